Context: an optimization exercise on an open-source flow, tuned for small area. The choices shown serve that exercise and are no tape-out recipe. Where RTL was checked, it was by simulation tests only, not by an equivalence proof against the original. The runs stand in the order in which they began. Some may have run side by side, so a run need not build on the results above it, and the first need not be the original design. Some runs may be left out. An edit can pass the tests and still lose a function that they never use. For run 1, only the layout was checked, not whether the RTL still works. The clock port is modelled as an ideal driver; clocking choices that lean on that would not hold on a real chip. No activity file was given, so power comes from the tool's default toggle rates.

**run.sh**
```bash
#!/bin/bash
# synth_recipe.tcl (not shown) runs the flow's synth.tcl, then flattens the netlist and writes it again
# the make line also repeats each setting of config.mk as NAME=value (left out here)
make -C /OpenROAD-flow-scripts/flow DESIGN_CONFIG=/design/flow/config.mk WORK_HOME=/design/flow/orfs CLKGATE_MAP_FILE= SYNTH_SCRIPT=/design/flow/synth_recipe.tcl finish
```
**config.mk**
```make
export PLATFORM = sky130hd
export DESIGN_NAME = busBridge3
export DESIGN_NICKNAME = busBridge3
export VERILOG_FILES = /design/flow/design.v
export SDC_FILE = /design/flow/constraint.sdc
export NUM_CORES = 4
export LEC_CHECK = 0
export CAP_MARGIN = 20
export CORE_MARGIN = 2
export CORE_UTILIZATION = 40
export SLEW_MARGIN = 20
```
**constraint.sdc**
```tcl
create_clock -name core_clock -period 5.0 [get_ports {i_CLK}]
set_input_delay 1.0000 -clock core_clock [delete_from_list [all_inputs] [get_ports {i_CLK}]]
set_output_delay 1.0000 -clock core_clock [all_outputs]
set_load 0.01 [all_outputs]
```
**design.v**
```verilog
`default_nettype none
module busBridge3
  (i_CLK,
   i_rst,
   i_dataRx,
   i_strobeRx,
   o_dataTx,
   i_strobeTx,
   i_strobeSync,
   o_busAddr,
   o_busData,
   i_busData,
   o_busWe,
   o_busRe,
   i_busAck  
   );
   input wire   i_CLK;      
   input wire   i_rst;  
   input wire [7:0] i_dataRx;
   input wire 	    i_strobeRx;  
   output wire [7:0] o_dataTx;
   input wire 	     i_strobeTx;  
   input wire 	     i_strobeSync;
   output reg [31:0] o_busAddr;
   output reg [31:0] o_busData;
   input wire [31:0] i_busData;
   output reg 	     o_busWe;   
   output reg 	     o_busRe;
   input wire 	     i_busAck;
   localparam STROBE_TX_DELAY = 32'd2;  
   reg 		     pendingRead;
   reg [15:0] 	     readMargin;
   reg [15:0] 	     readMarginMin;
   reg [31:0] 	     shiftIn;
   wire [31:0] 	     nextShiftIn = {i_dataRx, shiftIn[31:8]};
   reg [31:0] 	     shiftOut;
   wire [31:0] 	     nextShiftOut = {8'd0, shiftOut[31:8]};
   assign o_dataTx = shiftOut[7:0];
   localparam STATE_IDLE = 8'd0;
   localparam STATE_ADDRINC = 8'd1;
   localparam STATE_WORDWIDTH = 8'd2;
   localparam STATE_NWORDS = 8'd3;
   localparam STATE_ADDRWRITE = 8'd4;
   localparam STATE_WRITE = 8'd5;
   localparam STATE_ADDRREAD = 8'd6;
   localparam STATE_READ = 8'd7;
   localparam STATE_MARGIN = 8'd8;
   reg [1:0] 	     nRemMinusOne;
   reg [7:0] 	     state;
   reg [31:0] 	     addr;
   reg [7:0] 	     config_addrInc;
   reg [1:0] 	     config_wordwidthMinusOne;
   reg [15:0] 	     config_nWordsMinusOne;
   reg [15:0] 	     countNWords;
   task doRead(input [31:0] newAddr, input[15:0] paramCountMinusOne);
      begin
	 o_busRe <= 1'b1;
	 o_busAddr <= newAddr;
	 pendingRead <= 1'b1;
	 addr <= newAddr + {24'd0, config_addrInc};
	 readMargin <= 16'd0;	 
	 if (paramCountMinusOne == 16'd0) begin
	    state <= STATE_IDLE;
	    nRemMinusOne <= 2'd0;		 
	    countNWords <= 16'dx;		 
	 end else begin
	    countNWords <= paramCountMinusOne - 16'd1;
	    state <= STATE_READ;
	    nRemMinusOne <= config_wordwidthMinusOne;		 
	 end
      end
   endtask   
   always @(posedge i_CLK) begin
      o_busWe <= 1'b0;
      o_busRe <= 1'b0;      
      o_busAddr <= 32'bx;      
      o_busData <= 32'bx;      
      readMargin <= (readMargin == 16'hFFFF) ? readMargin : readMargin + 16'd1;
      if (i_strobeTx) begin
	 shiftOut 	<= nextShiftOut;
	 if (pendingRead)
	   readMarginMin <= 16'd0;  
	 else
	   readMarginMin <= readMargin < readMarginMin ? readMargin : readMarginMin;  
      end
      if (i_busAck & pendingRead) begin
	 shiftOut <= i_busData;
	 pendingRead <= 1'b0;
	 readMargin <= 16'd0;
      end
      if (i_strobeRx) begin
	 shiftIn <= nextShiftIn;
	 nRemMinusOne <= nRemMinusOne - 2'd1;
	 if (nRemMinusOne == 2'd0) begin
	    case (state)
	      STATE_IDLE: begin
		 case (i_dataRx)
		   STATE_ADDRWRITE: begin
		      state <= i_dataRx; 
		      nRemMinusOne <= 2'd3;
		   end
		   STATE_WRITE: begin
		      state <= i_dataRx;
		      countNWords <= config_nWordsMinusOne;
		      nRemMinusOne <= config_wordwidthMinusOne;      
		   end
		   STATE_ADDRREAD: begin
		      state <= i_dataRx; 
		      nRemMinusOne <= 2'd3;
		   end
		   STATE_ADDRINC: begin
		      state <= i_dataRx; 
		      nRemMinusOne <= 2'd0;
		   end
		   STATE_WORDWIDTH: begin 
		      state <= i_dataRx; 
		      nRemMinusOne <= 2'd0;
		   end
		   STATE_NWORDS: begin 
		      state <= i_dataRx; 
		      nRemMinusOne <= 2'd1;
		   end
		   STATE_READ: begin
		      doRead(addr, config_nWordsMinusOne);
		   end
		   STATE_MARGIN: begin
		      state <= i_dataRx; 
		      nRemMinusOne <= 2'd0;
		      if (pendingRead) begin
			 shiftOut <= 16'd0;
			 pendingRead <= 1'b0;
		      end else begin
			 shiftOut <= (readMarginMin < STROBE_TX_DELAY) ? 32'd0 : readMarginMin - STROBE_TX_DELAY;
		      end
		      readMarginMin <= 16'hFFFF;
		   end
		   default: begin 
		      state <= STATE_IDLE;
		      nRemMinusOne <= 2'd0;
		   end
		 endcase
	      end
	      STATE_ADDRWRITE: begin 
		 addr <= nextShiftIn;
		 state <= STATE_WRITE;
		 countNWords <= config_nWordsMinusOne;
		 nRemMinusOne <= config_wordwidthMinusOne;      
	      end
	      STATE_ADDRREAD: begin
		 doRead(nextShiftIn, config_nWordsMinusOne);
	      end
	      STATE_ADDRINC: begin 
		 config_addrInc <= nextShiftIn[31:24];
		 state <= STATE_IDLE;
		 nRemMinusOne <= 2'd0;
	      end
	      STATE_WORDWIDTH: begin
		 config_wordwidthMinusOne <= nextShiftIn[31:24];
		 state <= STATE_IDLE;
		 nRemMinusOne <= 2'd0;
	      end
	      STATE_NWORDS: begin
		 config_nWordsMinusOne <= nextShiftIn[31:16];
		 state <= STATE_IDLE;
		 nRemMinusOne <= 2'd0;
	      end
	      STATE_WRITE: begin
		 o_busWe <= 1'b1;
		 o_busAddr <= addr;		 
		 case (config_wordwidthMinusOne)
		   2'd0: o_busData <= {24'd0, nextShiftIn[31:24]};		   
		   2'd1: o_busData <= {16'd0, nextShiftIn[31:16]};
		   2'd2: o_busData <= {8'd0, nextShiftIn[31:8]};
		   2'd3: o_busData <= nextShiftIn;
		 endcase
		 addr <= addr + {24'd0, config_addrInc};
		 if (countNWords == 16'd0) begin
		    state <= STATE_IDLE;
		    nRemMinusOne <= 2'd0;		 
		    countNWords <= 16'dx;		 
		 end else begin
		    countNWords <= countNWords - 16'd1;
		    nRemMinusOne <= config_wordwidthMinusOne;		 
		 end
	      end
	      STATE_READ: begin
		 doRead(addr, countNWords);
	      end
	      STATE_MARGIN: begin
		 state <= STATE_IDLE;
		 nRemMinusOne <= 2'd0;		 	      
	      end
	      default: begin
		 state <= STATE_IDLE;
		 nRemMinusOne <= 2'd0;		 	      
	      end
	    endcase
	 end  
      end  
      if (i_strobeSync) begin
	 state <= STATE_IDLE;
	 nRemMinusOne <= 2'd0;
	 pendingRead <= 1'b0;	 
      end
      if (i_rst) begin
	 o_busWe <= 1'b0;
	 o_busRe <= 1'b0;
	 o_busAddr <= 32'd0;
	 pendingRead <= 1'b0;
	 readMargin <= 16'hFFFF;
	 readMarginMin <= 16'hFFFF;
	 shiftIn <= 32'd0;
	 shiftOut <= 32'd0;
	 nRemMinusOne <= 2'd0;
	 state <= STATE_IDLE;
	 addr <= 32'd0;
	 config_addrInc <= 8'd1;
	 config_wordwidthMinusOne <= 2'd3;
	 config_nWordsMinusOne <= 16'd0;
	 countNWords <= 16'd0;
      end
   end   
endmodule
```
==> impl_metrics.env, run 1 <==
export IMPL_final_cell_mix="239 x dfxtp_1, 168 x nand2_1, 152 x nor2_1, 117 x clkdlybuf4s50_1, 114 x a21oi_1"
export IMPL_tns_ps=0
export IMPL_hold_violations=0
export IMPL_syn2layout_area_growth_pct=19.03
export IMPL_grt_pass1_wl_mm=63.09
export IMPL_worst_pin_slew_ps=1010
export IMPL_cts_repair_resized=0
export IMPL_place_area_um2=14520
export IMPL_power_density_nw_per_um2=351.1
export IMPL_path_max_fanout=13
export IMPL_cts_sink_count=239
export IMPL_drive_above_1_share_pct=8.534
export IMPL_power_internal_mw=3.862
export IMPL_yosys_warnings=1
export IMPL_place_ws_ps=502.1
export IMPL_ant_nets=0
export IMPL_power_frac_comb_pct=21.0
export IMPL_drt_total_wl_mm=40.14
export IMPL_cts_root_buf="clkbuf_16"
export IMPL_synth_avg_cell_area_um2=8.186
export IMPL_setup_viol=0
export IMPL_postCtsHoldBufs=0
export IMPL_final_common_cell="dfxtp_1"
export IMPL_syn_num_nets=1663
export IMPL_dpl_hpwl_mm=27.26
export IMPL_clk_latency_ps=550
export IMPL_synthCells=1588
export IMPL_synth_edf_count=0
export IMPL_post_route_min_period_ps=4639
export IMPL_first_iter_violations=970
export IMPL_antenna_found_initial=0
export IMPL_num_vias=12150
export IMPL_relSlewSlack_pct=32.01
export IMPL_die_x_um=184.3
export IMPL_gp_congestion=0.8952
export IMPL_worstSetupEndpointType="register"
export IMPL_antennaDiodeCount=0
export IMPL_synth_yosys_seq_area_share_pct=36.81
export IMPL_clk_pin_slew_ps=60
export IMPL_worst_slack_ps=361.2
export IMPL_finClkSkew_ps=25.07
export IMPL_async_flop_share_pct=0
export IMPL_cts_tree="yes"
export IMPL_synth_distinct_cells=82
export IMPL_rsz0062_at_grt="no"
export IMPL_pwr_share_clk_pct=38.9
export IMPL_synth_largest_area_cell="dfxtp_1"
export IMPL_avgViaCountPerCell=5.768
export IMPL_critical_path_arrival_ps=5070
export IMPL_rows=66
export IMPL_die_h_um=184.3
export IMPL_drc=0
export IMPL_port_buffers=119
export IMPL_h_tree_depth=1
export IMPL_dr_pass1_iters=7
export IMPL_drv_slew=0
export IMPL_dp_cells=2057
export IMPL_min_path_type="reg -> reg"
export IMPL_ir_worst_vdd_mv=0.2621
export IMPL_netSwitchingPower_mw=1.571
export IMPL_synthTopCellsByArea="dfxtp_1 37%, mux2i_1 8.3%, nand2_1 4.9%, a21oi_1 4.4%, nor2_1 4.4%"
export IMPL_critPathLaunchType="register"
export IMPL_wl_per_cell_um=19.06
export IMPL_io_pins=120
export IMPL_max_freq_mhz=215.6
export IMPL_numCtsBuffers=28
export IMPL_required_ps=5430
export IMPL_period_share_pct=92.78
export IMPL_yosys_most_used_dff="dfxtp_1"
export IMPL_grt_usage_pct=23.14
export IMPL_dieArea_um2=33960
export IMPL_netlist_area_um2=13000
export IMPL_synth_top_area_share_pct=36.81
export IMPL_ff2ff_setup_slack_ps=360
export IMPL_grt_start_max_net_pins=64
export IMPL_p_seq_share_pct=40.1
export IMPL_swShare_pct=28.91
export IMPL_leakagePower_nw=6.249
export IMPL_max_cap_viol_count=0
export IMPL_overflow=0
export IMPL_status="complete, no violations"
export IMPL_cts_setup_buffers=0
export IMPL_nFillCells=3151
export IMPL_start_util_pct=40.26
export IMPL_core_area_um2=32290
export IMPL_finalPower_mw=5.432
export IMPL_final_nets=1720
export IMPL_grt_pass1_vias=11360
export IMPL_whs_ps=456.9
export IMPL_final_cells=2106
export IMPL_crit_type="reg -> reg"
export IMPL_finalInstanceArea_um2=15470
export IMPL_ys_ff_latch=239
export IMPL_final_util_pct=47.92
export IMPL_cts_buffer_depth=3
## synthesized netlist by cell type, types with 13 or more instances
| cell type | number |
|---|---|
| dfxtp_1 | 239 |
| nand2_1 | 169 |
| nor2_1 | 153 |
| a21oi_1 | 115 |
| mux2i_1 | 108 |
| clkbuf_1 | 101 |
| o21ai_0 | 89 |
| nand3_1 | 41 |
| nor3_1 | 41 |
| inv_1 | 35 |
| xnor2_1 | 32 |
| nor4_1 | 31 |
| a211oi_1 | 28 |
| ha_1 | 28 |
| nand4_1 | 28 |
| mux2_2 | 27 |
| a31oi_1 | 23 |
| and3_1 | 20 |
| xor2_1 | 19 |
| buf_2 | 18 |
| o22ai_1 | 17 |
| o221ai_1 | 16 |
| nor2b_1 | 13 |
## power groups by stage
stage	registers, mW	logic, mW	clock network (mW)
finish	2.18	1.14	2.11
global route	2.19	1.27	2.23
CTS	2.18	1.14	2.16
detailed placement	2.22	1.13	0
global placement	2.22	1.11	0
floorplan	2.16	0.876	0
## final timing paths
check                start  endpoint  depth (start not counted)
setup / recovery  state[3]  addr[16]                         13
hold / removal     addr[2]   addr[2]                          2
setup reg to reg  state[3]  addr[16]                         13
hold reg to reg    addr[2]   addr[2]                          2
## per-layer routing
metal	vias to the layer above	GRT usage [%]	part of all wire [%]	wire, µm
met2	412	38.16	47	18690
met5	-	0	0	0
met3	67	3.122	5.7	2288
li1	5878	-	-	-
met1	5790	31.30	45	17920
met4	0	7.360	3.1	1246
## sequential cells by signal, indices dropped and copies added (netlist names)
signal	flops
addr	32
o_busRe	1
shiftIn	24
config_nWordsMinusOne	16
config_addrInc	8
config_wordwidthMinusOne	2
readMargin	16
readMarginMin	16
shiftOut	32
pendingRead	1
o_busData	32
o_busWe	1
state	8
o_busAddr	32
countNWords	16
nRemMinusOne	2
## final cells by class
type | count | area (µm²) | area share (%)
flip-flops and latches | 239 | 4785 | 30.92
inverters | 38 | 142.6 | 0.9219
repair buffers | 161 | 1499 | 9.688
clock buffers | 41 | 830.8 | 5.370
multi-input cells | 1177 | 7542 | 48.75
clock inverters | 8 | 120.1 | 0.7763
well taps | 442 | 553.0 | 3.574
## cells by family after synthesis
family                   count (synthesis)  synth area share, %
AO/OA/AOI/OAI                          392                19.31
buffers and inverters                  172                5.284
multiplexers                           135                10.66
adder cells (fa/ha/maj)                 29                2.849
XOR/XNOR                                51                3.436
AND/OR/NAND/NOR                        570                21.66
flip-flops                             239                36.81
## critical path, stage by stage (launching register included)
cell and delay (ps):
dfxtp_1 340, or4_1 730, nor3_4 670, nand2_1 170
nand2_1 110, ha_1 200, fa_1 250, a211oi_1 90
nor2_1 260, o41a_1 470, nand2_1 190, or4b_2 640
a311oi_1 290, nor3_1 90
==> run 2: changes to the inputs <==
==> design.v (replaced) <==
`default_nettype none
module busBridge3
  (i_CLK,
   i_rst,
   i_dataRx,
   i_strobeRx,
   o_dataTx,
   i_strobeTx,
   i_strobeSync,
   o_busAddr,
   o_busData,
   i_busData,
   o_busWe,
   o_busRe,
   i_busAck  
   );
   input wire   i_CLK;
   input wire   i_rst;  
   input wire [7:0] i_dataRx;
   input wire 	    i_strobeRx;
   output wire [7:0] o_dataTx;
   input wire 	     i_strobeTx;
   input wire 	     i_strobeSync;
   output wire [31:0] o_busAddr;
   output wire [31:0] o_busData;
   input wire [31:0] i_busData;
   output reg 	     o_busWe;
   output reg 	     o_busRe;
   input wire 	     i_busAck;
   localparam [3:0] S_IDLE      = 4'd0;
   localparam [3:0] S_ADDRINC   = 4'd1;
   localparam [3:0] S_WORDWIDTH = 4'd2;
   localparam [3:0] S_NWORDS    = 4'd3;
   localparam [3:0] S_ADDRWRITE = 4'd4;
   localparam [3:0] S_WRITE     = 4'd5;
   localparam [3:0] S_ADDRREAD  = 4'd6;
   localparam [3:0] S_READ      = 4'd7;
   localparam [3:0] S_MARGIN    = 4'd8;
   reg [3:0] 	     state;
   reg [1:0] 	     byteIdx;       
   reg 		     pendingRead;
   reg [1:0] 	     marginPre;
   reg [15:0] 	     margin;
   reg [15:0] 	     marginMin;
   reg [31:0] 	     shiftIn;
   reg [31:0] 	     shiftOut;
   assign o_dataTx = shiftOut[7:0];
   reg [31:0] 	     addr;
   assign o_busAddr = addr;
   assign o_busData = shiftIn;
   reg [7:0] 	     config_addrInc;
   reg [1:0] 	     config_wordwidthMinusOne;
   reg [15:0] 	     config_nWordsMinusOne;
   reg [15:0] 	     countNWords;   
   wire 	     lastWord = countNWords == config_nWordsMinusOne;
   wire [31:0] 	     rxAddr = {i_dataRx, shiftIn[23:0]};
   reg [1:0] 	     lastIdx;
   always @(*) begin
      case (state)
	S_NWORDS: lastIdx = 2'd1;
	S_ADDRWRITE, S_ADDRREAD: lastIdx = 2'd3;
	S_WRITE, S_READ: lastIdx = config_wordwidthMinusOne;
	default: lastIdx = 2'd0;
      endcase
   end
   wire 	     lastByte = byteIdx == lastIdx;
   task doRead;
      begin
	 o_busRe <= 1'b1;
	 pendingRead <= 1'b1;
	 marginPre <= 2'd2;
	 margin <= 16'd0;
	 countNWords <= countNWords + 16'd1;
	 if (lastWord) begin
	    state <= S_IDLE;
	    countNWords <= 16'd0;
	 end else
	   state <= S_READ;
      end
   endtask
   always @(posedge i_CLK) begin
      o_busWe <= 1'b0;
      o_busRe <= 1'b0;
      if (marginPre != 2'd0)
	marginPre <= marginPre - 2'd1;
      else if (margin != 16'hFFFD)
	margin <= margin + 16'd1;
      if (o_busWe | o_busRe)
	addr <= addr + {24'd0, config_addrInc};
      if (i_strobeTx) begin
	 shiftOut <= {8'd0, shiftOut[31:8]};
	 if (pendingRead)
	   marginMin <= 16'd0;
	 else if (margin < marginMin)
	   marginMin <= margin;
      end
      if (i_busAck & pendingRead) begin
	 shiftOut <= i_busData;
	 pendingRead <= 1'b0;
	 marginPre <= 2'd2;
	 margin <= 16'd0;
      end
      if (i_strobeRx) begin
	 case (byteIdx)
	   2'd0: shiftIn <= {24'd0, i_dataRx};
	   2'd1: shiftIn[15:8] <= i_dataRx;
	   2'd2: shiftIn[23:16] <= i_dataRx;
	   2'd3: shiftIn[31:24] <= i_dataRx;
	 endcase
	 byteIdx <= byteIdx + 2'd1;
	 if (lastByte) begin
	    byteIdx <= 2'd0;
	    case (state)
	      S_IDLE: begin
		 case (i_dataRx)
		   8'd1, 8'd2, 8'd3, 8'd4, 8'd6: state <= i_dataRx[3:0];
		   8'd5: state <= S_WRITE;
		   8'd7: doRead;
		   8'd8: begin
		      state <= S_MARGIN;
		      if (pendingRead) begin
			 shiftOut <= 32'd0;
			 pendingRead <= 1'b0;
		      end else
			shiftOut <= {16'd0, marginMin};
		      marginMin <= 16'hFFFD;
		   end
		   default: ;
		 endcase
	      end
	      S_ADDRWRITE: begin
		 addr <= rxAddr;
		 state <= S_WRITE;
	      end
	      S_ADDRREAD: begin
		 addr <= rxAddr;
		 doRead;
	      end
	      S_ADDRINC: begin
		 config_addrInc <= i_dataRx;
		 state <= S_IDLE;
	      end
	      S_WORDWIDTH: begin
		 config_wordwidthMinusOne <= i_dataRx[1:0];
		 state <= S_IDLE;
	      end
	      S_NWORDS: begin
		 config_nWordsMinusOne <= {i_dataRx, shiftIn[7:0]};
		 state <= S_IDLE;
	      end
	      S_WRITE: begin
		 o_busWe <= 1'b1;
		 countNWords <= countNWords + 16'd1;
		 if (lastWord) begin
		    state <= S_IDLE;
		    countNWords <= 16'd0;
		 end
	      end
	      S_READ: doRead;
	      default: state <= S_IDLE;
	    endcase
	 end
      end
      if (i_strobeSync) begin
	 state <= S_IDLE;
	 byteIdx <= 2'd0;
	 pendingRead <= 1'b0;
	 countNWords <= 16'd0;
      end
      if (i_rst) begin
	 o_busWe <= 1'b0;
	 o_busRe <= 1'b0;
	 pendingRead <= 1'b0;
	 marginPre <= 2'd0;
	 margin <= 16'hFFFD;
	 marginMin <= 16'hFFFD;
	 shiftOut <= 32'd0;
	 byteIdx <= 2'd0;
	 state <= S_IDLE;
	 addr <= 32'd0;
	 config_addrInc <= 8'd1;
	 config_wordwidthMinusOne <= 2'd3;
	 config_nWordsMinusOne <= 16'd0;
	 countNWords <= 16'd0;
      end
   end
endmodule
==> run 2 against run 1 <==
Effect of this change:
- sequential share of layout area grew 4.9 points
- clock power shrank 36%
- via count shrank 37%
- still clean on timing, DRC and antenna
- synthesized area shrank 30%
- synthesized cell count shrank 37%
- highest routed layer unchanged
==> impl_metrics.env, run 2 <==
export IMPL_hold_depth=1
export IMPL_async_flop_share_pct=0
export IMPL_synth_distinct_cells=59
export IMPL_h_tree_depth=4
export IMPL_yosys_cell_count_top_type="dfxtp_1"
export IMPL_drive_above_1_share_pct=5.128
export IMPL_netSwitchingPower_mw=1.211
export IMPL_synth_avg_cell_area_um2=9.085
export IMPL_start_util_pct=40.57
export IMPL_power_density_nw_per_um2=358.9
export IMPL_required_ps=5270
export IMPL_wl_per_cell_um=17.92
export IMPL_num_vias=7623
export IMPL_crit_slowest_cell="o21ai_1"
export IMPL_met1_usage_pct=30.26
export IMPL_port_buffers=119
export IMPL_cts_buffer_depth=2
export IMPL_syn_num_nets=1085
export IMPL_cts_repair_resized=0
export IMPL_cts_tree="yes"
export IMPL_rsz0062_at_grt="no"
export IMPL_crit_type="in -> reg"
export IMPL_yosys_most_used_dff="dfxtp_1"
export IMPL_critPathLaunchType="primary input"
export IMPL_use_met3_pct=3.120
export IMPL_critical_path_arrival_ps=3680
export IMPL_rows=55
export IMPL_power_frac_comb_pct=22.4
export IMPL_pwr_share_clk_pct=34.1
export IMPL_die_h_um=155.3
export IMPL_yosys_top_cells_count="149 x dfxtp_1, 98 x nand2_1, 97 x nor2_1"
export IMPL_drc=0
export IMPL_reg2reg_from="state[2]"
export IMPL_holdPathEnd="marginPre[0]"
export IMPL_postCtsHoldBufs=0
export IMPL_relSlewSlack_pct=29.18
export IMPL_synthCells=1008
export IMPL_status="complete, no violations"
export IMPL_antennaDiodeCount=0
export IMPL_period_share_pct=68.13
export IMPL_final_cell_mix="149 x dfxtp_1, 117 x clkdlybuf4s50_1, 98 x nand2_1, 97 x nor2_1, 70 x a21oi_1"
export IMPL_leakagePower_nw=3.908
export IMPL_ys_ff_latch=181
export IMPL_cts_sink_count=181
export IMPL_dieArea_um2=24120
export IMPL_synth_largest_area_cell="dfxtp_1"
export IMPL_clk_pin_slew_ps=70
export IMPL_power_internal_mw=2.739
export IMPL_nFillCells=2132
export IMPL_grt_start_max_net_pins=71
export IMPL_drv_slew=0
export IMPL_min_from="marginPre[0]"
export IMPL_tns_ps=0
export IMPL_final_common_cell="dfxtp_1"
export IMPL_swShare_pct=30.66
export IMPL_synth_top_area_share_pct=32.57
export IMPL_place_area_um2=10420
export IMPL_grt_pass1_wl_mm=39.01
export IMPL_avgViaCountPerCell=5.536
export IMPL_antenna_found_initial=0
export IMPL_ff2ff_setup_slack_ps=1890
export IMPL_drt_total_wl_mm=24.68
export IMPL_dpl_hpwl_mm=16.91
export IMPL_synth_edf_count=32
export IMPL_numCtsBuffers=17
export IMPL_syn2layout_area_growth_pct=20.19
export IMPL_dr_pass1_iters=5
export IMPL_r2r_cells=7
export IMPL_grt_busiest_layer="met2"
export IMPL_min_path_type="reg -> reg"
export IMPL_synth_yosys_seq_area_share_pct=43.07
export IMPL_first_iter_violations=591
export IMPL_synthTopCellsByArea="dfxtp_1 33%, edfxtp_1 10%, xnor2_1 5.9%, ha_1 4.1%, nand2_1 4.0%"
export IMPL_gp_congestion=0.8518
export IMPL_ir_worst_vdd_mv=0.2656
export IMPL_max_cap_viol_count=0
export IMPL_yosys_warnings=1
export IMPL_whs_ps=452.0
export IMPL_die_x_um=155.3
export IMPL_ant_nets=0
export IMPL_grt_pass1_vias=6998
export IMPL_rr_endpoint="countNWords[9]"
export IMPL_core_area_um2=22570
export IMPL_max_freq_mhz=293.6
export IMPL_worstSetupEndpointType="register"
export IMPL_slowest_delay_ps=790
export IMPL_dp_cells=1345
export IMPL_grtUsageMet2_pct=30.43
export IMPL_multi_input_area_um2=4745
export IMPL_overflow=0
export IMPL_path_max_fanout=16
export IMPL_grt_usage_pct=20.26
export IMPL_netlist_area_um2=9158
export IMPL_setup_viol=0
export IMPL_final_nets=1156
export IMPL_final_cells=1377
export IMPL_finClkSkew_ps=18.37
export IMPL_path_cells="clkdlybuf4s50_1 > nor4_1 > and4b_1 > a22oi_1 > o21ai_1 > o21ai_0"
export IMPL_finalInstanceArea_um2=11010
export IMPL_post_route_min_period_ps=3406
export IMPL_cts_root_buf="clkbuf_16"
export IMPL_p_seq_share_pct=43.5
export IMPL_hold_violations=0
export IMPL_worst_pin_slew_ps=1053
export IMPL_clk_latency_ps=440
export IMPL_cts_setup_buffers=0
export IMPL_seqCellArea_um2=3944
export IMPL_io_pins=120
-- run 2: changes by cell type after synthesis, sizes merged, moves of 20 or more --
cell and delta:
edfxtp +32, a21oi -43, o21ai -67, nand2 -71, xnor2 +30, dfxtp -90, nor2 -56, a31oi -21
mux2 -27, nor4 -20, and2 +22, nor3 -26, mux2i -75, clkbuf -46
-- run 2: area by class of cell --
class | count | share of cell area (%)
Sequential cell | 181 | 35.83
Tap cell | 285 | 3.240
Timing Repair Buffer | 131 | 11.55
Inverter | 28 | 0.9549
Multi-Input combinational cell | 720 | 43.11
Clock buffer | 20 | 4.149
Clock inverter | 12 | 1.171
-- run 2: power groups by stage --
stage,logic (mW),clock network [mW],registers (mW)
2_1_floorplan,0.663,0,1.72
3_3_place_gp,0.872,0,1.75
3_5_place_dp,0.876,0,1.75
4_1_cts,0.885,1.37,1.72
5_1_grt,0.996,1.43,1.74
6_report,0.885,1.35,1.72
-- run 2: cells by family after synthesis --
family,after synthesis,share of synthesized area [%]
AOI/OAI and AO/OA,219,16.57
xor gates and xnor gates,75,7.173
and+or+nand+nor,362,19.98
buffers and inverters,107,5.287
DFF,181,43.07
adders and majority gates,31,4.318
muxes,33,3.607
-- run 2: how the worst max path moves through the flow --
stage | startpoint | end | slack (ps) | cells after the start
global placement | i_dataRx[5] | margin[2] | 1210 | 6
finish | i_dataRx[5] | margin[6] | 1590 | 6
CTS | i_dataRx[5] | margin[6] | 1620 | 6
global route | i_dataRx[5] | margin[6] | 1370 | 6
floorplan | i_dataRx[4] | countNWords[7] | 2390 | 7
detailed placement | i_dataRx[5] | margin[6] | 1160 | 6
-- run 2: stage by stage --
stage          util (%)  worst slack (ps)  power [mW]
6_report          48.76              1594       3.951
5_1_grt           48.76              1370       4.157
4_1_cts           48.75              1619       3.977
3_5_place_dp      46.15              1161       2.629
3_3_place_gp      46.15              1206       2.623
2_1_floorplan         -              2391       2.380
-- run 2: critical path, delay by kind of cell --
family / cells / cell delay [ps]
and+or+nand+nor: 2 / 910
AOI/OAI and AO/OA: 3 / 1130
buffers and inverters: 1 / 630
-- run 2: per-layer routing --
metal | wire [µm] | part of all wire [%] | vias up
met1 | 12270 | 50 | 3679
met5 | 0 | 0 | -
met4 | 343 | 1.4 | 0
met2 | 11050 | 45 | 148
li1 | - | - | 3769
met3 | 1023 | 4.1 | 27
==> run 3: changes to the inputs <==
==> flow/run.sh (new file) <==
#!/bin/bash
# Standard synthesis unchanged; the layout steps as standard, except that the ports
# are buffered with sky130_fd_sc_hd__buf_1 and CTS inserts no dummy loads.
set -euo pipefail
bash standard.sh synth > synth.log 2>&1
bash standard.sh \
  "BUFFER_PORTS_ARGS=-buffer_cell sky130_fd_sc_hd__buf_1" \
  "CTS_ARGS=-sink_clustering_enable -repair_clock_nets -dont_use_dummy_load" \
  finish > layout.log 2>&1
==> standard.sh (new file) <==
#!/bin/bash
# synth_recipe.tcl (not shown) runs the flow's synth.tcl, then flattens the netlist and writes it again
# the make line also repeats each setting of config.mk as NAME=value (left out here)
make -C /OpenROAD-flow-scripts/flow DESIGN_CONFIG=/design/flow/config.mk WORK_HOME=/design/flow/orfs CLKGATE_MAP_FILE= SYNTH_SCRIPT=/design/flow/synth_recipe.tcl "${@:-finish}"
removed: run.sh
==> run 3 against run 2 <==
Effect of this change:
- final cell count down 1.2%
- synthesized area stayed put
- via count is 0.59% lower
- non-clock buffer count is 1 lower
- wire length shrank 3.6%
- first-iteration DRC count down 8.0%
- synthesized cell count did not move
- cell area decreased by 8.2%
- critical endpoint is now countNWords[1]
- sequential share of layout area is 3.2 points higher
==> impl_metrics.env, run 3 <==
export IMPL_status="complete, no violations"
export IMPL_leakagePower_nw=3.546
export IMPL_path_max_fanout=31
export IMPL_required_ps=5350
export IMPL_dr_pass1_iters=5
export IMPL_cts_tree="yes"
export IMPL_finalInstanceArea_um2=10110
export IMPL_synth_top_area_share_pct=32.57
export IMPL_crit_family="compound AO/OA/AOI/OAI gates"
export IMPL_synth_edf_count=32
export IMPL_final_cell_mix="149 x dfxtp_1, 117 x buf_1, 98 x nand2_1, 97 x nor2_1, 70 x a21oi_1"
export IMPL_critical_path_arrival_ps=3550
export IMPL_drt_total_wl_mm=23.79
export IMPL_maxUsedRoutingLayer="met4"
export IMPL_synth_largest_area_cell="dfxtp_1"
export IMPL_post_route_min_period_ps=3202
export IMPL_cts_buffer_depth=2
export IMPL_avgViaCountPerCell=5.568
export IMPL_path_cells="nor2b_4 > a21oi_1 > o2111ai_4 > buf_4 > nor2_1 > a211o_1 > a21oi_1"
export IMPL_postCtsHoldBufs=0
export IMPL_hold_violations=0
export IMPL_rsz0062_at_grt="no"
export IMPL_setup_viol=0
export IMPL_syn_num_nets=1085
export IMPL_crit_buf_inv=1
export IMPL_async_flop_share_pct=0
export IMPL_ir_worst_vdd_mv=0.1944
export IMPL_yosys_warnings=1
export IMPL_crit_type="reg -> reg"
export IMPL_yosys_most_used_dff="dfxtp_1"
export IMPL_wl_per_cell_um=17.48
export IMPL_final_common_cell="dfxtp_1"
export IMPL_yosys_top_cells_count="149 x dfxtp_1, 98 x nand2_1, 97 x nor2_1"
export IMPL_cts_setup_buffers=0
export IMPL_num_vias=7578
export IMPL_syn2layout_area_growth_pct=10.37
export IMPL_max_freq_mhz=312.3
export IMPL_cp_startpoint="state[2]"
export IMPL_die_h_um=155.3
export IMPL_drive_above_1_share_pct=3.996
export IMPL_synth_distinct_cells=59
export IMPL_numCtsBuffers=17
export IMPL_clk_pin_slew_ps=70
export IMPL_wl_met2_mm=10.71
export IMPL_reg2reg_from="state[2]"
export IMPL_final_nets=1155
export IMPL_port_buffers=119
export IMPL_drv_slew=0
export IMPL_grt_pass1_wl_mm=37.91
export IMPL_cts_sink_count=181
export IMPL_cp_common_cell="a21oi_1"
export IMPL_synth_avg_cell_area_um2=9.085
export IMPL_yosys_cell_count_top_type="dfxtp_1"
export IMPL_drt_met1_wl_mm=11.83
export IMPL_clk_latency_ps=430
export IMPL_gp_congestion=0.8112
export IMPL_start_util_pct=40.57
export IMPL_overflow=0
export IMPL_die_x_um=155.3
export IMPL_netlist_area_um2=9158
export IMPL_antennaDiodeCount=0
export IMPL_rows=55
export IMPL_synthTopCellsByArea="dfxtp_1 33%, edfxtp_1 10%, xnor2_1 5.9%, ha_1 4.1%, nand2_1 4.0%"
export IMPL_place_area_um2=9678
export IMPL_grt_usage_pct=19.69
export IMPL_core_area_um2=22570
export IMPL_synthCells=1008
export IMPL_ys_ff_latch=181
export IMPL_grt_pass1_vias=7041
export IMPL_dpl_hpwl_mm=16.29
export IMPL_worst_slack_ps=1798
export IMPL_min_path_type="reg -> reg"
export IMPL_synth_yosys_seq_area_share_pct=43.07
export IMPL_critPathLaunchType="register"
export IMPL_h_tree_depth=4
export IMPL_crit_slowest_cell="o2111ai_4"
export IMPL_tns_ps=0
export IMPL_wl_met3_um=850
export IMPL_cts_repair_resized=0
export IMPL_power_density_nw_per_um2=362.2
export IMPL_dieArea_um2=24120
export IMPL_first_iter_violations=544
export IMPL_grt_start_max_net_pins=66
export IMPL_min_from="marginPre[0]"
export IMPL_worstSetupEndpointType="register"
export IMPL_period_share_pct=64.05
export IMPL_ant_nets=0
export IMPL_place_ws_ps=1524
export IMPL_relSlewSlack_pct=28.45
export IMPL_worst_pin_slew_ps=1066
export IMPL_cts_root_buf="clkbuf_16"
export IMPL_drc=0
export IMPL_slowest_delay_ps=700
export IMPL_io_pins=120
export IMPL_finClkSkew_ps=18.61
export IMPL_max_cap_viol_count=0
export IMPL_antenna_found_initial=0
[run 3: final timing paths]
| check | endpoint | slack, ps | cells after the start |
|---|---|---|---|
| min | marginPre[0] | 460 | 1 |
| max reg2reg | countNWords[1] | 1800 | 7 |
| min reg2reg | marginPre[0] | 460 | 1 |
| max | countNWords[1] | 1800 | 7 |
[run 3: per-stage QoR]
step,total power [mW],hold slack (ps),cells,util [%]
floorplan,2.380,424.1,1008,-
global placement,2.582,434.2,1344,42.88
detailed placement,2.591,452.5,1344,42.88
CTS,3.682,462.3,1361,44.76
global route,3.877,479.3,1361,44.78
finish,3.661,462.6,1361,44.78
[run 3: area by class of cell]
class                      instances  area (µm²)
inverter                          28       105.1
clock buffer                      17       425.4
multi-input combinational        720        4745
timing repair buffer             130       531.8
sequential                       181        3944
fill                            2234       12460
tap                              285       356.6
[run 3: logic make-up (layout without fill, tap and decap cells)]
family,count (synthesis),count (layout),synth area share (%)
multiplexers,33,33,3.607
buffers and inverters,107,175,5.287
XOR/XNOR,75,75,7.173
AO/OA/AOI/OAI,219,219,16.57
adder cells (fa/ha/maj),31,31,4.318
AND/OR/NAND/NOR,362,362,19.98
flip-flops,181,181,43.07
[run 3: metal layers]
metal  GRT usage, %  vias to the layer above
li1               -                     3753
met1          29.08                     3660
met2          28.95                      138
met3          3.733                       27
met4          6.291                        0
met5              0                        -
[run 3: power breakdown]
group | switching (mW) | leakage, nW | internal [mW]
Combinational | 0.507 | 1.81 | 0.345
Sequential | 0.124 | 1.53 | 1.60
Clock | 0.498 | 0.209 | 0.592
==> run 4: changes to the inputs <==
--- a/flow/run.sh
+++ b/flow/run.sh
@@ -5,5 +5,5 @@
 bash standard.sh synth > synth.log 2>&1
 bash standard.sh \
   "BUFFER_PORTS_ARGS=-buffer_cell sky130_fd_sc_hd__buf_1" \
-  "CTS_ARGS=-sink_clustering_enable -repair_clock_nets -dont_use_dummy_load" \
+  "CTS_ARGS=-sink_clustering_enable -repair_clock_nets -dont_use_dummy_load -buf_list {sky130_fd_sc_hd__clkbuf_4 sky130_fd_sc_hd__clkbuf_8}" \
   finish > layout.log 2>&1
==> run 4 against run 3 <==
Effect of this change:
- still clean
- critical path depth unchanged
- utilization down 0.85 points
- cell area down 1.9%
- setup slack better by 17 ps
- worst hold slack better by 3.8 ps
==> impl_metrics.env, run 4 <==
export IMPL_synth_largest_area_cell="dfxtp_1"
export IMPL_clk_latency_ps=460
export IMPL_h_tree_depth=4
export IMPL_synth_top_area_share_pct=32.57
export IMPL_critical_path_arrival_ps=3560
export IMPL_drive_above_1_share_pct=3.996
export IMPL_slowest_delay_ps=700
export IMPL_worstSetupEndpointType="register"
export IMPL_cts_sink_count=181
export IMPL_finClkSkew_ps=31.02
export IMPL_final_nets=1155
export IMPL_crit_family="compound AO/OA/AOI/OAI gates"
export IMPL_hold_violations=0
export IMPL_post_route_min_period_ps=3185
export IMPL_clk_pin_slew_ps=90
export IMPL_first_iter_violations=517
export IMPL_syn2layout_area_growth_pct=8.280
export IMPL_yosys_cell_count_top_type="dfxtp_1"
export IMPL_cts_root_buf="clkbuf_8"
export IMPL_drc=0
export IMPL_synth_yosys_seq_area_share_pct=43.07
export IMPL_start_util_pct=40.57
export IMPL_yosys_top_cells_count="149 x dfxtp_1, 98 x nand2_1, 97 x nor2_1"
export IMPL_grt_start_max_net_pins=66
export IMPL_numCtsBuffers=17
export IMPL_dr_pass1_iters=5
export IMPL_postCtsHoldBufs=0
export IMPL_synth_edf_count=32
export IMPL_cts_buffer_depth=2
export IMPL_drv_slew=0
export IMPL_critPathLaunchType="register"
export IMPL_crit_slowest_cell="o2111ai_4"
export IMPL_tns_ps=0
export IMPL_cp_common_cell="a21oi_1"
export IMPL_max_freq_mhz=314.0
export IMPL_finalPower_mw=3.326
export IMPL_holdPathEnd="marginPre[0]"
export IMPL_io_pins=120
export IMPL_antennaDiodeCount=0
export IMPL_r2r_cells=7
export IMPL_power_density_nw_per_um2=335.4
export IMPL_place_ws_ps=1524
export IMPL_ys_ff_latch=181
export IMPL_final_common_cell="dfxtp_1"
export IMPL_crit_buf_inv=1
export IMPL_synth_distinct_cells=59
export IMPL_grt_pass1_vias=7026
export IMPL_yosys_most_used_dff="dfxtp_1"
export IMPL_core_area_um2=22570
export IMPL_syn_num_nets=1085
export IMPL_die_x_um=155.3
export IMPL_relSlewSlack_pct=29.42
export IMPL_worst_pin_slew_ps=1052
export IMPL_period_share_pct=63.70
export IMPL_grt_usage_pct=19.61
export IMPL_reg2reg_from="state[2]"
export IMPL_worst_slack_ps=1815
export IMPL_cts_setup_buffers=0
export IMPL_crit_type="reg -> reg"
export IMPL_path_cells="nor2b_4 > a21oi_1 > o2111ai_4 > buf_4 > nor2_1 > a211o_1 > a21oi_1"
export IMPL_num_vias=7559
export IMPL_avgViaCountPerCell=5.554
export IMPL_max_cap_viol_count=0
export IMPL_grt_pass1_wl_mm=37.81
export IMPL_dieArea_um2=24120
export IMPL_synthTopCellsByArea="dfxtp_1 33%, edfxtp_1 10%, xnor2_1 5.9%, ha_1 4.1%, nand2_1 4.0%"
export IMPL_synthCells=1008
export IMPL_status="complete, no violations"
export IMPL_required_ps=5370
export IMPL_final_cell_mix="149 x dfxtp_1, 117 x buf_1, 98 x nand2_1, 97 x nor2_1, 70 x a21oi_1"
export IMPL_synth_avg_cell_area_um2=9.085
export IMPL_hold_depth=1
export IMPL_die_h_um=155.3
export IMPL_ff2ff_setup_slack_ps=1810
export IMPL_yosys_warnings=1
export IMPL_cts_tree="yes"
export IMPL_netlist_area_um2=9158
export IMPL_rows=55
export IMPL_overflow=0
export IMPL_antenna_found_initial=0
export IMPL_ir_worst_vdd_mv=0.1588
export IMPL_min_path_type="reg -> reg"
export IMPL_leakagePower_nw=3.459
export IMPL_gp_congestion=0.8112
export IMPL_rsz0062_at_grt="no"
export IMPL_min_from="marginPre[0]"
export IMPL_dpl_hpwl_mm=16.29
export IMPL_port_buffers=119
export IMPL_setup_viol=0
export IMPL_drt_total_wl_mm=23.67
export IMPL_ant_nets=0
export IMPL_cts_repair_resized=0
export IMPL_path_max_fanout=31
export IMPL_rr_endpoint="countNWords[1]"
export IMPL_wl_per_cell_um=17.39
export IMPL_async_flop_share_pct=0
-- run 4: cell counts after synthesis --
Identical to the previous run, type by type.
-- run 4: through the flow --
step | util (%) | area (µm²) | std cells | hold slack (ps)
2_1_floorplan | - | 9158 | 1008 | 424.1
3_3_place_gp | 42.88 | 9678 | 1344 | 434.2
3_5_place_dp | 42.88 | 9678 | 1344 | 452.5
4_1_cts | 43.91 | 9912 | 1361 | 466.4
5_1_grt | 43.93 | 9916 | 1361 | 484.0
6_report | 43.93 | 9916 | 1361 | 466.4
-- run 4: where the power goes --
group          total [mW]  internal [mW]  leakage (nW)  switching (mW)
Sequential           1.72           1.59          1.53           0.124
Combinational       0.850          0.345          1.81           0.506
Clock               0.758          0.301         0.122           0.457
Total                3.33           2.24          3.46            1.09
-- run 4: kinds of logic (layout without fill, tap and decap cells) --
logic type	count (synthesis)	after routing	synth area share (%)
compound gates	219	219	16.57
xor+xnor	75	75	7.173
fa+ha+maj	31	31	4.318
buf+inv	107	175	5.287
flops	181	181	43.07
mux	33	33	3.607
simple gates	362	362	19.98
-- run 4: area by class of cell --
cell class	instances	area, µm²
multi-input cells	720	4745
fillers	2251	12660
flip-flops and latches	181	3944
repair buffers	130	531.8
well taps	285	356.6
inverters	28	105.1
clock buffers	17	234.0
-- run 4: worst max-delay path by stage --
| stage | from | to | cells past startpoint |
|---|---|---|---|
| final | state[2] | countNWords[1] | 7 |
| after global routing | state[2] | countNWords[1] | 7 |
| after CTS | state[2] | countNWords[1] | 7 |
| after detailed placement | i_dataRx[5] | margin[10] | 6 |
| after global placement | i_dataRx[5] | margin[4] | 6 |
| after floorplan | i_dataRx[4] | countNWords[7] | 7 |
-- run 4: worst register-to-register path: stages (launching register included) --
cell       delay, ps
dfxtp_1          630
nor2b_4          360
a21oi_1          140
o2111ai_4        700
buf_4            440
nor2_1           150
a211o_1          490
a21oi_1          200
-- run 4: routing by layer --
| layer | vias up | track usage [%] | share of wire (%) |
|---|---|---|---|
| li1 | 3756 | - | - |
| met1 | 3609 | 29.08 | 50 |
| met2 | 163 | 28.76 | 45 |
| met3 | 31 | 3.733 | 3.8 |
| met4 | 0 | 6.073 | 1.9 |
| met5 | - | 0 | 0 |
==> run 5: changes to the inputs <==
==> flow/run.sh (replaced) <==
#!/bin/bash
# Own layout flow:
#  1. the standard synthesis, unchanged (standard.sh synth).
#  2. The combinational logic of that netlist is re-mapped by ABC for area (resyn.sh);
#     every flip-flop instance is kept as it is, with its name and cell type.
#  3. the standard layout steps, except that the ports are buffered with
#     sky130_fd_sc_hd__buf_1 and CTS inserts no dummy loads.
# Each tool's output goes to a log file of its own in this folder.
set -euo pipefail
R=orfs/results/sky130hd/busBridge3/base
bash standard.sh synth > synth.log 2>&1
cp $R/1_2_yosys.v 1_2_yosys.standard.v
bash flow/resyn.sh 1_2_yosys.standard.v $R/1_2_yosys.v > resyn.log 2>&1
rm -f $R/1_synth.odb $R/1_synth.sdc
bash standard.sh synth > synth_odb.log 2>&1
bash standard.sh \
  "BUFFER_PORTS_ARGS=-buffer_cell sky130_fd_sc_hd__buf_1" \
  "CTS_ARGS=-sink_clustering_enable -repair_clock_nets -dont_use_dummy_load -buf_list {sky130_fd_sc_hd__clkbuf_4 sky130_fd_sc_hd__clkbuf_8}" \
  finish > layout.log 2>&1
==> flow/abc.constr (new file) <==
set_driving_cell sky130_fd_sc_hd__buf_1
set_load 5
==> flow/keeptop.py (new file) <==
import re, sys
# print only module sys.argv[2] from the Verilog file sys.argv[1]
src = open(sys.argv[1]).read()
m = re.search(r'^module\s+' + re.escape(sys.argv[2]) + r'\b.*?^endmodule\s*$', src, re.S | re.M)
sys.stdout.write(m.group(0) + "\n")
==> flow/resyn.abc (new file) <==
&get -n
&st
&dch -f
&nf -R 1000
&put
==> flow/resyn.sh (new file) <==
#!/bin/bash
# resyn.sh IN.v OUT.v: re-map the combinational cells of a synthesized netlist with ABC
# (area-recovering script flow/resyn.abc); flip-flops and tie cells are kept as instances.
set -euo pipefail
LIB=$FLOW_HOME/platforms/sky130hd/lib/sky130_fd_sc_hd__tt_025C_1v80.lib
HERE=$(cd $(dirname $0) && pwd)
cat > resyn.ys <<EOY
read_liberty -ignore_miss_func $LIB
read_verilog $1
hierarchy -top $FLOW_TOP
setattr -mod -set keep_hierarchy 1 sky130_fd_sc_hd__dfxtp_1 sky130_fd_sc_hd__edfxtp_1 sky130_fd_sc_hd__dfrtp_1 sky130_fd_sc_hd__dfstp_1 sky130_fd_sc_hd__dfxbp_1 sky130_fd_sc_hd__conb_1
flatten
rename -hide w:*.*
opt_clean
abc -script $HERE/resyn.abc -liberty $LIB -dont_use sky130_fd_sc_hd__lpflow_bleeder_1 -dont_use sky130_fd_sc_hd__lpflow_clkbufkapwr_1 -dont_use sky130_fd_sc_hd__lpflow_clkbufkapwr_16 -dont_use sky130_fd_sc_hd__lpflow_clkbufkapwr_2 -dont_use sky130_fd_sc_hd__lpflow_clkbufkapwr_4 -dont_use sky130_fd_sc_hd__lpflow_clkbufkapwr_8 -dont_use sky130_fd_sc_hd__lpflow_clkinvkapwr_1 -dont_use sky130_fd_sc_hd__lpflow_clkinvkapwr_16 -dont_use sky130_fd_sc_hd__lpflow_clkinvkapwr_2 -dont_use sky130_fd_sc_hd__lpflow_clkinvkapwr_4 -dont_use sky130_fd_sc_hd__lpflow_clkinvkapwr_8 -dont_use sky130_fd_sc_hd__lpflow_decapkapwr_12 -dont_use sky130_fd_sc_hd__lpflow_decapkapwr_3 -dont_use sky130_fd_sc_hd__lpflow_decapkapwr_4 -dont_use sky130_fd_sc_hd__lpflow_decapkapwr_6 -dont_use sky130_fd_sc_hd__lpflow_decapkapwr_8 -dont_use sky130_fd_sc_hd__lpflow_inputiso0n_1 -dont_use sky130_fd_sc_hd__lpflow_inputiso0p_1 -dont_use sky130_fd_sc_hd__lpflow_inputiso1n_1 -dont_use sky130_fd_sc_hd__lpflow_inputiso1p_1 -dont_use sky130_fd_sc_hd__lpflow_inputisolatch_1 -dont_use sky130_fd_sc_hd__lpflow_isobufsrc_1 -dont_use sky130_fd_sc_hd__lpflow_isobufsrc_16 -dont_use sky130_fd_sc_hd__lpflow_isobufsrc_2 -dont_use sky130_fd_sc_hd__lpflow_isobufsrc_4 -dont_use sky130_fd_sc_hd__lpflow_isobufsrc_8 -dont_use sky130_fd_sc_hd__lpflow_isobufsrckapwr_16 -dont_use sky130_fd_sc_hd__lpflow_lsbuf_lh_hl_isowell_tap_1 -dont_use sky130_fd_sc_hd__lpflow_lsbuf_lh_hl_isowell_tap_2 -dont_use sky130_fd_sc_hd__lpflow_lsbuf_lh_hl_isowell_tap_4 -dont_use sky130_fd_sc_hd__lpflow_lsbuf_lh_isowell_4 -dont_use sky130_fd_sc_hd__lpflow_lsbuf_lh_isowell_tap_1 -dont_use sky130_fd_sc_hd__lpflow_lsbuf_lh_isowell_tap_2 -dont_use sky130_fd_sc_hd__lpflow_lsbuf_lh_isowell_tap_4 -dont_use sky130_fd_sc_hd__probe_p_8 -dont_use sky130_fd_sc_hd__probec_p_8  -constr $HERE/abc.constr -D $(awk "BEGIN{print $FLOW_PERIOD_NS*1000}")
splitnets
opt_clean -purge
hilomap -singleton -hicell sky130_fd_sc_hd__conb_1 HI -locell sky130_fd_sc_hd__conb_1 LO
insbuf -buf sky130_fd_sc_hd__buf_4 A X
stat -liberty $LIB
write_verilog -noattr -noexpr -nohex -nodec -selected $2.tmp
EOY
yosys -l resyn_yosys.log resyn.ys
# keep only the top module
python3 $HERE/keeptop.py $2.tmp $FLOW_TOP > $2
==> run 5 against run 4 <==
Effect of this change:
- clock skew up 11 ps
- clock-buffer cell count unchanged
- critical path depth up 11
- largest power group unchanged
- synthesized area down 14%
- die area down 14%
- fmax down 18%
==> impl_metrics.env, run 5 <==
export IMPL_status="complete, no violations"
export IMPL_port_buffers=119
export IMPL_relSlewSlack_pct=42.37
export IMPL_num_vias=6791
export IMPL_nFillCells=1976
export IMPL_final_cells=1269
export IMPL_syn_num_nets=907
export IMPL_ir_worst_vdd_mv=0.2584
export IMPL_cts_buffer_depth=2
export IMPL_antenna_found_initial=0
export IMPL_power_density_nw_per_um2=365.9
export IMPL_final_util_pct=46.23
export IMPL_worstSetupEndpointType="register"
export IMPL_min_from="marginPre[0]"
export IMPL_avgViaCountPerCell=5.351
export IMPL_synthCells=861
export IMPL_gp_congestion=0.8706
export IMPL_clk_pin_slew_ps=80
export IMPL_drc=0
export IMPL_max_freq_mhz=258.4
export IMPL_dr_pass1_iters=5
export IMPL_final_nets=1052
export IMPL_period_share_pct=77.41
export IMPL_finClkSkew_ps=42.24
export IMPL_place_ws_ps=985.1
export IMPL_netlist_area_um2=7885
export IMPL_synth_avg_cell_area_um2=9.158
export IMPL_rows=51
export IMPL_dieArea_um2=20850
export IMPL_postCtsHoldBufs=0
export IMPL_post_route_min_period_ps=3870
export IMPL_tns_ps=0
export IMPL_required_ps=5400
export IMPL_syn2layout_area_growth_pct=13.73
export IMPL_max_cap_viol_count=0
export IMPL_cts_sink_count=181
export IMPL_yosys_warnings=1
export IMPL_min_path_type="reg -> reg"
export IMPL_h_tree_depth=4
export IMPL_die_x_um=144.4
export IMPL_antennaDiodeCount=0
export IMPL_rsz0062_at_grt="no"
export IMPL_grt_usage_pct=20.10
export IMPL_io_pins=120
export IMPL_clk_latency_ps=470
export IMPL_reg2reg_from="addr[0]"
export IMPL_slowest_delay_ps=420
export IMPL_drt_total_wl_mm=20.82
export IMPL_cts_root_buf="clkbuf_8"
export IMPL_place_area_um2=8731
export IMPL_start_util_pct=40.65
export IMPL_seqCellArea_um2=3944
export IMPL_first_iter_violations=376
export IMPL_grt_start_max_net_pins=47
export IMPL_cts_setup_buffers=0
export IMPL_grt_pass1_wl_mm=32.73
export IMPL_numCtsBuffers=17
export IMPL_grt_pass1_vias=6263
export IMPL_path_cells="nand2_1 > o21ai_0 > nand3_1 > a21oi_1 > a21oi_1 > nor2_1 > a21oi_1 > nor3_1 > and2_0 > nor2_1 > nor2_1 > and2_0 > and3_1 > and2_0 > and3_1 > a21oi_1 > a311oi_1 > a21o_1"
export IMPL_setup_viol=0
export IMPL_dp_cells=1252
export IMPL_finalInstanceArea_um2=8967
export IMPL_hold_violations=0
export IMPL_path_max_fanout=9
export IMPL_cp_common_cell="a21oi_1"
export IMPL_ant_nets=0
export IMPL_final_cell_mix="149 x dfxtp_1, 117 x buf_1, 96 x nand2_1, 79 x a21oi_1, 70 x nor2_1"
export IMPL_multi_input_area_um2=3787
export IMPL_cts_repair_resized=0
export IMPL_cp_startpoint="addr[0]"
export IMPL_critPathLaunchType="register"
export IMPL_final_common_cell="dfxtp_1"
export IMPL_crit_slowest_cell="and2_0"
export IMPL_drive_above_1_share_pct=3.785
export IMPL_worst_slack_ps=1130
export IMPL_dpl_hpwl_mm=14.61
export IMPL_worst_pin_slew_ps=864.4
export IMPL_critical_path_arrival_ps=4270
export IMPL_overflow=0
export IMPL_cts_tree="yes"
export IMPL_leakagePower_nw=3.176
export IMPL_core_area_um2=19400
export IMPL_crit_type="reg -> reg"
export IMPL_drv_slew=0
export IMPL_wl_per_cell_um=16.41
export IMPL_die_h_um=144.4
run 5: worst max-delay path, delay by kind of cell (launching register included):
kind	cells	cell delay (ps)
and+or+nand+nor	11	2380
AOI/OAI and AO/OA	7	1100
DFF	1	360
run 5: final timing paths:
| kind | endpoint | slack, ps | cells past startpoint |
|---|---|---|---|
| hold / removal | marginPre[0] | 450 | 1 |
| hold reg to reg | marginPre[0] | 450 | 1 |
| setup / recovery | addr[25] | 1130 | 18 |
| setup reg to reg | addr[25] | 1130 | 18 |
run 5: per-stage QoR:
step / power (mW) / hold slack (ps)
final: 3.281 / 453.6
after floorplan: 2.313 / 422.4
after CTS: 3.303 / 460.5
after detailed placement: 2.558 / 450.0
after global routing: 3.483 / 492.1
after global placement: 2.555 / 438.1
run 5: where the power goes:
group	leakage, nW	total [mW]	switching, mW	internal [mW]
clock	0.122	0.754	0.453	0.301
combinational	1.52	0.770	0.433	0.338
sequential	1.53	1.76	0.156	1.60
run 5: cell type report:
type	instances	share of cell area [%]
inverters	29	1.214
multi-input cells	643	42.24
clock buffers	17	2.609
repair buffers	134	6.265
well taps	265	3.698
flip-flops and latches	181	43.98
run 5: layer usage:
layer	global-route usage [%]	wire, µm	vias to the layer above	part of all wire [%]
met4	5.008	200	0	0.96
met2	33.62	9724	175	47
met1	26.55	9807	3179	47
met3	4.305	1085	14	5.2
met5	0	0	-	0
li1	-	-	3423	-
==> run 6: changes to the inputs <==
--- a/design.v
+++ b/design.v
@@ -18,7 +18,7 @@
    input wire   i_rst;  
    input wire [7:0] i_dataRx;
    input wire 	    i_strobeRx;
-   output wire [7:0] o_dataTx;
+   output reg [7:0]  o_dataTx;
    input wire 	     i_strobeTx;
    input wire 	     i_strobeSync;
    output wire [31:0] o_busAddr;
@@ -43,8 +43,7 @@
    reg [15:0] 	     margin;
    reg [15:0] 	     marginMin;
    reg [31:0] 	     shiftIn;
-   reg [31:0] 	     shiftOut;
-   assign o_dataTx = shiftOut[7:0];
+   reg [31:8] 	     shiftOut;
    reg [31:0] 	     addr;
    assign o_busAddr = addr;
    assign o_busData = shiftIn;
@@ -53,6 +52,11 @@
    reg [15:0] 	     config_nWordsMinusOne;
    reg [15:0] 	     countNWords;   
    wire 	     lastWord = countNWords == config_nWordsMinusOne;
+   reg [1:0] 	     addrStep;      
+   reg 		     addrCarry;
+   wire 	     addrStep0 = addrStep == 2'd0;
+   wire 	     addrStepping = o_busWe | o_busRe | ~addrStep0;
+   wire [8:0] 	     addrSum = {1'b0, addr[7:0]} + {1'b0, config_addrInc & {8{addrStep0}}} + {8'd0, addrCarry & ~addrStep0};
    wire [31:0] 	     rxAddr = {i_dataRx, shiftIn[23:0]};
    reg [1:0] 	     lastIdx;
    always @(*) begin
@@ -85,17 +89,20 @@
 	marginPre <= marginPre - 2'd1;
       else if (margin != 16'hFFFD)
 	margin <= margin + 16'd1;
-      if (o_busWe | o_busRe)
-	addr <= addr + {24'd0, config_addrInc};
+      if (addrStepping) begin
+	 addr <= {addrSum[7:0], addr[31:8]};
+	 addrCarry <= addrSum[8];
+	 addrStep <= addrStep + 2'd1;
+      end
       if (i_strobeTx) begin
-	 shiftOut <= {8'd0, shiftOut[31:8]};
+	 {shiftOut, o_dataTx} <= {8'd0, shiftOut};
 	 if (pendingRead)
 	   marginMin <= 16'd0;
 	 else if (margin < marginMin)
 	   marginMin <= margin;
       end
       if (i_busAck & pendingRead) begin
-	 shiftOut <= i_busData;
+	 {shiftOut, o_dataTx} <= i_busData;
 	 pendingRead <= 1'b0;
 	 marginPre <= 2'd2;
 	 margin <= 16'd0;
@@ -119,10 +126,10 @@
 		   8'd8: begin
 		      state <= S_MARGIN;
 		      if (pendingRead) begin
-			 shiftOut <= 32'd0;
+			 {shiftOut, o_dataTx} <= 32'd0;
 			 pendingRead <= 1'b0;
 		      end else
-			shiftOut <= {16'd0, marginMin};
+			{shiftOut, o_dataTx} <= {16'd0, marginMin};
 		      marginMin <= 16'hFFFD;
 		   end
 		   default: ;
@@ -174,10 +181,11 @@
 	 marginPre <= 2'd0;
 	 margin <= 16'hFFFD;
 	 marginMin <= 16'hFFFD;
-	 shiftOut <= 32'd0;
+	 {shiftOut, o_dataTx} <= 32'd0;
 	 byteIdx <= 2'd0;
 	 state <= S_IDLE;
 	 addr <= 32'd0;
+	 addrStep <= 2'd0;
 	 config_addrInc <= 8'd1;
 	 config_wordwidthMinusOne <= 2'd3;
 	 config_nWordsMinusOne <= 16'd0;
==> run 6 against run 5 <==
Effect of this change:
- worst hold slack gained 12 ps
- global-route usage shrank 0.54 points
- utilization grew 0.49 points
- sequential cell count grew 3
- fmax grew 4.8%
- clock skew shrank 8.3 ps
- critical endpoint is now countNWords[15]
==> impl_metrics.env, run 6 <==
export IMPL_io_pins=120
export IMPL_r2r_cells=7
export IMPL_hold_violations=0
export IMPL_rows=51
export IMPL_cp_startpoint="i_dataRx[4]"
export IMPL_rsz0062_at_grt="no"
export IMPL_final_common_cell="dfxtp_1"
export IMPL_nFillCells=1978
export IMPL_critPathLaunchType="primary input"
export IMPL_drc=0
export IMPL_rr_endpoint="addr[19]"
export IMPL_postCtsHoldBufs=0
export IMPL_core_area_um2=19460
export IMPL_synthCells=876
export IMPL_grt_pass1_vias=6278
export IMPL_ir_worst_vdd_mv=0.1626
export IMPL_overflow=0
export IMPL_die_x_um=144.9
export IMPL_min_from="config_addrInc[0]"
export IMPL_leakagePower_nw=3.240
export IMPL_numCtsBuffers=17
export IMPL_grt_pass1_wl_mm=33.24
export IMPL_max_freq_mhz=270.9
export IMPL_syn2layout_area_growth_pct=14.50
export IMPL_critical_path_arrival_ps=4030
export IMPL_synth_avg_cell_area_um2=9.065
export IMPL_reg2reg_from="state[1]"
export IMPL_period_share_pct=73.83
export IMPL_drt_total_wl_mm=20.78
export IMPL_max_cap_viol_count=0
export IMPL_cts_repair_resized=0
export IMPL_post_route_min_period_ps=3692
export IMPL_dr_pass1_iters=5
export IMPL_grt_usage_pct=19.56
export IMPL_yosys_warnings=1
export IMPL_clk_latency_ps=470
export IMPL_avgViaCountPerCell=5.377
export IMPL_relSlewSlack_pct=27.40
export IMPL_crit_type="in -> reg"
export IMPL_slowest_delay_ps=660
export IMPL_crit_family="simple AND/OR/NAND/NOR gates"
export IMPL_ant_nets=0
export IMPL_die_h_um=144.9
export IMPL_drv_slew=0
export IMPL_required_ps=5340
export IMPL_cts_buffer_depth=2
export IMPL_drive_above_1_share_pct=3.502
export IMPL_netlist_area_um2=7941
export IMPL_worstSetupEndpointType="register"
export IMPL_power_density_nw_per_um2=345.2
export IMPL_first_iter_violations=447
export IMPL_num_vias=6952
export IMPL_cts_setup_buffers=0
export IMPL_crit_buf_inv=2
export IMPL_min_path_type="reg -> reg"
export IMPL_antenna_found_initial=1
export IMPL_holdPathEnd="config_addrInc[0]"
export IMPL_crit_slowest_cell="or4_1"
export IMPL_finClkSkew_ps=33.98
export IMPL_hold_depth=2
export IMPL_path_cells="buf_1 > or4_1 > nor4b_1 > nand2_1 > a211oi_1 > buf_4 > and4_1 > and3_1 > and3_1 > nand3_1 > xor2_1 > nor2_1"
export IMPL_final_cell_mix="151 x dfxtp_1, 121 x nor2_1, 118 x buf_1, 104 x nand2_1, 59 x o21ai_0"
export IMPL_h_tree_depth=4
export IMPL_gp_congestion=0.8191
export IMPL_tns_ps=0
export IMPL_worst_pin_slew_ps=1085
export IMPL_grt_start_max_net_pins=82
export IMPL_path_max_fanout=8
export IMPL_ff2ff_setup_slack_ps=1910
export IMPL_cts_tree="yes"
export IMPL_final_nets=1076
export IMPL_start_util_pct=40.80
export IMPL_antennaDiodeCount=0
export IMPL_clk_pin_slew_ps=80
export IMPL_cp_common_cell="and3_1"
export IMPL_port_buffers=119
export IMPL_dpl_hpwl_mm=14.30
export IMPL_dieArea_um2=21000
export IMPL_cts_sink_count=184
export IMPL_setup_viol=0
export IMPL_wl_per_cell_um=16.07
export IMPL_final_util_pct=46.72
export IMPL_status="complete, no violations"
export IMPL_syn_num_nets=922
export IMPL_cts_root_buf="clkbuf_8"
run 6: final cells by class:
type / count / area, µm² / share of cell area [%]
sequential: 184 / 4014 / 44.14
multi-input combinational: 663 / 3836 / 42.19
timing repair buffer: 135 / 568.0 / 6.247
tap: 265 / 331.6 / 3.647
clock buffer: 17 / 234.0 / 2.573
inverter: 29 / 108.9 / 1.197
run 6: stage by stage:
| step | power, mW | std cells | instance area [µm²] | setup WS, ps | hold slack, ps |
|---|---|---|---|---|---|
| 2_1_floorplan | 2.194 | 876 | 7948 | 1161 | 425.1 |
| 3_3_place_gp | 2.405 | 1276 | 8859 | 953.2 | 446.1 |
| 3_5_place_dp | 2.410 | 1276 | 8859 | 882.1 | 451.5 |
| 4_1_cts | 3.164 | 1293 | 9092 | 1368 | 469.4 |
| 5_1_grt | 3.313 | 1293 | 9092 | 1011 | 492.1 |
| 6_report | 3.139 | 1293 | 9092 | 1308 | 465.8 |
run 6: where the power goes:
group | total, mW | switching, mW | leakage (nW) | internal, mW
clock | 0.760 | 0.459 | 0.122 | 0.301
combinational | 0.652 | 0.378 | 1.56 | 0.274
sequential | 1.73 | 0.116 | 1.56 | 1.61
run 6: worst min-delay path, cell delays in order (launching register included):
cell	delay, ps
dfxtp_1	330
a21oi_1	50
o21ai_0	60
run 6: worst max-delay path by stage:
stage / slack (ps) / to / cells after the start
after floorplan: 1160 / countNWords[15] / 10
after global routing: 1010 / countNWords[15] / 12
after global placement: 950 / countNWords[15] / 12
final: 1310 / countNWords[15] / 12
after CTS: 1370 / countNWords[15] / 12
after detailed placement: 880 / countNWords[15] / 12
run 6: routing by layer:
metal | wire length (µm) | share of wire (%) | track usage [%] | up-vias
li1 | - | - | - | 3512
met1 | 10050 | 48 | 27.75 | 3239
met2 | 9391 | 45 | 30.38 | 174
met3 | 1042 | 5.0 | 3.585 | 25
met4 | 286 | 1.4 | 5.842 | 2
met5 | 12 | 0.058 | 0 | -
==> run 7: changes to the inputs <==
==> design.v: back to that of run 2 <==
--- a/flow/run.sh
+++ b/flow/run.sh
@@ -1,7 +1,7 @@
 #!/bin/bash
 # Own layout flow:
 #  1. the standard synthesis, unchanged (standard.sh synth).
-#  2. The combinational logic of that netlist is re-mapped by ABC for area (resyn.sh);
+#  2. The combinational logic of that netlist is re-mapped by ABC for area (resyn.sh, best of several scripts);
 #     every flip-flop instance is kept as it is, with its name and cell type.
 #  3. the standard layout steps, except that the ports are buffered with
 #     sky130_fd_sc_hd__buf_1 and CTS inserts no dummy loads.
==> flow/abc1.script (new file) <==
&get -n
&st
&dch -f
&nf -R 1000
&put
==> flow/abc2.script (new file) <==
&get -n
&st
&syn2
&dch -f
&nf -R 1000
&st
&syn2
&dch -f
&nf -R 1000
&st
&dch -f
&nf -R 1000
&put
==> flow/abc3.script (new file) <==
&get -n
&st
&deepsyn -T 30
&dch -f
&nf -R 1000
&put
==> flow/abc4.script (new file) <==
&get -n
&st
&deepsyn -T 30 -S 7
&dch -f
&nf -R 1000
&put
==> flow/pick.py (new file) <==
import re, sys
# pick.py LIB NETLIST... : print each netlist's cell area, then (last line) the smallest one
lib = open(sys.argv[1]).read()
area = {m.group(1): float(m.group(2)) for m in
        re.finditer(r'cell\s*\(\s*"?(\w+)"?\s*\)\s*\{.*?area\s*:\s*([\d.]+)', lib, re.S)}
best = None
for f in sys.argv[2:]:
    try:
        src = open(f).read()
    except OSError:
        continue
    cells = re.findall(r'^\s*(sky130_fd_sc_hd__\w+)\s+\S+\s*\(', src, re.M)
    if not cells or 'endmodule' not in src:
        continue
    a = sum(area[c] for c in cells)
    print("%s %.2f" % (f, a))
    if best is None or a < best[0]:
        best = (a, f)
print(best[1])
==> flow/resyn.sh (replaced) <==
#!/bin/bash
# resyn.sh IN.v OUT.v: re-map the combinational cells of a synthesized netlist with ABC.
# Every flip-flop and tie cell is kept as the instance it is. Each ABC script flow/abc*.script
# is tried (in parallel) and the netlist with the smallest cell area is kept.
set -euo pipefail
LIB=$FLOW_HOME/platforms/sky130hd/lib/sky130_fd_sc_hd__tt_025C_1v80.lib
HERE=$(cd $(dirname $0) && pwd)
IN=$(readlink -f $1)
D=$(awk "BEGIN{print $FLOW_PERIOD_NS*1000}")
for S in $HERE/abc*.script; do
  T=$(basename $S .script)
  cat > resyn_$T.ys <<EOY
read_liberty -ignore_miss_func $LIB
read_verilog $IN
hierarchy -top $FLOW_TOP
setattr -mod -set keep_hierarchy 1 sky130_fd_sc_hd__dfxtp_1 sky130_fd_sc_hd__edfxtp_1 sky130_fd_sc_hd__dfrtp_1 sky130_fd_sc_hd__dfstp_1 sky130_fd_sc_hd__dfxbp_1 sky130_fd_sc_hd__conb_1
flatten
rename -hide w:*.*
opt_clean
abc -script $S -liberty $LIB -dont_use sky130_fd_sc_hd__lpflow_bleeder_1 -dont_use sky130_fd_sc_hd__lpflow_clkbufkapwr_1 -dont_use sky130_fd_sc_hd__lpflow_clkbufkapwr_16 -dont_use sky130_fd_sc_hd__lpflow_clkbufkapwr_2 -dont_use sky130_fd_sc_hd__lpflow_clkbufkapwr_4 -dont_use sky130_fd_sc_hd__lpflow_clkbufkapwr_8 -dont_use sky130_fd_sc_hd__lpflow_clkinvkapwr_1 -dont_use sky130_fd_sc_hd__lpflow_clkinvkapwr_16 -dont_use sky130_fd_sc_hd__lpflow_clkinvkapwr_2 -dont_use sky130_fd_sc_hd__lpflow_clkinvkapwr_4 -dont_use sky130_fd_sc_hd__lpflow_clkinvkapwr_8 -dont_use sky130_fd_sc_hd__lpflow_decapkapwr_12 -dont_use sky130_fd_sc_hd__lpflow_decapkapwr_3 -dont_use sky130_fd_sc_hd__lpflow_decapkapwr_4 -dont_use sky130_fd_sc_hd__lpflow_decapkapwr_6 -dont_use sky130_fd_sc_hd__lpflow_decapkapwr_8 -dont_use sky130_fd_sc_hd__lpflow_inputiso0n_1 -dont_use sky130_fd_sc_hd__lpflow_inputiso0p_1 -dont_use sky130_fd_sc_hd__lpflow_inputiso1n_1 -dont_use sky130_fd_sc_hd__lpflow_inputiso1p_1 -dont_use sky130_fd_sc_hd__lpflow_inputisolatch_1 -dont_use sky130_fd_sc_hd__lpflow_isobufsrc_1 -dont_use sky130_fd_sc_hd__lpflow_isobufsrc_16 -dont_use sky130_fd_sc_hd__lpflow_isobufsrc_2 -dont_use sky130_fd_sc_hd__lpflow_isobufsrc_4 -dont_use sky130_fd_sc_hd__lpflow_isobufsrc_8 -dont_use sky130_fd_sc_hd__lpflow_isobufsrckapwr_16 -dont_use sky130_fd_sc_hd__lpflow_lsbuf_lh_hl_isowell_tap_1 -dont_use sky130_fd_sc_hd__lpflow_lsbuf_lh_hl_isowell_tap_2 -dont_use sky130_fd_sc_hd__lpflow_lsbuf_lh_hl_isowell_tap_4 -dont_use sky130_fd_sc_hd__lpflow_lsbuf_lh_isowell_4 -dont_use sky130_fd_sc_hd__lpflow_lsbuf_lh_isowell_tap_1 -dont_use sky130_fd_sc_hd__lpflow_lsbuf_lh_isowell_tap_2 -dont_use sky130_fd_sc_hd__lpflow_lsbuf_lh_isowell_tap_4 -dont_use sky130_fd_sc_hd__probe_p_8 -dont_use sky130_fd_sc_hd__probec_p_8  -constr $HERE/abc.constr -D $D
splitnets
opt_clean -purge
hilomap -singleton -hicell sky130_fd_sc_hd__conb_1 HI -locell sky130_fd_sc_hd__conb_1 LO
insbuf -buf sky130_fd_sc_hd__buf_4 A X
write_verilog -noattr -noexpr -nohex -nodec resyn_$T.all.v
EOY
  ( yosys -l resyn_$T.log resyn_$T.ys > /dev/null 2>&1 && python3 $HERE/keeptop.py resyn_$T.all.v $FLOW_TOP > resyn_$T.top.v ) &
done
wait
python3 $HERE/pick.py $LIB resyn_abc*.top.v > resyn_pick.txt
cat resyn_pick.txt
cp $(tail -1 resyn_pick.txt) $2
removed: flow/resyn.abc
==> run 7 against run 6 <==
Effect of this change:
- sequential share of layout area shrank 1.8 points
- clock power is essentially flat
- critical path depth grew 26
- first-iteration DRC count grew 18%
- total power grew 4.7%
- register-to-register slack lost 2600 ps
- worst hold slack lost 28 ps
- clock skew shrank 8.4 ps
- the layout now fails its checks (setup timing)
- largest power group unchanged
- final cell count shrank 6.8%
- die area shrank 9.4%
- critical path type is now reg -> reg
- critical endpoint is now addr[8]
==> impl_metrics.env, run 7 <==
export IMPL_status="complete, but fails checks"
export IMPL_check_failures="setup timing"
export IMPL_max_freq_mhz=175.4
export IMPL_dieArea_um2=19020
export IMPL_critPathLaunchType="register"
export IMPL_leakagePower_nw=3.671
export IMPL_rsz0062_at_grt="yes"
export IMPL_synthCells=722
export IMPL_worstSetupEndpointType="register"
export IMPL_worst_pin_slew_ps=890.7
export IMPL_crit_buf_inv=23
export IMPL_grt_start_max_net_pins=33
export IMPL_path_max_fanout=3
export IMPL_clk_latency_ps=460
export IMPL_critical_path_arrival_ps=6080
export IMPL_post_route_min_period_ps=5701
export IMPL_ant_nets=0
export IMPL_final_nets=1028
export IMPL_cts_tree="yes"
export IMPL_worst_slack_ps=-700.6
export IMPL_avgViaCountPerCell=5.375
export IMPL_gp_congestion=0.8217
export IMPL_overflow=0
export IMPL_die_h_um=137.9
export IMPL_required_ps=5380
export IMPL_dpl_hpwl_mm=13.37
export IMPL_finalPower_mw=3.288
export IMPL_finClkSkew_ps=25.54
export IMPL_drc=0
export IMPL_clk_pin_slew_ps=80
export IMPL_postCtsHoldBufs=0
export IMPL_port_buffers=119
export IMPL_drv_slew=0
export IMPL_power_density_nw_per_um2=352.5
export IMPL_max_cap_viol_count=0
export IMPL_cts_buffer_depth=2
export IMPL_final_common_cell="dfxtp_1"
export IMPL_die_x_um=137.9
export IMPL_first_iter_violations=528
export IMPL_h_tree_depth=4
export IMPL_syn_num_nets=768
export IMPL_wl_per_cell_um=17.21
export IMPL_cp_common_cell="buf_4"
export IMPL_final_cell_mix="146 x dfxtp_1, 119 x buf_1, 106 x buf_4, 97 x nand2_1, 45 x o21ai_0"
export IMPL_yosys_warnings=1
export IMPL_rows=48
export IMPL_hold_violations=0
export IMPL_core_area_um2=17420
export IMPL_io_pins=120
export IMPL_cts_root_buf="clkbuf_8"
export IMPL_drt_total_wl_mm=20.74
export IMPL_final_util_pct=53.55
export IMPL_synth_avg_cell_area_um2=9.937
export IMPL_nFillCells=1604
export IMPL_antenna_found_initial=0
export IMPL_min_path_type="reg -> reg"
export IMPL_num_vias=6477
export IMPL_grt_pass1_wl_mm=31.98
export IMPL_dr_pass1_iters=8
export IMPL_drive_above_1_share_pct=20.20
export IMPL_period_share_pct=114.0
export IMPL_numCtsBuffers=17
export IMPL_ir_worst_vdd_mv=0.1913
export IMPL_grt_usage_pct=21.88
export IMPL_setup_viol=10
export IMPL_cts_sink_count=181
export IMPL_crit_family="buffers and inverters"
export IMPL_antennaDiodeCount=0
export IMPL_syn2layout_area_growth_pct=30.00
export IMPL_netlist_area_um2=7174
export IMPL_relSlewSlack_pct=40.62
export IMPL_crit_slowest_cell="dfxtp_2"
export IMPL_start_util_pct=41.19
export IMPL_slowest_delay_ps=330
export IMPL_grt_pass1_vias=6093
export IMPL_crit_type="reg -> reg"
[run 7: tightest hold or removal path, stage by stage, from the launching register on]
cell and delay [ps]:
dfxtp_1 310, nand2_1 50, nand2_1 40
[run 7: layout make-up]
type,count,area (µm²),area share [%]
inverters,38,145.1,1.556
flip-flops and latches,181,3948,42.33
clock buffers,17,234.0,2.509
well taps,225,281.5,3.019
multi-input cells,495,3206,34.37
repair buffers,249,1513,16.22
[run 7: worst paths after layout]
path	slack [ps]	start	end	depth (start not counted)
max	-700	config_addrInc[1]	addr[8]	38
min	440	shiftOut[1]	shiftOut[1]	2
max reg2reg	-700	config_addrInc[1]	addr[8]	38
min reg2reg	440	shiftOut[1]	shiftOut[1]	2
[run 7: metrics by stage]
stage	std cells	area [µm²]	TNS [ps]	worst slack, ps	hold slack [ps]
after floorplan	722	7258	-2096	-620.5	414.5
after global placement	1113	8357	-2933	-594.3	426.9
after detailed placement	1113	8357	-4130	-699.2	430.6
after CTS	1195	9176	-2257	-510.4	440.6
after global routing	1205	9326	-7160	-940.6	463.4
final	1205	9326	-4617	-700.6	437.3
[run 7: repair_timing]
| item | 4_1_cts | 5_1_grt |
|---|---|---|
| endpoints found under the hold margin | 0 | 0 |
| pin swaps | 19 | 15 |
| gates cloned | 1 | 0 |
| resized for setup | 36 | 22 |
| setup endpoints to repair | 23 | 30 |
| setup buffers | 66 | 10 |
[run 7: where the power goes]
group | leakage [nW] | internal (mW) | switching, mW | total [mW]
logic | 2.02 | 0.409 | 0.406 | 0.816
clock network | 0.122 | 0.301 | 0.456 | 0.757
registers | 1.53 | 1.59 | 0.122 | 1.72
total | 3.67 | 2.30 | 0.984 | 3.29
[run 7: layer usage]
layer / up-vias / wire (µm) / global-route usage (%)
met5: - / 0 / 0
met2: 188 / 9498 / 33.69
met4: 0 / 308 / 7.596
met3: 23 / 1054 / 4.861
met1: 3078 / 9881 / 30.37
li1: 3188 / - / -
==> run 8: changes to the inputs <==
==> flow/run.sh (replaced) <==
#!/bin/bash
# Own layout flow:
#  1. the standard synthesis, unchanged (standard.sh synth).
#  2. The combinational logic of that netlist is re-mapped by ABC for area (resyn.sh);
#     every flip-flop instance is kept as it is, with its name and cell type.
#  3. the standard layout steps, except that the ports are buffered with
#     sky130_fd_sc_hd__buf_1 and CTS inserts no dummy loads.
# Each tool's output goes to a log file of its own in this folder.
set -euo pipefail
R=orfs/results/sky130hd/busBridge3/base
bash standard.sh synth > synth.log 2>&1
cp $R/1_2_yosys.v 1_2_yosys.standard.v
bash flow/resyn.sh 1_2_yosys.standard.v $R/1_2_yosys.v > resyn.log 2>&1
rm -f $R/1_synth.odb $R/1_synth.sdc
bash standard.sh synth > synth_odb.log 2>&1
bash standard.sh \
  "BUFFER_PORTS_ARGS=-buffer_cell sky130_fd_sc_hd__buf_1" \
  "CTS_ARGS=-sink_clustering_enable -repair_clock_nets -dont_use_dummy_load -buf_list {sky130_fd_sc_hd__clkbuf_8} -sink_clustering_size 24 -sink_clustering_max_diameter 80" \
  finish > layout.log 2>&1
==> flow/resyn.abc (new file) <==
&get -n
&st
&dch -f
&nf -R 1000
&put
==> flow/resyn.sh: back to that of run 5 <==
removed: flow/abc1.script
removed: flow/abc2.script
removed: flow/abc3.script
removed: flow/abc4.script
removed: flow/pick.py
==> run 8 against run 7 <==
Effect of this change:
- via count rose by 4.8%
- synthesized area rose by 9.9%
- global-route usage fell by 1.8 points
- die area up 9.6%
- fmax up 47%
- setup slack gained 1800 ps
- now clean on timing, DRC and antenna
- combinational power fell by 5.6%
- register-to-register slack gained 1800 ps
- utilization is 7.3 points lower
- first-iteration DRC count down 29%
- sequential power is 2% higher
==> impl_metrics.env, run 8 <==
export IMPL_drt_total_wl_mm=20.82
export IMPL_crit_type="reg -> reg"
export IMPL_num_vias=6791
export IMPL_tns_ps=0
export IMPL_synthCells=861
export IMPL_min_path_type="reg -> reg"
export IMPL_status="complete, no violations"
export IMPL_clk_pin_slew_ps=80
export IMPL_hold_depth=1
export IMPL_drv_slew=0
export IMPL_max_cap_viol_count=0
export IMPL_cts_tree="yes"
export IMPL_rr_endpoint="addr[25]"
export IMPL_worst_pin_slew_ps=864.4
export IMPL_period_share_pct=77.41
export IMPL_dr_pass1_iters=5
export IMPL_final_util_pct=46.23
export IMPL_rsz0062_at_grt="no"
export IMPL_wl_per_cell_um=16.41
export IMPL_max_freq_mhz=258.4
export IMPL_final_nets=1052
export IMPL_port_buffers=119
export IMPL_r2r_cells=18
export IMPL_dieArea_um2=20850
export IMPL_critPathLaunchType="register"
export IMPL_dpl_hpwl_mm=14.61
export IMPL_cts_setup_buffers=0
export IMPL_avgViaCountPerCell=5.351
export IMPL_cts_buffer_depth=2
export IMPL_die_x_um=144.4
export IMPL_cp_startpoint="addr[0]"
export IMPL_drive_above_1_share_pct=3.785
export IMPL_grt_pass1_wl_mm=32.73
export IMPL_worstSetupEndpointType="register"
export IMPL_rows=51
export IMPL_hold_violations=0
export IMPL_ir_worst_vdd_mv=0.2584
export IMPL_start_util_pct=40.65
export IMPL_clk_latency_ps=470
export IMPL_ant_nets=0
export IMPL_h_tree_depth=4
export IMPL_path_max_fanout=9
export IMPL_io_pins=120
export IMPL_final_cell_mix="149 x dfxtp_1, 117 x buf_1, 96 x nand2_1, 79 x a21oi_1, 70 x nor2_1"
export IMPL_netlist_area_um2=7885
export IMPL_syn_num_nets=907
export IMPL_finClkSkew_ps=42.24
export IMPL_core_area_um2=19400
export IMPL_yosys_warnings=1
export IMPL_relSlewSlack_pct=42.37
export IMPL_setup_viol=0
export IMPL_overflow=0
export IMPL_dp_cells=1252
export IMPL_cts_sink_count=181
export IMPL_required_ps=5400
export IMPL_grt_pass1_vias=6263
export IMPL_nFillCells=1976
export IMPL_worst_slack_ps=1130
export IMPL_finalPower_mw=3.281
export IMPL_antennaDiodeCount=0
export IMPL_synth_avg_cell_area_um2=9.158
export IMPL_cts_root_buf="clkbuf_8"
export IMPL_reg2reg_from="addr[0]"
export IMPL_power_density_nw_per_um2=365.9
export IMPL_grt_start_max_net_pins=47
export IMPL_cts_repair_resized=0
export IMPL_first_iter_violations=376
export IMPL_numCtsBuffers=17
export IMPL_final_cells=1269
export IMPL_place_ws_ps=985.1
export IMPL_critical_path_arrival_ps=4270
export IMPL_cp_endpoint="addr[25]"
export IMPL_leakagePower_nw=3.176
export IMPL_ff2ff_setup_slack_ps=1130
export IMPL_die_h_um=144.4
export IMPL_final_common_cell="dfxtp_1"
export IMPL_post_route_min_period_ps=3870
export IMPL_postCtsHoldBufs=0
export IMPL_syn2layout_area_growth_pct=13.73
export IMPL_gp_congestion=0.8706
export IMPL_antenna_found_initial=0
export IMPL_grt_usage_pct=20.10
export IMPL_drc=0
## run 8: how the worst min path moves through the flow
| stage | slack, ps | end | from |
|---|---|---|---|
| finish | 450 | marginPre[0] | marginPre[0] |
| global route | 490 | config_nWordsMinusOne[10] | config_nWordsMinusOne[10] |
| CTS | 460 | marginPre[0] | marginPre[0] |
| detailed placement | 450 | marginPre[0] | marginPre[0] |
| global placement | 440 | marginPre[0] | marginPre[0] |
| floorplan | 420 | marginPre[0] | marginPre[0] |
## run 8: area by class of cell
class | count | area [µm²] | area share, %
flip-flops and latches | 181 | 3944 | 43.98
multi-input cells | 643 | 3787 | 42.24
repair buffers | 134 | 561.8 | 6.265
well taps | 265 | 331.6 | 3.698
clock buffers | 17 | 234.0 | 2.609
inverters | 29 | 108.9 | 1.214
## run 8: power breakdown
group,internal [mW],switching [mW]
Clock,0.301,0.453
Combinational,0.338,0.433
Sequential,1.60,0.156
Total,2.24,1.04
## run 8: layer usage
layer | up-vias | part of all wire [%] | global-route usage (%)
met1 | 3179 | 47 | 26.55
met3 | 14 | 5.2 | 4.305
met2 | 175 | 47 | 33.62
li1 | 3423 | - | -
met5 | - | 0 | 0
met4 | 0 | 0.96 | 5.008
## run 8: stage by stage
stage | hold WS [ps] | area (µm²)
3_5_place_dp | 450.0 | 8731
4_1_cts | 460.5 | 8965
3_3_place_gp | 438.1 | 8731
2_1_floorplan | 422.4 | 7885
5_1_grt | 492.1 | 8967
6_report | 453.6 | 8967
## run 8: worst max-delay path, stage by stage, from the launching register on
cell and delay [ps]:
dfxtp_1 360, nand2_1 90, o21ai_0 250, nand3_1 150, a21oi_1 200, a21oi_1 90
nor2_1 110, a21oi_1 80, nor3_1 330, and2_0 210, nor2_1 60, nor2_1 150
and2_0 220, and3_1 280, and2_0 420, and3_1 360, a21oi_1 100, a311oi_1 260
a21o_1 120
==> run 9: changes to the inputs <==
--- a/flow/run.sh
+++ b/flow/run.sh
@@ -15,5 +15,5 @@
 bash standard.sh synth > synth_odb.log 2>&1
 bash standard.sh \
   "BUFFER_PORTS_ARGS=-buffer_cell sky130_fd_sc_hd__buf_1" \
-  "CTS_ARGS=-sink_clustering_enable -repair_clock_nets -dont_use_dummy_load -buf_list {sky130_fd_sc_hd__clkbuf_8} -sink_clustering_size 24 -sink_clustering_max_diameter 80" \
+  "CTS_ARGS=-sink_clustering_enable -repair_clock_nets -dont_use_dummy_load -buf_list {sky130_fd_sc_hd__clkbuf_16} -sink_clustering_size 32 -sink_clustering_max_diameter 100" \
   finish > layout.log 2>&1
==> run 9 against run 8 <==
Effect of this change:
- critical path type unchanged
- largest cell class unchanged
- still clean on timing, DRC and antenna
- critical endpoint unchanged
- sequential power is essentially flat
- combinational power is essentially flat
- die area is the same
- wire length grew 0.18%
- worst hold slack lost 1.7 ps
- clock-buffer cell count is the same
- utilization grew 0.99 points
- sequential cell count is the same
==> impl_metrics.env, run 9 <==
export IMPL_first_iter_violations=363
export IMPL_finalPower_mw=3.612
export IMPL_path_cells="nand2_1 > o21ai_0 > nand3_1 > a21oi_1 > a21oi_1 > nor2_1 > a21oi_1 > nor3_1 > and2_0 > nor2_1 > nor2_1 > and2_0 > and3_1 > and2_0 > and3_1 > a21oi_1 > a311oi_1 > a21o_1"
export IMPL_path_max_fanout=9
export IMPL_r2r_cells=18
export IMPL_cp_common_cell="a21oi_1"
export IMPL_rows=51
export IMPL_pwr_share_clk_pct=29.9
export IMPL_grt_pass1_vias=6243
export IMPL_relSlewSlack_pct=42.90
export IMPL_grt_start_max_net_pins=47
export IMPL_antenna_found_initial=0
export IMPL_gp_congestion=0.8706
export IMPL_rr_endpoint="addr[25]"
export IMPL_numCtsBuffers=17
export IMPL_p_seq_share_pct=48.7
export IMPL_syn2layout_area_growth_pct=16.15
export IMPL_wl_per_cell_um=16.43
export IMPL_final_nets=1052
export IMPL_finClkSkew_ps=27.98
export IMPL_reg2reg_from="addr[0]"
export IMPL_max_cap_viol_count=0
export IMPL_cts_tree="yes"
export IMPL_netlist_area_um2=7885
export IMPL_multi_input_area_um2=3787
export IMPL_clk_latency_ps=430
export IMPL_io_pins=120
export IMPL_final_common_cell="dfxtp_1"
export IMPL_cp_startpoint="addr[0]"
export IMPL_num_vias=6765
export IMPL_tns_ps=0
export IMPL_ant_nets=0
export IMPL_dp_cells=1252
export IMPL_finalInstanceArea_um2=9159
export IMPL_syn_num_nets=907
export IMPL_drv_slew=0
export IMPL_hold_depth=1
export IMPL_netSwitchingPower_mw=1.081
export IMPL_grt_usage_pct=20.15
export IMPL_status="complete, no violations"
export IMPL_drive_above_1_share_pct=3.785
export IMPL_drt_met1_wl_mm=9.829
export IMPL_maxUsedRoutingLayer="met4"
export IMPL_clk_pin_slew_ps=60
export IMPL_slowest_delay_ps=420
export IMPL_cts_buffer_depth=2
export IMPL_synth_avg_cell_area_um2=9.158
export IMPL_start_util_pct=40.65
export IMPL_final_cells=1269
export IMPL_final_cell_mix="149 x dfxtp_1, 117 x buf_1, 96 x nand2_1, 79 x a21oi_1, 70 x nor2_1"
export IMPL_seqCellArea_um2=3944
export IMPL_min_from="marginPre[0]"
export IMPL_h_tree_depth=4
export IMPL_worstSetupEndpointType="register"
export IMPL_overflow=0
export IMPL_drc=0
export IMPL_wl_met3_mm=1.005
export IMPL_hold_violations=0
export IMPL_yosys_warnings=1
export IMPL_place_area_um2=8731
export IMPL_leakagePower_nw=3.263
export IMPL_core_area_um2=19400
export IMPL_avgViaCountPerCell=5.331
export IMPL_cts_sink_count=181
export IMPL_ff2ff_setup_slack_ps=1140
export IMPL_wl_met2_mm=9.774
export IMPL_cts_repair_resized=0
export IMPL_antennaDiodeCount=0
export IMPL_post_route_min_period_ps=3860
export IMPL_postCtsHoldBufs=0
export IMPL_power_density_nw_per_um2=394.4
export IMPL_critPathLaunchType="register"
export IMPL_rsz0062_at_grt="no"
export IMPL_dpl_hpwl_mm=14.61
export IMPL_max_freq_mhz=259.1
export IMPL_worst_pin_slew_ps=856.5
export IMPL_die_h_um=144.4
export IMPL_setup_viol=0
export IMPL_grt_pass1_wl_mm=32.80
export IMPL_power_internal_mw=2.531
export IMPL_critical_path_arrival_ps=4230
export IMPL_port_buffers=119
export IMPL_cts_root_buf="clkbuf_16"
export IMPL_synthCells=861
export IMPL_crit_type="reg -> reg"
export IMPL_die_x_um=144.4
export IMPL_swShare_pct=29.93
export IMPL_nFillCells=1958
export IMPL_cts_setup_buffers=0
export IMPL_power_frac_comb_pct=21.4
export IMPL_dr_pass1_iters=5
export IMPL_drt_total_wl_mm=20.86
export IMPL_min_path_type="reg -> reg"
export IMPL_dieArea_um2=20850
export IMPL_required_ps=5370
export IMPL_crit_slowest_cell="and2_0"
export IMPL_period_share_pct=77.20
export IMPL_holdPathEnd="marginPre[0]"
export IMPL_ir_worst_vdd_mv=0.2546
## run 9: layer usage
metal  track usage [%]  vias to the layer above
li1                  -                     3426
met1             26.62                     3164
met2             33.65                      153
met3             3.940                       22
met4             5.723                        0
met5                 0                        -
## run 9: critical path, delay by kind of cell (launching register included)
family          cells  cell delay (ps)
simple gates       11             2380
compound gates      7             1090
flops               1              360
## run 9: area by class of cell
type	count	share of cell area [%]
Sequential cell	181	43.06
Multi-Input combinational cell	643	41.35
Timing Repair Buffer	134	6.134
Clock buffer	17	4.645
Tap cell	265	3.620
Inverter	29	1.189
## run 9: power by group through the flow
stage	logic, mW	clock network [mW]	registers (mW)
detailed placement	0.769	0	1.79
CTS	0.773	1.10	1.76
finish	0.773	1.08	1.76
global placement	0.763	0	1.79
global route	0.867	1.17	1.78
floorplan	0.566	0	1.75
## run 9: how the worst max path moves through the flow
stage,end,slack [ps],depth (start not counted)
4_1_cts,addr[25],1190,18
3_3_place_gp,countNWords[15],1070,11
6_report,addr[25],1140,18
2_1_floorplan,shiftOut[10],610,4
5_1_grt,addr[25],680,18
3_5_place_dp,countNWords[15],990,11
## run 9: metrics by stage
stage | setup WS [ps] | util, % | hold slack [ps]
final | 1140 | 47.21 | 451.9
after global routing | 682.1 | 47.21 | 489.8
after CTS | 1188 | 47.20 | 458.5
after detailed placement | 985.1 | 45.01 | 450.0
after global placement | 1073 | 45.01 | 438.1
after floorplan | 611.5 | - | 422.4
==> run 10: changes to the inputs <==
==> flow/run.sh (replaced) <==
#!/bin/bash
# Own layout flow:
#  1. the standard synthesis, unchanged (standard.sh synth).
#  2. flow/resyn.sh re-maps the combinational logic of that netlist with several ABC scripts;
#     every flip-flop instance is kept as it is, with its name and cell type.
#  3. the standard layout steps on the smallest candidate netlist, except that the ports
#     are buffered with sky130_fd_sc_hd__buf_1 and CTS uses clkbuf_4/clkbuf_8 and no dummy
#     loads. If that layout misses timing, the next candidate is laid out instead, ending
#     with the standard synthesis's netlist itself.
# Each tool's output goes to a log file of its own in this folder.
set -euo pipefail
R=orfs/results/sky130hd/busBridge3/base
bash standard.sh synth > synth.log 2>&1
cp $R/1_2_yosys.v 1_2_yosys.standard.v
bash flow/resyn.sh 1_2_yosys.standard.v > resyn.log 2>&1
mv orfs orfs_synth
n=0
for C in $(cat resyn_cands.txt); do
  n=$((n + 1))
  rm -rf orfs
  cp -a orfs_synth orfs
  cp $C $R/1_2_yosys.v
  rm -f $R/1_synth.odb $R/1_synth.sdc
  echo "try $n: $C" >> tries.log
  if bash standard.sh synth > synth_odb_$n.log 2>&1 &&
     bash standard.sh \
       "BUFFER_PORTS_ARGS=-buffer_cell sky130_fd_sc_hd__buf_1" \
       "CTS_ARGS=-sink_clustering_enable -repair_clock_nets -dont_use_dummy_load -buf_list {sky130_fd_sc_hd__clkbuf_4 sky130_fd_sc_hd__clkbuf_8}" \
       finish > layout_$n.log 2>&1 &&
     python3 -c "
import json, sys
ws = json.load(open('orfs/logs/sky130hd/busBridge3/base/6_report.json'))['finish__timing__setup__ws']
print('setup ws', ws)
sys.exit(0 if ws >= 0.05 else 1)" >> tries.log; then
    echo "kept try $n" >> tries.log
    exit 0
  fi
  mv orfs orfs_try$n
done
echo "no candidate met timing" >> tries.log
exit 1
==> flow/abc1.script (new file) <==
&get -n
&st
&dch -f
&nf -R 1000
&put
==> flow/abc2.script (new file) <==
&get -n
&st
&deepsyn -J 50 -T 300
&dch -f
&nf -R 1000
&put
==> flow/abc3.script (new file) <==
&get -n
&st
&deepsyn -J 50 -T 300
&dch -f
&nf -R 20
&put
==> flow/abc4.script (new file) <==
&get -n
&st
&deepsyn -J 50 -T 300
&dch -f
&nf -D 3500
&put
==> flow/abc5.script (new file) <==
&get -n
&st
&deepsyn -J 50 -S 3 -T 300
&dch -f
&nf -D 3500
&put
==> flow/abc6.script (new file) <==
&get -n
&st
&dch -f
&nf -D 3500
&put
==> flow/pick.py (new file) <==
import re, sys, os
# pick.py LIB MIN_SLACK NETLIST... : list the netlists (each with its sta_<name>.log slack)
# whose slack is at least MIN_SLACK, smallest cell area first; the others as comments.
lib = open(sys.argv[1]).read()
area = {m.group(1): float(m.group(2)) for m in
        re.finditer(r'cell\s*\(\s*"?(\w+)"?\s*\)\s*\{.*?area\s*:\s*([\d.]+)', lib, re.S)}
lim = float(sys.argv[2])
ok, bad = [], []
for f in sys.argv[3:]:
    try:
        src = open(f).read()
        log = open('sta_' + os.path.basename(f).split('_', 1)[1].replace('.top.v', '') + '.log').read()
    except OSError:
        continue
    cells = re.findall(r'^\s*(sky130_fd_sc_hd__\w+)\s+\S+\s*\(', src, re.M)
    m = re.search(r'worst slack max\s+(-?[\d.]+)', log)
    if not cells or 'endmodule' not in src or not m:
        continue
    a = sum(area[c] for c in cells)
    s = float(m.group(1))
    (ok if s >= lim else bad).append((a, s, f))
for a, s, f in sorted(bad):
    print("# %s area %.2f slack %.2f (too slow)" % (f, a, s))
for a, s, f in sorted(ok):
    print("# %s area %.2f slack %.2f" % (f, a, s))
for a, s, f in sorted(ok):
    print(f)
==> flow/resyn.sh (replaced) <==
#!/bin/bash
# resyn.sh IN.v: re-map the combinational cells of a synthesized netlist with ABC, once per
# script flow/abc*.script (in parallel). Every flip-flop and tie cell is kept as the instance it
# is. Writes resyn_cands.txt: the candidate netlists whose setup slack before placement (STA,
# no wires) is at least -0.1 ns, smallest cell area first, then IN.v itself as the last resort.
set -euo pipefail
LIB=$FLOW_HOME/platforms/sky130hd/lib/sky130_fd_sc_hd__tt_025C_1v80.lib
HERE=$(cd $(dirname $0) && pwd)
IN=$(readlink -f $1)
D=$(awk "BEGIN{print $FLOW_PERIOD_NS*1000}")
for S in $HERE/abc*.script; do
  T=$(basename $S .script)
  cat > resyn_$T.ys <<EOY
read_liberty -ignore_miss_func $LIB
read_verilog $IN
hierarchy -top $FLOW_TOP
setattr -mod -set keep_hierarchy 1 sky130_fd_sc_hd__dfxtp_1 sky130_fd_sc_hd__edfxtp_1 sky130_fd_sc_hd__dfrtp_1 sky130_fd_sc_hd__dfstp_1 sky130_fd_sc_hd__dfxbp_1 sky130_fd_sc_hd__conb_1
flatten
rename -hide w:*.*
opt_clean
abc -script $S -liberty $LIB -dont_use sky130_fd_sc_hd__lpflow_bleeder_1 -dont_use sky130_fd_sc_hd__lpflow_clkbufkapwr_1 -dont_use sky130_fd_sc_hd__lpflow_clkbufkapwr_16 -dont_use sky130_fd_sc_hd__lpflow_clkbufkapwr_2 -dont_use sky130_fd_sc_hd__lpflow_clkbufkapwr_4 -dont_use sky130_fd_sc_hd__lpflow_clkbufkapwr_8 -dont_use sky130_fd_sc_hd__lpflow_clkinvkapwr_1 -dont_use sky130_fd_sc_hd__lpflow_clkinvkapwr_16 -dont_use sky130_fd_sc_hd__lpflow_clkinvkapwr_2 -dont_use sky130_fd_sc_hd__lpflow_clkinvkapwr_4 -dont_use sky130_fd_sc_hd__lpflow_clkinvkapwr_8 -dont_use sky130_fd_sc_hd__lpflow_decapkapwr_12 -dont_use sky130_fd_sc_hd__lpflow_decapkapwr_3 -dont_use sky130_fd_sc_hd__lpflow_decapkapwr_4 -dont_use sky130_fd_sc_hd__lpflow_decapkapwr_6 -dont_use sky130_fd_sc_hd__lpflow_decapkapwr_8 -dont_use sky130_fd_sc_hd__lpflow_inputiso0n_1 -dont_use sky130_fd_sc_hd__lpflow_inputiso0p_1 -dont_use sky130_fd_sc_hd__lpflow_inputiso1n_1 -dont_use sky130_fd_sc_hd__lpflow_inputiso1p_1 -dont_use sky130_fd_sc_hd__lpflow_inputisolatch_1 -dont_use sky130_fd_sc_hd__lpflow_isobufsrc_1 -dont_use sky130_fd_sc_hd__lpflow_isobufsrc_16 -dont_use sky130_fd_sc_hd__lpflow_isobufsrc_2 -dont_use sky130_fd_sc_hd__lpflow_isobufsrc_4 -dont_use sky130_fd_sc_hd__lpflow_isobufsrc_8 -dont_use sky130_fd_sc_hd__lpflow_isobufsrckapwr_16 -dont_use sky130_fd_sc_hd__lpflow_lsbuf_lh_hl_isowell_tap_1 -dont_use sky130_fd_sc_hd__lpflow_lsbuf_lh_hl_isowell_tap_2 -dont_use sky130_fd_sc_hd__lpflow_lsbuf_lh_hl_isowell_tap_4 -dont_use sky130_fd_sc_hd__lpflow_lsbuf_lh_isowell_4 -dont_use sky130_fd_sc_hd__lpflow_lsbuf_lh_isowell_tap_1 -dont_use sky130_fd_sc_hd__lpflow_lsbuf_lh_isowell_tap_2 -dont_use sky130_fd_sc_hd__lpflow_lsbuf_lh_isowell_tap_4 -dont_use sky130_fd_sc_hd__probe_p_8 -dont_use sky130_fd_sc_hd__probec_p_8  -constr $HERE/abc.constr -D $D
splitnets
opt_clean -purge
hilomap -singleton -hicell sky130_fd_sc_hd__conb_1 HI -locell sky130_fd_sc_hd__conb_1 LO
insbuf -buf sky130_fd_sc_hd__buf_4 A X
write_verilog -noattr -noexpr -nohex -nodec resyn_$T.all.v
EOY
  (
    timeout 1200 yosys -l resyn_$T.log resyn_$T.ys > /dev/null 2>&1 &&
    python3 $HERE/keeptop.py resyn_$T.all.v $FLOW_TOP > resyn_$T.top.v &&
    cat > sta_$T.tcl <<EOT &&
read_lef $FLOW_HOME/platforms/sky130hd/lef/sky130_fd_sc_hd.tlef
read_lef $FLOW_HOME/platforms/sky130hd/lef/sky130_fd_sc_hd_merged.lef
read_liberty $LIB
read_verilog resyn_$T.top.v
link_design $FLOW_TOP
read_sdc $FLOW_SDC
set_driving_cell -lib_cell sky130_fd_sc_hd__buf_1 [all_inputs]
report_worst_slack -max
EOT
    openroad -no_init -exit sta_$T.tcl > sta_$T.log 2>&1
  ) &
done
wait
python3 $HERE/pick.py $LIB -0.1 resyn_abc*.top.v > resyn_pick.txt
cat resyn_pick.txt
grep -v '^#' resyn_pick.txt > resyn_cands.txt || true
echo $IN >> resyn_cands.txt
removed: flow/resyn.abc
==> run 10 against run 9 <==
Effect of this change:
- still clean
- via count decreased by 9.7%
- worst hold slack gained 9.6 ps
- wire length down 11%
- die area down 7.5%
- cell area down 7.5%
- sequential power hardly changed
- global-route usage fell by 1.1 points
- critical path type unchanged
- largest cell class unchanged
==> impl_metrics.env, run 10 <==
export IMPL_overflow=0
export IMPL_gp_congestion=0.8097
export IMPL_crit_type="reg -> reg"
export IMPL_critPathLaunchType="register"
export IMPL_antenna_found_initial=0
export IMPL_finClkSkew_ps=28.32
export IMPL_cts_sink_count=181
export IMPL_max_freq_mhz=211.3
export IMPL_core_area_um2=17900
export IMPL_cts_tree="yes"
export IMPL_maxUsedRoutingLayer="met4"
export IMPL_wl_met2_mm=8.113
export IMPL_multi_input_area_um2=3182
export IMPL_wl_met3_mm=1.034
export IMPL_min_path_type="reg -> reg"
export IMPL_dieArea_um2=19280
export IMPL_worstSetupEndpointType="register"
export IMPL_final_cell_mix="147 x dfxtp_1, 119 x buf_1, 78 x nand2_1, 52 x o21ai_0, 48 x clkinv_1"
export IMPL_path_max_fanout=16
export IMPL_antennaDiodeCount=0
export IMPL_whs_ps=461.5
export IMPL_syn2layout_area_growth_pct=16.46
export IMPL_r2r_cells=17
export IMPL_first_iter_violations=377
export IMPL_drt_met1_wl_mm=9.200
export IMPL_avgViaCountPerCell=5.477
export IMPL_numCtsBuffers=17
export IMPL_drc=0
export IMPL_syn_num_nets=778
export IMPL_leakagePower_nw=3.073
export IMPL_power_internal_mw=2.209
export IMPL_grt_start_max_net_pins=33
export IMPL_num_vias=6107
export IMPL_finalInstanceArea_um2=8471
export IMPL_min_from="marginPre[0]"
export IMPL_drive_above_1_share_pct=6.998
export IMPL_path_cells="clkinv_1 > maj3_1 > maj3_1 > maj3_1 > maj3_1 > maj3_1 > maj3_1 > maj3_1 > maj3_1 > a21oi_1 > or2_0 > a31oi_1 > a221o_1 > o221ai_1 > a21oi_1 > nor2b_4 > a221o_1"
export IMPL_rows=49
export IMPL_ant_nets=0
export IMPL_die_h_um=138.8
export IMPL_period_share_pct=94.64
export IMPL_final_nets=934
export IMPL_crit_slowest_cell="dfxtp_1"
export IMPL_synthCells=732
export IMPL_required_ps=5320
export IMPL_power_frac_comb_pct=21.2
export IMPL_netSwitchingPower_uw=920.7
export IMPL_seqCellArea_um2=3946
export IMPL_reg2reg_from="margin[1]"
export IMPL_die_x_um=138.8
export IMPL_netlist_area_um2=7273
export IMPL_h_tree_depth=4
export IMPL_power_density_nw_per_um2=369.4
export IMPL_final_common_cell="dfxtp_1"
export IMPL_wl_per_cell_um=16.68
export IMPL_hold_depth=1
export IMPL_clk_latency_ps=450
export IMPL_place_area_um2=8130
export IMPL_pwr_share_clk_pct=23.6
export IMPL_drt_total_wl_mm=18.60
export IMPL_port_buffers=119
export IMPL_slowest_delay_ps=380
export IMPL_drv_slew=0
export IMPL_hold_violations=0
export IMPL_relSlewSlack_pct=29.66
export IMPL_setup_viol=0
export IMPL_worst_pin_slew_ps=1049
export IMPL_status="complete, no violations"
export IMPL_io_pins=120
export IMPL_max_cap_viol_count=0
export IMPL_ff2ff_setup_slack_ps=270
export IMPL_dr_pass1_iters=5
export IMPL_grt_usage_pct=19.03
export IMPL_ir_worst_vdd_mv=0.1828
export IMPL_critical_path_arrival_ps=5060
export IMPL_grt_pass1_wl_mm=29.43
export IMPL_rr_endpoint="marginMin[10]"
export IMPL_swShare_pct=29.42
export IMPL_p_seq_share_pct=55.2
export IMPL_cts_root_buf="clkbuf_8"
export IMPL_yosys_warnings=1
export IMPL_nFillCells=1733
export IMPL_post_route_min_period_ps=4732
export IMPL_clk_pin_slew_ps=80
export IMPL_holdPathEnd="marginPre[0]"
export IMPL_start_util_pct=40.63
export IMPL_synth_avg_cell_area_um2=9.936
export IMPL_cp_common_cell="maj3_1"
export IMPL_dpl_hpwl_mm=13.30
export IMPL_grt_pass1_vias=5499
export IMPL_cts_buffer_depth=2
run 10: critical path: cells and delay by family (launching register included):
kind | cells | cell delay [ps]
AND/OR/NAND/NOR | 2 | 310
AO/OA/AOI/OAI | 6 | 930
flip-flops | 1 | 380
adder cells (fa/ha/maj) | 8 | 2870
buffers and inverters | 1 | 110
run 10: worst max path at each step:
stage	start	endpoint	slack [ps]	depth (start not counted)
after floorplan	addr[0]	addr[31]	80	18
after global placement	margin[1]	marginMin[12]	190	17
after detailed placement	addr[0]	addr[31]	-10	20
after CTS	addr[0]	addr[31]	60	20
after global routing	config_addrInc[1]	addr[31]	-5	20
final	margin[1]	marginMin[10]	270	17
run 10: what timing repair did:
action                                  in CTS  in global routing
gates cloned                                 0                  0
hold buffers                                 0                  0
pin swaps                                    0                  4
resized for setup                            2                 17
endpoints found under the setup margin       2                 12
setup buffers                                0                  4
run 10: metrics by stage:
stage	cells	TNS, ps	worst slack (ps)	utilization, %	total power, mW
finish	1115	0	267.8	47.32	3.129
floorplan	732	0	79.58	-	2.194
detailed placement	1094	-14.64	-14.64	45.42	2.405
global route	1115	-5.456	-5.456	47.32	3.302
global placement	1094	0	185.0	45.42	2.404
CTS	1111	0	57.15	46.75	3.145
run 10: power by group through the flow:
stage                     clock network [mW]  logic, mW  registers (mW)
after global placement                     0      0.647            1.76
after floorplan                            0      0.478            1.72
final                                  0.738      0.663            1.73
after CTS                              0.769      0.652            1.72
after detailed placement                   0      0.648            1.76
after global routing                   0.823      0.737            1.74
run 10: per-layer routing:
| metal | vias to the layer above | global-route usage (%) |
|---|---|---|
| li1 | 3048 | - |
| met1 | 2874 | 27.98 |
| met2 | 162 | 27.74 |
| met3 | 23 | 4.731 |
| met4 | 0 | 5.529 |
| met5 | - | 0 |
run 10: layout make-up:
cell class	instances	share of cell area, %
Sequential cell	181	46.59
Multi-Input combinational cell	495	37.56
Timing Repair Buffer	145	7.578
Tap cell	229	3.383
Clock buffer	17	2.762
Inverter	48	2.127
==> run 11: changes to the inputs <==
==> design.v: back to that of run 6 <==
==> run 11 against run 10 <==
Effect of this change:
- highest routed layer unchanged
- utilization grew 0.58 points
- via count grew 1.8%
- sequential share of layout area grew 1.5 points
- sequential cell count grew 3
- critical path type unchanged
- largest cell class unchanged
- synthesized area shrank 1.3%
- wire length grew 4.1%
- clock power grew 3%
- final cell count shrank 3.2%
- worst hold slack lost 30 ps
- critical endpoint is now marginMin[15]
==> impl_metrics.env, run 11 <==
export IMPL_power_density_nw_per_um2=386.7
export IMPL_ant_nets=0
export IMPL_die_h_um=138.0
export IMPL_required_ps=5320
export IMPL_wl_per_cell_um=17.94
export IMPL_netlist_area_um2=7181
export IMPL_num_vias=6214
export IMPL_power_frac_comb_pct=21.8
export IMPL_period_share_pct=94.54
export IMPL_final_common_cell="dfxtp_1"
export IMPL_multi_input_area_um2=2957
export IMPL_rows=48
export IMPL_power_internal_mw=2.245
export IMPL_reg2reg_from="margin[1]"
export IMPL_syn2layout_area_growth_pct=16.17
export IMPL_crit_slowest_cell="dfxtp_1"
export IMPL_seqCellArea_um2=4014
export IMPL_nFillCells=1685
export IMPL_worstSetupEndpointType="register"
export IMPL_p_seq_share_pct=54.7
export IMPL_dr_pass1_iters=11
export IMPL_final_nets=902
export IMPL_dpl_hpwl_mm=13.62
export IMPL_final_cell_mix="151 x dfxtp_1, 119 x buf_1, 71 x nand2_1, 67 x clkinv_1, 49 x a222oi_1"
export IMPL_grt_usage_pct=20.58
export IMPL_cts_sink_count=184
export IMPL_setup_viol=0
export IMPL_core_area_um2=17420
export IMPL_status="complete, no violations"
export IMPL_cts_buffer_depth=2
export IMPL_post_route_min_period_ps=4727
export IMPL_numCtsBuffers=17
export IMPL_swShare_pct=30.41
export IMPL_port_buffers=119
export IMPL_min_path_type="reg -> reg"
export IMPL_cp_endpoint="marginMin[15]"
export IMPL_rr_endpoint="marginMin[15]"
export IMPL_crit_buf_inv=1
export IMPL_grt_pass1_vias=5650
export IMPL_path_max_fanout=16
export IMPL_yosys_warnings=1
export IMPL_r2r_cells=18
export IMPL_cp_common_cell="maj3_1"
export IMPL_io_pins=120
export IMPL_final_util_pct=47.90
export IMPL_cts_tree="yes"
export IMPL_crit_type="reg -> reg"
export IMPL_start_util_pct=41.23
export IMPL_hold_violations=0
export IMPL_clk_latency_ps=470
export IMPL_worst_pin_slew_ps=1064
export IMPL_pwr_share_clk_pct=23.5
export IMPL_clk_pin_slew_ps=100
export IMPL_drive_above_1_share_pct=5.504
export IMPL_avgViaCountPerCell=5.759
export IMPL_drc=0
export IMPL_drv_slew=0
export IMPL_path_cells="inv_2 > maj3_1 > maj3_1 > maj3_1 > a21oi_1 > o2bb2ai_1 > maj3_1 > a21oi_1 > o2bb2ai_1 > maj3_1 > maj3_1 > maj3_1 > maj3_1 > a21oi_1 > a2bb2oi_1 > a21oi_1 > nor2b_4 > a221o_1"
export IMPL_ff2ff_setup_slack_ps=270
export IMPL_rsz0062_at_grt="no"
export IMPL_syn_num_nets=744
export IMPL_finClkSkew_ps=37.16
export IMPL_relSlewSlack_pct=28.66
export IMPL_cts_root_buf="clkbuf_8"
export IMPL_synthCells=698
export IMPL_h_tree_depth=4
export IMPL_critPathLaunchType="register"
export IMPL_slowest_delay_ps=370
export IMPL_antennaDiodeCount=0
export IMPL_tns_ps=0
export IMPL_antenna_found_initial=0
export IMPL_max_freq_mhz=211.5
export IMPL_max_cap_viol_count=0
export IMPL_dieArea_um2=19040
export IMPL_netSwitchingPower_uw=981.1
export IMPL_drt_total_wl_mm=19.36
export IMPL_worst_path_stages=18
export IMPL_ir_worst_vdd_mv=0.1662
export IMPL_cp_startpoint="margin[1]"
export IMPL_overflow=0
export IMPL_postCtsHoldBufs=0
export IMPL_first_iter_violations=709
export IMPL_die_x_um=138.0
export IMPL_grt_start_max_net_pins=33
export IMPL_grt_pass1_wl_mm=30.12
export IMPL_synth_avg_cell_area_um2=10.29
export IMPL_crit_family="adder cells"
export IMPL_gp_congestion=0.8879
export IMPL_leakagePower_nw=3.082
export IMPL_critical_path_arrival_ps=5050
[run 11: layout make-up]
class                      instances  share of cell area (%)
timing repair buffer             139                   7.200
clock buffer                      17                   2.805
tap                              225                   3.375
multi-input combinational        446                   35.44
sequential                       184                   48.12
inverter                          68                   3.060
[run 11: worst min path at each step]
stage | depth (start not counted) | start | end | slack, ps
after global placement | 2 | shiftOut[15] | shiftOut[15] | 430
after detailed placement | 2 | shiftOut[15] | shiftOut[15] | 430
after floorplan | 2 | shiftOut[14] | o_dataTx[6] | 410
final | 2 | shiftOut[22] | shiftOut[14] | 430
after CTS | 2 | shiftOut[22] | shiftOut[14] | 430
after global routing | 2 | o_dataTx[1] | o_dataTx[1] | 450
[run 11: timing repair]
action                     CTS  global route
setup endpoints to repair    0            17
resized for setup            0             5
setup buffers                0             0
hold endpoints to repair     0             0
[run 11: per-stage QoR]
| stage | instances | worst slack, ps | total power [mW] | area [µm²] | hold WS (ps) |
|---|---|---|---|---|---|
| after global placement | 1062 | 152.6 | 2.454 | 8093 | 425.3 |
| after CTS | 1079 | 75.85 | 3.224 | 8327 | 432.0 |
| after detailed placement | 1062 | 90.46 | 2.476 | 8093 | 429.7 |
| after global routing | 1079 | 27.37 | 3.403 | 8342 | 453.5 |
| after floorplan | 698 | 74.75 | 2.254 | 7181 | 414.5 |
| final | 1079 | 272.8 | 3.226 | 8342 | 431.2 |
[run 11: layer usage]
metal	part of all wire, %	track usage, %	vias up
li1	-	-	2976
met1	48	30.56	2953
met2	42	29.21	259
met3	8.4	4.861	26
met4	1.8	6.916	0
met5	0	0	-
[run 11: worst reg2reg max path, cell delays in order (launching register included)]
cell	delay [ps]
dfxtp_1	370
inv_2	60
maj3_1	350
maj3_1	360
maj3_1	350
a21oi_1	120
o2bb2ai_1	90
maj3_1	350
a21oi_1	130
o2bb2ai_1	90
maj3_1	350
maj3_1	360
maj3_1	360
maj3_1	360
a21oi_1	130
a2bb2oi_1	170
a21oi_1	110
nor2b_4	190
a221o_1	320
[run 11: power by group through the flow]
| stage | Clock (mW) | Sequential (mW) | Combinational [mW] |
|---|---|---|---|
| after detailed placement | 0 | 1.79 | 0.682 |
| after global routing | 0.834 | 1.78 | 0.787 |
| after CTS | 0.778 | 1.76 | 0.686 |
| final | 0.757 | 1.77 | 0.704 |
| after global placement | 0 | 1.79 | 0.667 |
| after floorplan | 0 | 1.75 | 0.509 |
==> run 12: changes to the inputs <==
--- a/design.v
+++ b/design.v
@@ -40,16 +40,26 @@
    reg [1:0] 	     byteIdx;       
    reg 		     pendingRead;
    reg [1:0] 	     marginPre;
-   reg [15:0] 	     margin;
+   reg [15:0] 	     marginN;       
+   wire [15:0] 	     margin = ~marginN;
    reg [15:0] 	     marginMin;
    reg [31:0] 	     shiftIn;
-   reg [31:8] 	     shiftOut;
+   reg [31:8] 	     shiftOutN;     
+   wire [31:8] 	     shiftOut = ~shiftOutN;
+   task setTx(input [31:0] x);
+      begin
+	 shiftOutN <= ~x[31:8];
+	 o_dataTx <= x[7:0];
+      end
+   endtask
    reg [31:0] 	     addr;
    assign o_busAddr = addr;
    assign o_busData = shiftIn;
-   reg [7:0] 	     config_addrInc;
+   reg [7:0] 	     config_addrIncN;     
+   wire [7:0] 	     config_addrInc = ~config_addrIncN;
    reg [1:0] 	     config_wordwidthMinusOne;
-   reg [15:0] 	     config_nWordsMinusOne;
+   reg [15:0] 	     config_nWordsMinusOneN;     
+   wire [15:0] 	     config_nWordsMinusOne = ~config_nWordsMinusOneN;
    reg [15:0] 	     countNWords;   
    wire 	     lastWord = countNWords == config_nWordsMinusOne;
    reg [1:0] 	     addrStep;      
@@ -73,7 +83,7 @@
 	 o_busRe <= 1'b1;
 	 pendingRead <= 1'b1;
 	 marginPre <= 2'd2;
-	 margin <= 16'd0;
+	 marginN <= 16'hFFFF;
 	 countNWords <= countNWords + 16'd1;
 	 if (lastWord) begin
 	    state <= S_IDLE;
@@ -88,24 +98,24 @@
       if (marginPre != 2'd0)
 	marginPre <= marginPre - 2'd1;
       else if (margin != 16'hFFFD)
-	margin <= margin + 16'd1;
+	marginN <= ~(margin + 16'd1);
       if (addrStepping) begin
 	 addr <= {addrSum[7:0], addr[31:8]};
 	 addrCarry <= addrSum[8];
 	 addrStep <= addrStep + 2'd1;
       end
       if (i_strobeTx) begin
-	 {shiftOut, o_dataTx} <= {8'd0, shiftOut};
+	 setTx({8'd0, shiftOut});
 	 if (pendingRead)
 	   marginMin <= 16'd0;
 	 else if (margin < marginMin)
 	   marginMin <= margin;
       end
       if (i_busAck & pendingRead) begin
-	 {shiftOut, o_dataTx} <= i_busData;
+	 setTx(i_busData);
 	 pendingRead <= 1'b0;
 	 marginPre <= 2'd2;
-	 margin <= 16'd0;
+	 marginN <= 16'hFFFF;
       end
       if (i_strobeRx) begin
 	 case (byteIdx)
@@ -126,10 +136,10 @@
 		   8'd8: begin
 		      state <= S_MARGIN;
 		      if (pendingRead) begin
-			 {shiftOut, o_dataTx} <= 32'd0;
+			 setTx(32'd0);
 			 pendingRead <= 1'b0;
 		      end else
-			{shiftOut, o_dataTx} <= {16'd0, marginMin};
+			setTx({16'd0, marginMin});
 		      marginMin <= 16'hFFFD;
 		   end
 		   default: ;
@@ -144,7 +154,7 @@
 		 doRead;
 	      end
 	      S_ADDRINC: begin
-		 config_addrInc <= i_dataRx;
+		 config_addrIncN <= ~(i_dataRx);
 		 state <= S_IDLE;
 	      end
 	      S_WORDWIDTH: begin
@@ -152,7 +162,7 @@
 		 state <= S_IDLE;
 	      end
 	      S_NWORDS: begin
-		 config_nWordsMinusOne <= {i_dataRx, shiftIn[7:0]};
+		 config_nWordsMinusOneN <= ~({i_dataRx, shiftIn[7:0]});
 		 state <= S_IDLE;
 	      end
 	      S_WRITE: begin
@@ -179,16 +189,16 @@
 	 o_busRe <= 1'b0;
 	 pendingRead <= 1'b0;
 	 marginPre <= 2'd0;
-	 margin <= 16'hFFFD;
+	 marginN <= 16'h0002;
 	 marginMin <= 16'hFFFD;
-	 {shiftOut, o_dataTx} <= 32'd0;
+	 setTx(32'd0);
 	 byteIdx <= 2'd0;
 	 state <= S_IDLE;
 	 addr <= 32'd0;
 	 addrStep <= 2'd0;
-	 config_addrInc <= 8'd1;
+	 config_addrIncN <= ~(8'd1);
 	 config_wordwidthMinusOne <= 2'd3;
-	 config_nWordsMinusOne <= 16'd0;
+	 config_nWordsMinusOneN <= ~(16'd0);
 	 countNWords <= 16'd0;
       end
    end
==> flow/abc7.script (new file) <==
&get -n
&st
&deepsyn -J 50 -S 4 -T 300
&dch -f
&nf -R 1000
&put
==> flow/abc8.script (new file) <==
&get -n
&st
&deepsyn -J 100 -T 300
&dch -f
&nf -R 1000
&put
==> flow/abc9.script (new file) <==
&get -n
&st
&deepsyn -J 50 -T 300
&dch -f
&nf -R 1000 -p
&put
==> run 12 against run 11 <==
Effect of this change:
- fmax rose by 6.9%
- setup slack improved by 310 ps
- critical path depth did not move
- register-to-register slack improved by 310 ps
- utilization fell by 0.47 points
- worst hold slack improved by 14 ps
- combinational power fell by 37%
- cell area fell by 2.0%
- critical endpoint is now countNWords[15]
- largest cell class unchanged
==> impl_metrics.env, run 12 <==
export IMPL_antennaDiodeCount=0
export IMPL_crit_family="simple AND/OR/NAND/NOR gates"
export IMPL_power_density_nw_per_um2=353.2
export IMPL_port_buffers=119
export IMPL_die_x_um=136.6
export IMPL_cts_setup_buffers=0
export IMPL_path_cells="nand2b_1 > a21oi_1 > xnor2_1 > o211ai_1 > nor4_1 > a22oi_1 > o21ai_0 > and3_1 > and3_1 > and2_0 > and3_1 > and2_0 > and3_1 > and3_1 > and2_0 > and3_1 > xnor2_1 > nor2_1"
export IMPL_syn_num_nets=750
export IMPL_power_frac_comb_pct=15.3
export IMPL_swShare_pct=28.38
export IMPL_final_util_pct=47.42
export IMPL_dpl_hpwl_mm=12.69
export IMPL_synth_avg_cell_area_um2=9.985
export IMPL_drc=0
export IMPL_leakagePower_nw=2.850
export IMPL_hold_violations=0
export IMPL_max_cap_viol_count=0
export IMPL_cts_buffer_depth=2
export IMPL_wl_per_cell_um=16.88
export IMPL_final_cells=1085
export IMPL_numCtsBuffers=17
export IMPL_cts_tree="yes"
export IMPL_required_ps=5340
export IMPL_max_freq_mhz=226.2
export IMPL_finClkSkew_ps=35.08
export IMPL_critical_path_arrival_ps=4760
export IMPL_nFillCells=1682
export IMPL_p_seq_share_pct=58.4
export IMPL_final_common_cell="dfxtp_1"
export IMPL_avgViaCountPerCell=5.498
export IMPL_grt_usage_pct=20.23
export IMPL_die_h_um=136.6
export IMPL_multi_input_area_um2=2912
export IMPL_relSlewSlack_pct=28.18
export IMPL_rsz0062_at_grt="no"
export IMPL_ff2ff_setup_slack_ps=580
export IMPL_cts_repair_resized=0
export IMPL_grt_start_max_net_pins=33
export IMPL_rows=48
export IMPL_core_area_um2=17240
export IMPL_worst_path_stages=18
export IMPL_clk_pin_slew_ps=80
export IMPL_dieArea_um2=18650
export IMPL_postCtsHoldBufs=0
export IMPL_tns_ps=0
export IMPL_pwr_share_clk_pct=26.3
export IMPL_antenna_found_initial=0
export IMPL_final_nets=908
export IMPL_status="complete, no violations"
export IMPL_grt_pass1_vias=5468
export IMPL_post_route_min_period_ps=4421
export IMPL_setup_viol=0
export IMPL_min_path_type="reg -> reg"
export IMPL_grt_pass1_wl_mm=29.06
export IMPL_worst_pin_slew_ps=1073
export IMPL_num_vias=5965
export IMPL_r2r_cells=18
export IMPL_slowest_delay_ps=410
export IMPL_overflow=0
export IMPL_netSwitchingPower_uw=819.4
export IMPL_seqCellArea_um2=4014
export IMPL_cp_common_cell="and3_1"
export IMPL_drive_above_1_share_pct=5.116
export IMPL_power_internal_mw=2.068
export IMPL_whs_ps=445.6
export IMPL_syn2layout_area_growth_pct=16.29
export IMPL_final_cell_mix="151 x dfxtp_1, 118 x buf_1, 80 x nor2_1, 68 x a21oi_1, 43 x nand2_1"
export IMPL_synthCells=704
export IMPL_crit_type="reg -> reg"
export IMPL_drv_slew=0
export IMPL_dr_pass1_iters=9
export IMPL_dp_cells=1068
export IMPL_hold_depth=2
export IMPL_drt_total_wl_mm=18.32
export IMPL_h_tree_depth=4
export IMPL_critPathLaunchType="register"
export IMPL_ir_worst_vdd_mv=0.1910
export IMPL_crit_slowest_cell="dfxtp_1"
export IMPL_period_share_pct=88.43
export IMPL_clk_latency_ps=480
export IMPL_worstSetupEndpointType="register"
export IMPL_crit_buf_inv=0
export IMPL_path_max_fanout=8
export IMPL_cts_root_buf="clkbuf_8"
export IMPL_gp_congestion=0.7846
export IMPL_io_pins=120
export IMPL_start_util_pct=40.78
export IMPL_cts_sink_count=184
export IMPL_first_iter_violations=445
export IMPL_netlist_area_um2=7029
export IMPL_ant_nets=0
export IMPL_yosys_warnings=1
## run 12: final timing paths
check                          start            endpoint
hold reg to reg   config_addrIncN[0]  config_addrIncN[0]
setup / recovery            state[2]     countNWords[15]
hold / removal    config_addrIncN[0]  config_addrIncN[0]
setup reg to reg            state[2]     countNWords[15]
## run 12: power by group through the flow
stage / registers, mW / logic, mW / clock network [mW]
2_1_floorplan: 1.69 / 0.303 / 0
5_1_grt: 1.70 / 0.500 / 0.829
3_5_place_dp: 1.72 / 0.440 / 0
4_1_cts: 1.68 / 0.443 / 0.783
6_report: 1.69 / 0.442 / 0.761
3_3_place_gp: 1.72 / 0.434 / 0
## run 12: through the flow
step	setup slack, ps	total power [mW]	instance area, µm²
after floorplan	708.2	1.993	7029
after global placement	245.0	2.152	7940
after detailed placement	137.7	2.158	7940
after CTS	592.9	2.911	8174
after global routing	124.6	3.027	8174
final	578.7	2.887	8174
## run 12: cell type report
class / count / share of cell area [%]
Timing Repair Buffer: 139 / 7.317
Clock buffer: 17 / 2.862
Sequential cell: 184 / 49.10
Tap cell: 225 / 3.444
Inverter: 36 / 1.653
Multi-Input combinational cell: 484 / 35.62
## run 12: routing by layer
layer	track usage [%]	share of wire [%]	vias to the layer above
met2	32.03	47	137
met4	6.539	1.5	0
met1	27.66	46	2846
met5	0	0	-
li1	-	-	2963
met3	4.259	4.8	19
## run 12: tightest hold or removal path, delay by kind of cell (launching register included)
| family | cells | cell delay (ps) |
|---|---|---|
| buffers and inverters | 1 | 40 |
| AOI/OAI and AO/OA | 1 | 50 |
| DFF | 1 | 310 |
==> run 13: changes to the inputs <==
--- a/config.mk
+++ b/config.mk
@@ -7,5 +7,5 @@
 export LEC_CHECK = 0
 export CAP_MARGIN = 20
 export CORE_MARGIN = 2
-export CORE_UTILIZATION = 40
+export CORE_UTILIZATION = 65
 export SLEW_MARGIN = 20
==> run 13 against run 12 <==
Effect of this change:
- still clean
- combinational power about the same
- sequential share of layout area rose by 0.68 points
- utilization is 30 points higher
- cell area down 1.4%
- worst hold slack gained 4.1 ps
- sequential cell count is the same
- die area decreased by 37%
==> impl_metrics.env, run 13 <==
export IMPL_status="complete, no violations"
export IMPL_cts_tree="yes"
export IMPL_dpl_hpwl_mm=12.46
export IMPL_netlist_area_um2=7029
export IMPL_gp_congestion=0.8989
export IMPL_dieArea_um2=11660
export IMPL_cts_setup_buffers=0
export IMPL_relSlewSlack_pct=35.69
export IMPL_yosys_warnings=1
export IMPL_syn2layout_area_growth_pct=14.70
export IMPL_die_x_um=108.0
export IMPL_drive_above_1_share_pct=5.122
export IMPL_numCtsBuffers=17
export IMPL_grt_pass1_vias=5833
export IMPL_drc=0
export IMPL_path_max_fanout=8
export IMPL_final_nets=907
export IMPL_swShare_pct=27.98
export IMPL_seqCellArea_um2=4014
export IMPL_dp_cells=978
export IMPL_grt_pass1_wl_mm=28.72
export IMPL_finClkSkew_ps=19.45
export IMPL_first_iter_violations=748
export IMPL_setup_viol=0
export IMPL_postCtsHoldBufs=0
export IMPL_cts_root_buf="clkbuf_8"
export IMPL_dr_pass1_iters=8
export IMPL_ant_nets=0
export IMPL_synthCells=704
export IMPL_avgViaCountPerCell=6.287
export IMPL_grt_start_max_net_pins=41
export IMPL_wl_per_cell_um=18.11
export IMPL_overflow=0
export IMPL_grt_usage_pct=31.88
export IMPL_final_cells=995
export IMPL_critical_path_arrival_ps=4830
export IMPL_tns_ps=0
export IMPL_min_path_type="reg -> reg"
export IMPL_synth_avg_cell_area_um2=9.985
export IMPL_multi_input_area_um2=2920
export IMPL_period_share_pct=89.84
export IMPL_slowest_delay_ps=370
export IMPL_worst_pin_slew_ps=960.4
export IMPL_max_cap_viol_count=0
export IMPL_die_h_um=108.0
export IMPL_nFillCells=729
export IMPL_power_internal_mw=2.064
export IMPL_crit_type="reg -> reg"
export IMPL_final_cell_mix="151 x dfxtp_1, 119 x buf_1, 80 x nor2_1, 66 x a21oi_1, 43 x nand2_1"
export IMPL_h_tree_depth=4
export IMPL_core_area_um2=10420
export IMPL_syn_num_nets=750
export IMPL_io_pins=120
export IMPL_required_ps=5340
export IMPL_path_cells="nand2b_1 > a21oi_1 > a31oi_1 > o211ai_1 > nor4_2 > a22oi_1 > o21ai_0 > and3_1 > and3_1 > and2_0 > and3_1 > and2_0 > and3_1 > and3_1 > and2_0 > and3_1 > xnor2_1 > nor2_1"
export IMPL_drv_slew=0
export IMPL_antenna_found_initial=0
export IMPL_cp_common_cell="and3_1"
export IMPL_worstSetupEndpointType="register"
export IMPL_cts_buffer_depth=2
export IMPL_clk_latency_ps=470
export IMPL_hold_violations=0
export IMPL_drt_total_wl_mm=18.02
export IMPL_clk_pin_slew_ps=80
export IMPL_crit_slowest_cell="nor4_2"
export IMPL_leakagePower_nw=2.843
export IMPL_max_freq_mhz=222.6
export IMPL_rsz0062_at_grt="no"
export IMPL_crit_buf_inv=0
export IMPL_power_density_nw_per_um2=355.3
export IMPL_pwr_share_clk_pct=25.7
export IMPL_ir_worst_vdd_mv=0.2559
export IMPL_post_route_min_period_ps=4492
export IMPL_whs_ps=449.8
export IMPL_start_util_pct=67.48
export IMPL_port_buffers=119
export IMPL_num_vias=6256
export IMPL_power_frac_comb_pct=15.3
export IMPL_critPathLaunchType="register"
export IMPL_cts_sink_count=184
export IMPL_p_seq_share_pct=58.9
export IMPL_antennaDiodeCount=0
export IMPL_netSwitchingPower_uw=801.5
export IMPL_crit_family="simple AND/OR/NAND/NOR gates"
export IMPL_rows=37
export IMPL_final_common_cell="dfxtp_1"
## run 13: changes by cell type in the layout (fill, tap and decap cells not counted)
cell,delta
buf_1,+1
nor4_1,-1
nor3b_1,+1
nor3b_2,-1
clkbuf_2,-1
buf_4,-1
a21oi_1,-2
a21oi_2,+2
nor4_2,+1
## run 13: power groups by stage
stage,combinational (mW),clock [mW],sequential (mW)
2_1_floorplan,0.303,0,1.69
3_3_place_gp,0.411,0,1.72
3_5_place_dp,0.429,0,1.72
4_1_cts,0.433,0.743,1.69
5_1_grt,0.494,0.801,1.70
6_report,0.439,0.737,1.69
## run 13: timing repair
action	CTS	global route
endpoints found under the setup margin	0	1
endpoints found under the hold margin	0	0
resized for setup	0	2
## run 13: final timing paths
| kind | cells past startpoint | startpoint | slack [ps] | end |
|---|---|---|---|---|
| setup / recovery | 18 | state[3] | 510 | countNWords[15] |
| hold / removal | 2 | config_addrIncN[0] | 450 | config_addrIncN[0] |
| setup reg to reg | 18 | state[3] | 510 | countNWords[15] |
| hold reg to reg | 2 | config_addrIncN[0] | 450 | config_addrIncN[0] |
## run 13: through the flow
stage                     setup WS, ps  power [mW]  area, µm²  util (%)
after floorplan                  708.2       1.993       7029         -
after global placement           310.8       2.127       7815     75.03
after detailed placement         19.85       2.149       7815     75.03
after CTS                        446.4       2.862       8049     77.27
after global routing             39.92       2.992       8063     77.41
final                            508.0       2.865       8063     77.41
## run 13: metal layers
layer  vias to the layer above  wire [µm]  global-route usage, %
met3                        49       1216                  6.028
met4                         0        589                  13.46
li1                       2960          -                      -
met5                         -          0                      0
met2                       274       8937                  54.31
met1                      2973       7273                  39.88
## run 13: layout make-up
type / instances / share of cell area [%]
sequential: 184 / 49.78
multi-input combinational: 484 / 36.22
timing repair buffer: 138 / 7.309
clock buffer: 17 / 2.902
tap: 136 / 2.110
inverter: 36 / 1.676
## run 13: worst min-delay path, cell delays in order (launching register included)
cell	delay [ps]
dfxtp_1	320
clkinv_1	40
o22ai_1	50
==> run 14: changes to the inputs <==
--- a/config.mk
+++ b/config.mk
@@ -7,5 +7,6 @@
 export LEC_CHECK = 0
 export CAP_MARGIN = 20
 export CORE_MARGIN = 2
-export CORE_UTILIZATION = 65
+export CORE_UTILIZATION = 40
+export GPL_TIMING_DRIVEN = 0
 export SLEW_MARGIN = 20
==> run 14 against run 13 <==
Effect of this change:
- still clean
- sequential cell count did not move
- fmax decreased by 2.4%
- register-to-register slack hardly changed
- cell area rose by 1.6%
- via count fell by 4.4%
- utilization shrank 30 points
- clock power rose by 3%
- first-iteration DRC count fell by 34%
==> impl_metrics.env, run 14 <==
export IMPL_dr_pass1_iters=7
export IMPL_worst_slack_ps=398.4
export IMPL_r2r_cells=18
export IMPL_status="complete, no violations"
export IMPL_cts_repair_resized=0
export IMPL_avgViaCountPerCell=5.532
export IMPL_max_cap_viol_count=0
export IMPL_crit_type="in -> reg"
export IMPL_leakagePower_nw=2.849
export IMPL_relSlewSlack_pct=28.30
export IMPL_drv_slew=0
export IMPL_path_cells="buf_1 > or4_1 > nor4_2 > a22oi_1 > o21ai_0 > and3_1 > and3_1 > and2_0 > and3_1 > and2_0 > and3_1 > and3_1 > and2_0 > and3_1 > xnor2_1 > nor2_1"
export IMPL_critPathLaunchType="primary input"
export IMPL_gp_congestion=0.8219
export IMPL_rsz0062_at_grt="no"
export IMPL_crit_buf_inv=1
export IMPL_cts_setup_buffers=0
export IMPL_hold_violations=0
export IMPL_reg2reg_from="state[2]"
export IMPL_antenna_found_initial=0
export IMPL_cts_sink_count=184
export IMPL_postCtsHoldBufs=0
export IMPL_grt_start_max_net_pins=41
export IMPL_io_pins=120
export IMPL_final_cell_mix="151 x dfxtp_1, 118 x buf_1, 79 x nor2_1, 67 x a21oi_1, 43 x nand2_1"
export IMPL_final_common_cell="dfxtp_1"
export IMPL_clk_pin_slew_ps=90
export IMPL_synthCells=704
export IMPL_num_vias=5980
export IMPL_power_density_nw_per_um2=351.3
export IMPL_period_share_pct=92.03
export IMPL_die_h_um=136.6
export IMPL_post_route_min_period_ps=4602
export IMPL_grt_pass1_vias=5410
export IMPL_required_ps=5320
export IMPL_place_area_um2=7945
export IMPL_dpl_hpwl_mm=12.72
export IMPL_drt_total_wl_mm=18.20
export IMPL_antennaDiodeCount=0
export IMPL_overflow=0
export IMPL_grt_pass1_wl_mm=28.44
export IMPL_dp_cells=1064
export IMPL_cts_root_buf="clkbuf_8"
export IMPL_synth_avg_cell_area_um2=9.985
export IMPL_drive_above_1_share_pct=5.257
export IMPL_min_from="config_addrIncN[0]"
export IMPL_clk_latency_ps=470
export IMPL_min_path_type="reg -> reg"
export IMPL_yosys_warnings=1
export IMPL_rows=48
export IMPL_grt_usage_pct=19.78
export IMPL_drc=0
export IMPL_dieArea_um2=18650
export IMPL_worst_pin_slew_ps=1073
export IMPL_worstSetupEndpointType="register"
export IMPL_slowest_delay_ps=630
export IMPL_max_freq_mhz=217.3
export IMPL_cp_common_cell="and3_1"
export IMPL_crit_slowest_cell="or4_1"
export IMPL_syn_num_nets=750
export IMPL_setup_viol=0
export IMPL_h_tree_depth=4
export IMPL_rr_endpoint="countNWords[15]"
export IMPL_critical_path_arrival_ps=4920
export IMPL_final_cells=1081
export IMPL_wl_per_cell_um=16.84
export IMPL_worst_path_stages=16
export IMPL_first_iter_violations=494
export IMPL_cts_tree="yes"
export IMPL_ir_worst_vdd_mv=0.1798
export IMPL_port_buffers=119
export IMPL_ant_nets=0
export IMPL_finalInstanceArea_um2=8194
export IMPL_final_nets=904
export IMPL_finClkSkew_ps=43.41
export IMPL_syn2layout_area_growth_pct=16.57
export IMPL_core_area_um2=17240
export IMPL_hold_depth=2
export IMPL_die_x_um=136.6
export IMPL_cts_buffer_depth=2
export IMPL_path_max_fanout=8
export IMPL_netlist_area_um2=7029
export IMPL_crit_family="simple AND/OR/NAND/NOR gates"
export IMPL_start_util_pct=40.78
export IMPL_numCtsBuffers=17
export IMPL_place_ws_ps=-112.1
export IMPL_ff2ff_setup_slack_ps=520
export IMPL_holdPathEnd="config_addrIncN[0]"
[run 14: report_power, final]
| part | internal [mW] | switching (mW) | total (mW) |
|---|---|---|---|
| clock network | 0.301 | 0.454 | 0.756 |
| registers | 1.59 | 0.0958 | 1.68 |
| logic | 0.175 | 0.264 | 0.439 |
| total | 2.06 | 0.814 | 2.88 |
[run 14: worst register-to-register path, cell delays in order (launching register included)]
cell,delay [ps]
dfxtp_1,400
nand2b_1,220
a21oi_1,180
a31oi_1,70
o211ai_1,420
nor4_2,120
a22oi_1,400
o21ai_0,270
and3_1,290
and3_1,210
and2_0,220
and3_1,230
and2_0,220
and3_1,260
and3_1,220
and2_0,220
and3_1,230
xnor2_1,130
nor2_1,50
[run 14: metrics by stage]
| step | total power, mW | utilization (%) | setup TNS [ps] | hold WS [ps] |
|---|---|---|---|---|
| floorplan | 1.993 | - | 0 | 411.7 |
| global route | 3.029 | 47.54 | 0 | 462.1 |
| finish | 2.879 | 47.54 | 0 | 447.5 |
| detailed placement | 2.153 | 46.09 | -112.1 | 435.5 |
| CTS | 2.902 | 47.45 | 0 | 446.4 |
| global placement | 2.137 | 45.01 | -47660 | 432.9 |
[run 14: layer usage]
metal	vias to the layer above	wire length [µm]	GRT usage (%)
li1	2961	-	-
met1	2840	8654	27.29
met2	159	8414	30.78
met3	20	886	4.556
met4	0	248	6.308
met5	-	0	0
[run 14: worst max path at each step]
stage                            from              end
after floorplan           i_dataRx[7]  countNWords[15]
after global placement          i_rst         addr[17]
after detailed placement  i_dataRx[7]  countNWords[15]
after CTS                 i_dataRx[4]  countNWords[15]
after global routing         state[2]  countNWords[15]
final                     i_dataRx[4]  countNWords[15]
[run 14: cell type report]
type / instances / area [µm²]
Timing Repair Buffer: 135 / 593.1
Fill cell: 1655 / 9042
Multi-Input combinational cell: 484 / 2937
Clock buffer: 17 / 234.0
Inverter: 36 / 135.1
Sequential cell: 184 / 4014
Tap cell: 225 / 281.5
==> run 15: changes to the inputs <==
--- a/config.mk
+++ b/config.mk
@@ -5,8 +5,7 @@
 export SDC_FILE = /design/flow/constraint.sdc
 export NUM_CORES = 4
 export LEC_CHECK = 0
-export CAP_MARGIN = 20
+export CAP_MARGIN = 0
 export CORE_MARGIN = 2
 export CORE_UTILIZATION = 40
-export GPL_TIMING_DRIVEN = 0
-export SLEW_MARGIN = 20
+export SLEW_MARGIN = 0
==> run 15 against run 14 <==
Effect of this change:
- still clean on timing, DRC and antenna
- non-clock buffer count grew 4
- via count shrank 0.25%
- critical path depth grew 2
- total power grew 0.31%
- worst hold slack lost 1.8 ps
- fmax grew 4.1%
- synthesized area is the same
==> impl_metrics.env, run 15 <==
export IMPL_clk_pin_slew_ps=80
export IMPL_path_cells="nand2b_1 > a21oi_1 > xnor2_1 > o211ai_1 > nor4_1 > a22oi_1 > o21ai_0 > and3_1 > and3_1 > and2_0 > and3_1 > and2_0 > and3_1 > and3_1 > and2_0 > and3_1 > xnor2_1 > nor2_1"
export IMPL_cp_startpoint="state[2]"
export IMPL_dp_cells=1068
export IMPL_start_util_pct=40.78
export IMPL_finalPower_mw=2.887
export IMPL_dr_pass1_iters=9
export IMPL_h_tree_depth=4
export IMPL_slowest_delay_ps=410
export IMPL_reg2reg_from="state[2]"
export IMPL_critical_path_arrival_ps=4760
export IMPL_path_max_fanout=8
export IMPL_wl_per_cell_um=16.88
export IMPL_hold_depth=2
export IMPL_place_ws_ps=137.7
export IMPL_num_vias=5965
export IMPL_cts_setup_buffers=0
export IMPL_final_util_pct=47.42
export IMPL_pwr_share_clk_pct=26.3
export IMPL_antennaDiodeCount=0
export IMPL_multi_input_area_um2=2912
export IMPL_grt_pass1_vias=5468
export IMPL_overflow=0
export IMPL_ir_worst_vdd_mv=0.1910
export IMPL_die_x_um=136.6
export IMPL_netlist_area_um2=7029
export IMPL_ant_nets=0
export IMPL_seqCellArea_um2=4014
export IMPL_postCtsHoldBufs=0
export IMPL_min_from="config_addrIncN[0]"
export IMPL_first_iter_violations=445
export IMPL_final_cell_mix="151 x dfxtp_1, 118 x buf_1, 80 x nor2_1, 68 x a21oi_1, 43 x nand2_1"
export IMPL_finalInstanceArea_um2=8174
export IMPL_finClkSkew_ps=35.08
export IMPL_crit_type="reg -> reg"
export IMPL_drive_above_1_share_pct=5.116
export IMPL_required_ps=5340
export IMPL_worstSetupEndpointType="register"
export IMPL_worst_pin_slew_ps=1187
export IMPL_max_freq_mhz=226.2
export IMPL_worst_slack_ps=578.7
export IMPL_cts_tree="yes"
export IMPL_dieArea_um2=18650
export IMPL_status="complete, no violations"
export IMPL_synth_avg_cell_area_um2=9.985
export IMPL_min_path_type="reg -> reg"
export IMPL_relSlewSlack_pct=20.01
export IMPL_numCtsBuffers=17
export IMPL_place_area_um2=7940
export IMPL_drc=0
export IMPL_max_cap_viol_count=0
export IMPL_final_common_cell="dfxtp_1"
export IMPL_whs_ps=445.6
export IMPL_p_seq_share_pct=58.4
export IMPL_holdPathEnd="config_addrIncN[0]"
export IMPL_leakagePower_nw=2.850
export IMPL_core_area_um2=17240
export IMPL_dpl_hpwl_mm=12.69
export IMPL_crit_slowest_cell="dfxtp_1"
export IMPL_antenna_found_initial=0
export IMPL_r2r_cells=18
export IMPL_gp_congestion=0.7846
export IMPL_clk_latency_ps=480
export IMPL_rsz0062_at_grt="no"
export IMPL_netSwitchingPower_uw=819.3
export IMPL_cts_root_buf="clkbuf_8"
export IMPL_swShare_pct=28.38
export IMPL_grt_pass1_wl_mm=29.06
export IMPL_final_cells=1085
export IMPL_die_h_um=136.6
export IMPL_syn2layout_area_growth_pct=16.29
export IMPL_tns_ps=0
export IMPL_rows=48
export IMPL_grt_start_max_net_pins=33
export IMPL_period_share_pct=88.43
export IMPL_power_density_nw_per_um2=353.2
export IMPL_grt_usage_pct=20.23
export IMPL_cts_repair_resized=0
export IMPL_hold_violations=0
export IMPL_setup_viol=0
export IMPL_yosys_warnings=1
export IMPL_power_frac_comb_pct=15.3
export IMPL_post_route_min_period_ps=4421
export IMPL_cts_buffer_depth=2
export IMPL_synthCells=704
export IMPL_critPathLaunchType="register"
export IMPL_ff2ff_setup_slack_ps=580
export IMPL_port_buffers=119
export IMPL_power_internal_mw=2.068
export IMPL_drv_slew=0
export IMPL_nFillCells=1682
export IMPL_cp_common_cell="and3_1"
export IMPL_syn_num_nets=750
export IMPL_rr_endpoint="countNWords[15]"
export IMPL_io_pins=120
export IMPL_cts_sink_count=184
export IMPL_final_nets=908
export IMPL_avgViaCountPerCell=5.498
export IMPL_drt_total_wl_mm=18.32
run 15: cell type report:
type / instances / share of cell area (%)
Clock buffer: 17 / 2.862
Timing Repair Buffer: 139 / 7.317
Tap cell: 225 / 3.444
Multi-Input combinational cell: 484 / 35.62
Inverter: 36 / 1.653
Sequential cell: 184 / 49.10
run 15: power by group through the flow:
stage / clock, mW / sequential (mW) / combinational, mW
global route: 0.829 / 1.70 / 0.500
finish: 0.761 / 1.69 / 0.442
global placement: 0 / 1.72 / 0.434
floorplan: 0 / 1.69 / 0.303
CTS: 0.783 / 1.68 / 0.443
detailed placement: 0 / 1.72 / 0.440
run 15: routing by layer:
layer / routed length (µm) / global-route usage, % / part of all wire [%]
met2: 8667 / 32.03 / 47
met5: 0 / 0 / 0
met3: 873 / 4.259 / 4.8
met1: 8509 / 27.66 / 46
met4: 269 / 6.539 / 1.5
run 15: worst max-delay path: cells and delay by family (launching register included):
kind / cells / cell delay, ps
flip-flops: 1 / 410
XOR/XNOR: 2 / 260
AND/OR/NAND/NOR: 12 / 2810
AO/OA/AOI/OAI: 4 / 830
run 15: how the worst max path moves through the flow:
stage	end	slack (ps)	depth (start not counted)
6_report	countNWords[15]	580	18
5_1_grt	countNWords[15]	120	18
4_1_cts	countNWords[15]	590	18
3_5_place_dp	countNWords[15]	140	17
3_3_place_gp	countNWords[15]	250	17
2_1_floorplan	countNWords[15]	710	15
==> run 16: changes to the inputs <==
--- a/flow/run.sh
+++ b/flow/run.sh
@@ -25,7 +25,7 @@
   if bash standard.sh synth > synth_odb_$n.log 2>&1 &&
      bash standard.sh \
        "BUFFER_PORTS_ARGS=-buffer_cell sky130_fd_sc_hd__buf_1" \
-       "CTS_ARGS=-sink_clustering_enable -repair_clock_nets -dont_use_dummy_load -buf_list {sky130_fd_sc_hd__clkbuf_4 sky130_fd_sc_hd__clkbuf_8}" \
+       "CTS_ARGS=-repair_clock_nets -dont_use_dummy_load -buf_list {sky130_fd_sc_hd__clkbuf_4 sky130_fd_sc_hd__clkbuf_8}" \
        finish > layout_$n.log 2>&1 &&
      python3 -c "
 import json, sys
--- a/config.mk
+++ b/config.mk
@@ -5,7 +5,7 @@
 export SDC_FILE = /design/flow/constraint.sdc
 export NUM_CORES = 4
 export LEC_CHECK = 0
-export CAP_MARGIN = 0
+export CAP_MARGIN = 20
 export CORE_MARGIN = 2
 export CORE_UTILIZATION = 40
-export SLEW_MARGIN = 0
+export SLEW_MARGIN = 20
==> run 16 against run 15 <==
Effect of this change:
- synthesized cell count stayed put
- largest cell class unchanged
- setup slack hardly changed
- synthesized area stayed put
- first-iteration DRC count stayed put
- cell area stayed put
- via count stayed put
- highest routed layer unchanged
- clock-buffer cell count stayed put
- die area stayed put
- sequential power hardly changed
- register-to-register slack hardly changed
- global-route usage stayed put
- total power hardly changed
- still clean
==> impl_metrics.env, run 16 <==
export IMPL_drc=0
export IMPL_min_path_type="reg -> reg"
export IMPL_hold_violations=0
export IMPL_cts_tree="yes"
export IMPL_leakagePower_nw=2.850
export IMPL_synth_avg_cell_area_um2=9.985
export IMPL_required_ps=5340
export IMPL_drt_total_wl_mm=18.32
export IMPL_use_met3_pct=4.259
export IMPL_synthCells=704
export IMPL_rows=48
export IMPL_cts_buffer_depth=2
export IMPL_cts_setup_buffers=0
export IMPL_gp_congestion=0.7846
export IMPL_syn2layout_area_growth_pct=16.29
export IMPL_grt_pass1_wl_mm=29.06
export IMPL_avgViaCountPerCell=5.498
export IMPL_post_route_min_period_ps=4421
export IMPL_numCtsBuffers=17
export IMPL_critical_path_arrival_ps=4760
export IMPL_rsz0062_at_grt="no"
export IMPL_cts_repair_resized=0
export IMPL_dpl_hpwl_mm=12.69
export IMPL_wl_per_cell_um=16.88
export IMPL_syn_num_nets=750
export IMPL_crit_type="reg -> reg"
export IMPL_antenna_found_initial=0
export IMPL_cts_root_buf="clkbuf_8"
export IMPL_netSwitchingPower_uw=819.4
export IMPL_grt_start_max_net_pins=33
export IMPL_clk_latency_ps=480
export IMPL_start_util_pct=40.78
export IMPL_cts_sink_count=184
export IMPL_p_seq_share_pct=58.4
export IMPL_die_h_um=136.6
export IMPL_die_x_um=136.6
export IMPL_grt_usage_pct=20.23
export IMPL_tns_ps=0
export IMPL_cp_startpoint="state[2]"
export IMPL_ir_worst_vdd_mv=0.1910
export IMPL_worstSetupEndpointType="register"
export IMPL_pwr_share_clk_pct=26.3
export IMPL_power_density_nw_per_um2=353.2
export IMPL_relSlewSlack_pct=28.18
export IMPL_netlist_area_um2=7029
export IMPL_first_iter_violations=445
export IMPL_num_vias=5965
export IMPL_io_pins=120
export IMPL_grt_busiest_layer="met2"
export IMPL_port_buffers=119
export IMPL_dr_pass1_iters=9
export IMPL_final_nets=908
export IMPL_min_from="config_addrIncN[0]"
export IMPL_clk_pin_slew_ps=80
export IMPL_whs_ps=445.6
export IMPL_max_cap_viol_count=0
export IMPL_postCtsHoldBufs=0
export IMPL_final_util_pct=47.42
export IMPL_antennaDiodeCount=0
export IMPL_status="complete, no violations"
export IMPL_h_tree_depth=4
export IMPL_critPathLaunchType="register"
export IMPL_path_max_fanout=8
export IMPL_grtUsageMet2_pct=32.03
export IMPL_worst_pin_slew_ps=1073
export IMPL_drive_above_1_share_pct=5.116
export IMPL_final_common_cell="dfxtp_1"
export IMPL_overflow=0
export IMPL_yosys_warnings=1
export IMPL_final_cell_mix="151 x dfxtp_1, 118 x buf_1, 80 x nor2_1, 68 x a21oi_1, 43 x nand2_1"
export IMPL_reg2reg_from="state[2]"
export IMPL_drv_slew=0
export IMPL_dieArea_um2=18650
export IMPL_setup_viol=0
export IMPL_grt_pass1_vias=5468
export IMPL_ant_nets=0
export IMPL_met1_usage_pct=27.66
export IMPL_power_internal_mw=2.068
export IMPL_swShare_pct=28.38
export IMPL_finClkSkew_ps=35.08
export IMPL_max_freq_mhz=226.2
export IMPL_core_area_um2=17240
export IMPL_power_frac_comb_pct=15.3
export IMPL_period_share_pct=88.43
[run 16: metrics by stage]
step	cell area [µm²]	setup WS (ps)	power, mW	instances
finish	8174	578.7	2.887	1085
detailed placement	7940	137.7	2.158	1068
floorplan	7029	708.2	1.993	704
global placement	7940	245.0	2.152	1068
global route	8174	124.6	3.027	1085
CTS	8174	592.9	2.911	1085
[run 16: worst paths after layout]
kind	to	slack, ps	depth (start not counted)
worst max-delay path	countNWords[15]	580	18
worst min-delay path	config_addrIncN[0]	450	2
worst max register to register	countNWords[15]	580	18
worst min register to register	config_addrIncN[0]	450	2
[run 16: area by class of cell]
class	count	area, µm²
inverter	36	135.1
sequential	184	4014
tap	225	281.5
timing repair buffer	139	598.1
fill	1682	9062
clock buffer	17	234.0
multi-input combinational	484	2912
[run 16: worst max-delay path, cell delays in order, from the launching register on]
cell and delay, ps:
dfxtp_1 410, nand2b_1 210, a21oi_1 210, xnor2_1 140, o211ai_1 190, nor4_1 410
a22oi_1 230, o21ai_0 200, and3_1 260, and3_1 200, and2_0 250, and3_1 230
and2_0 240, and3_1 270, and3_1 220, and2_0 250, and3_1 220, xnor2_1 120
nor2_1 50
[run 16: power groups by stage]
stage / clock, mW / combinational, mW / sequential [mW]
4_1_cts: 0.783 / 0.443 / 1.68
5_1_grt: 0.829 / 0.500 / 1.70
6_report: 0.761 / 0.442 / 1.69
2_1_floorplan: 0 / 0.303 / 1.69
3_3_place_gp: 0 / 0.434 / 1.72
3_5_place_dp: 0 / 0.440 / 1.72
[run 16: routing by layer]
layer | up-vias | routed length, µm | share of wire [%]
li1 | 2963 | - | -
met1 | 2846 | 8509 | 46
met2 | 137 | 8667 | 47
met3 | 19 | 873 | 4.8
met4 | 0 | 269 | 1.5
met5 | - | 0 | 0
==> run 17: changes to the inputs <==
--- a/design.v
+++ b/design.v
@@ -188,7 +188,6 @@
 	 o_busWe <= 1'b0;
 	 o_busRe <= 1'b0;
 	 pendingRead <= 1'b0;
-	 marginPre <= 2'd0;
 	 marginN <= 16'h0002;
 	 marginMin <= 16'hFFFD;
 	 setTx(32'd0);
--- a/flow/run.sh
+++ b/flow/run.sh
@@ -25,7 +25,7 @@
   if bash standard.sh synth > synth_odb_$n.log 2>&1 &&
      bash standard.sh \
        "BUFFER_PORTS_ARGS=-buffer_cell sky130_fd_sc_hd__buf_1" \
-       "CTS_ARGS=-repair_clock_nets -dont_use_dummy_load -buf_list {sky130_fd_sc_hd__clkbuf_4 sky130_fd_sc_hd__clkbuf_8}" \
+       "CTS_ARGS=-sink_clustering_enable -repair_clock_nets -dont_use_dummy_load -buf_list {sky130_fd_sc_hd__clkbuf_4 sky130_fd_sc_hd__clkbuf_8}" \
        finish > layout_$n.log 2>&1 &&
      python3 -c "
 import json, sys
==> run 17 against run 16 <==
Effect of this change:
- still clean on timing, DRC and antenna
- via count increased by 0.42%
- critical path depth unchanged
- clock skew decreased by 4.2 ps
- global-route usage is 1.2 points lower
- synthesized area down 0.43%
- clock-buffer cell count unchanged
- first-iteration DRC count increased by 4.5%
- die area fell by 0.42%
- clock power fell by 2%
- non-clock buffer count rose by 1
- critical endpoint unchanged
- largest cell class unchanged
==> impl_metrics.env, run 17 <==
export IMPL_synth_avg_cell_area_um2=9.872
export IMPL_antennaDiodeCount=0
export IMPL_slowest_delay_ps=470
export IMPL_drt_total_wl_mm=17.86
export IMPL_synthCells=709
export IMPL_final_util_pct=47.41
export IMPL_status="complete, no violations"
export IMPL_crit_slowest_cell="dfxtp_1"
export IMPL_core_area_um2=17180
export IMPL_postCtsHoldBufs=0
export IMPL_max_cap_viol_count=0
export IMPL_post_route_min_period_ps=4383
export IMPL_cts_root_buf="clkbuf_8"
export IMPL_ir_worst_vdd_mv=0.2529
export IMPL_h_tree_depth=4
export IMPL_avgViaCountPerCell=5.490
export IMPL_path_max_fanout=8
export IMPL_ff2ff_setup_slack_ps=620
export IMPL_numCtsBuffers=17
export IMPL_grt_usage_pct=19.01
export IMPL_cts_setup_buffers=0
export IMPL_start_util_pct=40.75
export IMPL_r2r_cells=18
export IMPL_final_nets=914
export IMPL_critical_path_arrival_ps=4680
export IMPL_cts_sink_count=184
export IMPL_num_vias=5990
export IMPL_hold_depth=2
export IMPL_nFillCells=1692
export IMPL_final_cell_mix="151 x dfxtp_1, 119 x buf_1, 83 x nor2_1, 70 x a21oi_1, 51 x nand2_1"
export IMPL_relSlewSlack_pct=32.18
export IMPL_grt_pass1_wl_mm=27.62
export IMPL_swShare_pct=30.99
export IMPL_required_ps=5300
export IMPL_dr_pass1_iters=8
export IMPL_worst_pin_slew_ps=1012
export IMPL_die_x_um=136.3
export IMPL_gp_congestion=0.7919
export IMPL_leakagePower_nw=2.840
export IMPL_drive_above_1_share_pct=5.081
export IMPL_crit_type="reg -> reg"
export IMPL_cts_repair_resized=0
export IMPL_critPathLaunchType="register"
export IMPL_wl_per_cell_um=16.37
export IMPL_dpl_hpwl_mm=12.59
export IMPL_die_h_um=136.3
export IMPL_cts_buffer_depth=2
export IMPL_final_common_cell="dfxtp_1"
export IMPL_io_pins=120
export IMPL_overflow=0
export IMPL_grt_start_max_net_pins=35
export IMPL_syn2layout_area_growth_pct=16.36
export IMPL_antenna_found_initial=0
export IMPL_syn_num_nets=755
export IMPL_worstSetupEndpointType="register"
export IMPL_tns_ps=0
export IMPL_setup_viol=0
export IMPL_path_cells="clkinv_1 > o21ai_0 > o21ai_0 > a221oi_1 > o21ai_0 > a21oi_1 > a21boi_0 > and3_1 > and3_1 > and2_0 > and3_1 > and2_0 > and3_1 > and2_0 > and3_1 > and2_0 > and3_1 > nor3_1"
export IMPL_crit_buf_inv=1
export IMPL_cp_common_cell="and3_1"
export IMPL_yosys_warnings=1
export IMPL_dieArea_um2=18570
export IMPL_finClkSkew_ps=30.83
export IMPL_rsz0062_at_grt="no"
export IMPL_crit_family="simple AND/OR/NAND/NOR gates"
export IMPL_reg2reg_from="state[0]"
export IMPL_holdPathEnd="config_addrIncN[0]"
export IMPL_power_internal_mw=2.217
export IMPL_power_frac_comb_pct=21.4
export IMPL_power_density_nw_per_um2=394.6
export IMPL_cts_tree="yes"
export IMPL_pwr_share_clk_pct=23.3
export IMPL_min_from="config_addrIncN[0]"
export IMPL_port_buffers=119
export IMPL_cp_startpoint="state[0]"
export IMPL_clk_pin_slew_ps=80
export IMPL_netlist_area_um2=6999
export IMPL_period_share_pct=87.65
export IMPL_rr_endpoint="countNWords[15]"
export IMPL_rows=48
export IMPL_max_freq_mhz=228.2
export IMPL_drc=0
export IMPL_first_iter_violations=465
export IMPL_clk_latency_ps=450
export IMPL_grt_pass1_vias=5341
export IMPL_hold_violations=0
export IMPL_min_path_type="reg -> reg"
export IMPL_ant_nets=0
export IMPL_netSwitchingPower_uw=995.9
export IMPL_drv_slew=0
export IMPL_p_seq_share_pct=55.3
==> run 17: area by class of cell <==
class	count	area (µm²)	share of cell area [%]
Multi-Input combinational cell	493	2890	35.49
Timing Repair Buffer	140	604.3	7.421
Clock buffer	17	234.0	2.873
Inverter	32	120.1	1.475
Sequential cell	184	4014	49.29
Tap cell	225	281.5	3.457
==> run 17: worst register-to-register path, stage by stage, from the launching register on <==
cell	delay, ps
dfxtp_1	470
clkinv_1	190
o21ai_0	250
o21ai_0	100
a221oi_1	220
o21ai_0	160
a21oi_1	190
a21boi_0	300
and3_1	280
and3_1	210
and2_0	240
and3_1	220
and2_0	240
and3_1	220
and2_0	250
and3_1	230
and2_0	250
and3_1	190
nor3_1	40
==> run 17: how the worst max path moves through the flow <==
stage	endpoint	slack (ps)	cells after the start
3_5_place_dp	countNWords[15]	150	16
2_1_floorplan	countNWords[15]	450	16
6_report	countNWords[15]	620	18
3_3_place_gp	countNWords[15]	240	16
4_1_cts	countNWords[15]	590	18
5_1_grt	countNWords[15]	60	18
==> run 17: through the flow <==
| step | worst slack (ps) | hold slack [ps] | area [µm²] | instances | total power, mW |
|---|---|---|---|---|---|
| CTS | 594.6 | 450.6 | 8143 | 1091 | 3.235 |
| floorplan | 450.7 | 421.2 | 6999 | 709 | 2.267 |
| global placement | 238.5 | 432.5 | 7909 | 1074 | 2.485 |
| detailed placement | 148.2 | 438.6 | 7909 | 1074 | 2.492 |
| global route | 61.29 | 468.5 | 8144 | 1091 | 3.402 |
| finish | 617.3 | 447.4 | 8144 | 1091 | 3.213 |
==> run 17: routing by layer <==
layer	global-route usage (%)	wire length (µm)	share of wire, %
met2	30.18	8385	47
met5	0	0	0
met3	3.729	925	5.2
met1	26.40	8364	47
met4	5.324	186	1.0
==> run 17: power groups by stage <==
stage | clock network [mW] | logic, mW | registers (mW)
floorplan | 0 | 0.501 | 1.77
CTS | 0.773 | 0.686 | 1.78
global placement | 0 | 0.673 | 1.81
finish | 0.748 | 0.687 | 1.78
detailed placement | 0 | 0.682 | 1.81
global route | 0.817 | 0.787 | 1.80
==> run 18: changes to the inputs <==
--- a/flow/run.sh
+++ b/flow/run.sh
@@ -26,7 +26,7 @@
      bash standard.sh \
        "BUFFER_PORTS_ARGS=-buffer_cell sky130_fd_sc_hd__buf_1" \
        "CTS_ARGS=-sink_clustering_enable -repair_clock_nets -dont_use_dummy_load -buf_list {sky130_fd_sc_hd__clkbuf_4 sky130_fd_sc_hd__clkbuf_8}" \
-       finish > layout_$n.log 2>&1 &&
+       RECOVER_POWER=100 finish > layout_$n.log 2>&1 &&
      python3 -c "
 import json, sys
 ws = json.load(open('orfs/logs/sky130hd/busBridge3/base/6_report.json'))['finish__timing__setup__ws']
==> run 18 against run 17 <==
Effect of this change:
- now fails the layout checks on capacitance limit, slew limit
- first-iteration DRC count grew 11%
- clock power about the same
- combinational power is 0.9% lower
- wire length is 0.43% higher
- synthesized cell count unchanged
- critical path type unchanged
- highest routed layer unchanged
==> impl_metrics.env, run 18 <==
export IMPL_num_vias=5954
export IMPL_path_cells="clkinv_1 > o21ai_0 > o21a_1 > a221oi_1 > o21ai_0 > clkbuf_1 > nor2_1 > nand2_1 > nor2_2 > clkbuf_2 > nor3_1 > clkbuf_2 > a22oi_1 > o21ai_0"
export IMPL_dpl_hpwl_mm=12.59
export IMPL_slowest_delay_ps=1540
export IMPL_max_freq_mhz=221.1
export IMPL_crit_buf_inv=4
export IMPL_ant_nets=0
export IMPL_postCtsHoldBufs=0
export IMPL_relSlewSlack_pct=-20.25
export IMPL_max_cap_viol_count=1
export IMPL_wl_per_cell_um=16.44
export IMPL_place_ws_ps=148.2
export IMPL_rsz0062_at_grt="no"
export IMPL_clk_pin_slew_ps=80
export IMPL_hold_violations=0
export IMPL_drv_slew=16
export IMPL_crit_slowest_cell="nor3_1"
export IMPL_grt_start_max_net_pins=35
export IMPL_period_share_pct=90.47
export IMPL_final_common_cell="dfxtp_1"
export IMPL_core_area_um2=17180
export IMPL_io_pins=120
export IMPL_numCtsBuffers=17
export IMPL_antennaDiodeCount=0
export IMPL_worst_pin_slew_ps=1790
export IMPL_cts_buffer_depth=2
export IMPL_overflow=0
export IMPL_final_cell_mix="151 x dfxtp_1, 118 x buf_1, 83 x nor2_1, 70 x a21oi_1, 51 x nand2_1"
export IMPL_dieArea_um2=18570
export IMPL_setup_viol=0
export IMPL_grt_pass1_vias=5341
export IMPL_worstSetupEndpointType="register"
export IMPL_die_h_um=136.3
export IMPL_clk_latency_ps=460
export IMPL_cts_root_buf="clkbuf_8"
export IMPL_antenna_found_initial=0
export IMPL_syn2layout_area_growth_pct=15.30
export IMPL_critPathLaunchType="register"
export IMPL_cts_setup_buffers=0
export IMPL_ff2ff_setup_slack_ps=480
export IMPL_final_nets=914
export IMPL_path_max_fanout=34
export IMPL_gp_congestion=0.7919
export IMPL_min_path_type="reg -> reg"
export IMPL_worst_slack_ps=476.6
export IMPL_cts_tree="yes"
export IMPL_yosys_warnings=1
export IMPL_synthCells=709
export IMPL_finClkSkew_ps=31.15
export IMPL_avgViaCountPerCell=5.457
export IMPL_port_buffers=119
export IMPL_grt_usage_pct=19.01
export IMPL_drive_above_1_share_pct=3.002
export IMPL_power_density_nw_per_um2=397.4
export IMPL_drt_total_wl_mm=17.94
export IMPL_cp_common_cell="o21ai_0"
export IMPL_h_tree_depth=4
export IMPL_post_route_min_period_ps=4523
export IMPL_cts_sink_count=184
export IMPL_tns_ps=0
export IMPL_critical_path_arrival_ps=4900
export IMPL_required_ps=5380
export IMPL_syn_num_nets=755
export IMPL_drc=0
export IMPL_start_util_pct=40.75
export IMPL_status="complete, but fails checks"
export IMPL_rows=48
export IMPL_crit_type="reg -> reg"
export IMPL_first_iter_violations=515
export IMPL_die_x_um=136.3
export IMPL_grt_pass1_wl_mm=27.62
export IMPL_leakagePower_nw=2.782
export IMPL_whs_ps=447.4
export IMPL_dr_pass1_iters=6
export IMPL_netlist_area_um2=6999
export IMPL_check_failures="capacitance limit, slew limit"
export IMPL_synth_avg_cell_area_um2=9.872
export IMPL_ir_worst_vdd_mv=0.2530
export IMPL_crit_family="simple AND/OR/NAND/NOR gates"
export IMPL_cts_repair_resized=0
run 18: path summary, 6_finish.rpt:
kind / start / end / cells past startpoint
max: state[0] / addr[28] / 14
min: config_addrIncN[0] / config_addrIncN[0] / 2
max reg2reg: state[0] / addr[28] / 14
min reg2reg: config_addrIncN[0] / config_addrIncN[0] / 2
run 18: cell type report:
cell class,instances,area [µm²]
clock buffer,17,234.0
fill,1719,9106
inverter,32,120.1
multi-input combinational,493,2878
sequential,184,4014
tap,225,281.5
timing repair buffer,140,543.0
run 18: metrics by stage:
stage               std cells  power (mW)  util [%]  area, µm²
floorplan                 709       2.267         -       6999
global placement         1074       2.485     46.04       7909
detailed placement       1074       2.492     46.04       7909
CTS                      1091       3.235     47.41       8143
global route             1091       3.396     46.98       8070
finish                   1091       3.207     46.98       8070
run 18: routing by layer:
| metal | up-vias | share of wire, % | global-route usage, % |
|---|---|---|---|
| met3 | 15 | 4.5 | 3.729 |
| met4 | 0 | 1.0 | 5.324 |
| met5 | - | 0 | 0 |
| li1 | 2978 | - | - |
| met2 | 128 | 47 | 30.18 |
| met1 | 2833 | 47 | 26.40 |
run 18: worst reg2reg max path: cells and delay by family (launching register included):
kind | cells | cell delay, ps
compound gates | 6 | 790
buf+inv | 4 | 1410
flops | 1 | 470
simple gates | 4 | 1790
run 18: power breakdown:
part	internal [mW]	switching (mW)	total, mW	leakage (nW)
clock	0.301	0.447	0.748	0.122
combinational	0.282	0.399	0.681	1.10
sequential	1.63	0.150	1.78	1.56
total	2.21	0.995	3.21	2.78
==> run 19: changes to the inputs <==
--- a/flow/run.sh
+++ b/flow/run.sh
@@ -25,8 +25,8 @@
   if bash standard.sh synth > synth_odb_$n.log 2>&1 &&
      bash standard.sh \
        "BUFFER_PORTS_ARGS=-buffer_cell sky130_fd_sc_hd__buf_1" \
-       "CTS_ARGS=-sink_clustering_enable -repair_clock_nets -dont_use_dummy_load -buf_list {sky130_fd_sc_hd__clkbuf_4 sky130_fd_sc_hd__clkbuf_8}" \
-       RECOVER_POWER=100 finish > layout_$n.log 2>&1 &&
+       "CTS_ARGS=-sink_clustering_enable -sink_clustering_size 30 -sink_clustering_max_diameter 150 -sink_clustering_levels 1 -repair_clock_nets -dont_use_dummy_load -buf_list {sky130_fd_sc_hd__clkbuf_4 sky130_fd_sc_hd__clkbuf_8}" \
+       finish > layout_$n.log 2>&1 &&
      python3 -c "
 import json, sys
 ws = json.load(open('orfs/logs/sky130hd/busBridge3/base/6_report.json'))['finish__timing__setup__ws']
==> run 19 against run 18 <==
Effect of this change:
- now clean on timing, DRC and antenna
- first-iteration DRC count shrank 9.7%
- worst hold slack is the same
- clock skew is essentially flat
- sequential cell count is the same
- synthesized cell count is the same
- combinational power grew 0.9%
- sequential power is essentially flat
- critical path depth grew 4
- fmax grew 3.2%
- total power grew 0.19%
- global-route usage is the same
- critical path type unchanged
- largest cell class unchanged
- largest power group unchanged
==> impl_metrics.env, run 19 <==
export IMPL_period_share_pct=87.65
export IMPL_required_ps=5300
export IMPL_drv_slew=0
export IMPL_max_freq_mhz=228.2
export IMPL_wl_met3_um=925
export IMPL_cts_buffer_depth=2
export IMPL_rows=48
export IMPL_finClkSkew_ps=30.83
export IMPL_syn_num_nets=755
export IMPL_die_x_um=136.3
export IMPL_netlist_area_um2=6999
export IMPL_dieArea_um2=18570
export IMPL_post_route_min_period_ps=4383
export IMPL_grt_start_max_net_pins=35
export IMPL_num_vias=5990
export IMPL_grt_usage_pct=19.01
export IMPL_worstSetupEndpointType="register"
export IMPL_maxUsedRoutingLayer="met4"
export IMPL_crit_buf_inv=1
export IMPL_h_tree_depth=4
export IMPL_antennaDiodeCount=0
export IMPL_cp_startpoint="state[0]"
export IMPL_grt_pass1_wl_mm=27.62
export IMPL_drc=0
export IMPL_clk_latency_ps=450
export IMPL_hold_violations=0
export IMPL_grt_pass1_vias=5341
export IMPL_place_ws_ps=148.2
export IMPL_path_cells="clkinv_1 > o21ai_0 > o21ai_0 > a221oi_1 > o21ai_0 > a21oi_1 > a21boi_0 > and3_1 > and3_1 > and2_0 > and3_1 > and2_0 > and3_1 > and2_0 > and3_1 > and2_0 > and3_1 > nor3_1"
export IMPL_final_cell_mix="151 x dfxtp_1, 119 x buf_1, 83 x nor2_1, 70 x a21oi_1, 51 x nand2_1"
export IMPL_final_nets=914
export IMPL_drive_above_1_share_pct=5.081
export IMPL_critPathLaunchType="register"
export IMPL_final_common_cell="dfxtp_1"
export IMPL_ir_worst_vdd_mv=0.2529
export IMPL_start_util_pct=40.75
export IMPL_slowest_delay_ps=470
export IMPL_cts_tree="yes"
export IMPL_io_pins=120
export IMPL_cts_root_buf="clkbuf_8"
export IMPL_core_area_um2=17180
export IMPL_leakagePower_nw=2.840
export IMPL_setup_viol=0
export IMPL_min_from="config_addrIncN[0]"
export IMPL_cts_sink_count=184
export IMPL_max_cap_viol_count=0
export IMPL_die_h_um=136.3
export IMPL_postCtsHoldBufs=0
export IMPL_crit_slowest_cell="dfxtp_1"
export IMPL_cp_common_cell="and3_1"
export IMPL_crit_type="reg -> reg"
export IMPL_power_density_nw_per_um2=394.6
export IMPL_drt_total_wl_mm=17.86
export IMPL_yosys_warnings=1
export IMPL_drt_met1_wl_mm=8.364
export IMPL_antenna_found_initial=0
export IMPL_crit_family="simple AND/OR/NAND/NOR gates"
export IMPL_dr_pass1_iters=8
export IMPL_worst_slack_ps=617.3
export IMPL_critical_path_arrival_ps=4680
export IMPL_finalPower_mw=3.213
export IMPL_syn2layout_area_growth_pct=16.36
export IMPL_port_buffers=119
export IMPL_wl_per_cell_um=16.37
export IMPL_synth_avg_cell_area_um2=9.872
export IMPL_first_iter_violations=465
export IMPL_cts_setup_buffers=0
export IMPL_path_max_fanout=8
export IMPL_synthCells=709
export IMPL_rsz0062_at_grt="no"
export IMPL_min_path_type="reg -> reg"
export IMPL_ant_nets=0
export IMPL_relSlewSlack_pct=32.18
export IMPL_nFillCells=1692
export IMPL_gp_congestion=0.7919
export IMPL_worst_pin_slew_ps=1012
export IMPL_tns_ps=0
export IMPL_clk_pin_slew_ps=80
export IMPL_numCtsBuffers=17
export IMPL_reg2reg_from="state[0]"
export IMPL_avgViaCountPerCell=5.490
export IMPL_dpl_hpwl_mm=12.59
export IMPL_final_util_pct=47.41
export IMPL_wl_met2_mm=8.385
export IMPL_overflow=0
export IMPL_cts_repair_resized=0
export IMPL_status="complete, no violations"
==> run 19: cell types whose count changed in the layout (fill, tap and decap cells not counted), sizes merged <==
cell    previous run  this run
clkbuf            35        17
buf              122       140
==> run 19: per-layer routing <==
metal / vias to the layer above / GRT usage [%]
met4: 0 / 5.324
met2: 152 / 30.18
met1: 2843 / 26.40
met5: - / 0
met3: 14 / 3.729
li1: 2981 / -
==> run 19: power breakdown <==
part / internal, mW / switching [mW]
logic: 0.288 / 0.400
clock network: 0.301 / 0.447
registers: 1.63 / 0.149
total: 2.22 / 0.996
==> run 19: metrics by stage <==
step                std cells  area (µm²)  hold slack [ps]
floorplan                 709        6999            421.2
global placement         1074        7909            432.5
detailed placement       1074        7909            438.6
CTS                      1091        8143            450.6
global route             1091        8144            468.5
finish                   1091        8144            447.4
==> run 19: final timing paths <==
path	slack [ps]	endpoint	cells after the start
worst min register to register	450	config_addrIncN[0]	2
worst max-delay path	620	countNWords[15]	18
worst min-delay path	450	config_addrIncN[0]	2
worst max register to register	620	countNWords[15]	18
==> run 19: layout make-up <==
type | instances | area [µm²] | share of cell area [%]
sequential | 184 | 4014 | 49.29
clock buffer | 17 | 234.0 | 2.873
inverter | 32 | 120.1 | 1.475
multi-input combinational | 493 | 2890 | 35.49
timing repair buffer | 140 | 604.3 | 7.421
tap | 225 | 281.5 | 3.457
==> run 19: tightest hold or removal path, stage by stage, from the launching register on <==
cell	delay, ps
dfxtp_1	320
clkinv_1	40
o22ai_1	50
==> run 20: changes to the inputs <==
--- a/flow/run.sh
+++ b/flow/run.sh
@@ -5,7 +5,8 @@
 #     every flip-flop instance is kept as it is, with its name and cell type.
 #  3. the standard layout steps on the smallest candidate netlist, except that the ports
 #     are buffered with sky130_fd_sc_hd__buf_1 and CTS uses clkbuf_4/clkbuf_8 and no dummy
-#     loads. If that layout misses timing, the next candidate is laid out instead, ending
+#     loads, and after CTS the gates off the critical paths are downsized (flow/post_cts.tcl).
+#     If that layout misses timing, the next candidate is laid out instead, ending
 #     with the standard synthesis's netlist itself.
 # Each tool's output goes to a log file of its own in this folder.
 set -euo pipefail
@@ -25,7 +26,8 @@
   if bash standard.sh synth > synth_odb_$n.log 2>&1 &&
      bash standard.sh \
        "BUFFER_PORTS_ARGS=-buffer_cell sky130_fd_sc_hd__buf_1" \
-       "CTS_ARGS=-sink_clustering_enable -sink_clustering_size 30 -sink_clustering_max_diameter 150 -sink_clustering_levels 1 -repair_clock_nets -dont_use_dummy_load -buf_list {sky130_fd_sc_hd__clkbuf_4 sky130_fd_sc_hd__clkbuf_8}" \
+       "CTS_ARGS=-sink_clustering_enable -repair_clock_nets -dont_use_dummy_load -buf_list {sky130_fd_sc_hd__clkbuf_4 sky130_fd_sc_hd__clkbuf_8}" \
+       "POST_CTS_TCL=$PWD/flow/post_cts.tcl" \
        finish > layout_$n.log 2>&1 &&
      python3 -c "
 import json, sys
==> flow/post_cts.tcl (new file) <==
# Run after CTS (POST_CTS_TCL): downsize gates on paths with positive slack, then repair
# any slew or capacitance violation that leaves, and legalize the placement again.
estimate_parasitics -placement
repair_timing -verbose -recover_power 100 -match_cell_footprint
repair_design -verbose -slew_margin 20 -cap_margin 20 -match_cell_footprint
detailed_placement
check_placement -verbose
estimate_parasitics -placement
report_worst_slack -max
==> run 20 against run 19 <==
Effect of this change:
- fmax barely moved
- still clean on timing, DRC and antenna
- synthesized area did not move
- sequential cell count did not move
- wire length barely moved
- combinational power barely moved
- sequential power barely moved
- setup slack improved by 1.0 ps
- critical path type unchanged
- critical endpoint unchanged
- via count fell by 0.43%
- clock-buffer cell count did not move
- worst hold slack barely moved
- total power fell by 0.12%
==> impl_metrics.env, run 20 <==
export IMPL_status="complete, no violations"
export IMPL_clk_latency_ps=460
export IMPL_nFillCells=1716
export IMPL_seqCellArea_um2=4014
export IMPL_syn_num_nets=755
export IMPL_yosys_warnings=1
export IMPL_grtUsageMet2_pct=30.40
export IMPL_holdPathEnd="config_addrIncN[0]"
export IMPL_multi_input_area_um2=2884
export IMPL_ff2ff_setup_slack_ps=620
export IMPL_cts_tree="yes"
export IMPL_final_util_pct=47.09
export IMPL_ir_worst_vdd_mv=0.2531
export IMPL_met1_usage_pct=26.38
export IMPL_tns_ps=0
export IMPL_finClkSkew_ps=32.10
export IMPL_syn2layout_area_growth_pct=15.55
export IMPL_drt_total_wl_mm=17.88
export IMPL_drv_slew=0
export IMPL_hold_violations=0
export IMPL_wl_per_cell_um=16.37
export IMPL_final_common_cell="dfxtp_1"
export IMPL_drc=0
export IMPL_grt_pass1_vias=5353
export IMPL_first_iter_violations=465
export IMPL_grt_start_max_net_pins=35
export IMPL_final_cell_mix="151 x dfxtp_1, 133 x buf_1, 83 x nor2_1, 70 x a21oi_1, 51 x nand2_1"
export IMPL_grt_busiest_layer="met2"
export IMPL_critical_path_arrival_ps=4680
export IMPL_place_area_um2=7909
export IMPL_synth_avg_cell_area_um2=9.872
export IMPL_cts_sink_count=184
export IMPL_max_cap_viol_count=0
export IMPL_rr_endpoint="countNWords[15]"
export IMPL_required_ps=5300
export IMPL_worstSetupEndpointType="register"
export IMPL_power_density_nw_per_um2=396.8
export IMPL_die_h_um=136.3
export IMPL_worst_pin_slew_ps=991.4
export IMPL_min_path_type="reg -> reg"
export IMPL_dpl_hpwl_mm=12.59
export IMPL_overflow=0
export IMPL_finalInstanceArea_um2=8088
export IMPL_hold_depth=2
export IMPL_grt_pass1_wl_mm=27.67
export IMPL_gp_congestion=0.7919
export IMPL_ant_nets=0
export IMPL_avgViaCountPerCell=5.462
export IMPL_clk_pin_slew_ps=80
export IMPL_antennaDiodeCount=0
export IMPL_num_vias=5964
export IMPL_synthCells=709
export IMPL_post_route_min_period_ps=4382
export IMPL_relSlewSlack_pct=33.54
export IMPL_io_pins=120
export IMPL_reg2reg_from="state[0]"
export IMPL_grt_usage_pct=19.05
export IMPL_leakagePower_nw=2.792
export IMPL_setup_viol=0
export IMPL_start_util_pct=40.75
export IMPL_rows=48
export IMPL_dr_pass1_iters=5
export IMPL_netlist_area_um2=6999
export IMPL_whs_ps=447.6
export IMPL_period_share_pct=87.63
export IMPL_dieArea_um2=18570
export IMPL_min_from="config_addrIncN[0]"
export IMPL_drive_above_1_share_pct=3.460
export IMPL_path_max_fanout=8
export IMPL_crit_type="reg -> reg"
export IMPL_port_buffers=119
export IMPL_max_freq_mhz=228.2
export IMPL_rsz0062_at_grt="no"
export IMPL_r2r_cells=18
export IMPL_core_area_um2=17180
export IMPL_antenna_found_initial=0
export IMPL_final_nets=915
export IMPL_use_met3_pct=3.729
export IMPL_critPathLaunchType="register"
export IMPL_die_x_um=136.3
==> run 20: worst max-delay path by stage <==
stage	slack (ps)	endpoint	from	cells past startpoint
2_1_floorplan	450	countNWords[15]	i_strobeRx	16
3_3_place_gp	240	countNWords[15]	i_dataRx[7]	16
3_5_place_dp	150	countNWords[15]	i_dataRx[7]	16
5_1_grt	90	countNWords[15]	state[0]	18
6_report	620	countNWords[15]	state[0]	18
==> run 20: worst max-delay path: stages, from the launching register on <==
cell      delay (ps)
dfxtp_1          470
clkinv_1         180
o21ai_0          250
o21ai_0          100
a221oi_1         210
o21ai_0          160
a21oi_1          190
a21boi_0         310
and3_1           280
and3_1           210
and2_0           240
and3_1           220
and2_0           240
and3_1           220
and2_0           250
and3_1           230
and2_0           260
and3_1           190
nor3_1            40
==> run 20: per-layer routing <==
layer / wire, µm / vias up
li1: - / 2982
met1: 8412 / 2824
met3: 832 / 14
met4: 189 / 0
met2: 8442 / 144
met5: 0 / -
==> run 20: metrics by stage <==
step | worst slack [ps] | instances | total power [mW]
after detailed placement | 148.2 | 1074 | 2.492
after global placement | 238.5 | 1074 | 2.485
final | 618.3 | 1092 | 3.209
after global routing | 93.43 | 1092 | 3.399
after floorplan | 450.7 | 709 | 2.267
==> run 20: report_power, final <==
part / switching, mW / internal, mW
Sequential: 0.148 / 1.63
Combinational: 0.401 / 0.284
Clock: 0.446 / 0.301
Total: 0.995 / 2.21
==> run 20: cell type report <==
cell class	count	area share, %
clock buffers	17	2.893
multi-input cells	493	35.66
repair buffers	141	6.853
inverters	32	1.485
well taps	225	3.481
flip-flops and latches	184	49.63
==> run 21: changes to the inputs <==
==> flow/post_cts.tcl (replaced) <==
# Run after CTS (POST_CTS_TCL): downsize gates on paths with positive slack, then repair
# any slew or capacitance violation that leaves, and legalize the placement again.
estimate_parasitics -placement
repair_timing -verbose -recover_power 100
repair_design -verbose -slew_margin 20 -cap_margin 20
detailed_placement
check_placement -verbose
estimate_parasitics -placement
report_worst_slack -max
==> run 21 against run 20 <==
Effect of this change:
- final cell count did not move
- wire length did not move
- largest power group unchanged
- global-route usage barely moved
- sequential power barely moved
- highest routed layer unchanged
==> impl_metrics.env, run 21 <==
export IMPL_avgViaCountPerCell=5.441
export IMPL_syn2layout_area_growth_pct=15.55
export IMPL_reg2reg_from="state[0]"
export IMPL_whs_ps=447.7
export IMPL_hold_depth=2
export IMPL_critical_path_arrival_ps=4700
export IMPL_critPathLaunchType="register"
export IMPL_grt_start_max_net_pins=35
export IMPL_final_nets=915
export IMPL_final_cells=1092
export IMPL_place_area_um2=7909
export IMPL_status="complete, no violations"
export IMPL_p_seq_share_pct=55.5
export IMPL_port_buffers=119
export IMPL_synth_avg_cell_area_um2=9.872
export IMPL_drt_total_wl_mm=17.88
export IMPL_post_route_min_period_ps=4397
export IMPL_use_met3_pct=3.729
export IMPL_max_cap_viol_count=0
export IMPL_max_freq_mhz=227.4
export IMPL_hold_violations=0
export IMPL_setup_viol=0
export IMPL_yosys_warnings=1
export IMPL_cts_sink_count=184
export IMPL_syn_num_nets=755
export IMPL_first_iter_violations=482
export IMPL_final_cell_mix="151 x dfxtp_1, 118 x buf_1, 83 x nor2_1, 70 x a21oi_1, 51 x nand2_1"
export IMPL_num_vias=5942
export IMPL_grtUsageMet2_pct=30.29
export IMPL_cp_startpoint="state[0]"
export IMPL_worst_pin_slew_ps=1002
export IMPL_period_share_pct=87.95
export IMPL_grt_busiest_layer="met2"
export IMPL_antenna_found_initial=0
export IMPL_ir_worst_vdd_mv=0.2526
export IMPL_leakagePower_nw=2.791
export IMPL_swShare_pct=30.88
export IMPL_power_density_nw_per_um2=396.1
export IMPL_die_x_um=136.3
export IMPL_clk_latency_ps=450
export IMPL_min_from="config_addrIncN[0]"
export IMPL_rr_endpoint="countNWords[15]"
export IMPL_netSwitchingPower_uw=989.4
export IMPL_dieArea_um2=18570
export IMPL_drive_above_1_share_pct=3.460
export IMPL_ff2ff_setup_slack_ps=600
export IMPL_path_max_fanout=8
export IMPL_dr_pass1_iters=7
export IMPL_power_internal_mw=2.214
export IMPL_finalInstanceArea_um2=8088
export IMPL_io_pins=120
export IMPL_overflow=0
export IMPL_r2r_cells=18
export IMPL_clk_pin_slew_ps=80
export IMPL_finClkSkew_ps=31.31
export IMPL_finalPower_mw=3.203
export IMPL_dp_cells=1074
export IMPL_synthCells=709
export IMPL_dpl_hpwl_mm=12.59
export IMPL_gp_congestion=0.7919
export IMPL_crit_type="reg -> reg"
export IMPL_grt_pass1_vias=5344
export IMPL_antennaDiodeCount=0
export IMPL_required_ps=5300
export IMPL_drv_slew=0
export IMPL_wl_per_cell_um=16.37
export IMPL_tns_ps=0
export IMPL_pwr_share_clk_pct=23.2
export IMPL_grt_pass1_wl_mm=27.65
export IMPL_final_common_cell="dfxtp_1"
export IMPL_ant_nets=0
export IMPL_core_area_um2=17180
export IMPL_worstSetupEndpointType="register"
export IMPL_rows=48
export IMPL_holdPathEnd="config_addrIncN[0]"
export IMPL_start_util_pct=40.75
export IMPL_met1_usage_pct=26.40
export IMPL_min_path_type="reg -> reg"
export IMPL_rsz0062_at_grt="no"
export IMPL_grt_usage_pct=19.03
export IMPL_die_h_um=136.3
export IMPL_cts_tree="yes"
export IMPL_netlist_area_um2=6999
export IMPL_power_frac_comb_pct=21.3
export IMPL_drc=0
export IMPL_relSlewSlack_pct=32.81
[run 21: worst max-delay path, cell delays in order (launching register included)]
cell and delay, ps:
dfxtp_1 470, clkinv_1 170, o21ai_0 250, o21ai_0 100, a221oi_1 220, o21ai_0 160, a21oi_1 190, a21boi_0 320
and3_1 280, and3_1 210, and2_0 240, and3_1 220, and2_0 240, and3_1 220, and2_0 250, and3_1 230
and2_0 260, and3_1 190, nor3_1 40
[run 21: how the worst max path moves through the flow]
stage	to	slack [ps]
floorplan	countNWords[15]	450
global placement	countNWords[15]	240
global route	countNWords[15]	90
finish	countNWords[15]	600
detailed placement	countNWords[15]	150
[run 21: cell type report]
class                           count  area [µm²]
Clock buffer                       17       234.0
Fill cell                        1716        9089
Inverter                           32       120.1
Multi-Input combinational cell    493        2884
Sequential cell                   184        4014
Tap cell                          225       281.5
Timing Repair Buffer              141       554.3
[run 21: per-layer routing]
metal  part of all wire [%]  up-vias
li1                       -     2981
met1                     47     2800
met2                     47      145
met3                    5.0       16
met4                    1.0        0
met5                      0        -
[run 21: stage by stage]
step	util [%]	setup WS, ps
2_1_floorplan	-	450.7
3_3_place_gp	46.04	238.5
3_5_place_dp	46.04	148.2
5_1_grt	47.09	92.55
6_report	47.09	602.7
[run 21: power groups by stage]
stage / registers (mW) / clock network, mW / logic [mW]
2_1_floorplan: 1.77 / 0 / 0.501
6_report: 1.78 / 0.744 / 0.683
3_5_place_dp: 1.81 / 0 / 0.682
5_1_grt: 1.80 / 0.817 / 0.784
3_3_place_gp: 1.81 / 0 / 0.673
==> run 22: changes to the inputs <==
--- a/flow/run.sh
+++ b/flow/run.sh
@@ -31,9 +31,12 @@
        finish > layout_$n.log 2>&1 &&
      python3 -c "
 import json, sys
-ws = json.load(open('orfs/logs/sky130hd/busBridge3/base/6_report.json'))['finish__timing__setup__ws']
-print('setup ws', ws)
-sys.exit(0 if ws >= 0.05 else 1)" >> tries.log; then
+m = json.load(open('orfs/logs/sky130hd/busBridge3/base/6_report.json'))
+ws = m['finish__timing__setup__ws']
+hs = m['finish__timing__hold__ws']
+drv = m.get('finish__timing__drv__max_slew', 0) + m.get('finish__timing__drv__max_cap', 0)
+print('setup ws', ws, 'hold ws', hs, 'slew/cap violations', drv)
+sys.exit(0 if ws >= 0.05 and hs >= 0 and drv == 0 else 1)" >> tries.log; then
     echo "kept try $n" >> tries.log
     exit 0
   fi
==> flow/post_cts.tcl (replaced) <==
# Run after CTS (POST_CTS_TCL): downsize gates on paths with positive slack, then repair
# any slew or capacitance violation that leaves, and legalize the placement again.
estimate_parasitics -placement
repair_timing -verbose -recover_power 100 -match_cell_footprint
repair_design -verbose -slew_margin 20 -cap_margin 20 -match_cell_footprint
detailed_placement
check_placement -verbose
estimate_parasitics -placement
report_worst_slack -max
==> run 22 against run 21 <==
Effect of this change:
- cell area unchanged
- worst hold slack is essentially flat
- non-clock buffer count is the same
- fmax rose by 0.36%
- clock power increased by 0.5%
- largest cell class unchanged
- largest power group unchanged
- setup slack gained 16 ps
- sequential share of layout area unchanged
- total power rose by 0.19%
- critical path depth unchanged
- first-iteration DRC count shrank 3.5%
- combinational power about the same
==> impl_metrics.env, run 22 <==
export IMPL_final_nets=915
export IMPL_power_frac_comb_pct=21.3
export IMPL_die_h_um=136.3
export IMPL_clk_pin_slew_ps=80
export IMPL_critical_path_arrival_ps=4680
export IMPL_ir_worst_vdd_mv=0.2531
export IMPL_path_cells="clkinv_1 > o21ai_0 > o21ai_0 > a221oi_1 > o21ai_0 > a21oi_1 > a21boi_0 > and3_1 > and3_1 > and2_0 > and3_1 > and2_0 > and3_1 > and2_0 > and3_1 > and2_0 > and3_1 > nor3_1"
export IMPL_cts_sink_count=184
export IMPL_yosys_warnings=1
export IMPL_clk_latency_ps=460
export IMPL_tns_ps=0
export IMPL_drt_total_wl_mm=17.88
export IMPL_crit_family="simple AND/OR/NAND/NOR gates"
export IMPL_io_pins=120
export IMPL_min_path_type="reg -> reg"
export IMPL_swShare_pct=31.01
export IMPL_rows=48
export IMPL_grt_usage_pct=19.05
export IMPL_required_ps=5300
export IMPL_grt_start_max_net_pins=35
export IMPL_synthCells=709
export IMPL_wl_met3_um=832
export IMPL_ant_nets=0
export IMPL_cp_common_cell="and3_1"
export IMPL_critPathLaunchType="register"
export IMPL_max_freq_mhz=228.2
export IMPL_port_buffers=119
export IMPL_start_util_pct=40.75
export IMPL_drc=0
export IMPL_finClkSkew_ps=32.10
export IMPL_gp_congestion=0.7919
export IMPL_first_iter_violations=465
export IMPL_slowest_delay_ps=470
export IMPL_synth_avg_cell_area_um2=9.872
export IMPL_syn2layout_area_growth_pct=15.55
export IMPL_final_cell_mix="151 x dfxtp_1, 133 x buf_1, 83 x nor2_1, 70 x a21oi_1, 51 x nand2_1"
export IMPL_period_share_pct=87.63
export IMPL_overflow=0
export IMPL_relSlewSlack_pct=33.54
export IMPL_dpl_hpwl_mm=12.59
export IMPL_antenna_found_initial=0
export IMPL_die_x_um=136.3
export IMPL_num_vias=5964
export IMPL_finalPower_mw=3.209
export IMPL_dr_pass1_iters=5
export IMPL_hold_violations=0
export IMPL_wl_per_cell_um=16.37
export IMPL_worstSetupEndpointType="register"
export IMPL_p_seq_share_pct=55.4
export IMPL_pwr_share_clk_pct=23.3
export IMPL_rsz0062_at_grt="no"
export IMPL_avgViaCountPerCell=5.462
export IMPL_wl_met2_mm=8.442
export IMPL_cts_tree="yes"
export IMPL_core_area_um2=17180
export IMPL_final_common_cell="dfxtp_1"
export IMPL_leakagePower_nw=2.792
export IMPL_maxUsedRoutingLayer="met4"
export IMPL_syn_num_nets=755
export IMPL_worst_pin_slew_ps=991.4
export IMPL_grt_pass1_vias=5353
export IMPL_grt_pass1_wl_mm=27.67
export IMPL_post_route_min_period_ps=4382
export IMPL_drt_met1_wl_mm=8.412
export IMPL_power_internal_mw=2.214
export IMPL_crit_slowest_cell="dfxtp_1"
export IMPL_path_max_fanout=8
export IMPL_drive_above_1_share_pct=3.460
export IMPL_netSwitchingPower_uw=995.4
export IMPL_status="complete, no violations"
export IMPL_drv_slew=0
export IMPL_netlist_area_um2=6999
export IMPL_crit_type="reg -> reg"
export IMPL_dieArea_um2=18570
export IMPL_max_cap_viol_count=0
export IMPL_antennaDiodeCount=0
export IMPL_crit_buf_inv=1
export IMPL_power_density_nw_per_um2=396.8
export IMPL_setup_viol=0
run 22: worst reg2reg max path, delay by kind of cell (launching register included):
family	cells	cell delay, ps
AO/OA/AOI/OAI	6	1230
buffers and inverters	1	180
flip-flops	1	470
AND/OR/NAND/NOR	11	2380
run 22: metrics by stage:
stage | instances | hold slack (ps) | cell area [µm²] | util, % | worst slack, ps
2_1_floorplan | 709 | 421.2 | 6999 | - | 450.7
6_report | 1092 | 447.6 | 8088 | 47.09 | 618.3
3_5_place_dp | 1074 | 438.6 | 7909 | 46.04 | 148.2
5_1_grt | 1092 | 468.5 | 8088 | 47.09 | 93.43
3_3_place_gp | 1074 | 432.5 | 7909 | 46.04 | 238.5
run 22: cell type report:
cell class	instances	area [µm²]
Sequential cell	184	4014
Clock buffer	17	234.0
Tap cell	225	281.5
Multi-Input combinational cell	493	2884
Fill cell	1716	9089
Inverter	32	120.1
Timing Repair Buffer	141	554.3
run 22: final timing paths:
| check | from | end | slack (ps) | depth (start not counted) |
|---|---|---|---|---|
| max | state[0] | countNWords[15] | 620 | 18 |
| min | config_addrIncN[0] | config_addrIncN[0] | 450 | 2 |
| max reg2reg | state[0] | countNWords[15] | 620 | 18 |
| min reg2reg | config_addrIncN[0] | config_addrIncN[0] | 450 | 2 |
run 22: layer usage:
layer,track usage (%),vias to the layer above
met1,26.38,2824
met4,5.266,0
met3,3.729,14
met2,30.40,144
li1,-,2982
met5,0,-
run 22: power groups by stage:
stage          clock (mW)  sequential (mW)  combinational [mW]
2_1_floorplan           0             1.77               0.501
3_3_place_gp            0             1.81               0.673
3_5_place_dp            0             1.81               0.682
5_1_grt             0.817             1.80               0.784
6_report            0.748             1.78               0.685
==> run 23: changes to the inputs <==
--- a/flow/run.sh
+++ b/flow/run.sh
@@ -26,7 +26,7 @@
   if bash standard.sh synth > synth_odb_$n.log 2>&1 &&
      bash standard.sh \
        "BUFFER_PORTS_ARGS=-buffer_cell sky130_fd_sc_hd__buf_1" \
-       "CTS_ARGS=-sink_clustering_enable -repair_clock_nets -dont_use_dummy_load -buf_list {sky130_fd_sc_hd__clkbuf_4 sky130_fd_sc_hd__clkbuf_8}" \
+       "CTS_ARGS=-sink_clustering_enable -sink_clustering_size 25 -sink_clustering_max_diameter 200 -sink_clustering_buffer sky130_fd_sc_hd__clkbuf_8 -repair_clock_nets -dont_use_dummy_load -buf_list {sky130_fd_sc_hd__clkbuf_4 sky130_fd_sc_hd__clkbuf_8}" \
        "POST_CTS_TCL=$PWD/flow/post_cts.tcl" \
        finish > layout_$n.log 2>&1 &&
      python3 -c "
==> run 23 against run 22 <==
Effect of this change:
- sequential share of layout area stayed put
- synthesized cell count unchanged
- largest power group unchanged
- sequential cell count unchanged
- non-clock buffer count unchanged
- clock power about the same
- clock skew stayed put
- global-route usage did not move
- clock-buffer cell count unchanged
- register-to-register slack hardly changed
- critical endpoint unchanged
- wire length unchanged
==> impl_metrics.env, run 23 <==
export IMPL_max_cap_viol_count=0
export IMPL_dr_pass1_iters=5
export IMPL_rows=48
export IMPL_required_ps=5300
export IMPL_critical_path_arrival_ps=4680
export IMPL_dieArea_um2=18570
export IMPL_power_internal_mw=2.214
export IMPL_final_cell_mix="151 x dfxtp_1, 133 x buf_1, 83 x nor2_1, 70 x a21oi_1, 51 x nand2_1"
export IMPL_start_util_pct=40.75
export IMPL_netSwitchingPower_uw=995.4
export IMPL_antenna_found_initial=0
export IMPL_port_buffers=119
export IMPL_finalPower_mw=3.209
export IMPL_yosys_warnings=1
export IMPL_power_density_nw_per_um2=396.8
export IMPL_min_path_type="reg -> reg"
export IMPL_worstSetupEndpointType="register"
export IMPL_syn2layout_area_growth_pct=15.55
export IMPL_core_area_um2=17180
export IMPL_relSlewSlack_pct=33.54
export IMPL_power_frac_comb_pct=21.3
export IMPL_clk_pin_slew_ps=80
export IMPL_drv_slew=0
export IMPL_gp_congestion=0.7919
export IMPL_final_util_pct=47.09
export IMPL_overflow=0
export IMPL_cts_sink_count=184
export IMPL_slowest_delay_ps=470
export IMPL_cts_tree="yes"
export IMPL_synth_avg_cell_area_um2=9.872
export IMPL_avgViaCountPerCell=5.462
export IMPL_num_vias=5964
export IMPL_swShare_pct=31.01
export IMPL_die_x_um=136.3
export IMPL_antennaDiodeCount=0
export IMPL_crit_type="reg -> reg"
export IMPL_tns_ps=0
export IMPL_grt_pass1_vias=5353
export IMPL_drc=0
export IMPL_post_route_min_period_ps=4382
export IMPL_path_cells="clkinv_1 > o21ai_0 > o21ai_0 > a221oi_1 > o21ai_0 > a21oi_1 > a21boi_0 > and3_1 > and3_1 > and2_0 > and3_1 > and2_0 > and3_1 > and2_0 > and3_1 > and2_0 > and3_1 > nor3_1"
export IMPL_grt_start_max_net_pins=35
export IMPL_status="complete, no violations"
export IMPL_grt_pass1_wl_mm=27.67
export IMPL_ir_worst_vdd_mv=0.2531
export IMPL_period_share_pct=87.63
export IMPL_netlist_area_um2=6999
export IMPL_syn_num_nets=755
export IMPL_whs_ps=447.6
export IMPL_synthCells=709
export IMPL_crit_buf_inv=1
export IMPL_worst_pin_slew_ps=991.4
export IMPL_drive_above_1_share_pct=3.460
export IMPL_leakagePower_nw=2.792
export IMPL_finClkSkew_ps=32.10
export IMPL_cp_common_cell="and3_1"
export IMPL_nFillCells=1716
export IMPL_pwr_share_clk_pct=23.3
export IMPL_worst_slack_ps=618.3
export IMPL_hold_violations=0
export IMPL_p_seq_share_pct=55.4
export IMPL_critPathLaunchType="register"
export IMPL_rsz0062_at_grt="no"
export IMPL_clk_latency_ps=460
export IMPL_ant_nets=0
export IMPL_setup_viol=0
export IMPL_dpl_hpwl_mm=12.59
export IMPL_final_common_cell="dfxtp_1"
export IMPL_place_ws_ps=148.2
export IMPL_grt_usage_pct=19.05
export IMPL_die_h_um=136.3
export IMPL_crit_family="simple AND/OR/NAND/NOR gates"
export IMPL_first_iter_violations=465
export IMPL_drt_total_wl_mm=17.88
export IMPL_crit_slowest_cell="dfxtp_1"
export IMPL_final_nets=915
export IMPL_wl_per_cell_um=16.37
export IMPL_path_max_fanout=8
export IMPL_max_freq_mhz=228.2
export IMPL_io_pins=120
## run 23: path summary, 6_finish.rpt
path	startpoint	endpoint	depth (start not counted)	slack (ps)
worst max register to register	state[0]	countNWords[15]	18	620
worst min-delay path	config_addrIncN[0]	config_addrIncN[0]	2	450
worst max-delay path	state[0]	countNWords[15]	18	620
worst min register to register	config_addrIncN[0]	config_addrIncN[0]	2	450
## run 23: layer usage
layer	GRT usage [%]	up-vias	share of wire, %
met5	0	-	0
met4	5.266	0	1.1
met3	3.729	14	4.7
met2	30.40	144	47
met1	26.38	2824	47
li1	-	2982	-
## run 23: stage by stage
step / cells / cell area (µm²)
floorplan: 709 / 6999
global placement: 1074 / 7909
detailed placement: 1074 / 7909
global route: 1092 / 8088
finish: 1092 / 8088
## run 23: cell type report
type | count | area, µm² | area share [%]
timing repair buffer | 141 | 554.3 | 6.853
sequential | 184 | 4014 | 49.63
inverter | 32 | 120.1 | 1.485
multi-input combinational | 493 | 2884 | 35.66
tap | 225 | 281.5 | 3.481
clock buffer | 17 | 234.0 | 2.893
## run 23: worst reg2reg max path: stages, from the launching register on
cell and delay, ps:
dfxtp_1 470, clkinv_1 180, o21ai_0 250, o21ai_0 100
a221oi_1 220, o21ai_0 160, a21oi_1 190, a21boi_0 310
and3_1 280, and3_1 210, and2_0 240, and3_1 220
and2_0 240, and3_1 220, and2_0 250, and3_1 230
and2_0 260, and3_1 190, nor3_1 40
## run 23: power by group through the flow
stage	combinational, mW	sequential (mW)	clock, mW
6_report	0.685	1.78	0.748
5_1_grt	0.784	1.80	0.817
3_5_place_dp	0.682	1.81	0
3_3_place_gp	0.673	1.81	0
2_1_floorplan	0.501	1.77	0

## separate check: timing with driven ports
How much do the figures lean on ideal ports? The routed layouts below were timed once more, with nothing changed but the port constraints.
Step 1 (the two cells are an assumption about what drives the block):
set clk [get_ports {i_CLK}]
set_driving_cell -lib_cell sky130_fd_sc_hd__clkbuf_16 $clk
set_driving_cell -lib_cell sky130_fd_sc_hd__buf_2 [delete_from_list [all_inputs] $clk]
Step 2 moves the port delays by t, midway between the first and last clock arrival at a register: inputs arrive t later, outputs are due t later. That takes back most of the time a late clock gives input paths.
a / b / c = no drivers / after step 1 / after step 2; a / b = the first two.
| run | t (ns) | slack for setup (ns) | pins driven straight from the clock port |
|---|---|---|---|
| run 1 | 0.589 | 0.361 / 0.361 / 0.361 | 1 |
| run 2 | 0.473 | 1.594 / 1.618 / 1.145 | 1 |
| run 3 | 0.469 | 1.798 / 1.798 / 1.550 | 1 |
| run 4 | 0.495 | 1.815 / 1.815 / 1.544 | 1 |
| run 5 | 0.488 | 1.130 / 1.130 / 0.911 | 1 |
| run 6 | 0.495 | 1.308 / 1.321 / 0.825 | 1 |
| run 7 | 0.484 | -0.701 / -0.701 / -0.701 | 1 |
| run 8 | 0.488 | 1.130 / 1.130 / 0.911 | 1 |
| run 9 | 0.459 | 1.140 / 1.140 / 0.868 | 1 |
| run 10 | 0.483 | 0.268 / 0.268 / 0.103 | 1 |
| run 11 | 0.488 | 0.273 / 0.273 / 0.209 | 1 |
| run 12 | 0.491 | 0.579 / 0.579 / 0.092 | 1 |
| run 13 | 0.491 | 0.508 / 0.508 / 0.028 | 1 |
| run 14 | 0.483 | 0.398 / 0.413 / -0.070 | 1 |
| run 15 | 0.491 | 0.579 / 0.579 / 0.092 | 1 |
| run 16 | 0.491 | 0.579 / 0.579 / 0.092 | 1 |
| run 17 | 0.478 | 0.617 / 0.617 / 0.207 | 1 |
| run 18 | 0.481 | 0.477 / 0.477 / 0.188 | 1 |
| run 19 | 0.478 | 0.617 / 0.617 / 0.207 | 1 |
| run 20 | 0.479 | 0.618 / 0.618 / 0.169 | 1 |
| run 21 | 0.477 | 0.603 / 0.603 / 0.177 | 1 |
| run 22 | 0.479 | 0.618 / 0.618 / 0.169 | 1 |
| run 23 | 0.479 | 0.618 / 0.618 / 0.169 | 1 |
With both steps, setup timing fails in run 14, where it was met with ideal ports.
